Source: an optimization exercise on an open RTL-to-GDS flow (aim: small area). Production flows keep margins and buffers that such runs may drop. Where RTL was checked, it was by simulation tests only, not by an equivalence proof against the original. The runs stand in the order in which they began. Some may have run side by side, so a run need not build on the results above it, and the first need not be the original design. The series may have gaps, and a smaller design here may also do less where the tests do not look. Only the layout flow was run in runs 1 and 2; the RTL was not checked for function there. In run 18 the design's own scripts or RTL, not TritonCTS, make the clock network. The clock port is modelled as an ideal driver, which makes a skipped or thinned clock tree look cheaper than it is; a real chip needs a root buffer or a tree. Power is estimated from default activity; no workload was simulated.

===== design/flow/design.v =====
`timescale 1ns / 1ps
module top_FSM_LightStand_PWM(
    input i_clk, i_reset,
    input [2:0] i_button,
    output o_light
    );
    reg [6:0] r_div;
    wire w_tick = (r_div == 7'd99);
    always @(posedge i_clk or posedge i_reset) begin
        if (i_reset) r_div <= 7'd50;
        else if (w_tick) r_div <= 7'd0;
        else r_div <= r_div + 7'd1;
    end
    reg [49:0] r_ring;
    reg [3:0] r_carry;       
    reg [2:1] r_pushed;      
    reg [2:0] r_level;       
    reg r_light;
    wire [12:0] w_cnt0 = r_ring[12:0];
    wire [12:0] w_cnt1 = r_ring[25:13];
    wire [12:0] w_cnt2 = r_ring[38:26];
    wire [9:0]  w_pwm  = r_ring[48:39];
    wire [2:0]  w_p    = {r_pushed, r_ring[49]};
    wire [2:0] w_full = {
        w_cnt2[12] & w_cnt2[9] & w_cnt2[8] & w_cnt2[7] & w_cnt2[3],
        w_cnt1[12] & w_cnt1[9] & w_cnt1[8] & w_cnt1[7] & w_cnt1[3],
        w_cnt0[12] & w_cnt0[9] & w_cnt0[8] & w_cnt0[7] & w_cnt0[3]};
    wire w_pwm_full = w_pwm[9] & w_pwm[8] & w_pwm[7] & w_pwm[6] & w_pwm[5]
                    & w_pwm[2] & w_pwm[1] & w_pwm[0];
    wire [2:0] w_diff = i_button ^ w_p;
    wire [2:0] w_flip = {3{w_tick}} & w_diff & w_full;    
    wire [2:0] w_inc  = {3{w_tick}} & w_diff & ~w_full;
    wire [2:0] w_rel  = w_flip & w_p;                     
    wire w_pwm_clr = w_tick & w_pwm_full;
    wire w_pwm_inc = w_tick & ~w_pwm_full;
    wire [3:0] w_cin = r_carry | {w_pwm_inc, w_inc};
    wire [3:0] w_ain = {r_ring[39], r_ring[26], r_ring[13], r_ring[0]};
    wire [49:0] w_next;
    genvar g;
    generate for (g = 0; g < 50; g = g + 1) begin : sh
        if (g == 49)      assign w_next[g] = w_ain[0] ^ w_cin[0];
        else if (g == 12) assign w_next[g] = w_ain[1] ^ w_cin[1];
        else if (g == 25) assign w_next[g] = w_ain[2] ^ w_cin[2];
        else if (g == 38) assign w_next[g] = (w_ain[3] & ~w_pwm_clr) ^ w_cin[3];
        else if (g == 48) assign w_next[g] = r_ring[49] ^ w_flip[0];
        else if (g == 2 || g == 6 || g == 7 || g == 8 || g == 11)
            assign w_next[g] = r_ring[g+1] & ~w_flip[0];
        else if (g == 15 || g == 19 || g == 20 || g == 21 || g == 24)
            assign w_next[g] = r_ring[g+1] & ~w_flip[1];
        else if (g == 28 || g == 32 || g == 33 || g == 34 || g == 37)
            assign w_next[g] = r_ring[g+1] & ~w_flip[2];
        else if (g == 39 || g == 40 || g == 43 || g == 44 || g == 45 || g == 46 || g == 47)
            assign w_next[g] = r_ring[g+1] & ~w_pwm_clr;
        else
            assign w_next[g] = r_ring[g+1];
    end endgenerate
    reg [2:0] w_lnext;
    always @(*) begin
        if (w_rel[0]) w_lnext = (r_level == 3'd4) ? 3'd4 : r_level + 3'd1;
        else if (w_rel[1]) w_lnext = (r_level == 3'd0) ? 3'd0 : r_level - 3'd1;
        else if (w_rel[2]) w_lnext = 3'd0;
        else w_lnext = r_level;
    end
    reg w_y;
    always @(*) begin
        case (r_level)
            3'd1: w_y = (w_pwm < 10'd300);
            3'd2: w_y = (w_pwm < 10'd600);
            3'd3: w_y = (w_pwm < 10'd800);
            3'd4: w_y = (w_pwm < 10'd999);
            default: w_y = 1'b0;
        endcase
    end
    always @(posedge i_clk or posedge i_reset) begin
        if (i_reset) begin
            r_ring <= 50'd1 << 38;    
            r_carry <= 4'd0;
            r_pushed <= 2'b00;
            r_level <= 3'd0;
            r_light <= 1'b0;
        end else begin
            r_ring <= w_next;
            r_carry <= w_cin & w_ain;
            if (w_tick) begin
                r_pushed <= r_pushed ^ w_flip[2:1];
                r_level <= w_lnext;
                r_light <= w_y;
            end
        end
    end
    assign o_light = r_light;
endmodule

===== design/flow/run.sh =====
#!/bin/bash
# synth_recipe.tcl (not shown) runs the flow's synth.tcl, then flattens the netlist and writes it again
# the make line also repeats each setting of config.mk as NAME=value (left out here)
make -C /OpenROAD-flow-scripts/flow DESIGN_CONFIG=/design/flow/config.mk WORK_HOME=/design/flow/orfs CLKGATE_MAP_FILE= SYNTH_SCRIPT=/design/flow/synth_recipe.tcl finish

===== design/flow/config.mk =====
export PLATFORM = sky130hd
export DESIGN_NAME = top_FSM_LightStand_PWM
export DESIGN_NICKNAME = top_FSM_LightStand_PWM
export VERILOG_FILES = /design/flow/design.v
export SDC_FILE = /design/flow/constraint.sdc
export NUM_CORES = 4
export LEC_CHECK = 0
export CAP_MARGIN = 20
export CORE_MARGIN = 2
export CORE_UTILIZATION = 40
export SLEW_MARGIN = 20

===== design/flow/constraint.sdc =====
create_clock -name core_clock -period 10.0 [get_ports {i_clk}]
set_input_delay 2.0000 -clock core_clock [delete_from_list [all_inputs] [get_ports {i_clk}]]
set_output_delay 2.0000 -clock core_clock [all_outputs]
set_load 0.01 [all_outputs]

==> qor.log, run 1 <==
qor: outcome.status no timing/DRC/antenna violations
qor: sta.holdWs 0.350 ns
qor: drt.first_iter_violations 80
qor: worst_setup_path.timing_worst_setup_path_type input port to flop
qor: sta.timing.final.crit_share 0.375
qor: worst_setup_path.cp_data_arrival_time 3.97 ns
qor: sta.grt_setup_unrepaired no
qor: job.timing.max_cap.violations 0
qor: sta.slew-limit-headroom 0.467
qor: drt.post_drt_via_cell_ratio 4.97
qor: drt.avgRoutedWirePerCell 13.2 µm
qor: sta.finalClockSkew 0.00871 ns
qor: worst_setup_path.cp.required 10.22 ns
qor: final_layout.final_layout_size_suffix_gt1_frac 0.133
qor: worst_setup_path.critical_path.max_fanout 7
qor: floorplan.io-pin-count 6
qor: power.power_density_of_the_placed_cells 176 nW/µm²
qor: global_routing.globalRouteTotalUtil 0.127
qor: cts.cts-resized-gates 0
qor: cts.clock_path_buffers 2
qor: drt.drt_pre_antenna_iters 4
qor: sta.finalSetupViolations 0
qor: global_routing.number_of_antenna_violations_at_the_first_check_in_global_routing 0
qor: power.p_comb_frac 0.016
qor: power.swShare 0.202
qor: power.share_clk_of_total_power 0.461
qor: worst_setup_path.path_buf_inv 1
qor: global_routing.first_global_vias 1481
qor: worst_setup_path.cp_top_family simple AND/OR/NAND/NOR gates
qor: cts.cts.clk_slew.worst_paths 0.07 ns
qor: global_routing.grt_remaining_overflow 0
qor: sta.max_clock_freq 267 MHz
qor: sta.tightest_slew 0.799 ns
qor: final_layout.multi_input_area 877 µm²
qor: sta.hold_viol_final 0
qor: cts.ctsRootBufferMaster sky130_fd_sc_hd__clkbuf_8
qor: worst_setup_path.cp_cell_sequence clkdlybuf4s50_1 > xnor2_1 > nor3_2 > ha_1 > nor2b_1 > a21boi_0 > o221ai_1 > mux2_2
qor: power.vdd_drop_max 0.0000869 V
qor: cts.worst_skew_pair.late_latency 0.34 ns
qor: logic_synthesis.netlist_top_cells_area sky130_fd_sc_hd__dfrtp_1 61%, sky130_fd_sc_hd__ha_1 6.3%, sky130_fd_sc_hd__nor2b_1 5.5%
qor: worst_setup_path.critPathSlowestCell sky130_fd_sc_hd__clkdlybuf4s50_1
qor: drt.ant_nets 0
qor: logic_synthesis.number_of_warning_messages_in_the_yosys_log 1
qor: logic_synthesis.syn_area_per_cell 13.1 µm²
qor: power.total_leakage_power 1.46 nW
qor: floorplan.core-area 6310 µm²
qor: logic_synthesis.synth_adder_area_share 0.0626
qor: worst_setup_path.timing.critical_path.depth 8
qor: global_routing.grt_start_max_net_pins 68
qor: logic_synthesis.ys_seq_area_frac 0.647
qor: floorplan.die_area 7160 µm²
qor: logic_synthesis.share_of_the_synthesized_area_in_compound_gates_ao_oa_aoi_oai 0.0804
qor: worst_setup_path.worst_setup_path_start_kind input port
qor: cts.postCtsSetupRepairBufs 0
qor: final_layout.syn_to_final_growth 13.5%
qor: logic_synthesis.synth_ff_type sky130_fd_sc_hd__dfrtp_1
qor: floorplan.placement_rows 29
qor: final_layout.insertedDiodeCount 0
qor: cts.htreeDepth 3
qor: final_layout.nets 231
qor: cts.clock-sinks 67
qor: worst_setup_path.worst_path_max_stage_delay 0.41 ns
qor: worst_hold_path.holdPathStages 0
qor: sta.finalWorstPathRequiredPeriod 3.75 ns
qor: final_layout.seq_area 1680 µm²
qor: drt.remaining_drc_errors 0
qor: global_routing.grt_pass1_wl 6910 µm
qor: logic_synthesis.synthesis.nets 217
qor: drt.vias 1465
qor: floorplan.overall_die_width 84.6 µm
qor: sta.setup_total_negative_slack 0 ns
qor: logic_synthesis.largest_family_of_logic_cells_by_synthesized_area simple AND/OR/NAND/NOR gates
qor: placement.place_hpwl 2520 µm
qor: power.power.net_switching 0.105 mW
qor: drt.routed_wire_length 3880 µm
qor: logic_synthesis.synth_mux_area_frac 0.00818
qor: logic_synthesis.synth_top_cell_area_share 0.607
qor: worst_setup_path.setup.worst_path.end_class flop
qor: logic_synthesis.synth-async-reset-ratio 1.00
qor: logic_synthesis.synth_xor_xnor_area_share 0.0270
qor: power.report.power.total 0.519 mW
qor: placement.port_buffers 5
qor: logic_synthesis.netlist-cell-type-count 39
qor: cts.cts_hold_buffers 0
qor: logic_synthesis.number_of_flops_mapped_to_enable_cells_by_yosys 0
qor: power.power.internal 0.414 mW
qor: logic_synthesis.yosys_reg_bits 67
qor: floorplan.initial_utilization 0.412
qor: logic_synthesis.synth.cell_area 2600 µm²
qor: logic_synthesis.synth_simple_gate_area_frac 0.159
qor: worst_setup_path.reg2regPathDepth 9
qor: cts.clock_tree_from_tritoncts built
qor: power.pwr-share-seq 0.523
qor: logic_synthesis.synthCells 199
qor: floorplan.dieHeight 84.6 µm
qor: logic_synthesis.post-synth-top-area-cell sky130_fd_sc_hd__dfrtp_1
qor: sta.final-max-slew-violation-count 0
qor: placement.routabilityCongestion 0.862
qor: cts.cts_buffers 9
qor: final_layout.nFillCells 580
qor: worst_hold_path.worstHoldPathType flop to flop
==> cell usage after synthesis, types with 2 or more instances <==
cell type and number:
sky130_fd_sc_hd__ha_1 13, sky130_fd_sc_hd__a31oi_1 3, sky130_fd_sc_hd__nor3_2 2, sky130_fd_sc_hd__a21o_1 4
sky130_fd_sc_hd__and3_1 4, sky130_fd_sc_hd__and2_1 2, sky130_fd_sc_hd__inv_1 5, sky130_fd_sc_hd__nor2_1 9
sky130_fd_sc_hd__nand3_1 10, sky130_fd_sc_hd__nand2_1 12, sky130_fd_sc_hd__dfstp_2 4, sky130_fd_sc_hd__o21ai_0 5
sky130_fd_sc_hd__o311ai_0 2, sky130_fd_sc_hd__nor3_1 2, sky130_fd_sc_hd__dfrtp_1 63, sky130_fd_sc_hd__nor3_4 2
sky130_fd_sc_hd__a21oi_1 3, sky130_fd_sc_hd__o2111ai_1 3, sky130_fd_sc_hd__nor2b_1 23, sky130_fd_sc_hd__buf_2 2
sky130_fd_sc_hd__xnor2_1 7, sky130_fd_sc_hd__a22o_1 2
==> area by class of cell <==
| class | instances | area share |
|---|---|---|
| flip-flops and latches | 67 | 0.570 |
| multi-input cells | 124 | 0.297 |
| inverters | 5 | 0.00636 |
| clock buffers | 10 | 0.0433 |
| well taps | 77 | 0.0327 |
| clock inverters | 6 | 0.0305 |
| repair buffers | 6 | 0.0195 |
==> layout by cell type (no fill, tap or decap), types with 5 or more instances in the layout <==
| cell type | count |
|---|---|
| sky130_fd_sc_hd__o21ai_0 | 5 |
| sky130_fd_sc_hd__nand3_1 | 10 |
| sky130_fd_sc_hd__clkdlybuf4s50_1 | 5 |
| sky130_fd_sc_hd__nand2_1 | 12 |
| sky130_fd_sc_hd__clkbuf_8 | 9 |
| sky130_fd_sc_hd__nor2b_1 | 23 |
| sky130_fd_sc_hd__xnor2_1 | 7 |
| sky130_fd_sc_hd__nor2_1 | 9 |
| sky130_fd_sc_hd__ha_1 | 13 |
| sky130_fd_sc_hd__dfrtp_1 | 63 |
==> path summary, 6_finish.rpt <==
| kind | startpoint | end | slack [ns] |
|---|---|---|---|
| worst min register to register | r_ring[17] | r_ring[16] | 0.35 |
| worst max register to register | r_div[1] | r_level[1] | 7.08 |
| min in group asynchronous | i_reset | r_ring[31] | 2.19 |
| worst max-delay path | i_button[0] | r_level[1] | 6.25 |
| worst min-delay path | r_ring[17] | r_ring[16] | 0.35 |
| max in group asynchronous | i_reset | r_div[3] | 7.26 |
==> through the flow <==
| stage | cells | util | instance area, µm² | setup WS (ns) |
|---|---|---|---|---|
| 5_1_grt | 295 | 0.467 | 2950 | 6.11 |
| 4_1_cts | 295 | 0.467 | 2950 | 6.28 |
| 2_1_floorplan | 199 | - | 2600 | 6.32 |
| 3_3_place_gp | 279 | 0.433 | 2730 | 6.01 |
| 6_report | 295 | 0.467 | 2950 | 6.25 |
| 3_5_place_dp | 279 | 0.433 | 2730 | 5.93 |
==> cells by family after synthesis <==
kind of cell | count (synthesis)
simple gates | 72
flops | 67
compound gates | 29
fa+ha+maj | 13
xor+xnor | 8
buf+inv | 8
mux | 2
==> layer usage <==
layer,share of wire,global-route usage,up-vias
met3,0.042,0.0619,4
met2,0.43,0.175,17
li1,-,-,714
met4,0.0098,0.0390,0
met5,0,0,-
met1,0.52,0.177,730
==> power groups by stage <==
stage               logic, mW  clock network, mW  registers (mW)
finish                0.00812              0.239           0.271
detailed placement    0.00872                  0           0.276
floorplan             0.00511                  0           0.276
global placement      0.00860                  0           0.276
global route          0.00983              0.262           0.271
CTS                   0.00867              0.249           0.271
==> sequential cells by signal, summed over array words and instances (netlist names) <==
register / cells
r_light: 1
r_pushed: 2
r_carry: 4
r_level: 3
r_ring: 50
r_div: 7
==> run 2, diff against run 1 <==
--- a/design/flow/config.mk
+++ b/design/flow/config.mk
@@ -8,4 +8,7 @@
 export CAP_MARGIN = 20
 export CORE_MARGIN = 2
 export CORE_UTILIZATION = 40
+export CTS_BUF_LIST = sky130_fd_sc_hd__clkbuf_4
+export CTS_CLUSTER_DIAMETER = 100
+export CTS_CLUSTER_SIZE = 32
 export SLEW_MARGIN = 20
==> run 2 against run 1 <==
Compared with the run above:
- critical path depth did not move
- register-to-register slack improved by 0.02 ns
- combinational power barely moved
==> qor.log, run 2 <==
qor: worst_setup_path.critical_path.max_fanout 7
qor: logic_synthesis.yosys_reg_bits 67
qor: global_routing.first_global_vias 1485
qor: global_routing.globalRouteTotalUtil 0.127
qor: drt.first_iter_violations 60
qor: logic_synthesis.number_of_warning_messages_in_the_yosys_log 1
qor: floorplan.dieHeight 84.6 µm
qor: drt.drt_pre_antenna_iters 4
qor: floorplan.initial_utilization 0.412
qor: floorplan.placement_rows 29
qor: worst_setup_path.cp_data_arrival_time 3.95 ns
qor: cts.cts-resized-gates 0
qor: drt.remaining_drc_errors 0
qor: logic_synthesis.number_of_flops_mapped_to_enable_cells_by_yosys 0
qor: logic_synthesis.synth-async-reset-ratio 1.00
qor: drt.ant_nets 0
qor: sta.timing.final.crit_share 0.364
qor: power.total_leakage_power 1.44 nW
qor: sta.finalSetupViolations 0
qor: logic_synthesis.post-synth-top-area-cell sky130_fd_sc_hd__dfrtp_1
qor: global_routing.grt_pass1_wl 6860 µm
qor: floorplan.die_area 7160 µm²
qor: worst_setup_path.reg2reg_from r_div[1]
qor: final_layout.largest_registers_in_the_final_layout r_ring x50, r_div x7, r_carry x4
qor: cts.ctsRootBufferMaster sky130_fd_sc_hd__clkbuf_4
qor: worst_setup_path.timing_worst_setup_path_type input port to flop
qor: final_layout.largest_register_ffs 50
qor: placement.place_hpwl 2520 µm
qor: drt.avgRoutedWirePerCell 13.1 µm
qor: logic_synthesis.netlist_top_cells_area sky130_fd_sc_hd__dfrtp_1 61%, sky130_fd_sc_hd__ha_1 6.3%, sky130_fd_sc_hd__nor2b_1 5.5%
qor: worst_setup_path.cp_top_family buffers and inverters
qor: cts.clock-sinks 67
qor: global_routing.number_of_antenna_violations_at_the_first_check_in_global_routing 0
qor: worst_hold_path.worstHoldPathType flop to flop
qor: power.vdd_drop_max 0.000112 V
qor: sta.hold_viol_final 0
qor: logic_synthesis.synth_ff_type sky130_fd_sc_hd__dfrtp_1
qor: final_layout.layout.cells.most_common sky130_fd_sc_hd__dfrtp_1
qor: power.report.power.total 0.477 mW
qor: cts.cts_buffers 9
qor: final_layout.final_layout_size_suffix_gt1_frac 0.138
qor: sta.setup_total_negative_slack 0 ns
qor: outcome.status no timing/DRC/antenna violations
qor: placement.routabilityCongestion 0.862
qor: worst_setup_path.cp_cell_sequence clkdlybuf4s50_1 > xnor2_1 > nor3_2 > ha_1 > nor2b_1 > a21boi_0 > o221ai_1 > mux2_2
qor: cts.cts_hold_buffers 0
qor: floorplan.core-area 6310 µm²
qor: worst_setup_path.critPathSlowestCell sky130_fd_sc_hd__clkdlybuf4s50_1
qor: final_layout.syn_to_final_growth 11.5%
qor: worst_setup_path.timing.critical_path.depth 8
qor: drt.vias 1460
qor: worst_setup_path.timing.reg2reg.setup_slack 7.10 ns
qor: worst_setup_path.regToRegEndpoint r_level[1]
qor: placement.dp_cells 279
qor: logic_synthesis.synth_common_cells 63 x sky130_fd_sc_hd__dfrtp_1, 23 x sky130_fd_sc_hd__nor2b_1, 13 x sky130_fd_sc_hd__ha_1
qor: final_layout.commonest_non_fill_non_tap_cells_in_the_layout 63 x sky130_fd_sc_hd__dfrtp_1, 23 x sky130_fd_sc_hd__nor2b_1, 13 x sky130_fd_sc_hd__ha_1, 12 x sky130_fd_sc_hd__nand2_1
qor: final_layout.final_core_utilization 0.459
qor: worst_setup_path.worst_path_max_stage_delay 0.41 ns
qor: global_routing.grt_remaining_overflow 0
qor: worst_setup_path.worst_setup_path_start_kind input port
qor: drt.post_drt_via_cell_ratio 4.95
qor: sta.finalWorstPathRequiredPeriod 3.64 ns
qor: logic_synthesis.synth_most_common_cell sky130_fd_sc_hd__dfrtp_1
qor: cts.htreeDepth 3
qor: sta.finalClockSkew 0.0122 ns
qor: cts.postCtsSetupRepairBufs 0
qor: logic_synthesis.ys_seq_area_frac 0.647
qor: worst_setup_path.setup.worst_path.end_class flop
qor: worst_setup_path.cp.required 10.30 ns
qor: cts.cts.clk_slew.worst_paths 0.11 ns
qor: job.timing.max_cap.violations 0
qor: logic_synthesis.synth.cell_area 2600 µm²
qor: logic_synthesis.synthesis.nets 217
qor: final_layout.regMostFlops r_ring
qor: cts.clock_tree_from_tritoncts built
qor: global_routing.grt_start_max_net_pins 68
qor: final_layout.nets 231
qor: sta.grt_setup_unrepaired no
qor: placement.port_buffers 5
qor: worst_setup_path.path_buf_inv 1
qor: worst_setup_path.reg2regPathDepth 9
qor: floorplan.overall_die_width 84.6 µm
qor: sta.tightest_slew 0.803 ns
qor: drt.routed_wire_length 3860 µm
qor: sta.max_clock_freq 275 MHz
qor: sta.final-max-slew-violation-count 0
qor: logic_synthesis.synth_top_cell_area_share 0.607
qor: power.power_density_of_the_placed_cells 165 nW/µm²
qor: logic_synthesis.syn_area_per_cell 13.1 µm²
qor: final_layout.finalNonFillerCells 295
qor: logic_synthesis.synthCells 199
qor: worst_setup_path.endpoint r_level[1]
qor: worst_setup_path.crit_path_start i_button[0]
qor: final_layout.insertedDiodeCount 0
qor: cts.worst_skew_pair.late_latency 0.40 ns
qor: sta.slew-limit-headroom 0.464
qor: floorplan.io-pin-count 6
qor: cts.clock_path_buffers 2
qor: logic_synthesis.netlist-cell-type-count 39
==> run 2: cell counts after synthesis <==
Identical to the previous run, type by type.
==> run 2: cell families (layout without fill, tap and decap cells) <==
family | count (synthesis) | in the layout | synth area share
and+or+nand+nor | 72 | 72 | 0.159
xor gates and xnor gates | 8 | 8 | 0.0270
buffers and inverters | 8 | 27 | 0.0154
muxes | 2 | 2 | 0.00818
DFF | 67 | 67 | 0.647
adders and majority gates | 13 | 13 | 0.0626
AOI/OAI and AO/OA | 29 | 29 | 0.0804
==> run 2: how the worst min path moves through the flow <==
| stage | endpoint | slack, ns | start | cells after the start |
|---|---|---|---|---|
| 2_1_floorplan | r_ring[0] | 0.33 | r_ring[1] | 0 |
| 3_3_place_gp | r_ring[22] | 0.33 | r_ring[23] | 0 |
| 3_5_place_dp | r_ring[16] | 0.33 | r_ring[17] | 0 |
| 4_1_cts | r_ring[16] | 0.36 | r_ring[17] | 0 |
| 5_1_grt | r_ring[16] | 0.37 | r_ring[17] | 0 |
| 6_report | r_ring[16] | 0.36 | r_ring[17] | 0 |
==> run 2: metrics by stage <==
step                worst slack (ns)  cell area (µm²)  hold WS, ns
finish                          6.36             2900        0.359
global route                    6.22             2900        0.373
CTS                             6.39             2900        0.362
detailed placement              5.93             2730        0.335
global placement                6.01             2730        0.332
floorplan                       6.32             2600        0.331
==> run 2: where the power goes <==
group,switching [mW],leakage (nW),internal (mW)
Combinational,0.00588,0.459,0.00225
Sequential,0.000180,0.895,0.271
Clock,0.0935,0.0866,0.105
Total,0.0995,1.44,0.378
==> run 2: area by class of cell <==
type | instances | area, µm²
Clock buffer | 10 | 75.1
Clock inverter | 6 | 90.1
Fill cell | 586 | 3420
Inverter | 5 | 18.8
Multi-Input combinational cell | 124 | 877
Sequential cell | 67 | 1680
Tap cell | 77 | 96.3
Timing Repair Buffer | 6 | 57.6
==> run 2: metal layers <==
layer  up-vias  share of wire  GRT usage
li1        715              -          -
met1       723           0.52      0.176
met2        13           0.42      0.171
met3         9          0.030     0.0501
met4         0          0.025     0.0693
met5         -              0          0
==> run 3, diff against run 2 <==
==> design/flow/design.v (replaced) <==
`timescale 1ns / 1ps
module top_FSM_LightStand_PWM(
    input i_clk, i_reset,
    input [2:0] i_button,
    output o_light
    );
    localparam [12:0] CNT_OFS  = 13'd128;
    localparam [12:0] CNT_END  = CNT_OFS + 13'd5000;
    localparam [12:0] CNT_SEEN = 13'b1010000001000;
    localparam [9:0]  PWM_OFS  = 10'd1;
    localparam [9:0]  PWM_END  = PWM_OFS + 10'd999;
    localparam [9:0]  PWM_SEEN = 10'b1111101000;
    reg [6:0] r_div;
    wire w_tick = (r_div[5:0] == 6'b100011);
    always @(posedge i_clk or posedge i_reset) begin
        if (i_reset) r_div <= 7'd12;
        else r_div <= {r_div[5:0], r_div[6] ^ r_div[0] ^ w_tick};
    end
    reg [49:0] r_ring;
    reg [3:0] r_carry;       
    reg [2:1] r_pushed;      
    reg [2:0] r_level;       
    reg r_light;
    wire [12:0] w_cnt0 = r_ring[12:0];
    wire [12:0] w_cnt1 = r_ring[25:13];
    wire [12:0] w_cnt2 = r_ring[38:26];
    wire [9:0]  w_pwm  = r_ring[48:39];
    wire [2:0]  w_p    = {r_pushed, r_ring[49]};
    wire [2:0] w_full = {
        (w_cnt2 & CNT_SEEN) == (CNT_END & CNT_SEEN),
        (w_cnt1 & CNT_SEEN) == (CNT_END & CNT_SEEN),
        (w_cnt0 & CNT_SEEN) == (CNT_END & CNT_SEEN)};
    wire w_pwm_full = (w_pwm & PWM_SEEN) == (PWM_END & PWM_SEEN);
    wire [2:0] w_diff = i_button ^ w_p;
    wire [2:0] w_flip = {3{w_tick}} & w_diff & w_full;    
    wire [2:0] w_inc  = {3{w_tick}} & w_diff & ~w_full;
    wire [2:0] w_rel  = w_flip & w_p;                     
    wire w_pwm_clr = w_tick & w_pwm_full;
    wire w_pwm_inc = w_tick & ~w_pwm_full;
    wire [3:0] w_cin = r_carry | {w_pwm_inc, w_inc};
    wire [3:0] w_ain = {r_ring[39], r_ring[26], r_ring[13], r_ring[0]};
    wire [3:0] w_sum = w_ain ^ w_cin;
    wire [49:0] w_clr;
    wire [49:0] w_val;
    assign w_clr = {1'b0, {10{w_pwm_clr}}, {13{w_flip[2]}}, {13{w_flip[1]}}, {13{w_flip[0]}}};
    assign w_val = {1'b0, PWM_OFS, CNT_OFS, CNT_OFS, CNT_OFS};
    localparam [49:0] CHG = {1'b0, PWM_END ^ PWM_OFS, CNT_END ^ CNT_OFS, CNT_END ^ CNT_OFS, CNT_END ^ CNT_OFS};
    wire [49:0] w_in = {w_sum[0], r_ring[49:40], w_sum[3], r_ring[38:27], w_sum[2],
                        r_ring[25:14], w_sum[1], r_ring[12:1]};
    wire [49:0] w_at = {r_ring[0], r_ring[49:1]};    
    wire [49:0] w_next;
    genvar g;
    generate for (g = 0; g < 50; g = g + 1) begin : sh
        localparam integer S = (g + 1) % 50;    
        if (S == 49)
            assign w_next[g] = r_ring[49] ^ w_flip[0];
        else if (CHG[S])
            assign w_next[g] = w_clr[S] ? w_val[S] : w_in[g];
        else
            assign w_next[g] = w_in[g];
    end endgenerate
    function lt_const(input [9:0] a, input [9:0] k);
        integer i;
        reg lt, eq;
        begin
            lt = 1'b0; eq = 1'b1;
            for (i = 9; i >= 0; i = i - 1) begin
                if (k[i]) begin
                    lt = lt | (eq & ~a[i]);
                    eq = eq & a[i];
                end else
                    eq = eq & ~a[i];
            end
            lt_const = lt;
        end
    endfunction
    reg [2:0] w_lnext;
    always @(*) begin
        w_lnext = r_level;
        if (w_rel[0])
            case (r_level)
                3'd0: w_lnext = 3'd1;
                3'd1: w_lnext = 3'd2;
                3'd2: w_lnext = 3'd3;
                default: w_lnext = 3'd4;
            endcase
        else if (w_rel[1])
            case (r_level)
                3'd4: w_lnext = 3'd3;
                3'd3: w_lnext = 3'd2;
                3'd2: w_lnext = 3'd1;
                default: w_lnext = 3'd0;
            endcase
        else if (w_rel[2])
            w_lnext = 3'd0;
    end
    reg w_y;
    always @(*) begin
        case (r_level)
            3'd1: w_y = lt_const(w_pwm, PWM_OFS + 10'd300);
            3'd2: w_y = lt_const(w_pwm, PWM_OFS + 10'd600);
            3'd3: w_y = lt_const(w_pwm, PWM_OFS + 10'd800);
            3'd4: w_y = lt_const(w_pwm, PWM_OFS + 10'd999);
            default: w_y = 1'b0;
        endcase
    end
    localparam [49:0] TICK0 = {1'b0, PWM_OFS + 10'd1, CNT_OFS, CNT_OFS, CNT_OFS};
    localparam [49:0] RESET = {TICK0[0], TICK0[49:1]};
    always @(posedge i_clk or posedge i_reset) begin
        if (i_reset) begin
            r_ring <= RESET;
            r_carry <= 4'd0;
            r_pushed <= 2'b00;
            r_level <= 3'd0;
            r_light <= 1'b0;
        end else begin
            r_ring <= w_next;
            r_carry <= w_cin & w_ain;
            r_pushed <= r_pushed ^ w_flip[2:1];
            r_level <= w_lnext;
            if (w_tick) r_light <= w_y;
        end
    end
    assign o_light = r_light;
endmodule
==> run 3 against run 2 <==
Compared with the run above:
- wire length is 8.4% lower
- non-clock buffer count grew 1
- total power rose by 1.0%
- count of clock-buffer cells in the layout unchanged
- utilization barely moved
- synthesized cell count down 18%
- sequential share of layout area is 5.0 points higher
- clock skew hardly changed
- combinational power increased by 18%
- register-to-register slack better by 0.74 ns
==> qor.log, run 3 <==
qor: power.share_clk_of_total_power 0.414
qor: drt.remaining_drc_errors 0
qor: drt.routed-wl-met3 168 µm
qor: floorplan.io-pin-count 6
qor: sta.setup_total_negative_slack 0 ns
qor: sta.final.setup.worst_slack 6.64 ns
qor: worst_setup_path.worst_path_max_stage_delay 0.55 ns
qor: drt.routed_wire_length 3530 µm
qor: drt.post_drt_via_cell_ratio 4.86
qor: logic_synthesis.post-synth-top-area-cell sky130_fd_sc_hd__dfrtp_1
qor: power.power.net_switching 0.103 mW
qor: power.pwr-share-seq 0.566
qor: sta.finalSetupViolations 0
qor: floorplan.core-area 5820 µm²
qor: final_layout.largest_register_ffs 50
qor: job.timing.max_cap.violations 0
qor: power.total_leakage_power 1.36 nW
qor: floorplan.overall_die_width 81.0 µm
qor: final_layout.insertedDiodeCount 0
qor: logic_synthesis.synth_most_common_cell sky130_fd_sc_hd__dfrtp_1
qor: power.vdd_drop_max 0.000108 V
qor: drt.wl_met2 1640 µm
qor: cts.clock_tree_from_tritoncts built
qor: global_routing.grt_start_max_net_pins 68
qor: global_routing.number_of_antenna_violations_at_the_first_check_in_global_routing 0
qor: sta.final-max-slew-violation-count 0
qor: cts.cts_buffers 9
qor: outcome.status no timing/DRC/antenna violations
qor: cts.clock_path_buffers 2
qor: sta.grt_setup_unrepaired no
qor: worst_setup_path.critPathSlowestCell sky130_fd_sc_hd__clkdlybuf4s50_1
qor: floorplan.dieHeight 81.0 µm
qor: drt.drt_pre_antenna_iters 4
qor: placement.routabilityCongestion 0.817
qor: power.swShare 0.213
qor: sta.finalClockSkew 0.0123 ns
qor: sta.timing.final.crit_share 0.336
qor: cts.cts-resized-gates 0
qor: cts.htreeDepth 3
qor: worst_setup_path.cp_cell_sequence clkdlybuf4s50_1
qor: logic_synthesis.synthesis.nets 176
qor: logic_synthesis.netlist-cell-type-count 39
qor: drt.highest-signal-layer met4
qor: logic_synthesis.synth_top_cell_area_share 0.644
qor: worst_setup_path.timing_worst_setup_path_type flop to output pin
qor: sta.slew-limit-headroom 0.481
qor: logic_synthesis.yosys_reg_bits 67
qor: power.power_density_of_the_placed_cells 181 nW/µm²
qor: logic_synthesis.syn_area_per_cell 14.4 µm²
qor: final_layout.nFillCells 544
qor: worst_setup_path.cp_data_arrival_time 1.36 ns
qor: logic_synthesis.netlist_top_cells_area sky130_fd_sc_hd__dfrtp_1 64%, sky130_fd_sc_hd__dfstp_2 6.7%, sky130_fd_sc_hd__nor2b_1 4.0%
qor: logic_synthesis.synth_ff_type sky130_fd_sc_hd__dfrtp_1
qor: sta.hold_viol_final 0
qor: final_layout.nets 190
qor: final_layout.commonest_non_fill_non_tap_cells_in_the_layout 61 x sky130_fd_sc_hd__dfrtp_1, 15 x sky130_fd_sc_hd__nor2b_1, 10 x sky130_fd_sc_hd__clkbuf_4, 7 x sky130_fd_sc_hd__ha_1
qor: worst_setup_path.worst_setup_path_start_kind flop
qor: logic_synthesis.synth_common_cells 61 x sky130_fd_sc_hd__dfrtp_1, 15 x sky130_fd_sc_hd__nor2b_1, 7 x sky130_fd_sc_hd__ha_1
qor: drt.avgRoutedWirePerCell 13.7 µm
qor: worst_setup_path.critical_path.max_fanout 3
qor: power.power.internal 0.380 mW
qor: global_routing.globalRouteTotalUtil 0.132
qor: cts.cts.clk_slew.worst_paths 0.11 ns
qor: worst_setup_path.cp_top_family buffers and inverters
qor: global_routing.grt_remaining_overflow 0
qor: worst_setup_path.path_buf_inv 1
qor: placement.port_buffers 5
qor: sta.finalWorstPathRequiredPeriod 3.36 ns
qor: cts.clock-sinks 67
qor: floorplan.die_area 6560 µm²
qor: power.p_comb_frac 0.020
qor: sta.tightest_slew 0.779 ns
qor: cts.cts_hold_buffers 0
qor: sta.max_clock_freq 298 MHz
qor: final_layout.layout.cells.most_common sky130_fd_sc_hd__dfrtp_1
qor: final_layout.final_layout_size_suffix_gt1_frac 0.169
qor: placement.placement.setup.worst_slack 6.23 ns
qor: logic_synthesis.synth.cell_area 2370 µm²
qor: logic_synthesis.number_of_warning_messages_in_the_yosys_log 1
qor: floorplan.placement_rows 28
qor: global_routing.first_global_vias 1327
qor: worst_hold_path.worstHoldPathType flop to flop
qor: drt.wl_met1 1640 µm
qor: worst_setup_path.cp.required 8.00 ns
qor: drt.ant_nets 0
qor: final_layout.regMostFlops r_ring
qor: final_layout.syn_to_final_growth 12.7%
qor: worst_setup_path.setup.worst_path.end_class output pin
qor: logic_synthesis.ys_seq_area_frac 0.711
qor: final_layout.seq_area 1680 µm²
qor: logic_synthesis.synth-async-reset-ratio 1.00
qor: floorplan.initial_utilization 0.407
qor: placement.place_hpwl 2220 µm
qor: cts.postCtsSetupRepairBufs 0
qor: drt.vias 1254
qor: logic_synthesis.synthCells 164
qor: cts.ctsRootBufferMaster sky130_fd_sc_hd__clkbuf_4
qor: global_routing.grt_pass1_wl 6130 µm
qor: final_layout.largest_registers_in_the_final_layout r_ring x50, r_div x7, r_carry x4
qor: final_layout.multi_input_area 654 µm²
qor: logic_synthesis.number_of_flops_mapped_to_enable_cells_by_yosys 0
qor: cts.worst_skew_pair.late_latency 0.42 ns
qor: drt.first_iter_violations 121
run 3: cell type report:
type	count	share of cell area
Multi-Input combinational cell	91	0.245
Tap cell	75	0.0351
Timing Repair Buffer	7	0.0244
Sequential cell	67	0.631
Clock buffer	10	0.0281
Clock inverter	6	0.0337
Inverter	2	0.00281
run 3: logic make-up (layout without fill, tap and decap cells):
group	Yosys count	after routing	synth area share
compound gates	21	21	0.0607
xor+xnor	6	6	0.0222
fa+ha+maj	7	7	0.0370
buf+inv	6	25	0.0132
flops	67	67	0.711
mux	1	1	0.00422
simple gates	56	56	0.152
run 3: worst paths after layout:
kind / slack [ns] / from / depth (start not counted) / to
setup reg to reg: 7.84 / r_div[3] / 8 / r_level[0]
min in group asynchronous: 2.13 / i_reset / 3 / r_div[0]
hold / removal: 0.36 / r_ring[2] / 0 / r_ring[1]
setup / recovery: 6.64 / r_light / 1 / o_light
hold reg to reg: 0.36 / r_ring[2] / 0 / r_ring[1]
max in group asynchronous: 7.36 / i_reset / 3 / r_ring[5]
run 3: power by group through the flow:
stage	Clock [mW]	Combinational (mW)	Sequential, mW
floorplan	0	0.00639	0.278
global placement	0	0.00984	0.278
detailed placement	0	0.0102	0.278
CTS	0.210	0.0102	0.273
global route	0.220	0.0113	0.273
finish	0.200	0.00963	0.273
run 3: metal layers:
layer | vias up | global-route usage
met4 | 0 | 0.0763
li1 | 594 | -
met3 | 8 | 0.0700
met1 | 632 | 0.161
met5 | - | 0
met2 | 20 | 0.187
run 3: metrics by stage:
stage | cells | hold WS, ns | total power, mW | utilization | area, µm²
2_1_floorplan | 164 | 0.331 | 0.284 | - | 2370
3_3_place_gp | 242 | 0.334 | 0.288 | 0.431 | 2500
3_5_place_dp | 242 | 0.337 | 0.288 | 0.431 | 2500
4_1_cts | 258 | 0.361 | 0.493 | 0.459 | 2670
5_1_grt | 258 | 0.371 | 0.504 | 0.459 | 2670
6_report | 258 | 0.359 | 0.482 | 0.459 | 2670
==> run 4, diff against run 3 <==
==> design/flow/flow/run.sh (new file) <==
#!/bin/bash
# The standard layout with three changes: CTS without dummy clock loads,
# port buffers of the smallest buffer cell, and downsizing of gates off the
# critical path after global routing.
set -euo pipefail
bash standard.sh \
  "CTS_ARGS=-sink_clustering_enable -repair_clock_nets -dont_use_dummy_load -buf_list sky130_fd_sc_hd__clkbuf_4 -sink_clustering_size 32 -sink_clustering_max_diameter 100" \
  "BUFFER_PORTS_ARGS=-buffer_cell sky130_fd_sc_hd__buf_1" \
  RECOVER_POWER=100 \
  finish > standard.log 2>&1
==> design/flow/standard.sh (new file) <==
#!/bin/bash
# synth_recipe.tcl (not shown) runs the flow's synth.tcl, then flattens the netlist and writes it again
# the make line also repeats each setting of config.mk as NAME=value (left out here)
make -C /OpenROAD-flow-scripts/flow DESIGN_CONFIG=/design/flow/config.mk WORK_HOME=/design/flow/orfs CLKGATE_MAP_FILE= SYNTH_SCRIPT=/design/flow/synth_recipe.tcl "${@:-finish}"
removed: design/flow/run.sh
==> run 4 against run 3 <==
Compared with the run above:
- the layout now fails its checks (capacitance limit, slew limit)
- utilization fell by 3.1 points
- worst hold slack got worse by 0.023 ns
- synthesized area unchanged
- via count down 0.88%
- first-iteration DRC count is 4.1% lower
- count of clock-buffer cells in the layout fell by 1
- final area decreased by 6.8%
- sequential share of layout area increased by 4.6 points
==> qor.log, run 4 <==
qor: global_routing.first_global_vias 1313
qor: final_layout.largest_register_ffs 50
qor: final_layout.syn_to_final_growth 5.02%
qor: final_layout.commonest_non_fill_non_tap_cells_in_the_layout 61 x sky130_fd_sc_hd__dfrtp_1, 15 x sky130_fd_sc_hd__nor2b_1, 9 x sky130_fd_sc_hd__clkbuf_4, 8 x sky130_fd_sc_hd__nor3_1, 7 x sky130_fd_sc_hd__ha_1
qor: final_layout.nets 190
qor: job.timing.max_cap.violations 1
qor: cts.ctsRootBufferMaster sky130_fd_sc_hd__clkbuf_4
qor: cts.cts.clk_slew.worst_paths 0.10 ns
qor: logic_synthesis.post-synth-top-area-cell sky130_fd_sc_hd__dfrtp_1
qor: placement.routabilityCongestion 0.810
qor: global_routing.globalRouteTotalUtil 0.138
qor: worst_setup_path.cp_cell_sequence buf_1 > clkinv_1 > clkbuf_1
qor: drt.remaining_drc_errors 0
qor: logic_synthesis.synthCells 164
qor: final_layout.nFillCells 573
qor: worst_setup_path.critPathSlowestCell sky130_fd_sc_hd__clkbuf_1
qor: cts.cts_hold_buffers 0
qor: global_routing.grt_pass1_wl 6430 µm
qor: cts.clock-sinks 67
qor: drt.drt_pre_antenna_iters 5
qor: power.vdd_drop_max 0.000106 V
qor: placement.dp_cells 242
qor: sta.final-max-slew-violation-count 68
qor: worst_setup_path.timing_worst_setup_path_type input port to asynchronous set/reset pin
qor: cts.htreeDepth 3
qor: cts.cts_buffers 9
qor: floorplan.placement_rows 28
qor: final_layout.insertedDiodeCount 0
qor: floorplan.dieHeight 81.0 µm
qor: final_layout.largest_registers_in_the_final_layout r_ring x50, r_div x7, r_carry x4
qor: final_layout.layout.cells.most_common sky130_fd_sc_hd__dfrtp_1
qor: drt.vias 1243
qor: power.power_density_of_the_placed_cells 160 nW/µm²
qor: drt.first_iter_violations 116
qor: drt.ant_nets 0
qor: floorplan.io-pin-count 6
qor: logic_synthesis.ys_seq_area_frac 0.711
qor: worst_setup_path.setup.worst_path.end_class asynchronous set/reset pin
qor: cts.clock_path_buffers 2
qor: logic_synthesis.netlist-cell-type-count 39
qor: logic_synthesis.synth_most_common_cell sky130_fd_sc_hd__dfrtp_1
qor: worst_setup_path.cp_top_family buffers and inverters
qor: logic_synthesis.synth_top_cell_area_share 0.644
qor: logic_synthesis.syn_area_per_cell 14.4 µm²
qor: logic_synthesis.number_of_warning_messages_in_the_yosys_log 1
qor: logic_synthesis.yosys_reg_bits 67
qor: final_layout.finalNonFillerCells 251
qor: floorplan.die_area 6560 µm²
qor: logic_synthesis.netlist_top_cells_area sky130_fd_sc_hd__dfrtp_1 64%, sky130_fd_sc_hd__dfstp_2 6.7%, sky130_fd_sc_hd__nor2b_1 4.0%
qor: worst_hold_path.worstHoldPathType flop to flop
qor: placement.port_buffers 5
qor: worst_setup_path.critical_path.max_fanout 67
qor: placement.placement.setup.worst_slack 6.62 ns
qor: floorplan.core-area 5820 µm²
qor: sta.slew-limit-headroom -1.23
qor: sta.final.setup.worst_slack 5.24 ns
qor: logic_synthesis.synth_common_cells 61 x sky130_fd_sc_hd__dfrtp_1, 15 x sky130_fd_sc_hd__nor2b_1, 7 x sky130_fd_sc_hd__ha_1
qor: global_routing.grt_start_max_net_pins 68
qor: global_routing.number_of_antenna_violations_at_the_first_check_in_global_routing 0
qor: sta.finalClockSkew 0.0340 ns
qor: cts.cts-resized-gates 0
qor: outcome.failed_layout_checks capacitance limit, slew limit
qor: floorplan.overall_die_width 81.0 µm
qor: worst_setup_path.cp.required 9.72 ns
qor: final_layout.regMostFlops r_ring
qor: cts.postCtsSetupRepairBufs 0
qor: drt.post_drt_via_cell_ratio 4.95
qor: logic_synthesis.number_of_flops_mapped_to_enable_cells_by_yosys 0
qor: logic_synthesis.synthesis.nets 176
qor: outcome.status finished with violations
qor: worst_setup_path.worst_setup_path_start_kind input port
qor: floorplan.initial_utilization 0.407
qor: global_routing.grt_remaining_overflow 0
qor: final_layout.final_layout_size_suffix_gt1_frac 0.0795
qor: sta.finalWorstPathRequiredPeriod 4.76 ns
qor: worst_setup_path.cp_data_arrival_time 4.49 ns
qor: worst_setup_path.worst_path_max_stage_delay 2.34 ns
qor: logic_synthesis.synth.cell_area 2370 µm²
qor: sta.timing.final.crit_share 0.476
qor: sta.tightest_slew 3.35 ns
qor: drt.avgRoutedWirePerCell 14.2 µm
qor: sta.hold_viol_final 0
qor: drt.routed_wire_length 3570 µm
qor: sta.grt_setup_unrepaired no
qor: worst_setup_path.path_buf_inv 3
qor: sta.finalSetupViolations 0
qor: sta.max_clock_freq 210 MHz
qor: placement.place_hpwl 2340 µm
qor: logic_synthesis.synth_ff_type sky130_fd_sc_hd__dfrtp_1
qor: cts.clock_tree_from_tritoncts built
qor: logic_synthesis.synth-async-reset-ratio 1.00
qor: sta.setup_total_negative_slack 0 ns
qor: power.total_leakage_power 1.25 nW
qor: cts.worst_skew_pair.late_latency 0.40 ns
[run 4: cell counts after synthesis]
No cell type changed its count.
[run 4: routing by layer]
metal  up-vias  track usage  wire length, µm
li1        588            -                -
met1       627        0.181             1720
met2        23        0.192             1620
met3         5       0.0733              169
met4         0       0.0559               54
met5         -            0                0
[run 4: kinds of logic after synthesis]
| kind of cell | share of synthesized area |
|---|---|
| AOI/OAI and AO/OA | 0.0607 |
| xor gates and xnor gates | 0.0222 |
| adders and majority gates | 0.0370 |
| buffers and inverters | 0.0132 |
| DFF | 0.711 |
| muxes | 0.00422 |
| and+or+nand+nor | 0.152 |
[run 4: metrics by stage]
| step | instance area, µm² | power (mW) | hold WS, ns | util |
|---|---|---|---|---|
| global route | 2490 | 0.421 | 0.351 | 0.428 |
| detailed placement | 2470 | 0.287 | 0.336 | 0.425 |
| global placement | 2470 | 0.287 | 0.334 | 0.425 |
| finish | 2490 | 0.398 | 0.335 | 0.428 |
| CTS | 2540 | 0.407 | 0.338 | 0.437 |
| floorplan | 2370 | 0.284 | 0.331 | - |
[run 4: area by class of cell]
| class | count | area, µm² | share of cell area |
|---|---|---|---|
| sequential | 67 | 1680 | 0.677 |
| clock buffer | 9 | 67.6 | 0.0271 |
| timing repair buffer | 7 | 26.3 | 0.0106 |
| multi-input combinational | 91 | 609 | 0.245 |
| inverter | 2 | 7.51 | 0.00302 |
| tap | 75 | 93.8 | 0.0377 |
[run 4: final timing paths]
kind | cells past startpoint | endpoint | from | slack (ns)
max | 3 | r_ring[44] | i_reset | 5.24
min | 0 | r_ring[4] | r_ring[5] | 0.34
max reg2reg | 8 | r_level[0] | r_div[2] | 7.34
min reg2reg | 0 | r_ring[4] | r_ring[5] | 0.34
max in group core_clock | 7 | r_level[0] | i_button[0] | 6.81
min in group asynchronous | 3 | r_ring[18] | i_reset | 2.85
[run 4: where the power goes]
part           internal (mW)  switching [mW]  leakage (nW)
clock network         0.0417          0.0752        0.0414
registers              0.272        0.000611         0.903
logic                0.00172         0.00624         0.310
total                  0.316          0.0820          1.25
==> run 5, diff against run 4 <==
--- a/design/flow/design.v
+++ b/design/flow/design.v
@@ -4,6 +4,7 @@
     input [2:0] i_button,
     output o_light
     );
+    localparam integer B0 = 0, B1 = 13, BP = 26, BC = 27, B2 = 37;
     localparam [12:0] CNT_OFS  = 13'd128;
     localparam [12:0] CNT_END  = CNT_OFS + 13'd5000;
     localparam [12:0] CNT_SEEN = 13'b1010000001000;
@@ -12,20 +13,21 @@
     localparam [9:0]  PWM_SEEN = 10'b1111101000;
     reg [6:0] r_div;
     wire w_tick = (r_div[5:0] == 6'b100011);
+    wire w_pwm_step = (r_div[4:0] == 5'b01101);
     always @(posedge i_clk or posedge i_reset) begin
         if (i_reset) r_div <= 7'd12;
         else r_div <= {r_div[5:0], r_div[6] ^ r_div[0] ^ w_tick};
     end
     reg [49:0] r_ring;
-    reg [3:0] r_carry;       
+    reg [2:0] r_carry;       
     reg [2:1] r_pushed;      
     reg [2:0] r_level;       
     reg r_light;
-    wire [12:0] w_cnt0 = r_ring[12:0];
-    wire [12:0] w_cnt1 = r_ring[25:13];
-    wire [12:0] w_cnt2 = r_ring[38:26];
-    wire [9:0]  w_pwm  = r_ring[48:39];
-    wire [2:0]  w_p    = {r_pushed, r_ring[49]};
+    wire [12:0] w_cnt0 = r_ring[B0+12:B0];
+    wire [12:0] w_cnt1 = r_ring[B1+12:B1];
+    wire [12:0] w_cnt2 = r_ring[B2+12:B2];
+    wire [9:0]  w_pwm  = r_ring[BC+9:BC];
+    wire [2:0]  w_p    = {r_pushed, r_ring[BP]};
     wire [2:0] w_full = {
         (w_cnt2 & CNT_SEEN) == (CNT_END & CNT_SEEN),
         (w_cnt1 & CNT_SEEN) == (CNT_END & CNT_SEEN),
@@ -36,26 +38,24 @@
     wire [2:0] w_inc  = {3{w_tick}} & w_diff & ~w_full;
     wire [2:0] w_rel  = w_flip & w_p;                     
     wire w_pwm_clr = w_tick & w_pwm_full;
-    wire w_pwm_inc = w_tick & ~w_pwm_full;
-    wire [3:0] w_cin = r_carry | {w_pwm_inc, w_inc};
-    wire [3:0] w_ain = {r_ring[39], r_ring[26], r_ring[13], r_ring[0]};
-    wire [3:0] w_sum = w_ain ^ w_cin;
-    wire [49:0] w_clr;
-    wire [49:0] w_val;
-    assign w_clr = {1'b0, {10{w_pwm_clr}}, {13{w_flip[2]}}, {13{w_flip[1]}}, {13{w_flip[0]}}};
-    assign w_val = {1'b0, PWM_OFS, CNT_OFS, CNT_OFS, CNT_OFS};
-    localparam [49:0] CHG = {1'b0, PWM_END ^ PWM_OFS, CNT_END ^ CNT_OFS, CNT_END ^ CNT_OFS, CNT_END ^ CNT_OFS};
-    wire [49:0] w_in = {w_sum[0], r_ring[49:40], w_sum[3], r_ring[38:27], w_sum[2],
-                        r_ring[25:14], w_sum[1], r_ring[12:1]};
-    wire [49:0] w_at = {r_ring[0], r_ring[49:1]};    
+    wire [2:0] w_cin = r_carry | w_inc | {2'b00, w_pwm_step};
+    wire [2:0] w_ain = {r_ring[B2], r_ring[B1], r_ring[B0]};
+    wire [2:0] w_sum = w_ain ^ w_cin;
+    localparam [12:0] CNT_CHG = CNT_END ^ CNT_OFS;
+    localparam [9:0]  PWM_CHG = PWM_END ^ (PWM_OFS - 10'd1);
+    localparam [49:0] CHG = {CNT_CHG, PWM_CHG, 1'b0, CNT_CHG, CNT_CHG};
+    localparam [49:0] VAL = {CNT_OFS, PWM_OFS - 10'd1, 1'b0, CNT_OFS, CNT_OFS};
+    wire [49:0] w_clr = {{13{w_flip[2]}}, {10{w_pwm_clr}}, 1'b0, {13{w_flip[1]}}, {13{w_flip[0]}}};
+    wire [49:0] w_in = {w_sum[0], r_ring[49:B2+1], w_sum[2], r_ring[B2-1:B1+1],
+                        w_sum[1], r_ring[B1-1:1]};
     wire [49:0] w_next;
     genvar g;
     generate for (g = 0; g < 50; g = g + 1) begin : sh
         localparam integer S = (g + 1) % 50;    
-        if (S == 49)
-            assign w_next[g] = r_ring[49] ^ w_flip[0];
+        if (S == BP)
+            assign w_next[g] = r_ring[BP] ^ w_flip[0];
         else if (CHG[S])
-            assign w_next[g] = w_clr[S] ? w_val[S] : w_in[g];
+            assign w_next[g] = w_clr[S] ? VAL[S] : w_in[g];
         else
             assign w_next[g] = w_in[g];
     end endgenerate
@@ -100,16 +100,16 @@
             3'd1: w_y = lt_const(w_pwm, PWM_OFS + 10'd300);
             3'd2: w_y = lt_const(w_pwm, PWM_OFS + 10'd600);
             3'd3: w_y = lt_const(w_pwm, PWM_OFS + 10'd800);
-            3'd4: w_y = lt_const(w_pwm, PWM_OFS + 10'd999);
+            3'd4: w_y = ~w_pwm_full;
             default: w_y = 1'b0;
         endcase
     end
-    localparam [49:0] TICK0 = {1'b0, PWM_OFS + 10'd1, CNT_OFS, CNT_OFS, CNT_OFS};
+    localparam [49:0] TICK0 = {CNT_OFS, PWM_OFS + 10'd1, 1'b0, CNT_OFS, CNT_OFS};
     localparam [49:0] RESET = {TICK0[0], TICK0[49:1]};
     always @(posedge i_clk or posedge i_reset) begin
         if (i_reset) begin
             r_ring <= RESET;
-            r_carry <= 4'd0;
+            r_carry <= 3'd0;
             r_pushed <= 2'b00;
             r_level <= 3'd0;
             r_light <= 1'b0;
==> design/flow/flow/run.sh (replaced) <==
#!/bin/bash
# The standard layout with these changes:
# - after the standard synthesis, every combinational cell gets its smallest
#   drive strength (flow/downsize.py); the placement resizer sizes up what
#   needs it;
# - CTS without dummy clock loads, with clkbuf_4;
# - port buffers of the smallest buffer cell.
set -euo pipefail
bash standard.sh synth > synth.log 2>&1
R=orfs/results/$FLOW_PLATFORM/top_FSM_LightStand_PWM/base
python3 flow/downsize.py $R/1_2_yosys.v \
  $FLOW_HOME/platforms/sky130hd/lib/sky130_fd_sc_hd__tt_025C_1v80.lib > downsize.log 2>&1
bash standard.sh \
  "CTS_ARGS=-sink_clustering_enable -repair_clock_nets -dont_use_dummy_load -buf_list sky130_fd_sc_hd__clkbuf_4 -sink_clustering_size 32 -sink_clustering_max_diameter 100" \
  "BUFFER_PORTS_ARGS=-buffer_cell sky130_fd_sc_hd__buf_1" \
  finish > standard.log 2>&1
==> design/flow/flow/downsize.py (new file) <==
"""Give every combinational cell of the synthesized netlist its smallest
drive strength; the placement resizer sizes up what needs it."""
import re, sys
lib = open(sys.argv[2]).read()
area = {m.group(1): float(m.group(2)) for m in re.finditer(
    r'cell\s*\(\s*"?(sky130_fd_sc_hd__\w+?)"?\s*\)\s*\{.*?area\s*:\s*([\d.]+)', lib, re.S)}
dont = set(sys.argv[3].split()) if len(sys.argv) > 3 else set()
fam = {}
for c in area:
    m = re.match(r'(sky130_fd_sc_hd__\w+)_(\d+)$', c)
    if m and c not in dont:
        fam.setdefault(m.group(1), []).append(c)
def smallest(c):
    m = re.match(r'(sky130_fd_sc_hd__\w+)_(\d+)$', c)
    if not m or m.group(1).split('__')[1].startswith(('df', 'sdf', 'edf', 'dl', 'conb')):
        return c
    opts = fam.get(m.group(1), [c])
    return min(opts, key=lambda x: (area[x], x != c))
src = open(sys.argv[1]).read()
n = 0
def sub(m):
    global n
    new = smallest(m.group(2))
    n += new != m.group(2)
    return m.group(1) + new
out = re.sub(r'^(\s*)(sky130_fd_sc_hd__\w+)(?=\s)', sub, src, flags=re.M)
open(sys.argv[1], 'w').write(out)
print(f"downsized {n} cells")
--- a/design/flow/config.mk
+++ b/design/flow/config.mk
@@ -8,7 +8,4 @@
 export CAP_MARGIN = 20
 export CORE_MARGIN = 2
 export CORE_UTILIZATION = 40
-export CTS_BUF_LIST = sky130_fd_sc_hd__clkbuf_4
-export CTS_CLUSTER_DIAMETER = 100
-export CTS_CLUSTER_SIZE = 32
 export SLEW_MARGIN = 20
==> run 5 against run 4 <==
Compared with the run above:
- first-iteration DRC count shrank 53%
- register-to-register slack got worse by 0.12 ns
- synthesized cell count is 5.5% lower
- critical path depth increased by 5
- now clean on timing, DRC and antenna
- maximum frequency is 41% higher
- final cell count decreased by 4.8%
- sequential share of layout area grew 1.5 points
- largest cell class unchanged
- clock power about the same
- die area is 5.8% lower
- largest power group unchanged
- clock skew shrank 0.0071 ns
- setup slack improved by 1.4 ns
- critical path type is now input port to flop
==> qor.log, run 5 <==
qor: logic_synthesis.synthCells 155
qor: drt.vias 1161
qor: placement.area_after_detailed_placement 2330 µm²
qor: final_layout.commonest_non_fill_non_tap_cells_in_the_layout 60 x sky130_fd_sc_hd__dfrtp_1, 13 x sky130_fd_sc_hd__nor2b_1, 11 x sky130_fd_sc_hd__nor2_1, 9 x sky130_fd_sc_hd__clkbuf_4, 8 x sky130_fd_sc_hd__nor3_1
qor: worst_setup_path.critical_path.max_fanout 7
qor: cts.cts-resized-gates 0
qor: sta.finalWorstPathRequiredPeriod 3.38 ns
qor: placement.routabilityCongestion 0.862
qor: drt.ant_nets 0
qor: drt.drt_pre_antenna_iters 4
qor: sta.grt_setup_unrepaired no
qor: final_layout.stdcell_area 2400 µm²
qor: cts.clock_path_buffers 2
qor: cts.cts_hold_buffers 0
qor: final_layout.final_layout_size_suffix_gt1_frac 0.114
qor: logic_synthesis.synthesis.nets 166
qor: drt.post_drt_via_cell_ratio 4.86
qor: floorplan.die_area 6170 µm²
qor: drt.first_iter_violations 54
qor: sta.slew-limit-headroom 0.491
qor: logic_synthesis.synth.cell_area 2220 µm²
qor: sta.setup_total_negative_slack 0 ns
qor: placement.dp_cells 230
qor: global_routing.grt_start_max_net_pins 67
qor: worst_setup_path.worst_setup_path_start_kind input port
qor: floorplan.placement_rows 27
qor: worst_setup_path.timing_worst_setup_path_type input port to flop
qor: cts.htreeDepth 3
qor: sta.max_clock_freq 296 MHz
qor: worst_setup_path.regToRegEndpoint r_level[0]
qor: worst_setup_path.reg2reg_from r_div[3]
qor: final_layout.syn_to_final_growth 7.76%
qor: final_layout.nets 180
qor: worst_hold_path.worstHoldPathType flop to flop
qor: worst_setup_path.endpoint r_level[0]
qor: global_routing.grt_pass1_wl 6010 µm
qor: worst_setup_path.reg2regPathDepth 8
qor: drt.avgRoutedWirePerCell 14.0 µm
qor: final_layout.nFillCells 487
qor: sta.hold_viol_final 0
qor: global_routing.grt_remaining_overflow 0
qor: cts.worst_skew_pair.late_latency 0.41 ns
qor: placement.place_hpwl 2100 µm
qor: worst_setup_path.cp_data_arrival_time 3.64 ns
qor: final_layout.largest_registers_in_the_final_layout r_ring x50, r_div x7
qor: final_layout.insertedDiodeCount 0
qor: floorplan.overall_die_width 78.6 µm
qor: sta.final.setup.worst_slack 6.62 ns
qor: global_routing.globalRouteTotalUtil 0.135
qor: sta.finalClockSkew 0.0269 ns
qor: final_layout.regMostFlops r_ring
qor: final_layout.layout.cells.most_common sky130_fd_sc_hd__dfrtp_1
qor: cts.cts_buffers 9
qor: cts.clock_tree_from_tritoncts built
qor: floorplan.dieHeight 78.6 µm
qor: sta.final-max-slew-violation-count 0
qor: placement.placement.setup.worst_slack 6.22 ns
qor: sta.holdWs 0.340 ns
qor: logic_synthesis.number_of_warning_messages_in_the_yosys_log 1
qor: drt.routed_wire_length 3350 µm
qor: drt.remaining_drc_errors 0
qor: worst_setup_path.setup.worst_path.end_class flop
qor: sta.timing.final.crit_share 0.338
qor: floorplan.io-pin-count 6
qor: worst_setup_path.timing.reg2reg.setup_slack 7.22 ns
qor: power.total_leakage_power 1.18 nW
qor: logic_synthesis.syn_area_per_cell 14.4 µm²
qor: job.timing.max_cap.violations 0
qor: global_routing.number_of_antenna_violations_at_the_first_check_in_global_routing 0
qor: cts.postCtsSetupRepairBufs 0
qor: power.vdd_drop_max 0.0000903 V
qor: cts.clock-sinks 66
qor: final_layout.largest_register_ffs 50
qor: placement.port_buffers 5
qor: worst_setup_path.cp.required 10.27 ns
qor: floorplan.initial_utilization 0.409
qor: sta.finalSetupViolations 0
qor: floorplan.core-area 5440 µm²
qor: sta.tightest_slew 0.764 ns
qor: outcome.status no timing/DRC/antenna violations
qor: power.power_density_of_the_placed_cells 164 nW/µm²
qor: cts.cts.clk_slew.worst_paths 0.09 ns
qor: worst_setup_path.crit_path_start i_button[0]
qor: final_layout.finalNonFillerCells 239
qor: global_routing.first_global_vias 1220
qor: cts.ctsRootBufferMaster sky130_fd_sc_hd__clkbuf_4
==> run 5: critical path, cell delays in order <==
cell and delay [ns]:
sky130_fd_sc_hd__buf_1 0.08, sky130_fd_sc_hd__xnor2_1 0.13, sky130_fd_sc_hd__nor3_1 0.39, sky130_fd_sc_hd__ha_1 0.38, sky130_fd_sc_hd__nor2_1 0.06, sky130_fd_sc_hd__mux2_2 0.27, sky130_fd_sc_hd__a221oi_1 0.25, sky130_fd_sc_hd__a21oi_1 0.08
==> run 5: how the worst min path moves through the flow <==
| stage | from | endpoint | slack, ns | cells after the start |
|---|---|---|---|---|
| 4_1_cts | r_ring[38] | r_ring[37] | 0.34 | 0 |
| 3_5_place_dp | r_ring[15] | r_ring[14] | 0.33 | 0 |
| 2_1_floorplan | r_ring[1] | r_ring[0] | 0.33 | 0 |
| 6_report | r_ring[2] | r_ring[1] | 0.34 | 0 |
| 3_3_place_gp | r_ring[4] | r_ring[3] | 0.33 | 0 |
| 5_1_grt | r_ring[41] | r_ring[40] | 0.35 | 0 |
==> run 5: cell type report <==
cell class | count | area, µm² | area share
flip-flops and latches | 66 | 1660 | 0.692
multi-input cells | 81 | 536 | 0.223
well taps | 72 | 90.1 | 0.0376
clock buffers | 9 | 67.6 | 0.0282
repair buffers | 6 | 26.3 | 0.0110
inverters | 5 | 18.8 | 0.00783
==> run 5: per-layer routing <==
layer	share of wire	vias up	routed length (µm)	global-route usage
met5	0	-	0	0
met4	0.015	0	50	0.0579
met3	0.048	8	161	0.0724
met2	0.46	27	1540	0.191
met1	0.48	578	1590	0.171
li1	-	548	-	-
==> run 5: report_power, final <==
group	total (mW)	switching [mW]	internal, mW
registers	0.269	0.000645	0.268
logic	0.00792	0.00603	0.00189
clock network	0.116	0.0747	0.0417
total	0.393	0.0814	0.312
==> run 5: per-stage QoR <==
| step | power, mW | utilization |
|---|---|---|
| after detailed placement | 0.282 | 0.428 |
| after global routing | 0.418 | 0.441 |
| after CTS | 0.400 | 0.441 |
| after floorplan | 0.279 | - |
| final | 0.393 | 0.441 |
| after global placement | 0.282 | 0.428 |
==> run 6, diff against run 5 <==
==> design/flow/flow/run.sh (replaced) <==
#!/bin/bash
# The standard layout with these changes:
# - after the standard synthesis, every combinational cell gets its smallest
#   drive strength (flow/downsize.py); the placement resizer sizes up what
#   needs it;
# - the clock tree is four clkbuf_8 driven by the clock port, one per
#   quarter of the registers (flow/pre_cts.tcl, run before CTS, which then
#   has nothing left to do);
# - port buffers of the smallest buffer cell.
set -euo pipefail
bash standard.sh synth > synth.log 2>&1
R=orfs/results/$FLOW_PLATFORM/top_FSM_LightStand_PWM/base
python3 flow/downsize.py $R/1_2_yosys.v \
  $FLOW_HOME/platforms/sky130hd/lib/sky130_fd_sc_hd__tt_025C_1v80.lib > downsize.log 2>&1
bash standard.sh \
  "PRE_CTS_TCL=$PWD/flow/pre_cts.tcl" \
  "CTS_ARGS=-clk_nets i_clk -dont_use_dummy_load -buf_list sky130_fd_sc_hd__clkbuf_1" \
  "BUFFER_PORTS_ARGS=-buffer_cell sky130_fd_sc_hd__buf_1" \
  finish > standard.log 2>&1
==> design/flow/flow/pre_cts.tcl (new file) <==
# The clock tree: the clock port drives four clkbuf_8, each of which drives
# the registers of one quarter of the placed design (split at the median x,
# then each half at its median y). Run before CTS, which then finds only the
# port's net, with its four buffers, and leaves it alone.
set block [ord::get_db_block]
set clk_net [$block findNet i_clk]
set master [[ord::get_db] findMaster sky130_fd_sc_hd__clkbuf_8]
set sinks {}
foreach iterm [$clk_net getITerms] {
  set loc [[$iterm getInst] getLocation]
  lappend sinks [list $iterm [lindex $loc 0] [lindex $loc 1]]
}
set sinks [lsort -real -index 1 $sinks]
set half [expr {[llength $sinks] / 2}]
set groups {}
foreach part [list [lrange $sinks 0 [expr {$half - 1}]] [lrange $sinks $half end]] {
  set part [lsort -real -index 2 $part]
  set q [expr {[llength $part] / 2}]
  lappend groups [lrange $part 0 [expr {$q - 1}]] [lrange $part $q end]
}
set i 0
foreach group $groups {
  set buf [odb::dbInst_create $block $master clkbuf_leaf_$i]
  set net [odb::dbNet_create $block clknet_leaf_$i]
  $net setSigType CLOCK
  set sx 0; set sy 0
  foreach s $group {
    set iterm [lindex $s 0]
    $iterm disconnect
    $iterm connect $net
    set sx [expr {$sx + [lindex $s 1]}]
    set sy [expr {$sy + [lindex $s 2]}]
  }
  [$buf findITerm A] connect $clk_net
  [$buf findITerm X] connect $net
  set n [llength $group]
  $buf setLocation [expr {int($sx / $n)}] [expr {int($sy / $n)}]
  $buf setPlacementStatus PLACED
  puts "clock buffer $i drives $n registers"
  incr i
}
detailed_placement
==> run 6 against run 5 <==
Compared with the run above:
- still clean on timing, DRC and antenna
- combinational power barely moved
- maximum frequency rose by 4.1%
- clock power fell by 3%
==> qor.log, run 6 <==
qor: cts.worst_skew_pair.late_latency 0.51 ns
qor: worst_setup_path.cp.required 10.39 ns
qor: final_layout.final_layout_size_suffix_gt1_frac 0.0848
qor: floorplan.initial_utilization 0.409
qor: worst_setup_path.cp_cell_sequence buf_1 > xnor2_1 > nor3_1 > ha_1 > nor2_1 > mux2_2 > a221oi_1 > a21oi_1
qor: outcome.status no timing/DRC/antenna violations
qor: drt.post_drt_via_cell_ratio 4.79
qor: cts.cts_hold_buffers 0
qor: worst_setup_path.reg2reg_from r_div[3]
qor: global_routing.number_of_antenna_violations_at_the_first_check_in_global_routing 0
qor: worst_setup_path.worst_setup_path_start_kind input port
qor: final_layout.regMostFlops r_ring
qor: sta.hold_viol_final 0
qor: floorplan.die_area 6170 µm²
qor: placement.port_buffers 5
qor: final_layout.nets 178
qor: sta.holdWs 0.347 ns
qor: floorplan.io-pin-count 6
qor: sta.slew-limit-headroom 0.492
qor: worst_setup_path.critical_path.max_fanout 7
qor: worst_setup_path.worst_path_max_stage_delay 0.39 ns
qor: final_layout.layout.cells.most_common sky130_fd_sc_hd__dfrtp_1
qor: power.report.power.total 0.389 mW
qor: worst_hold_path.worstHoldPathType flop to flop
qor: sta.final-max-slew-violation-count 0
qor: drt.first_iter_violations 64
qor: drt.avgRoutedWirePerCell 13.6 µm
qor: worst_setup_path.critPathSlowestCell sky130_fd_sc_hd__nor3_1
qor: final_layout.syn_to_final_growth 7.71%
qor: logic_synthesis.syn_area_per_cell 14.4 µm²
qor: cts.cts-resized-gates 0
qor: placement.routabilityCongestion 0.862
qor: floorplan.placement_rows 27
qor: final_layout.largest_register_ffs 50
qor: floorplan.dieHeight 78.6 µm
qor: final_layout.insertedDiodeCount 0
qor: placement.area_after_detailed_placement 2330 µm²
qor: global_routing.grt_start_max_net_pins 67
qor: cts.cts_buffers 3
qor: drt.drt_pre_antenna_iters 4
qor: sta.finalClockSkew 0.00632 ns
qor: drt.vias 1135
qor: worst_hold_path.hold_path.startpoint r_ring[2]
qor: worst_setup_path.crit_path_start i_button[0]
qor: cts.clock_tree_from_tritoncts built
qor: sta.grt_setup_unrepaired no
qor: final_layout.largest_registers_in_the_final_layout r_ring x50, r_div x7
qor: sta.final.setup.worst_slack 6.76 ns
qor: final_layout.commonest_non_fill_non_tap_cells_in_the_layout 60 x sky130_fd_sc_hd__dfrtp_1, 13 x sky130_fd_sc_hd__nor2b_1, 11 x sky130_fd_sc_hd__nor2_1, 8 x sky130_fd_sc_hd__nor3_1
qor: global_routing.first_global_vias 1217
qor: sta.finalWorstPathRequiredPeriod 3.24 ns
qor: drt.routed_wire_length 3230 µm
qor: drt.ant_nets 0
qor: sta.setup_total_negative_slack 0 ns
qor: power.vdd_drop_max 0.0000984 V
qor: sta.timing.final.crit_share 0.324
qor: placement.placement.setup.worst_slack 6.22 ns
qor: worst_setup_path.timing.reg2reg.setup_slack 7.25 ns
qor: logic_synthesis.synthCells 155
qor: floorplan.overall_die_width 78.6 µm
qor: power.total_leakage_power 1.18 nW
qor: drt.remaining_drc_errors 0
qor: worst_setup_path.setup.worst_path.end_class flop
qor: cts.postCtsSetupRepairBufs 0
qor: global_routing.grt_pass1_wl 5920 µm
qor: sta.tightest_slew 0.763 ns
qor: global_routing.grt_remaining_overflow 0
qor: placement.place_hpwl 2100 µm
qor: logic_synthesis.synthesis.nets 166
qor: final_layout.nFillCells 480
qor: worst_setup_path.cp_data_arrival_time 3.63 ns
qor: worst_setup_path.timing_worst_setup_path_type input port to flop
qor: cts.cts.clk_slew.worst_paths 0.10 ns
qor: power.power_density_of_the_placed_cells 162 nW/µm²
qor: logic_synthesis.synth.cell_area 2220 µm²
qor: sta.max_clock_freq 309 MHz
qor: global_routing.globalRouteTotalUtil 0.123
qor: logic_synthesis.number_of_warning_messages_in_the_yosys_log 1
qor: sta.finalSetupViolations 0
qor: final_layout.stdcell_area 2400 µm²
qor: floorplan.core-area 5440 µm²
qor: job.timing.max_cap.violations 0
==> run 6: final timing paths <==
kind                                    end  cells past startpoint
worst max-delay path             r_level[0]                      8
worst min-delay path              r_ring[1]                      0
worst max register to register   r_level[0]                      8
worst min register to register    r_ring[1]                      0
max in group asynchronous        r_ring[37]                      3
min in group asynchronous       r_pushed[1]                      3
==> run 6: power by group <==
group	leakage [nW]	internal, mW	switching, mW
Clock	0.0323	0.0408	0.0716
Combinational	0.255	0.00189	0.00602
Sequential	0.888	0.268	0.000663
==> run 6: per-layer routing <==
metal  up-vias  global-route usage  share of wire
met5         -                   0              0
li1        547                   -              -
met4         0              0.0474         0.0071
met3         2              0.0287          0.041
met2        20               0.185           0.47
met1       566               0.173           0.48
==> run 6: cell type report, without the clock buffers <==
class / count / area, µm² / share of cell area
buffer: 4 / 55.1 / 0.0230
inverter: 5 / 18.8 / 0.00783
multi-input combinational: 81 / 536 / 0.223
sequential: 66 / 1660 / 0.692
tap: 72 / 90.1 / 0.0376
timing repair buffer: 6 / 26.3 / 0.0110
==> run 6: worst max-delay path: cells and delay by family <==
kind            cells  cell delay, ns
buf+inv             1            0.08
compound gates      2            0.33
fa+ha+maj           1            0.37
simple gates        2            0.45
xor+xnor            1            0.13
mux                 1            0.27
==> run 6: through the flow <==
| stage | cells | utilization |
|---|---|---|
| after detailed placement | 230 | 0.428 |
| final | 237 | 0.441 |
| after CTS | 237 | 0.441 |
| after global placement | 230 | 0.428 |
| after global routing | 237 | 0.441 |
| after floorplan | 155 | - |
==> run 7, diff against run 6 <==
==> design/flow/flow/run.sh (replaced) <==
#!/bin/bash
# The standard layout with these changes:
# - the standard synthesis maps the logic with an area-oriented ABC script
#   (flow/abc_map.script in place of ORFS's abc_speed.script; everything
#   else in synthesis is unchanged);
# - after the standard synthesis, every combinational cell gets its smallest
#   drive strength (flow/downsize.py); the placement resizer sizes up what
#   needs it;
# - the clock tree is a clkbuf_2 that drives four clkbuf_8, one per quarter
#   of the registers (flow/pre_cts.tcl, run before CTS, which then has
#   nothing left to do);
# - port buffers of the smallest buffer cell.
set -euo pipefail
rm -rf scripts_abc
cp -r "$FLOW_HOME/scripts" scripts_abc
cp flow/abc_map.script scripts_abc/abc_speed.script
bash standard.sh "SCRIPTS_DIR=$PWD/scripts_abc" synth > synth.log 2>&1
R=orfs/results/$FLOW_PLATFORM/top_FSM_LightStand_PWM/base
python3 flow/downsize.py $R/1_2_yosys.v \
  $FLOW_HOME/platforms/sky130hd/lib/sky130_fd_sc_hd__tt_025C_1v80.lib > downsize.log 2>&1
bash standard.sh \
  "PRE_CTS_TCL=$PWD/flow/pre_cts.tcl" \
  "CTS_ARGS=-clk_nets i_clk -dont_use_dummy_load -buf_list sky130_fd_sc_hd__clkbuf_1" \
  "BUFFER_PORTS_ARGS=-buffer_cell sky130_fd_sc_hd__buf_1" \
  finish > standard.log 2>&1
==> design/flow/flow/abc_map.script (new file) <==
&get -n
&st
&dch -f
&nf -R 1000
&put
--- a/design/flow/flow/pre_cts.tcl
+++ b/design/flow/flow/pre_cts.tcl
@@ -1,7 +1,8 @@
-# The clock tree: the clock port drives four clkbuf_8, each of which drives
-# the registers of one quarter of the placed design (split at the median x,
-# then each half at its median y). Run before CTS, which then finds only the
-# port's net, with its four buffers, and leaves it alone.
+# The clock tree: the clock port drives one clkbuf_2, which drives four
+# clkbuf_8, each of which drives the registers of one quarter of the placed
+# design (split at the median x, then each half at its median y). Run before
+# CTS, which then finds the port's net with a single sink and leaves it
+# alone.
 set block [ord::get_db_block]
 set clk_net [$block findNet i_clk]
 set master [[ord::get_db] findMaster sky130_fd_sc_hd__clkbuf_8]
@@ -18,6 +19,18 @@
   set q [expr {[llength $part] / 2}]
   lappend groups [lrange $part 0 [expr {$q - 1}]] [lrange $part $q end]
 }
+set root [odb::dbInst_create $block [[ord::get_db] findMaster sky130_fd_sc_hd__clkbuf_2] clkbuf_root]
+set root_net [odb::dbNet_create $block clknet_root]
+$root_net setSigType CLOCK
+[$root findITerm A] connect $clk_net
+[$root findITerm X] connect $root_net
+set rx 0; set ry 0
+foreach s $sinks {
+  set rx [expr {$rx + [lindex $s 1]}]
+  set ry [expr {$ry + [lindex $s 2]}]
+}
+$root setLocation [expr {int($rx / [llength $sinks])}] [expr {int($ry / [llength $sinks])}]
+$root setPlacementStatus PLACED
 set i 0
 foreach group $groups {
   set buf [odb::dbInst_create $block $master clkbuf_leaf_$i]
@@ -31,7 +44,7 @@
     set sx [expr {$sx + [lindex $s 1]}]
     set sy [expr {$sy + [lindex $s 2]}]
   }
-  [$buf findITerm A] connect $clk_net
+  [$buf findITerm A] connect $root_net
   [$buf findITerm X] connect $net
   set n [llength $group]
   $buf setLocation [expr {int($sx / $n)}] [expr {int($sy / $n)}]
==> run 7 against run 6 <==
Compared with the run above:
- final area down 1.4%
- critical path depth shrank 1
- first-iteration DRC count is 47% higher
- register-to-register slack better by 0.36 ns
- maximum frequency grew 6.9%
- critical path type unchanged
- critical endpoint is now r_level[1]
- highest routed layer unchanged
==> qor.log, run 7 <==
qor: outcome.status no timing/DRC/antenna violations
qor: worst_setup_path.cp.required 10.30 ns
qor: global_routing.grt_start_max_net_pins 67
qor: logic_synthesis.number_of_warning_messages_in_the_yosys_log 1
qor: cts.worst_skew_pair.late_latency 0.41 ns
qor: global_routing.number_of_antenna_violations_at_the_first_check_in_global_routing 0
qor: floorplan.placement_rows 26
qor: final_layout.layout.cells.most_common sky130_fd_sc_hd__dfrtp_1
qor: global_routing.grt_remaining_overflow 0
qor: logic_synthesis.synth-async-reset-ratio 1.00
qor: power.power_density_of_the_placed_cells 164 nW/µm²
qor: worst_setup_path.timing_worst_setup_path_type input port to flop
qor: logic_synthesis.synth_most_common_cell sky130_fd_sc_hd__dfrtp_1
qor: logic_synthesis.synth_ff_type sky130_fd_sc_hd__dfrtp_1
qor: logic_synthesis.synth_common_cells 60 x sky130_fd_sc_hd__dfrtp_1, 13 x sky130_fd_sc_hd__nand2_1, 9 x sky130_fd_sc_hd__nor2_1, 9 x sky130_fd_sc_hd__nor2b_1, 7 x sky130_fd_sc_hd__o21ai_0
qor: sta.final-max-slew-violation-count 0
qor: final_layout.syn_to_final_growth 7.94%
qor: drt.post_drt_via_cell_ratio 4.92
qor: sta.timing.final.crit_share 0.303
qor: floorplan.core-area 5200 µm²
qor: final_layout.commonest_non_fill_non_tap_cells_in_the_layout 60 x sky130_fd_sc_hd__dfrtp_1, 13 x sky130_fd_sc_hd__nand2_1, 9 x sky130_fd_sc_hd__nor2_1, 9 x sky130_fd_sc_hd__nor2b_1, 7 x sky130_fd_sc_hd__o21ai_0
qor: final_layout.finalNonFillerCells 233
qor: sta.hold_viol_final 0
qor: logic_synthesis.synth_top_cell_area_share 0.686
qor: placement.area_after_detailed_placement 2300 µm²
qor: logic_synthesis.netlist-cell-type-count 27
qor: sta.setup_total_negative_slack 0 ns
qor: cts.postCtsSetupRepairBufs 0
qor: floorplan.die_area 6080 µm²
qor: sta.finalWorstPathRequiredPeriod 3.03 ns
qor: drt.routed_wire_length 3170 µm
qor: logic_synthesis.number_of_flops_mapped_to_enable_cells_by_yosys 0
qor: drt.first_iter_violations 94
qor: logic_synthesis.post-synth-top-area-cell sky130_fd_sc_hd__dfrtp_1
qor: drt.avgRoutedWirePerCell 13.6 µm
qor: cts.cts-resized-gates 0
qor: placement.dp_cells 228
qor: sta.finalSetupViolations 0
qor: logic_synthesis.netlist_top_cells_area sky130_fd_sc_hd__dfrtp_1 69%, sky130_fd_sc_hd__dfstp_2 7.2%, sky130_fd_sc_hd__ha_1 3.4%
qor: worst_hold_path.worstHoldPathType flop to flop
qor: cts.cts.clk_slew.worst_paths 0.10 ns
qor: floorplan.overall_die_width 78.0 µm
qor: final_layout.final_layout_size_suffix_gt1_frac 0.0798
qor: logic_synthesis.synthCells 152
qor: final_layout.nFillCells 472
qor: final_layout.regMostFlops r_ring
qor: drt.drt_pre_antenna_iters 4
qor: worst_setup_path.critical_path.max_fanout 6
qor: global_routing.grt_pass1_wl 5550 µm
qor: sta.slew-limit-headroom 0.485
qor: worst_setup_path.cp_cell_sequence buf_1 > xnor2_1 > nor3_1 > ha_1 > nor3_1 > a22oi_1 > o21ai_0
qor: floorplan.initial_utilization 0.421
qor: final_layout.largest_registers_in_the_final_layout r_ring x50, r_div x7
qor: floorplan.dieHeight 78.0 µm
qor: sta.finalClockSkew 0.00909 ns
qor: power.total_leakage_power 1.20 nW
qor: logic_synthesis.syn_area_per_cell 14.4 µm²
qor: floorplan.io-pin-count 6
qor: drt.vias 1146
qor: drt.remaining_drc_errors 0
qor: worst_setup_path.critPathSlowestCell sky130_fd_sc_hd__nor3_1
qor: power.vdd_drop_max 0.000109 V
qor: worst_setup_path.cp_data_arrival_time 3.33 ns
qor: logic_synthesis.synth.cell_area 2190 µm²
qor: final_layout.stdcell_area 2360 µm²
qor: worst_setup_path.worst_setup_path_start_kind input port
qor: job.timing.max_cap.violations 0
qor: placement.port_buffers 5
qor: sta.max_clock_freq 330 MHz
qor: logic_synthesis.synthesis.nets 163
qor: global_routing.globalRouteTotalUtil 0.110
qor: placement.routabilityCongestion 0.783
qor: worst_setup_path.setup.worst_path.end_class flop
qor: global_routing.first_global_vias 1151
qor: final_layout.insertedDiodeCount 0
qor: drt.ant_nets 0
qor: final_layout.nets 176
qor: worst_setup_path.timing.critical_path.mode_cell sky130_fd_sc_hd__nor3_1
qor: logic_synthesis.yosys_reg_bits 66
qor: cts.cts_hold_buffers 0
qor: sta.grt_setup_unrepaired no
qor: final_layout.largest_register_ffs 50
qor: logic_synthesis.ys_seq_area_frac 0.758
qor: sta.tightest_slew 0.773 ns
qor: placement.place_hpwl 2050 µm
qor: worst_setup_path.worst_path_max_stage_delay 0.42 ns
==> run 7: power breakdown <==
group	leakage [nW]	switching (mW)	total, mW	internal (mW)
Combinational	0.284	0.00598	0.00781	0.00183
Sequential	0.888	0.000707	0.269	0.268
Clock	0.0329	0.0716	0.110	0.0384
Total	1.20	0.0783	0.387	0.308
==> run 7: path summary, 6_finish.rpt <==
check | start | slack, ns | end | cells past startpoint
max | i_button[0] | 6.97 | r_level[1] | 7
max reg2reg | r_div[2] | 7.61 | r_level[1] | 7
min | r_ring[18] | 0.35 | r_ring[17] | 0
min reg2reg | r_ring[18] | 0.35 | r_ring[17] | 0
max in group asynchronous | i_reset | 7.72 | r_ring[13] | 3
min in group asynchronous | i_reset | 1.78 | r_ring[47] | 3
==> run 7: logic make-up (layout without fill, tap and decap cells) <==
| kind of cell | count (synthesis) | in the layout | share of synthesized area |
|---|---|---|---|
| flops | 66 | 66 | 0.758 |
| simple gates | 55 | 55 | 0.129 |
| compound gates | 19 | 19 | 0.0571 |
| fa+ha+maj | 6 | 6 | 0.0343 |
| xor+xnor | 5 | 5 | 0.0200 |
| buf+inv | 1 | 12 | 0.00171 |
==> run 7: layout make-up <==
cell class / instances / area, µm² / area share
multi-input combinational: 85 / 527 / 0.223
timing repair buffer: 6 / 26.3 / 0.0111
buffer: 5 / 60.1 / 0.0254
inverter: 1 / 3.75 / 0.00159
tap: 70 / 87.6 / 0.0371
sequential: 66 / 1660 / 0.702
==> run 7: metrics by stage <==
stage               power (mW)  worst slack, ns  utilization  hold WS [ns]
floorplan                0.280             6.82            -         0.331
global placement         0.282             6.64        0.443         0.335
detailed placement       0.282             6.52        0.443         0.335
CTS                      0.367             6.51        0.454         0.335
global route             0.405             6.83        0.454         0.358
finish                   0.387             6.97        0.454         0.348
==> run 7: worst max-delay path, delay by kind of cell <==
kind	cells	cell delay [ns]
xor+xnor	1	0.13
buf+inv	1	0.08
fa+ha+maj	1	0.34
compound gates	2	0.26
simple gates	2	0.53
==> run 7: routing by layer <==
| metal | global-route usage | vias to the layer above | wire (µm) |
|---|---|---|---|
| li1 | - | 537 | - |
| met3 | 0.0151 | 7 | 128 |
| met5 | 0 | - | 0 |
| met4 | 0.0281 | 0 | 67 |
| met2 | 0.166 | 27 | 1490 |
| met1 | 0.170 | 575 | 1480 |
==> run 8, diff against run 7 <==
--- a/design/flow/flow/pre_cts.tcl
+++ b/design/flow/flow/pre_cts.tcl
@@ -12,12 +12,13 @@
   lappend sinks [list $iterm [lindex $loc 0] [lindex $loc 1]]
 }
 set sinks [lsort -real -index 1 $sinks]
-set half [expr {[llength $sinks] / 2}]
+set nleaf 3
 set groups {}
-foreach part [list [lrange $sinks 0 [expr {$half - 1}]] [lrange $sinks $half end]] {
-  set part [lsort -real -index 2 $part]
-  set q [expr {[llength $part] / 2}]
-  lappend groups [lrange $part 0 [expr {$q - 1}]] [lrange $part $q end]
+set total [llength $sinks]
+for {set k 0} {$k < $nleaf} {incr k} {
+  set lo [expr {($k * $total) / $nleaf}]
+  set hi [expr {(($k + 1) * $total) / $nleaf - 1}]
+  lappend groups [lrange $sinks $lo $hi]
 }
 set root [odb::dbInst_create $block [[ord::get_db] findMaster sky130_fd_sc_hd__clkbuf_2] clkbuf_root]
 set root_net [odb::dbNet_create $block clknet_root]
==> run 8 against run 7 <==
Compared with the run above:
- still clean
- critical path depth did not move
- utilization fell by 0.26 points
- wire length fell by 1.2%
- total power fell by 3.5%
- die area did not move
- sequential power barely moved
==> qor.log, run 8 <==
qor: outcome.status no timing/DRC/antenna violations
qor: logic_synthesis.yosys_reg_bits 66
qor: sta.setup_total_negative_slack 0 ns
qor: global_routing.globalRouteTotalUtil 0.108
qor: worst_setup_path.cp.required 10.24 ns
qor: logic_synthesis.synthCells 152
qor: placement.routabilityCongestion 0.783
qor: sta.tightest_slew 0.780 ns
qor: cts.cts_hold_buffers 0
qor: floorplan.overall_die_width 78.0 µm
qor: floorplan.die_area 6080 µm²
qor: sta.grt_setup_unrepaired no
qor: final_layout.regMostFlops r_ring
qor: cts.cts.clk_slew.worst_paths 0.12 ns
qor: logic_synthesis.syn_area_per_cell 14.4 µm²
qor: final_layout.final_layout_size_suffix_gt1_frac 0.0741
qor: worst_hold_path.worstHoldPathType flop to flop
qor: global_routing.grt_start_max_net_pins 67
qor: logic_synthesis.netlist_top_cells_area sky130_fd_sc_hd__dfrtp_1 69%, sky130_fd_sc_hd__dfstp_2 7.2%, sky130_fd_sc_hd__ha_1 3.4%
qor: drt.post_drt_via_cell_ratio 4.91
qor: power.power_density_of_the_placed_cells 159 nW/µm²
qor: logic_synthesis.synth_adder_area_share 0.0343
qor: sta.timing.final.crit_share 0.308
qor: global_routing.number_of_antenna_violations_at_the_first_check_in_global_routing 0
qor: sta.finalSetupViolations 0
qor: logic_synthesis.post-synth-top-area-cell sky130_fd_sc_hd__dfrtp_1
qor: logic_synthesis.number_of_warning_messages_in_the_yosys_log 1
qor: global_routing.grt_remaining_overflow 0
qor: logic_synthesis.synth_simple_gate_area_frac 0.129
qor: floorplan.io-pin-count 6
qor: logic_synthesis.synth_common_cells 60 x sky130_fd_sc_hd__dfrtp_1, 13 x sky130_fd_sc_hd__nand2_1, 9 x sky130_fd_sc_hd__nor2_1, 9 x sky130_fd_sc_hd__nor2b_1, 7 x sky130_fd_sc_hd__o21ai_0
qor: placement.place_hpwl 2050 µm
qor: worst_setup_path.cp_data_arrival_time 3.32 ns
qor: logic_synthesis.number_of_flops_mapped_to_enable_cells_by_yosys 0
qor: drt.drt_pre_antenna_iters 4
qor: logic_synthesis.synth_most_common_cell sky130_fd_sc_hd__dfrtp_1
qor: sta.slew-limit-headroom 0.480
qor: drt.remaining_drc_errors 0
qor: final_layout.insertedDiodeCount 0
qor: sta.max_clock_freq 325 MHz
qor: floorplan.dieHeight 78.0 µm
qor: sta.final-max-slew-violation-count 0
qor: logic_synthesis.netlist-cell-type-count 27
qor: final_layout.nets 175
qor: power.vdd_drop_max 0.000125 V
qor: drt.vias 1138
qor: logic_synthesis.synth_xor_xnor_area_share 0.0200
qor: sta.finalClockSkew 0.0109 ns
qor: floorplan.initial_utilization 0.421
qor: logic_synthesis.synth_ff_type sky130_fd_sc_hd__dfrtp_1
qor: job.timing.max_cap.violations 0
qor: logic_synthesis.synth_mux_area_frac 0
qor: final_layout.commonest_non_fill_non_tap_cells_in_the_layout 60 x sky130_fd_sc_hd__dfrtp_1, 13 x sky130_fd_sc_hd__nand2_1, 9 x sky130_fd_sc_hd__nor2_1, 9 x sky130_fd_sc_hd__nor2b_1, 7 x sky130_fd_sc_hd__o21ai_0
qor: final_layout.largest_registers_in_the_final_layout r_ring x50, r_div x7
qor: drt.first_iter_violations 108
qor: drt.routed_wire_length 3130 µm
qor: sta.hold_viol_final 0
qor: final_layout.finalNonFillerCells 232
qor: worst_setup_path.setup.worst_path.end_class flop
qor: drt.avgRoutedWirePerCell 13.5 µm
qor: global_routing.grt_pass1_wl 5530 µm
qor: logic_synthesis.share_of_the_synthesized_area_in_compound_gates_ao_oa_aoi_oai 0.0571
qor: worst_setup_path.timing_worst_setup_path_type input port to flop
qor: cts.postCtsSetupRepairBufs 0
qor: logic_synthesis.synth-async-reset-ratio 1.00
qor: final_layout.syn_to_final_growth 7.31%
qor: worst_setup_path.critical_path.max_fanout 6
qor: sta.finalWorstPathRequiredPeriod 3.08 ns
qor: floorplan.core-area 5200 µm²
qor: placement.dp_cells 228
qor: floorplan.placement_rows 26
qor: final_layout.layout.cells.most_common sky130_fd_sc_hd__dfrtp_1
qor: drt.ant_nets 0
qor: worst_setup_path.worst_setup_path_start_kind input port
qor: logic_synthesis.ys_seq_area_frac 0.758
qor: cts.worst_skew_pair.late_latency 0.36 ns
qor: cts.cts-resized-gates 0
qor: logic_synthesis.largest_family_of_logic_cells_by_synthesized_area simple AND/OR/NAND/NOR gates
qor: global_routing.first_global_vias 1143
qor: placement.port_buffers 5
qor: logic_synthesis.synthesis.nets 163
qor: logic_synthesis.synth.cell_area 2190 µm²
qor: final_layout.largest_register_ffs 50
qor: logic_synthesis.synth_top_cell_area_share 0.686
qor: power.total_leakage_power 1.20 nW
[run 8: cell counts after synthesis]
No cell type changed its count.
[run 8: layout make-up]
cell class,instances,area (µm²)
multi-input combinational,85,527
timing repair buffer,6,26.3
buffer,4,46.3
inverter,1,3.75
fill,476,2860
tap,70,87.6
sequential,66,1660
[run 8: cell families (layout without fill, tap and decap cells)]
logic type | after synthesis | after routing
compound gates | 19 | 19
xor+xnor | 5 | 5
fa+ha+maj | 6 | 6
buf+inv | 1 | 11
flops | 66 | 66
simple gates | 55 | 55
[run 8: report_power, final]
group	switching (mW)	total [mW]	internal (mW)
Combinational	0.00602	0.00784	0.00182
Clock	0.0662	0.0965	0.0302
Sequential	0.000702	0.269	0.268
Total	0.0730	0.373	0.300
[run 8: path summary, 6_finish.rpt]
check,depth (start not counted),slack (ns),to,startpoint
min in group asynchronous,3,1.83,r_div[5],i_reset
hold / removal,0,0.35,r_ring[20],r_ring[21]
hold reg to reg,0,0.35,r_ring[20],r_ring[21]
max in group asynchronous,3,7.66,r_ring[14],i_reset
setup reg to reg,7,7.61,r_level[1],r_div[2]
setup / recovery,7,6.92,r_level[1],i_button[0]
[run 8: worst max-delay path: stages]
cell	delay (ns)
sky130_fd_sc_hd__buf_1	0.08
sky130_fd_sc_hd__xnor2_1	0.13
sky130_fd_sc_hd__nor3_1	0.42
sky130_fd_sc_hd__ha_1	0.34
sky130_fd_sc_hd__nor3_1	0.10
sky130_fd_sc_hd__a22oi_1	0.14
sky130_fd_sc_hd__o21ai_0	0.12
[run 8: routing by layer]
layer / wire [µm] / up-vias / track usage
met4: 39 / 0 / 0.0158
met2: 1460 / 25 / 0.168
met3: 129 / 4 / 0.0163
met5: 0 / - / 0
li1: - / 531 / -
met1: 1500 / 578 / 0.167
[run 8: per-stage QoR]
stage / hold slack, ns / cell area (µm²) / setup slack [ns] / util / power (mW)
finish: 0.349 / 2350 / 6.92 / 0.451 / 0.373
global route: 0.370 / 2350 / 6.79 / 0.451 / 0.392
CTS: 0.335 / 2350 / 6.51 / 0.451 / 0.357
detailed placement: 0.335 / 2300 / 6.52 / 0.443 / 0.282
global placement: 0.335 / 2300 / 6.64 / 0.443 / 0.282
floorplan: 0.331 / 2190 / 6.82 / - / 0.280
==> run 9, diff against run 8 <==
--- a/design/flow/flow/pre_cts.tcl
+++ b/design/flow/flow/pre_cts.tcl
@@ -5,20 +5,25 @@
 # alone.
 set block [ord::get_db_block]
 set clk_net [$block findNet i_clk]
-set master [[ord::get_db] findMaster sky130_fd_sc_hd__clkbuf_8]
+set master [[ord::get_db] findMaster sky130_fd_sc_hd__clkbuf_4]
 set sinks {}
 foreach iterm [$clk_net getITerms] {
   set loc [[$iterm getInst] getLocation]
   lappend sinks [list $iterm [lindex $loc 0] [lindex $loc 1]]
 }
+# split the registers into NCOL columns by x, each column into NROW groups by y
+set ncol 2
+set nrow 3
 set sinks [lsort -real -index 1 $sinks]
-set nleaf 3
 set groups {}
 set total [llength $sinks]
-for {set k 0} {$k < $nleaf} {incr k} {
-  set lo [expr {($k * $total) / $nleaf}]
-  set hi [expr {(($k + 1) * $total) / $nleaf - 1}]
-  lappend groups [lrange $sinks $lo $hi]
+for {set c 0} {$c < $ncol} {incr c} {
+  set col [lrange $sinks [expr {($c * $total) / $ncol}] [expr {(($c + 1) * $total) / $ncol - 1}]]
+  set col [lsort -real -index 2 $col]
+  set n [llength $col]
+  for {set r 0} {$r < $nrow} {incr r} {
+    lappend groups [lrange $col [expr {($r * $n) / $nrow}] [expr {(($r + 1) * $n) / $nrow - 1}]]
+  }
 }
 set root [odb::dbInst_create $block [[ord::get_db] findMaster sky130_fd_sc_hd__clkbuf_2] clkbuf_root]
 set root_net [odb::dbNet_create $block clknet_root]
==> run 9 against run 8 <==
Compared with the run above:
- worst hold slack worse by 0.0019 ns
- first-iteration DRC count down 12%
- sequential power about the same
- synthesized cell count unchanged
- via count up 2.0%
- combinational power up 0.8%
- maximum frequency up 1.9%
- register-to-register slack about the same
- critical endpoint unchanged
- largest power group unchanged
==> qor.log, run 9 <==
qor: power.power_density_of_the_placed_cells 161 nW/µm²
qor: sta.slew-limit-headroom 0.475
qor: worst_setup_path.cp_data_arrival_time 3.33 ns
qor: cts.cts_hold_buffers 0
qor: drt.vias 1161
qor: power.swShare 0.208
qor: sta.finalClockSkew 0.0171 ns
qor: global_routing.grt_start_max_net_pins 67
qor: power.power.internal 0.300 mW
qor: logic_synthesis.number_of_flops_mapped_to_enable_cells_by_yosys 0
qor: sta.timing.final.crit_share 0.302
qor: power.vdd_drop_max 0.0000946 V
qor: sta.hold_viol_final 0
qor: sta.holdWs 0.347 ns
qor: placement.place_hpwl 2050 µm
qor: worst_setup_path.timing_worst_setup_path_type input port to flop
qor: worst_setup_path.cp.required 10.30 ns
qor: logic_synthesis.ys_seq_area_frac 0.758
qor: logic_synthesis.synth-async-reset-ratio 1.00
qor: final_layout.syn_to_final_growth 7.49%
qor: global_routing.grt_remaining_overflow 0
qor: outcome.status no timing/DRC/antenna violations
qor: logic_synthesis.netlist-cell-type-count 27
qor: final_layout.commonest_non_fill_non_tap_cells_in_the_layout 60 x sky130_fd_sc_hd__dfrtp_1, 13 x sky130_fd_sc_hd__nand2_1, 9 x sky130_fd_sc_hd__nor2_1, 9 x sky130_fd_sc_hd__nor2b_1, 7 x sky130_fd_sc_hd__o21ai_0
qor: power.total_leakage_power 1.20 nW
qor: drt.ant_nets 0
qor: logic_synthesis.synth_common_cells 60 x sky130_fd_sc_hd__dfrtp_1, 13 x sky130_fd_sc_hd__nand2_1, 9 x sky130_fd_sc_hd__nor2_1, 9 x sky130_fd_sc_hd__nor2b_1, 7 x sky130_fd_sc_hd__o21ai_0
qor: drt.post_drt_via_cell_ratio 4.94
qor: cts.postCtsSetupRepairBufs 0
qor: floorplan.die_area 6080 µm²
qor: placement.placement.setup.worst_slack 6.52 ns
qor: logic_synthesis.yosys_reg_bits 66
qor: logic_synthesis.post-synth-top-area-cell sky130_fd_sc_hd__dfrtp_1
qor: logic_synthesis.synth.cell_area 2190 µm²
qor: cts.worst_skew_pair.late_latency 0.43 ns
qor: sta.final-max-slew-violation-count 0
qor: floorplan.dieHeight 78.0 µm
qor: logic_synthesis.synth_ff_type sky130_fd_sc_hd__dfrtp_1
qor: worst_setup_path.critical_path.max_fanout 6
qor: final_layout.largest_register_ffs 50
qor: logic_synthesis.synthesis.nets 163
qor: sta.setup_total_negative_slack 0 ns
qor: global_routing.grt_pass1_wl 5570 µm
qor: logic_synthesis.number_of_warning_messages_in_the_yosys_log 1
qor: logic_synthesis.netlist_top_cells_area sky130_fd_sc_hd__dfrtp_1 69%, sky130_fd_sc_hd__dfstp_2 7.2%, sky130_fd_sc_hd__ha_1 3.4%
qor: final_layout.final_layout_size_suffix_gt1_frac 0.0909
qor: logic_synthesis.synth_top_cell_area_share 0.686
qor: power.share_clk_of_total_power 0.270
qor: drt.avgRoutedWirePerCell 13.6 µm
qor: worst_hold_path.worstHoldPathType flop to flop
qor: sta.final.setup.worst_slack 6.98 ns
qor: sta.max_clock_freq 331 MHz
qor: worst_setup_path.setup.worst_path.end_class flop
qor: sta.grt_setup_unrepaired no
qor: power.pwr-share-seq 0.709
qor: power.power.net_switching 0.0787 mW
qor: cts.cts-resized-gates 0
qor: placement.routabilityCongestion 0.783
qor: floorplan.io-pin-count 6
qor: final_layout.largest_registers_in_the_final_layout r_ring x50, r_div x7
qor: global_routing.number_of_antenna_violations_at_the_first_check_in_global_routing 0
qor: floorplan.core-area 5200 µm²
qor: sta.finalSetupViolations 0
qor: drt.remaining_drc_errors 0
qor: sta.tightest_slew 0.787 ns
qor: sta.finalWorstPathRequiredPeriod 3.02 ns
qor: final_layout.regMostFlops r_ring
qor: global_routing.first_global_vias 1157
qor: job.timing.max_cap.violations 0
qor: global_routing.globalRouteTotalUtil 0.110
qor: final_layout.insertedDiodeCount 0
qor: worst_setup_path.worst_setup_path_start_kind input port
qor: floorplan.overall_die_width 78.0 µm
qor: placement.port_buffers 5
qor: drt.routed_wire_length 3210 µm
qor: final_layout.layout.cells.most_common sky130_fd_sc_hd__dfrtp_1
qor: drt.first_iter_violations 95
qor: final_layout.nets 178
qor: logic_synthesis.synthCells 152
qor: floorplan.initial_utilization 0.421
qor: floorplan.placement_rows 26
qor: logic_synthesis.syn_area_per_cell 14.4 µm²
qor: logic_synthesis.synth_most_common_cell sky130_fd_sc_hd__dfrtp_1
qor: power.p_comb_frac 0.021
qor: cts.cts.clk_slew.worst_paths 0.12 ns
qor: drt.drt_pre_antenna_iters 4
-- run 9: stage by stage --
| stage | instance area (µm²) | cells | util | power [mW] |
|---|---|---|---|---|
| final | 2350 | 235 | 0.452 | 0.379 |
| after global routing | 2350 | 235 | 0.452 | 0.397 |
| after global placement | 2300 | 228 | 0.443 | 0.282 |
| after detailed placement | 2300 | 228 | 0.443 | 0.282 |
| after CTS | 2350 | 235 | 0.452 | 0.358 |
| after floorplan | 2190 | 152 | - | 0.280 |
-- run 9: kinds of logic (layout without fill, tap and decap cells) --
family | Yosys count | count (layout) | synth area share
flip-flops | 66 | 66 | 0.758
adder cells (fa/ha/maj) | 6 | 6 | 0.0343
AND/OR/NAND/NOR | 55 | 55 | 0.129
buffers and inverters | 1 | 14 | 0.00171
XOR/XNOR | 5 | 5 | 0.0200
AO/OA/AOI/OAI | 19 | 19 | 0.0571
-- run 9: layer usage --
layer / global-route usage / part of all wire
met1: 0.170 / 0.48
met2: 0.166 / 0.46
met3: 0.0151 / 0.035
met4: 0.0246 / 0.023
met5: 0 / 0
-- run 9: worst paths after layout --
path	from	slack [ns]	endpoint	depth (start not counted)
setup / recovery	i_button[0]	6.98	r_level[1]	7
hold / removal	r_ring[18]	0.35	r_ring[17]	0
setup reg to reg	r_div[2]	7.61	r_level[1]	7
hold reg to reg	r_ring[18]	0.35	r_ring[17]	0
max in group asynchronous	i_reset	7.71	r_ring[7]	3
min in group asynchronous	i_reset	1.77	r_ring[48]	3
-- run 9: cell type report --
cell class	instances	area, µm²
Timing Repair Buffer	6	26.3
Inverter	1	3.75
Buffer	7	50.0
Sequential cell	66	1660
Multi-Input combinational cell	85	527
Fill cell	474	2850
Tap cell	70	87.6
-- run 9: power groups by stage --
| stage | clock network (mW) | registers [mW] | logic (mW) |
|---|---|---|---|
| 3_5_place_dp | 0 | 0.274 | 0.00828 |
| 3_3_place_gp | 0 | 0.274 | 0.00794 |
| 6_report | 0.102 | 0.269 | 0.00790 |
| 2_1_floorplan | 0 | 0.274 | 0.00578 |
| 5_1_grt | 0.118 | 0.269 | 0.00939 |
| 4_1_cts | 0.0758 | 0.274 | 0.00832 |
-- run 9: critical path: stages --
cell and delay (ns):
sky130_fd_sc_hd__buf_1 0.08, sky130_fd_sc_hd__xnor2_1 0.13, sky130_fd_sc_hd__nor3_1 0.42, sky130_fd_sc_hd__ha_1 0.34, sky130_fd_sc_hd__nor3_1 0.11, sky130_fd_sc_hd__a22oi_1 0.14, sky130_fd_sc_hd__o21ai_0 0.12
==> run 10, diff against run 9 <==
--- a/design/flow/design.v
+++ b/design/flow/design.v
@@ -8,9 +8,9 @@
     localparam [12:0] CNT_OFS  = 13'd128;
     localparam [12:0] CNT_END  = CNT_OFS + 13'd5000;
     localparam [12:0] CNT_SEEN = 13'b1010000001000;
-    localparam [9:0]  PWM_OFS  = 10'd1;
+    localparam [9:0]  PWM_OFS  = 10'd4;
     localparam [9:0]  PWM_END  = PWM_OFS + 10'd999;
-    localparam [9:0]  PWM_SEEN = 10'b1111101000;
+    localparam [9:0]  PWM_SEEN = 10'b1111101011;
     reg [6:0] r_div;
     wire w_tick = (r_div[5:0] == 6'b100011);
     wire w_pwm_step = (r_div[4:0] == 5'b01101);
--- a/design/flow/flow/pre_cts.tcl
+++ b/design/flow/flow/pre_cts.tcl
@@ -5,25 +5,19 @@
 # alone.
 set block [ord::get_db_block]
 set clk_net [$block findNet i_clk]
-set master [[ord::get_db] findMaster sky130_fd_sc_hd__clkbuf_4]
+set master [[ord::get_db] findMaster sky130_fd_sc_hd__clkbuf_8]
 set sinks {}
 foreach iterm [$clk_net getITerms] {
   set loc [[$iterm getInst] getLocation]
   lappend sinks [list $iterm [lindex $loc 0] [lindex $loc 1]]
 }
-# split the registers into NCOL columns by x, each column into NROW groups by y
-set ncol 2
-set nrow 3
 set sinks [lsort -real -index 1 $sinks]
+set half [expr {[llength $sinks] / 2}]
 set groups {}
-set total [llength $sinks]
-for {set c 0} {$c < $ncol} {incr c} {
-  set col [lrange $sinks [expr {($c * $total) / $ncol}] [expr {(($c + 1) * $total) / $ncol - 1}]]
-  set col [lsort -real -index 2 $col]
-  set n [llength $col]
-  for {set r 0} {$r < $nrow} {incr r} {
-    lappend groups [lrange $col [expr {($r * $n) / $nrow}] [expr {(($r + 1) * $n) / $nrow - 1}]]
-  }
+foreach part [list [lrange $sinks 0 [expr {$half - 1}]] [lrange $sinks $half end]] {
+  set part [lsort -real -index 2 $part]
+  set q [expr {[llength $part] / 2}]
+  lappend groups [lrange $part 0 [expr {$q - 1}]] [lrange $part $q end]
 }
 set root [odb::dbInst_create $block [[ord::get_db] findMaster sky130_fd_sc_hd__clkbuf_2] clkbuf_root]
 set root_net [odb::dbNet_create $block clknet_root]
==> run 10 against run 9 <==
Compared with the run above:
- sequential share of layout area hardly changed
- critical path type unchanged
- die area decreased by 0.37%
- largest cell class unchanged
- register-to-register slack better by 0.12 ns
- synthesized cell count up 1.3%
- clock power rose by 7%
- critical path depth unchanged
- still clean on timing, DRC and antenna
==> qor.log, run 10 <==
qor: final_layout.final_layout_size_suffix_gt1_frac 0.0848
qor: drt.avgRoutedWirePerCell 13.4 µm
qor: global_routing.grt_pass1_wl 5620 µm
qor: cts.cts.clk_slew.worst_paths 0.10 ns
qor: cts.cts_hold_buffers 0
qor: worst_setup_path.reg2reg_from r_div[2]
qor: drt.vias 1137
qor: power.report.power.total 0.383 mW
qor: floorplan.overall_die_width 77.8 µm
qor: final_layout.regMostFlops r_ring
qor: sta.slew-limit-headroom 0.485
qor: worst_hold_path.worstHoldPathType flop to flop
qor: power.total_leakage_power 1.18 nW
qor: power.pwr-share-seq 0.698
qor: worst_setup_path.critical_path.max_fanout 5
qor: sta.holdWs 0.352 ns
qor: sta.hold_viol_final 0
qor: sta.final-max-slew-violation-count 0
qor: logic_synthesis.synth_ff_type sky130_fd_sc_hd__dfrtp_1
qor: floorplan.placement_rows 26
qor: final_layout.nets 178
qor: global_routing.grt_remaining_overflow 0
qor: final_layout.nFillCells 469
qor: floorplan.die_area 6060 µm²
qor: power.power_density_of_the_placed_cells 163 nW/µm²
qor: worst_setup_path.worst_setup_path_start_kind input port
qor: global_routing.globalRouteTotalUtil 0.113
qor: worst_setup_path.regToRegEndpoint r_level[1]
qor: global_routing.met2_usage 0.176
qor: worst_setup_path.timing.reg2reg.setup_slack 7.73 ns
qor: placement.port_buffers 5
qor: global_routing.groute.layer.met1.usage 0.173
qor: sta.finalClockSkew 0.00793 ns
qor: sta.tightest_slew 0.772 ns
qor: logic_synthesis.netlist_top_cells_area sky130_fd_sc_hd__dfrtp_1 68%, sky130_fd_sc_hd__dfstp_2 8.4%, sky130_fd_sc_hd__ha_1 3.4%
qor: power.p_comb_frac 0.018
qor: job.timing.max_cap.violations 0
qor: logic_synthesis.number_of_flops_mapped_to_enable_cells_by_yosys 0
qor: logic_synthesis.ys_seq_area_frac 0.761
qor: global_routing.grt_most_used_layer met2
qor: outcome.status no timing/DRC/antenna violations
qor: power.vdd_drop_max 0.000103 V
qor: logic_synthesis.share_of_the_synthesized_area_in_compound_gates_ao_oa_aoi_oai 0.0453
qor: global_routing.globalRouteMet3Util 0.0116
qor: logic_synthesis.number_of_warning_messages_in_the_yosys_log 1
qor: sta.finalWorstPathRequiredPeriod 2.96 ns
qor: placement.routabilityCongestion 0.789
qor: drt.remaining_drc_errors 0
qor: worst_setup_path.setup.worst_path.end_class flop
qor: logic_synthesis.yosys_reg_bits 66
qor: global_routing.number_of_antenna_violations_at_the_first_check_in_global_routing 0
qor: logic_synthesis.synthCells 154
qor: worst_setup_path.timing_worst_setup_path_type input port to flop
qor: logic_synthesis.post-synth-top-area-cell sky130_fd_sc_hd__dfrtp_1
qor: logic_synthesis.largest_family_of_logic_cells_by_synthesized_area simple AND/OR/NAND/NOR gates
qor: placement.area_after_detailed_placement 2290 µm²
qor: floorplan.dieHeight 77.8 µm
qor: sta.grt_setup_unrepaired no
qor: cts.worst_skew_pair.late_latency 0.40 ns
qor: logic_synthesis.synth_xor_xnor_area_share 0.0201
qor: final_layout.layout.cells.most_common sky130_fd_sc_hd__dfrtp_1
qor: logic_synthesis.synth_common_cells 59 x sky130_fd_sc_hd__dfrtp_1, 19 x sky130_fd_sc_hd__nand2_1, 9 x sky130_fd_sc_hd__nor2_1, 9 x sky130_fd_sc_hd__nor2b_1, 7 x sky130_fd_sc_hd__dfstp_2
qor: worst_hold_path.hold_path.startpoint r_ring[41]
qor: logic_synthesis.synth.cell_area 2180 µm²
qor: logic_synthesis.synth_mux_area_frac 0
qor: final_layout.final_core_utilization 0.455
qor: final_layout.largest_register_ffs 50
qor: cts.postCtsSetupRepairBufs 0
qor: drt.ant_nets 0
qor: power.swShare 0.199
qor: logic_synthesis.synth_most_common_cell sky130_fd_sc_hd__dfrtp_1
qor: final_layout.stdcell_area 2350 µm²
qor: sta.finalSetupViolations 0
qor: power.share_clk_of_total_power 0.284
qor: worst_setup_path.cp.required 10.29 ns
qor: final_layout.insertedDiodeCount 0
qor: final_layout.commonest_non_fill_non_tap_cells_in_the_layout 59 x sky130_fd_sc_hd__dfrtp_1, 19 x sky130_fd_sc_hd__nand2_1, 9 x sky130_fd_sc_hd__nor2_1, 9 x sky130_fd_sc_hd__nor2b_1, 7 x sky130_fd_sc_hd__dfstp_2
qor: global_routing.first_global_vias 1192
qor: placement.place_hpwl 2150 µm
qor: logic_synthesis.synthesis.nets 165
qor: worst_hold_path.hold-path-endpoint r_ring[40]
qor: logic_synthesis.synth_adder_area_share 0.0344
qor: floorplan.io-pin-count 6
qor: power.power.net_switching 0.0760 mW
qor: drt.post_drt_via_cell_ratio 4.84
qor: drt.drt_pre_antenna_iters 4
qor: drt.routed_wire_length 3150 µm
qor: sta.max_clock_freq 337 MHz
qor: logic_synthesis.netlist-cell-type-count 26
qor: logic_synthesis.synth-async-reset-ratio 1.00
qor: final_layout.largest_registers_in_the_final_layout r_ring x50, r_div x7
qor: floorplan.initial_utilization 0.422
qor: logic_synthesis.synth_simple_gate_area_frac 0.137
qor: power.power.internal 0.307 mW
qor: floorplan.core-area 5170 µm²
qor: final_layout.syn_to_final_growth 7.97%
qor: sta.timing.final.crit_share 0.296
qor: logic_synthesis.syn_area_per_cell 14.2 µm²
qor: worst_setup_path.cp_data_arrival_time 3.25 ns
qor: worst_setup_path.reg2regPathDepth 7
qor: global_routing.grt_start_max_net_pins 67
qor: sta.setup_total_negative_slack 0 ns
qor: drt.first_iter_violations 73
qor: cts.cts-resized-gates 0
qor: logic_synthesis.synth_top_cell_area_share 0.677
qor: worst_hold_path.holdPathStages 0
[run 10: cell types whose count changed after synthesis, moves of 2 or more]
cell,change
sky130_fd_sc_hd__xnor2_1,-2
sky130_fd_sc_hd__a21oi_1,+2
sky130_fd_sc_hd__nand2_1,+6
sky130_fd_sc_hd__o21ai_0,-2
sky130_fd_sc_hd__xor2_1,+2
[run 10: final cells by class]
| class | instances | area (µm²) | area share |
|---|---|---|---|
| flip-flops and latches | 66 | 1660 | 0.705 |
| inverters | 1 | 3.75 | 0.00159 |
| well taps | 70 | 87.6 | 0.0372 |
| plain buffers | 5 | 60.1 | 0.0255 |
| multi-input cells | 87 | 517 | 0.219 |
| repair buffers | 6 | 26.3 | 0.0112 |
[run 10: power by group through the flow]
| stage | Combinational (mW) | Sequential (mW) | Clock, mW |
|---|---|---|---|
| 5_1_grt | 0.00831 | 0.268 | 0.124 |
| 3_3_place_gp | 0.00703 | 0.273 | 0 |
| 4_1_cts | 0.00734 | 0.273 | 0.0846 |
| 2_1_floorplan | 0.00486 | 0.273 | 0 |
| 6_report | 0.00676 | 0.267 | 0.109 |
| 3_5_place_dp | 0.00732 | 0.273 | 0 |
[run 10: metrics by stage]
step	instances	setup slack, ns
5_1_grt	235	6.91
6_report	235	7.04
4_1_cts	235	6.61
3_3_place_gp	230	6.72
3_5_place_dp	230	6.60
2_1_floorplan	154	6.90
[run 10: metal layers]
metal,vias to the layer above,share of wire
met5,-,0
met1,571,0.48
li1,535,-
met4,0,0.024
met2,22,0.46
met3,9,0.040
[run 10: worst max-delay path, cell delays in order]
cell and delay (ns):
sky130_fd_sc_hd__buf_1 0.08, sky130_fd_sc_hd__xnor2_1 0.13, sky130_fd_sc_hd__nor3_1 0.38, sky130_fd_sc_hd__ha_1 0.29
sky130_fd_sc_hd__nor3_1 0.10, sky130_fd_sc_hd__a22oi_1 0.16, sky130_fd_sc_hd__o21ai_0 0.10
[run 10: cells by family after synthesis]
logic type	Yosys count
fa+ha+maj	6
compound gates	16
buf+inv	1
xor+xnor	5
flops	66
simple gates	60
[run 10: worst max-delay path by stage]
stage | from | end | slack (ns)
2_1_floorplan | i_button[0] | r_level[1] | 6.90
3_3_place_gp | i_button[0] | r_level[1] | 6.72
3_5_place_dp | i_button[1] | r_level[1] | 6.60
4_1_cts | i_button[1] | r_level[1] | 6.61
5_1_grt | i_button[0] | r_level[1] | 6.91
6_report | i_button[1] | r_level[1] | 7.04
==> run 11, diff against run 10 <==
--- a/design/flow/flow/pre_cts.tcl
+++ b/design/flow/flow/pre_cts.tcl
@@ -12,12 +12,13 @@
   lappend sinks [list $iterm [lindex $loc 0] [lindex $loc 1]]
 }
 set sinks [lsort -real -index 1 $sinks]
-set half [expr {[llength $sinks] / 2}]
+set nleaf 3
 set groups {}
-foreach part [list [lrange $sinks 0 [expr {$half - 1}]] [lrange $sinks $half end]] {
-  set part [lsort -real -index 2 $part]
-  set q [expr {[llength $part] / 2}]
-  lappend groups [lrange $part 0 [expr {$q - 1}]] [lrange $part $q end]
+set total [llength $sinks]
+for {set k 0} {$k < $nleaf} {incr k} {
+  set lo [expr {($k * $total) / $nleaf}]
+  set hi [expr {(($k + 1) * $total) / $nleaf - 1}]
+  lappend groups [lrange $sinks $lo $hi]
 }
 set root [odb::dbInst_create $block [[ord::get_db] findMaster sky130_fd_sc_hd__clkbuf_2] clkbuf_root]
 set root_net [odb::dbNet_create $block clknet_root]
--- a/design/flow/config.mk
+++ b/design/flow/config.mk
@@ -7,5 +7,5 @@
 export LEC_CHECK = 0
 export CAP_MARGIN = 20
 export CORE_MARGIN = 2
-export CORE_UTILIZATION = 40
+export CORE_UTILIZATION = 60
 export SLEW_MARGIN = 20
==> run 11 against run 10 <==
Compared with the run above:
- first-iteration DRC count increased by 29%
- final cell count decreased by 11%
- utilization increased by 22 points
- clock skew decreased by 0.0027 ns
- register-to-register slack about the same
- critical path depth increased by 1
- setup slack got worse by 0.054 ns
- largest power group unchanged
- highest routed layer unchanged
==> qor.log, run 11 <==
qor: job.timing.max_cap.violations 0
qor: drt.vias 1135
qor: logic_synthesis.synthCells 154
qor: placement.area_after_detailed_placement 2260 µm²
qor: logic_synthesis.synth_common_cells 59 x sky130_fd_sc_hd__dfrtp_1, 19 x sky130_fd_sc_hd__nand2_1, 9 x sky130_fd_sc_hd__nor2_1, 9 x sky130_fd_sc_hd__nor2b_1, 7 x sky130_fd_sc_hd__dfstp_2
qor: logic_synthesis.ys_seq_area_frac 0.761
qor: logic_synthesis.number_of_warning_messages_in_the_yosys_log 1
qor: drt.remaining_drc_errors 0
qor: sta.max_clock_freq 331 MHz
qor: worst_hold_path.holdPathStages 0
qor: sta.slew-limit-headroom 0.498
qor: worst_setup_path.reg2reg_from r_div[2]
qor: final_layout.insertedDiodeCount 0
qor: logic_synthesis.syn_area_per_cell 14.2 µm²
qor: final_layout.nets 177
qor: drt.routed_wire_length 3190 µm
qor: worst_setup_path.regToRegEndpoint r_level[1]
qor: cts.cts.clk_slew.worst_paths 0.12 ns
qor: logic_synthesis.netlist_top_cells_area sky130_fd_sc_hd__dfrtp_1 68%, sky130_fd_sc_hd__dfstp_2 8.4%, sky130_fd_sc_hd__ha_1 3.4%
qor: outcome.status no timing/DRC/antenna violations
qor: final_layout.final_layout_size_suffix_gt1_frac 0.0793
qor: logic_synthesis.synthesis.nets 165
qor: power.vdd_drop_max 0.000130 V
qor: floorplan.initial_utilization 0.638
qor: floorplan.core-area 3420 µm²
qor: worst_setup_path.critPathSlowestCell sky130_fd_sc_hd__ha_1
qor: placement.placement.setup.worst_slack 6.60 ns
qor: power.total_leakage_power 1.17 nW
qor: cts.cts_hold_buffers 0
qor: global_routing.grt_start_max_net_pins 67
qor: final_layout.syn_to_final_growth 5.97%
qor: drt.avgRoutedWirePerCell 15.2 µm
qor: sta.setup_total_negative_slack 0 ns
qor: cts.postCtsSetupRepairBufs 0
qor: logic_synthesis.post-synth-top-area-cell sky130_fd_sc_hd__dfrtp_1
qor: worst_setup_path.timing.reg2reg.setup_slack 7.72 ns
qor: worst_setup_path.timing_worst_setup_path_type input port to flop
qor: final_layout.commonest_non_fill_non_tap_cells_in_the_layout 59 x sky130_fd_sc_hd__dfrtp_1, 19 x sky130_fd_sc_hd__nand2_1, 9 x sky130_fd_sc_hd__nor2_1, 9 x sky130_fd_sc_hd__nor2b_1, 7 x sky130_fd_sc_hd__dfstp_2
qor: drt.ant_nets 0
qor: cts.cts-resized-gates 0
qor: logic_synthesis.synth_top_cell_area_share 0.677
qor: global_routing.first_global_vias 1216
qor: final_layout.largest_register_ffs 50
qor: final_layout.nFillCells 254
qor: final_layout.layout.cells.most_common sky130_fd_sc_hd__dfrtp_1
qor: worst_hold_path.worstHoldPathType flop to flop
qor: global_routing.number_of_antenna_violations_at_the_first_check_in_global_routing 0
qor: worst_setup_path.worst_setup_path_start_kind input port
qor: worst_setup_path.cp.required 10.25 ns
qor: sta.finalSetupViolations 0
qor: floorplan.io-pin-count 6
qor: sta.finalClockSkew 0.00521 ns
qor: logic_synthesis.synth_ff_type sky130_fd_sc_hd__dfrtp_1
qor: placement.port_buffers 5
qor: cts.worst_skew_pair.late_latency 0.36 ns
qor: sta.timing.final.crit_share 0.302
qor: logic_synthesis.netlist-cell-type-count 26
qor: worst_setup_path.setup.worst_path.end_class flop
qor: worst_hold_path.hold_path.startpoint r_ring[14]
qor: drt.first_iter_violations 94
qor: power.power_density_of_the_placed_cells 160 nW/µm²
qor: sta.grt_setup_unrepaired no
qor: placement.routabilityCongestion 0.848
qor: sta.holdWs 0.360 ns
qor: drt.drt_pre_antenna_iters 4
qor: logic_synthesis.synth.cell_area 2180 µm²
qor: worst_setup_path.cp_cell_sequence buf_1 > xor2_1 > nand2_1 > nor2_1 > ha_1 > nor3_1 > a22oi_1 > o21ai_0
qor: floorplan.overall_die_width 64.3 µm
qor: floorplan.dieHeight 64.3 µm
qor: worst_setup_path.cp_data_arrival_time 3.27 ns
qor: placement.place_hpwl 2180 µm
qor: sta.final-max-slew-violation-count 0
qor: drt.post_drt_via_cell_ratio 5.40
qor: worst_hold_path.hold-path-endpoint r_ring[13]
qor: worst_setup_path.reg2regPathDepth 7
qor: final_layout.stdcell_area 2310 µm²
qor: sta.final.setup.worst_slack 6.98 ns
qor: logic_synthesis.synth_most_common_cell sky130_fd_sc_hd__dfrtp_1
qor: sta.finalWorstPathRequiredPeriod 3.02 ns
qor: floorplan.placement_rows 21
qor: floorplan.die_area 4130 µm²
qor: sta.tightest_slew 0.753 ns
qor: logic_synthesis.yosys_reg_bits 66
qor: worst_setup_path.worst_path_max_stage_delay 0.30 ns
qor: final_layout.regMostFlops r_ring
qor: global_routing.grt_pass1_wl 5800 µm
qor: global_routing.grt_remaining_overflow 0
qor: final_layout.largest_registers_in_the_final_layout r_ring x50, r_div x7
qor: global_routing.globalRouteTotalUtil 0.176
qor: final_layout.final_core_utilization 0.677
qor: sta.hold_viol_final 0
qor: logic_synthesis.number_of_flops_mapped_to_enable_cells_by_yosys 0
qor: logic_synthesis.synth-async-reset-ratio 1.00
qor: worst_setup_path.critical_path.max_fanout 6
-- run 11: worst max path at each step --
stage,startpoint,to,slack (ns),depth (start not counted)
floorplan,i_button[0],r_level[1],6.90,7
global placement,i_button[0],r_level[1],6.71,8
detailed placement,i_button[0],r_level[1],6.60,8
CTS,i_button[0],r_level[1],6.60,8
global route,i_button[0],r_level[1],6.80,8
finish,i_button[0],r_level[1],6.98,8
-- run 11: cells by family (layout without fill, tap and decap cells) --
logic type,Yosys count,after routing,share of synthesized area
xor+xnor,5,5,0.0201
compound gates,16,16,0.0453
buf+inv,1,11,0.00172
flops,66,66,0.761
fa+ha+maj,6,6,0.0344
simple gates,60,60,0.137
-- run 11: through the flow --
| step | instances | power (mW) |
|---|---|---|
| 2_1_floorplan | 154 | 0.277 |
| 3_3_place_gp | 206 | 0.279 |
| 3_5_place_dp | 206 | 0.280 |
| 4_1_cts | 210 | 0.354 |
| 5_1_grt | 210 | 0.386 |
| 6_report | 210 | 0.370 |
-- run 11: critical path: cells and delay by family --
kind	cells	cell delay (ns)
AOI/OAI and AO/OA	2	0.24
buffers and inverters	1	0.10
xor gates and xnor gates	1	0.20
adders and majority gates	1	0.30
and+or+nand+nor	3	0.43
-- run 11: layout make-up --
cell class / count / area, µm² / area share
inverters: 1 / 3.75 / 0.00162
multi-input cells: 87 / 517 / 0.224
repair buffers: 6 / 26.3 / 0.0114
plain buffers: 4 / 46.3 / 0.0200
well taps: 46 / 57.6 / 0.0249
flip-flops and latches: 66 / 1660 / 0.718
-- run 11: metal layers --
layer	GRT usage	up-vias	wire length, µm
li1	-	535	-
met1	0.264	573	1500
met4	0.0186	0	36
met3	0.0229	4	160
met5	0	-	0
met2	0.292	23	1500
-- run 11: report_power, final --
part           total (mW)  switching (mW)  leakage [nW]  internal (mW)
Clock              0.0960          0.0658        0.0257         0.0302
Sequential          0.268        0.000243         0.889          0.267
Combinational     0.00671         0.00550         0.255        0.00120
==> run 12, diff against run 11 <==
--- a/design/flow/config.mk
+++ b/design/flow/config.mk
@@ -7,5 +7,5 @@
 export LEC_CHECK = 0
 export CAP_MARGIN = 20
 export CORE_MARGIN = 2
-export CORE_UTILIZATION = 60
+export CORE_UTILIZATION = 70
 export SLEW_MARGIN = 20
==> run 12 against run 11 <==
Compared with the run above:
- flip-flop and latch count unchanged
- critical path depth unchanged
- maximum frequency increased by 0.73%
- still clean
==> qor.log, run 12 <==
qor: final_layout.nets 177
qor: worst_setup_path.critPathSlowestCell sky130_fd_sc_hd__ha_1
qor: global_routing.first_global_vias 1145
qor: cts.cts.clk_slew.worst_paths 0.12 ns
qor: logic_synthesis.synth.cell_area 2180 µm²
qor: final_layout.seq_area 1660 µm²
qor: sta.finalWorstPathRequiredPeriod 3.00 ns
qor: final_layout.insertedDiodeCount 0
qor: power.vdd_drop_max 0.000118 V
qor: cts.cts-resized-gates 0
qor: drt.ant_nets 0
qor: final_layout.largest_register_ffs 50
qor: cts.cts_hold_buffers 0
qor: worst_setup_path.timing.reg2reg.setup_slack 7.76 ns
qor: job.timing.max_cap.violations 0
qor: floorplan.placement_rows 20
qor: floorplan.core-area 3000 µm²
qor: worst_setup_path.regToRegEndpoint r_level[1]
qor: worst_setup_path.setup.worst_path.end_class flop
qor: logic_synthesis.syn_area_per_cell 14.2 µm²
qor: final_layout.largest_registers_in_the_final_layout r_ring x50, r_div x7
qor: drt.post_drt_via_cell_ratio 5.73
qor: sta.finalClockSkew 0.0134 ns
qor: drt.drt_pre_antenna_iters 4
qor: drt.vias 1129
qor: placement.dp_cells 193
qor: worst_hold_path.worstHoldPathType flop to flop
qor: sta.setup_total_negative_slack 0 ns
qor: worst_setup_path.worst_setup_path_start_kind input port
qor: final_layout.regMostFlops r_ring
qor: worst_setup_path.reg2reg_from r_div[2]
qor: sta.grt_setup_unrepaired no
qor: cts.postCtsSetupRepairBufs 0
qor: final_layout.final_layout_size_suffix_gt1_frac 0.0793
qor: placement.routabilityCongestion 0.722
qor: cts.worst_skew_pair.late_latency 0.35 ns
qor: logic_synthesis.synth_ff_type sky130_fd_sc_hd__dfrtp_1
qor: sta.timing.final.crit_share 0.300
qor: worst_hold_path.hold_path.startpoint r_ring[17]
qor: logic_synthesis.netlist-cell-type-count 26
qor: sta.hold_viol_final 0
qor: worst_setup_path.reg2regPathDepth 7
qor: outcome.status no timing/DRC/antenna violations
qor: placement.place_hpwl 2130 µm
qor: global_routing.grt_pass1_wl 5230 µm
qor: power.power_density_of_the_placed_cells 161 nW/µm²
qor: sta.tightest_slew 0.752 ns
qor: logic_synthesis.yosys_reg_bits 66
qor: logic_synthesis.synth_top_cell_area_share 0.677
qor: floorplan.io-pin-count 6
qor: sta.finalSetupViolations 0
qor: drt.routed_wire_length 3100 µm
qor: global_routing.grt_start_max_net_pins 67
qor: logic_synthesis.number_of_warning_messages_in_the_yosys_log 1
qor: global_routing.grt_remaining_overflow 0
qor: worst_setup_path.cp.required 10.24 ns
qor: logic_synthesis.synthesis.nets 165
qor: global_routing.number_of_antenna_violations_at_the_first_check_in_global_routing 0
qor: logic_synthesis.synthCells 154
qor: logic_synthesis.synth_common_cells 59 x sky130_fd_sc_hd__dfrtp_1, 19 x sky130_fd_sc_hd__nand2_1, 9 x sky130_fd_sc_hd__nor2_1, 9 x sky130_fd_sc_hd__nor2b_1, 7 x sky130_fd_sc_hd__dfstp_2
qor: floorplan.die_area 3580 µm²
qor: sta.slew-limit-headroom 0.498
qor: final_layout.layout.cells.most_common sky130_fd_sc_hd__dfrtp_1
qor: final_layout.syn_to_final_growth 5.22%
qor: worst_setup_path.cp_data_arrival_time 3.24 ns
qor: worst_hold_path.holdPathStages 0
qor: logic_synthesis.synth_most_common_cell sky130_fd_sc_hd__dfrtp_1
qor: global_routing.globalRouteTotalUtil 0.192
qor: worst_setup_path.cp_cell_sequence buf_1 > xor2_1 > nand2_1 > nor2_1 > ha_1 > nor3_1 > a22oi_1 > o21ai_0
qor: final_layout.multi_input_area 517 µm²
qor: logic_synthesis.number_of_flops_mapped_to_enable_cells_by_yosys 0
qor: sta.final-max-slew-violation-count 0
qor: worst_setup_path.critical_path.max_fanout 6
qor: floorplan.overall_die_width 59.8 µm
qor: worst_setup_path.timing_worst_setup_path_type input port to flop
qor: power.total_leakage_power 1.17 nW
qor: final_layout.nFillCells 193
qor: sta.max_clock_freq 334 MHz
qor: floorplan.dieHeight 59.8 µm
qor: worst_setup_path.worst_path_max_stage_delay 0.30 ns
qor: floorplan.initial_utilization 0.726
qor: sta.holdWs 0.359 ns
qor: logic_synthesis.post-synth-top-area-cell sky130_fd_sc_hd__dfrtp_1
qor: final_layout.commonest_non_fill_non_tap_cells_in_the_layout 59 x sky130_fd_sc_hd__dfrtp_1, 19 x sky130_fd_sc_hd__nand2_1, 9 x sky130_fd_sc_hd__nor2_1, 9 x sky130_fd_sc_hd__nor2b_1, 7 x sky130_fd_sc_hd__dfstp_2
qor: placement.port_buffers 5
qor: logic_synthesis.netlist_top_cells_area sky130_fd_sc_hd__dfrtp_1 68%, sky130_fd_sc_hd__dfstp_2 8.4%, sky130_fd_sc_hd__ha_1 3.4%
qor: drt.first_iter_violations 30
qor: logic_synthesis.synth-async-reset-ratio 1.00
qor: final_layout.finalNonFillerCells 197
qor: worst_hold_path.hold-path-endpoint r_ring[16]
qor: drt.avgRoutedWirePerCell 15.7 µm
qor: logic_synthesis.ys_seq_area_frac 0.761
qor: drt.remaining_drc_errors 0
## run 12: layer usage
metal  vias up  share of wire  track usage
met5         -              0            0
met2        14           0.51        0.342
met4         0         0.0055       0.0159
met3         2          0.019       0.0130
li1        533              -            -
met1       580           0.47        0.274
## run 12: per-stage QoR
stage / worst slack, ns / utilization / total power [mW] / instance area (µm²)
floorplan: 6.90 / - / 0.277 / 2180
global placement: 6.72 / 0.749 / 0.279 / 2250
detailed placement: 6.64 / 0.749 / 0.280 / 2250
CTS: 6.65 / 0.764 / 0.354 / 2290
global route: 6.90 / 0.764 / 0.384 / 2290
finish: 7.00 / 0.764 / 0.370 / 2290
## run 12: worst max-delay path by stage
stage,slack [ns],from,depth (start not counted),end
after floorplan,6.90,i_button[0],7,r_level[1]
after global placement,6.72,i_button[0],8,r_level[1]
after detailed placement,6.64,i_button[0],8,r_level[1]
after CTS,6.65,i_button[0],8,r_level[1]
after global routing,6.90,i_button[0],8,r_level[1]
final,7.00,i_button[0],8,r_level[1]
## run 12: kinds of logic after synthesis
| kind of cell | Yosys count | share of synthesized area |
|---|---|---|
| xor gates and xnor gates | 5 | 0.0201 |
| DFF | 66 | 0.761 |
| adders and majority gates | 6 | 0.0344 |
| AOI/OAI and AO/OA | 16 | 0.0453 |
| buffers and inverters | 1 | 0.00172 |
| and+or+nand+nor | 60 | 0.137 |
## run 12: final cells by class
type	instances	area share
plain buffers	4	0.0202
inverters	1	0.00164
multi-input cells	87	0.225
flip-flops and latches	66	0.724
well taps	33	0.0180
repair buffers	6	0.0115
## run 12: worst max-delay path, delay by kind of cell
kind                     cells  cell delay, ns
buffers and inverters        1            0.08
AND/OR/NAND/NOR              3            0.42
adder cells (fa/ha/maj)      1            0.30
XOR/XNOR                     1            0.20
AO/OA/AOI/OAI                2            0.24
## run 12: power by group
| group | internal, mW | switching, mW | leakage, nW |
|---|---|---|---|
| Clock | 0.0303 | 0.0650 | 0.0257 |
| Sequential | 0.267 | 0.000247 | 0.889 |
| Combinational | 0.00121 | 0.00544 | 0.255 |
| Total | 0.299 | 0.0707 | 1.17 |
==> run 13, diff against run 12 <==
--- a/design/flow/flow/pre_cts.tcl
+++ b/design/flow/flow/pre_cts.tcl
@@ -5,20 +5,19 @@
 # alone.
 set block [ord::get_db_block]
 set clk_net [$block findNet i_clk]
-set master [[ord::get_db] findMaster sky130_fd_sc_hd__clkbuf_8]
+set master [[ord::get_db] findMaster sky130_fd_sc_hd__buf_6]
 set sinks {}
 foreach iterm [$clk_net getITerms] {
   set loc [[$iterm getInst] getLocation]
   lappend sinks [list $iterm [lindex $loc 0] [lindex $loc 1]]
 }
 set sinks [lsort -real -index 1 $sinks]
-set nleaf 3
+set half [expr {[llength $sinks] / 2}]
 set groups {}
-set total [llength $sinks]
-for {set k 0} {$k < $nleaf} {incr k} {
-  set lo [expr {($k * $total) / $nleaf}]
-  set hi [expr {(($k + 1) * $total) / $nleaf - 1}]
-  lappend groups [lrange $sinks $lo $hi]
+foreach part [list [lrange $sinks 0 [expr {$half - 1}]] [lrange $sinks $half end]] {
+  set part [lsort -real -index 2 $part]
+  set q [expr {[llength $part] / 2}]
+  lappend groups [lrange $part 0 [expr {$q - 1}]] [lrange $part $q end]
 }
 set root [odb::dbInst_create $block [[ord::get_db] findMaster sky130_fd_sc_hd__clkbuf_2] clkbuf_root]
 set root_net [odb::dbNet_create $block clknet_root]
--- a/design/flow/config.mk
+++ b/design/flow/config.mk
@@ -7,5 +7,5 @@
 export LEC_CHECK = 0
 export CAP_MARGIN = 20
 export CORE_MARGIN = 2
-export CORE_UTILIZATION = 70
+export CORE_UTILIZATION = 40
 export SLEW_MARGIN = 20
==> run 13 against run 12 <==
Compared with the run above:
- final area grew 2.2%
- via count grew 1.9%
- sequential power hardly changed
- maximum frequency grew 0.54%
- still clean
- largest cell class unchanged
==> qor.log, run 13 <==
qor: sta.finalSetupViolations 0
qor: drt.routed_wire_length 3180 µm
qor: worst_hold_path.hold_path.startpoint r_ring[41]
qor: worst_setup_path.cp.required 10.28 ns
qor: final_layout.nFillCells 474
qor: worst_setup_path.reg2reg_from r_div[2]
qor: final_layout.syn_to_final_growth 7.52%
qor: logic_synthesis.number_of_flops_mapped_to_enable_cells_by_yosys 0
qor: floorplan.initial_utilization 0.422
qor: logic_synthesis.synthCells 154
qor: drt.routed-wl-met3 113 µm
qor: drt.wl_met2 1440 µm
qor: logic_synthesis.synth_top_cell_area_share 0.677
qor: final_layout.final_layout_size_suffix_gt1_frac 0.0848
qor: drt.remaining_drc_errors 0
qor: final_layout.commonest_non_fill_non_tap_cells_in_the_layout 59 x sky130_fd_sc_hd__dfrtp_1, 19 x sky130_fd_sc_hd__nand2_1, 9 x sky130_fd_sc_hd__nor2_1, 9 x sky130_fd_sc_hd__nor2b_1, 7 x sky130_fd_sc_hd__dfstp_2
qor: global_routing.globalRouteTotalUtil 0.113
qor: cts.cts-resized-gates 0
qor: worst_setup_path.timing.reg2reg.setup_slack 7.72 ns
qor: logic_synthesis.synthesis.nets 165
qor: power.total_leakage_power 1.17 nW
qor: cts.cts.clk_slew.worst_paths 0.10 ns
qor: floorplan.core-area 5170 µm²
qor: drt.post_drt_via_cell_ratio 4.89
qor: power.power.net_switching 0.0776 mW
qor: logic_synthesis.netlist_top_cells_area sky130_fd_sc_hd__dfrtp_1 68%, sky130_fd_sc_hd__dfstp_2 8.4%, sky130_fd_sc_hd__ha_1 3.4%
qor: final_layout.layout.cells.most_common sky130_fd_sc_hd__dfrtp_1
qor: logic_synthesis.synth_common_cells 59 x sky130_fd_sc_hd__dfrtp_1, 19 x sky130_fd_sc_hd__nand2_1, 9 x sky130_fd_sc_hd__nor2_1, 9 x sky130_fd_sc_hd__nor2b_1, 7 x sky130_fd_sc_hd__dfstp_2
qor: drt.drt_pre_antenna_iters 4
qor: power.power_density_of_the_placed_cells 162 nW/µm²
qor: final_layout.largest_registers_in_the_final_layout r_ring x50, r_div x7
qor: outcome.status no timing/DRC/antenna violations
qor: placement.routabilityCongestion 0.789
qor: logic_synthesis.syn_area_per_cell 14.2 µm²
qor: worst_setup_path.reg2regPathDepth 7
qor: final_layout.largest_register_ffs 50
qor: drt.avgRoutedWirePerCell 13.5 µm
qor: worst_setup_path.worst_setup_path_start_kind input port
qor: sta.slew-limit-headroom 0.486
qor: sta.finalWorstPathRequiredPeriod 2.98 ns
qor: sta.final-max-slew-violation-count 0
qor: floorplan.dieHeight 77.8 µm
qor: floorplan.placement_rows 26
qor: worst_hold_path.holdPathStages 0
qor: power.p_comb_frac 0.018
qor: logic_synthesis.number_of_warning_messages_in_the_yosys_log 1
qor: final_layout.finalNonFillerCells 235
qor: worst_setup_path.timing_worst_setup_path_type input port to flop
qor: power.power.internal 0.302 mW
qor: cts.cts_hold_buffers 0
qor: drt.first_iter_violations 63
qor: worst_setup_path.cp_data_arrival_time 3.26 ns
qor: worst_setup_path.setup.worst_path.end_class flop
qor: floorplan.io-pin-count 6
qor: placement.place_hpwl 2150 µm
qor: worst_setup_path.critical_path.max_fanout 5
qor: power.vdd_drop_max 0.000111 V
qor: sta.max_clock_freq 336 MHz
qor: global_routing.number_of_antenna_violations_at_the_first_check_in_global_routing 0
qor: global_routing.grt_start_max_net_pins 67
qor: placement.dp_cells 230
qor: drt.wl_met1 1550 µm
qor: logic_synthesis.ys_seq_area_frac 0.761
qor: power.share_clk_of_total_power 0.277
qor: worst_hold_path.hold-path-endpoint r_ring[40]
qor: placement.port_buffers 5
qor: power.pwr-share-seq 0.705
qor: floorplan.overall_die_width 77.8 µm
qor: logic_synthesis.yosys_reg_bits 66
qor: global_routing.grt_remaining_overflow 0
qor: drt.vias 1150
qor: sta.finalClockSkew 0.00914 ns
qor: global_routing.first_global_vias 1195
qor: global_routing.grt_pass1_wl 5620 µm
qor: final_layout.insertedDiodeCount 0
qor: logic_synthesis.synth.cell_area 2180 µm²
qor: power.swShare 0.204
qor: logic_synthesis.synth_ff_type sky130_fd_sc_hd__dfrtp_1
qor: worst_setup_path.regToRegEndpoint r_level[1]
qor: sta.hold_viol_final 0
qor: drt.highest-signal-layer met4
qor: worst_hold_path.worstHoldPathType flop to flop
qor: logic_synthesis.netlist-cell-type-count 26
qor: final_layout.regMostFlops r_ring
qor: sta.timing.final.crit_share 0.298
qor: logic_synthesis.synth_most_common_cell sky130_fd_sc_hd__dfrtp_1
qor: logic_synthesis.synth-async-reset-ratio 1.00
qor: drt.ant_nets 0
qor: floorplan.die_area 6060 µm²
qor: sta.grt_setup_unrepaired no
qor: final_layout.nets 178
qor: cts.worst_skew_pair.late_latency 0.39 ns
qor: sta.tightest_slew 0.771 ns
qor: logic_synthesis.post-synth-top-area-cell sky130_fd_sc_hd__dfrtp_1
qor: sta.setup_total_negative_slack 0 ns
qor: cts.postCtsSetupRepairBufs 0
qor: job.timing.max_cap.violations 0
-- run 13: cell counts after synthesis --
Identical to the previous run, type by type.
-- run 13: per-stage QoR --
step	hold WS (ns)	total power, mW	utilization	worst slack (ns)	instance area, µm²
after floorplan	0.331	0.277	-	6.90	2180
after global placement	0.332	0.280	0.444	6.72	2290
after detailed placement	0.337	0.280	0.444	6.60	2290
after CTS	0.335	0.361	0.453	6.61	2340
after global routing	0.364	0.396	0.453	6.89	2340
final	0.354	0.380	0.453	7.02	2340
-- run 13: power groups by stage --
stage	registers, mW	clock network, mW	logic (mW)
floorplan	0.273	0	0.00486
CTS	0.273	0.0809	0.00734
global placement	0.273	0	0.00703
detailed placement	0.273	0	0.00732
finish	0.268	0.105	0.00677
global route	0.268	0.120	0.00832
-- run 13: per-layer routing --
layer / up-vias / global-route usage
met1: 585 / 0.171
met3: 9 / 0.0116
met2: 22 / 0.178
met4: 0 / 0.0250
met5: - / 0
li1: 534 / -
-- run 13: worst max-delay path by stage --
stage,startpoint,to,slack (ns),cells after the start
after floorplan,i_button[0],r_level[1],6.90,7
after global placement,i_button[0],r_level[1],6.72,8
after detailed placement,i_button[1],r_level[1],6.60,7
after CTS,i_button[1],r_level[1],6.61,7
after global routing,i_button[0],r_level[1],6.89,8
final,i_button[1],r_level[1],7.02,7
-- run 13: cells by family (layout without fill, tap and decap cells) --
| logic type | Yosys count | count (layout) | share of synthesized area |
|---|---|---|---|
| fa+ha+maj | 6 | 6 | 0.0344 |
| buf+inv | 1 | 12 | 0.00172 |
| flops | 66 | 66 | 0.761 |
| compound gates | 16 | 16 | 0.0453 |
| xor+xnor | 5 | 5 | 0.0201 |
| simple gates | 60 | 60 | 0.137 |
-- run 13: cell type report --
| type | count | area [µm²] | area share |
|---|---|---|---|
| tap | 70 | 87.6 | 0.0374 |
| inverter | 1 | 3.75 | 0.00160 |
| sequential | 66 | 1660 | 0.708 |
| multi-input combinational | 87 | 517 | 0.220 |
| timing repair buffer | 6 | 26.3 | 0.0112 |
| buffer | 5 | 50.0 | 0.0213 |
-- run 13: worst max-delay path, cell delays in order --
cell	delay (ns)
sky130_fd_sc_hd__buf_1	0.08
sky130_fd_sc_hd__xnor2_1	0.13
sky130_fd_sc_hd__nor3_1	0.38
sky130_fd_sc_hd__ha_1	0.30
sky130_fd_sc_hd__nor3_1	0.10
sky130_fd_sc_hd__a22oi_1	0.16
sky130_fd_sc_hd__o21ai_0	0.10
==> run 14, diff against run 13 <==
--- a/design/flow/flow/pre_cts.tcl
+++ b/design/flow/flow/pre_cts.tcl
@@ -19,18 +19,6 @@
   set q [expr {[llength $part] / 2}]
   lappend groups [lrange $part 0 [expr {$q - 1}]] [lrange $part $q end]
 }
-set root [odb::dbInst_create $block [[ord::get_db] findMaster sky130_fd_sc_hd__clkbuf_2] clkbuf_root]
-set root_net [odb::dbNet_create $block clknet_root]
-$root_net setSigType CLOCK
-[$root findITerm A] connect $clk_net
-[$root findITerm X] connect $root_net
-set rx 0; set ry 0
-foreach s $sinks {
-  set rx [expr {$rx + [lindex $s 1]}]
-  set ry [expr {$ry + [lindex $s 2]}]
-}
-$root setLocation [expr {int($rx / [llength $sinks])}] [expr {int($ry / [llength $sinks])}]
-$root setPlacementStatus PLACED
 set i 0
 foreach group $groups {
   set buf [odb::dbInst_create $block $master clkbuf_leaf_$i]
@@ -44,7 +32,7 @@
     set sx [expr {$sx + [lindex $s 1]}]
     set sy [expr {$sy + [lindex $s 2]}]
   }
-  [$buf findITerm A] connect $root_net
+  [$buf findITerm A] connect $clk_net
   [$buf findITerm X] connect $net
   set n [llength $group]
   $buf setLocation [expr {int($sx / $n)}] [expr {int($sy / $n)}]
@@ -53,3 +41,5 @@
   incr i
 }
 detailed_placement
+# keep CTS from buffering the port net
+set_dont_touch [get_nets i_clk]
==> run 14 against run 13 <==
Compared with the run above:
- the run now fails in clock tree synthesis (4_1_cts)
- synthesized cell count did not move
- synthesized area stayed put
==> qor.log, run 14 <==
qor: outcome.status aborted with a tool error
qor: outcome.halt_stage clock tree synthesis (4_1_cts)
qor: outcome.run.stop_error [ERROR ODB-0372] Attempt to disconnect iterm clkbuf_leaf_3/A of dont_touch net i_clk
qor: floorplan.placement_rows 26
qor: logic_synthesis.synth-async-reset-ratio 1.00
qor: floorplan.initial_utilization 0.422
qor: logic_synthesis.synth_common_cells 59 x sky130_fd_sc_hd__dfrtp_1, 19 x sky130_fd_sc_hd__nand2_1, 9 x sky130_fd_sc_hd__nor2_1, 9 x sky130_fd_sc_hd__nor2b_1, 7 x sky130_fd_sc_hd__dfstp_2
qor: logic_synthesis.number_of_warning_messages_in_the_yosys_log 1
qor: logic_synthesis.synth_most_common_cell sky130_fd_sc_hd__dfrtp_1
qor: logic_synthesis.syn_area_per_cell 14.2 µm²
qor: placement.area_after_detailed_placement 2290 µm²
qor: floorplan.io-pin-count 6
qor: logic_synthesis.netlist-cell-type-count 26
qor: logic_synthesis.ys_seq_area_frac 0.761
qor: logic_synthesis.number_of_flops_mapped_to_enable_cells_by_yosys 0
qor: floorplan.dieHeight 77.8 µm
qor: placement.routabilityCongestion 0.789
qor: logic_synthesis.synth_ff_type sky130_fd_sc_hd__dfrtp_1
qor: logic_synthesis.synth.cell_area 2180 µm²
qor: logic_synthesis.synth_top_cell_area_share 0.677
qor: logic_synthesis.yosys_reg_bits 66
qor: logic_synthesis.post-synth-top-area-cell sky130_fd_sc_hd__dfrtp_1
qor: floorplan.overall_die_width 77.8 µm
qor: logic_synthesis.synthCells 154
qor: placement.place_hpwl 2150 µm
qor: logic_synthesis.synthesis.nets 165
qor: placement.port_buffers 5
qor: logic_synthesis.netlist_top_cells_area sky130_fd_sc_hd__dfrtp_1 68%, sky130_fd_sc_hd__dfstp_2 8.4%, sky130_fd_sc_hd__ha_1 3.4%
## run 14: cell counts after synthesis
Identical to the previous run, type by type.
## run 14: worst min-delay path by stage
stage                     slack [ns]  startpoint    endpoint
after floorplan                 0.33   r_ring[1]   r_ring[0]
after global placement          0.33   r_ring[9]   r_ring[8]
after detailed placement        0.34  r_ring[45]  r_ring[44]
## run 14: kinds of logic after synthesis
family                   synth area share
AND/OR/NAND/NOR                     0.137
XOR/XNOR                           0.0201
flip-flops                          0.761
buffers and inverters             0.00172
AO/OA/AOI/OAI                      0.0453
adder cells (fa/ha/maj)            0.0344
## run 14: power by group through the flow
stage	sequential [mW]	clock [mW]	combinational, mW
after floorplan	0.273	0	0.00486
after detailed placement	0.273	0	0.00732
after global placement	0.273	0	0.00703
## run 14: metrics by stage
step / power, mW / setup WS [ns] / cells / hold slack, ns
2_1_floorplan: 0.277 / 6.90 / 154 / 0.331
3_3_place_gp: 0.280 / 6.72 / 230 / 0.332
3_5_place_dp: 0.280 / 6.60 / 230 / 0.337
==> run 15, diff against run 14 <==
==> design/flow/flow/pre_cts.tcl (replaced) <==
# The clock tree: the clock port drives one clkbuf_2, which drives four
# clkbuf_8, each of which drives the registers of one quarter of the placed
# design (split at the median x, then each half at its median y). Run before
# CTS, which then finds the port's net with a single sink and leaves it
# alone.
set block [ord::get_db_block]
set clk_net [$block findNet i_clk]
set master [[ord::get_db] findMaster sky130_fd_sc_hd__buf_4]
set sinks {}
foreach iterm [$clk_net getITerms] {
  set loc [[$iterm getInst] getLocation]
  lappend sinks [list $iterm [lindex $loc 0] [lindex $loc 1]]
}
# split the registers into NLEAF groups: bands by x, each band cut in two by y
set nleaf 5
set sinks [lsort -real -index 1 $sinks]
set groups {}
set total [llength $sinks]
for {set k 0} {$k < $nleaf} {incr k} {
  lappend groups [lrange $sinks [expr {($k * $total) / $nleaf}] [expr {(($k + 1) * $total) / $nleaf - 1}]]
}
set root [odb::dbInst_create $block [[ord::get_db] findMaster sky130_fd_sc_hd__clkbuf_2] clkbuf_root]
set root_net [odb::dbNet_create $block clknet_root]
$root_net setSigType CLOCK
[$root findITerm A] connect $clk_net
[$root findITerm X] connect $root_net
set rx 0; set ry 0
foreach s $sinks {
  set rx [expr {$rx + [lindex $s 1]}]
  set ry [expr {$ry + [lindex $s 2]}]
}
$root setLocation [expr {int($rx / [llength $sinks])}] [expr {int($ry / [llength $sinks])}]
$root setPlacementStatus PLACED
set i 0
foreach group $groups {
  set buf [odb::dbInst_create $block $master clkbuf_leaf_$i]
  set net [odb::dbNet_create $block clknet_leaf_$i]
  $net setSigType CLOCK
  set sx 0; set sy 0
  foreach s $group {
    set iterm [lindex $s 0]
    $iterm disconnect
    $iterm connect $net
    set sx [expr {$sx + [lindex $s 1]}]
    set sy [expr {$sy + [lindex $s 2]}]
  }
  [$buf findITerm A] connect $root_net
  [$buf findITerm X] connect $net
  set n [llength $group]
  $buf setLocation [expr {int($sx / $n)}] [expr {int($sy / $n)}]
  $buf setPlacementStatus PLACED
  puts "clock buffer $i drives $n registers"
  incr i
}
detailed_placement
==> run 15 against run 14 <==
Compared with the run above:
- the run now finishes clean
- synthesized area unchanged
- synthesized cell count unchanged
==> qor.log, run 15 <==
qor: power.power_density_of_the_placed_cells 158 nW/µm²
qor: global_routing.grt_pass1_wl 5720 µm
qor: worst_setup_path.cp_top_family simple AND/OR/NAND/NOR gates
qor: global_routing.grt_start_max_net_pins 67
qor: floorplan.core-area 5170 µm²
qor: worst_setup_path.cp.required 10.24 ns
qor: sta.final-max-slew-violation-count 0
qor: worst_setup_path.worst_path_max_stage_delay 0.41 ns
qor: sta.grt_setup_unrepaired no
qor: logic_synthesis.synth_ff_type sky130_fd_sc_hd__dfrtp_1
qor: final_layout.regMostFlops r_ring
qor: worst_setup_path.path_buf_inv 1
qor: worst_setup_path.timing_worst_setup_path_type input port to flop
qor: drt.vias 1130
qor: logic_synthesis.synth_top_cell_area_share 0.677
qor: global_routing.number_of_antenna_violations_at_the_first_check_in_global_routing 0
qor: drt.drt_pre_antenna_iters 4
qor: logic_synthesis.netlist-cell-type-count 26
qor: logic_synthesis.yosys_reg_bits 66
qor: sta.hold_viol_final 0
qor: placement.place_hpwl 2150 µm
qor: sta.holdWs 0.349 ns
qor: power.report.power.total 0.370 mW
qor: final_layout.seq_area 1660 µm²
qor: cts.cts.clk_slew.worst_paths 0.11 ns
qor: logic_synthesis.synth_common_cells 59 x sky130_fd_sc_hd__dfrtp_1, 19 x sky130_fd_sc_hd__nand2_1, 9 x sky130_fd_sc_hd__nor2_1, 9 x sky130_fd_sc_hd__nor2b_1, 7 x sky130_fd_sc_hd__dfstp_2
qor: cts.cts-resized-gates 0
qor: drt.first_iter_violations 47
qor: drt.post_drt_via_cell_ratio 4.79
qor: worst_setup_path.cp_cell_sequence buf_1 > xnor2_1 > nor3_1 > ha_1 > nor3_1 > a22oi_1 > o21ai_0
qor: power.vdd_drop_max 0.000156 V
qor: floorplan.dieHeight 77.8 µm
qor: final_layout.largest_registers_in_the_final_layout r_ring x50, r_div x7
qor: worst_setup_path.cp_data_arrival_time 3.29 ns
qor: floorplan.overall_die_width 77.8 µm
qor: logic_synthesis.synthCells 154
qor: worst_setup_path.critical_path.max_fanout 5
qor: final_layout.commonest_non_fill_non_tap_cells_in_the_layout 59 x sky130_fd_sc_hd__dfrtp_1, 19 x sky130_fd_sc_hd__nand2_1, 9 x sky130_fd_sc_hd__nor2_1, 9 x sky130_fd_sc_hd__nor2b_1, 7 x sky130_fd_sc_hd__dfstp_2
qor: logic_synthesis.synth.cell_area 2180 µm²
qor: worst_setup_path.timing.critical_path.mode_cell sky130_fd_sc_hd__nor3_1
qor: final_layout.layout.cells.most_common sky130_fd_sc_hd__dfrtp_1
qor: logic_synthesis.netlist_top_cells_area sky130_fd_sc_hd__dfrtp_1 68%, sky130_fd_sc_hd__dfstp_2 8.4%, sky130_fd_sc_hd__ha_1 3.4%
qor: floorplan.io-pin-count 6
qor: sta.finalSetupViolations 0
qor: cts.worst_skew_pair.late_latency 0.35 ns
qor: global_routing.globalRouteTotalUtil 0.115
qor: worst_hold_path.worstHoldPathType flop to flop
qor: job.timing.max_cap.violations 0
qor: drt.remaining_drc_errors 0
qor: logic_synthesis.number_of_warning_messages_in_the_yosys_log 1
qor: outcome.status no timing/DRC/antenna violations
qor: logic_synthesis.synth_most_common_cell sky130_fd_sc_hd__dfrtp_1
qor: final_layout.final_layout_size_suffix_gt1_frac 0.0904
qor: logic_synthesis.syn_area_per_cell 14.2 µm²
qor: drt.routed_wire_length 3180 µm
qor: final_layout.nFillCells 476
qor: sta.max_clock_freq 328 MHz
qor: logic_synthesis.ys_seq_area_frac 0.761
qor: placement.port_buffers 5
qor: sta.timing.final.crit_share 0.305
qor: global_routing.first_global_vias 1212
qor: power.total_leakage_power 1.17 nW
qor: final_layout.nets 179
qor: sta.slew-limit-headroom 0.474
qor: sta.finalWorstPathRequiredPeriod 3.05 ns
qor: final_layout.syn_to_final_growth 7.17%
qor: logic_synthesis.post-synth-top-area-cell sky130_fd_sc_hd__dfrtp_1
qor: final_layout.multi_input_area 517 µm²
qor: drt.ant_nets 0
qor: floorplan.die_area 6060 µm²
qor: placement.routabilityCongestion 0.789
qor: worst_setup_path.critPathSlowestCell sky130_fd_sc_hd__nor3_1
qor: final_layout.insertedDiodeCount 0
qor: worst_setup_path.worst_setup_path_start_kind input port
qor: cts.cts_hold_buffers 0
qor: sta.finalClockSkew 0.0113 ns
qor: logic_synthesis.synthesis.nets 165
qor: logic_synthesis.number_of_flops_mapped_to_enable_cells_by_yosys 0
qor: logic_synthesis.synth-async-reset-ratio 1.00
qor: floorplan.initial_utilization 0.422
qor: sta.tightest_slew 0.789 ns
qor: drt.avgRoutedWirePerCell 13.5 µm
qor: floorplan.placement_rows 26
qor: global_routing.grt_remaining_overflow 0
qor: final_layout.largest_register_ffs 50
qor: sta.setup_total_negative_slack 0 ns
qor: cts.postCtsSetupRepairBufs 0
qor: worst_setup_path.setup.worst_path.end_class flop
[run 15: cell counts after synthesis]
No cell type changed its count.
[run 15: area by class of cell]
type                       count  share of cell area
sequential                    66               0.710
tap                           70              0.0375
buffer                         6              0.0182
multi-input combinational     87               0.221
inverter                       1             0.00161
timing repair buffer           6              0.0112
[run 15: metrics by stage]
step | cells | instance area (µm²) | setup slack, ns | util
after floorplan | 154 | 2180 | 6.90 | -
after global placement | 230 | 2290 | 6.72 | 0.444
after detailed placement | 230 | 2290 | 6.60 | 0.444
after CTS | 236 | 2340 | 6.59 | 0.452
after global routing | 236 | 2340 | 6.88 | 0.452
final | 236 | 2340 | 6.95 | 0.452
[run 15: final timing paths]
check	startpoint	to	slack (ns)	depth (start not counted)
max	i_button[1]	r_level[1]	6.95	7
min	r_ring[17]	r_ring[16]	0.35	0
max reg2reg	r_div[2]	r_level[1]	7.70	7
min reg2reg	r_ring[17]	r_ring[16]	0.35	0
max in group asynchronous	i_reset	r_ring[11]	7.64	3
min in group asynchronous	i_reset	r_ring[7]	1.83	3
[run 15: cell families (layout without fill, tap and decap cells)]
logic type | count (synthesis) | in the layout | synth area share
AOI/OAI and AO/OA | 16 | 16 | 0.0453
xor gates and xnor gates | 5 | 5 | 0.0201
adders and majority gates | 6 | 6 | 0.0344
buffers and inverters | 1 | 13 | 0.00172
DFF | 66 | 66 | 0.761
and+or+nand+nor | 60 | 60 | 0.137
[run 15: metal layers]
layer,GRT usage,up-vias,part of all wire
met2,0.199,17,0.48
met5,0,-,0
li1,-,536,-
met4,0.0161,0,0.0085
met3,0.0140,4,0.032
met1,0.159,573,0.48
[run 15: power by group]
part | internal [mW] | switching, mW | leakage [nW] | total, mW
clock network | 0.0283 | 0.0672 | 0.0282 | 0.0955
logic | 0.00121 | 0.00567 | 0.255 | 0.00688
registers | 0.267 | 0.000218 | 0.889 | 0.267
[run 15: worst register-to-register path: stages (launching register included)]
cell	delay, ns
sky130_fd_sc_hd__dfstp_2	0.40
sky130_fd_sc_hd__nor4b_1	0.36
sky130_fd_sc_hd__nand3_1	0.26
sky130_fd_sc_hd__nor3_1	0.51
sky130_fd_sc_hd__ha_1	0.30
sky130_fd_sc_hd__nor3_1	0.10
sky130_fd_sc_hd__a22oi_1	0.16
sky130_fd_sc_hd__o21ai_0	0.10
==> run 16, diff against run 15 <==
--- a/design/flow/flow/run.sh
+++ b/design/flow/flow/run.sh
@@ -6,7 +6,7 @@
 # - after the standard synthesis, every combinational cell gets its smallest
 #   drive strength (flow/downsize.py); the placement resizer sizes up what
 #   needs it;
-# - the clock tree is a clkbuf_2 that drives four clkbuf_8, one per quarter
+# - the clock tree is a clkbuf_2 that drives four buf_6, one per quarter
 #   of the registers (flow/pre_cts.tcl, run before CTS, which then has
 #   nothing left to do);
 # - port buffers of the smallest buffer cell.
--- a/design/flow/flow/pre_cts.tcl
+++ b/design/flow/flow/pre_cts.tcl
@@ -1,23 +1,23 @@
 # The clock tree: the clock port drives one clkbuf_2, which drives four
-# clkbuf_8, each of which drives the registers of one quarter of the placed
+# buf_6, each of which drives the registers of one quarter of the placed
 # design (split at the median x, then each half at its median y). Run before
 # CTS, which then finds the port's net with a single sink and leaves it
 # alone.
 set block [ord::get_db_block]
 set clk_net [$block findNet i_clk]
-set master [[ord::get_db] findMaster sky130_fd_sc_hd__buf_4]
+set master [[ord::get_db] findMaster sky130_fd_sc_hd__buf_6]
 set sinks {}
 foreach iterm [$clk_net getITerms] {
   set loc [[$iterm getInst] getLocation]
   lappend sinks [list $iterm [lindex $loc 0] [lindex $loc 1]]
 }
-# split the registers into NLEAF groups: bands by x, each band cut in two by y
-set nleaf 5
 set sinks [lsort -real -index 1 $sinks]
+set half [expr {[llength $sinks] / 2}]
 set groups {}
-set total [llength $sinks]
-for {set k 0} {$k < $nleaf} {incr k} {
-  lappend groups [lrange $sinks [expr {($k * $total) / $nleaf}] [expr {(($k + 1) * $total) / $nleaf - 1}]]
+foreach part [list [lrange $sinks 0 [expr {$half - 1}]] [lrange $sinks $half end]] {
+  set part [lsort -real -index 2 $part]
+  set q [expr {[llength $part] / 2}]
+  lappend groups [lrange $part 0 [expr {$q - 1}]] [lrange $part $q end]
 }
 set root [odb::dbInst_create $block [[ord::get_db] findMaster sky130_fd_sc_hd__clkbuf_2] clkbuf_root]
 set root_net [odb::dbNet_create $block clknet_root]
==> run 16 against run 15 <==
Compared with the run above:
- maximum frequency grew 2.4%
- flip-flop and latch count is the same
- total power grew 2.6%
- final cell count shrank 0.42%
- global-route usage shrank 0.13 points
- clock power grew 9.9%
- critical endpoint unchanged
- largest cell class unchanged
==> qor.log, run 16 <==
qor: final_layout.multi_input_area 517 µm²
qor: placement.placement.setup.worst_slack 6.60 ns
qor: placement.place_hpwl 2150 µm
qor: worst_setup_path.setup.worst_path.end_class flop
qor: logic_synthesis.synth_most_common_cell sky130_fd_sc_hd__dfrtp_1
qor: drt.remaining_drc_errors 0
qor: sta.grt_setup_unrepaired no
qor: cts.cts-resized-gates 0
qor: drt.avgRoutedWirePerCell 13.5 µm
qor: final_layout.largest_registers_in_the_final_layout r_ring x50, r_div x7
qor: worst_hold_path.worstHoldPathType flop to flop
qor: sta.max_clock_freq 336 MHz
qor: worst_hold_path.hold-path-endpoint r_ring[40]
qor: final_layout.syn_to_final_growth 7.52%
qor: logic_synthesis.synth.cell_area 2180 µm²
qor: floorplan.die_area 6060 µm²
qor: worst_setup_path.timing.reg2reg.setup_slack 7.72 ns
qor: logic_synthesis.synth_common_cells 59 x sky130_fd_sc_hd__dfrtp_1, 19 x sky130_fd_sc_hd__nand2_1, 9 x sky130_fd_sc_hd__nor2_1, 9 x sky130_fd_sc_hd__nor2b_1, 7 x sky130_fd_sc_hd__dfstp_2
qor: outcome.status no timing/DRC/antenna violations
qor: final_layout.seq_area 1660 µm²
qor: global_routing.first_global_vias 1195
qor: global_routing.grt_remaining_overflow 0
qor: worst_setup_path.reg2reg_from r_div[2]
qor: power.total_leakage_power 1.17 nW
qor: floorplan.overall_die_width 77.8 µm
qor: final_layout.final_layout_size_suffix_gt1_frac 0.0848
qor: worst_setup_path.cp.required 10.28 ns
qor: job.timing.max_cap.violations 0
qor: floorplan.core-area 5170 µm²
qor: global_routing.number_of_antenna_violations_at_the_first_check_in_global_routing 0
qor: logic_synthesis.number_of_flops_mapped_to_enable_cells_by_yosys 0
qor: sta.setup_total_negative_slack 0 ns
qor: final_layout.insertedDiodeCount 0
qor: sta.hold_viol_final 0
qor: logic_synthesis.post-synth-top-area-cell sky130_fd_sc_hd__dfrtp_1
qor: drt.wl_met1 1550 µm
qor: global_routing.grt_pass1_wl 5620 µm
qor: floorplan.placement_rows 26
qor: floorplan.dieHeight 77.8 µm
qor: final_layout.nets 178
qor: global_routing.globalRouteTotalUtil 0.113
qor: final_layout.regMostFlops r_ring
qor: worst_setup_path.critical_path.max_fanout 5
qor: placement.routabilityCongestion 0.789
qor: drt.vias 1150
qor: worst_setup_path.regToRegEndpoint r_level[1]
qor: global_routing.grt_start_max_net_pins 67
qor: sta.finalSetupViolations 0
qor: sta.slew-limit-headroom 0.486
qor: logic_synthesis.synth-async-reset-ratio 1.00
qor: cts.postCtsSetupRepairBufs 0
qor: floorplan.initial_utilization 0.422
qor: placement.port_buffers 5
qor: drt.drt_pre_antenna_iters 4
qor: worst_hold_path.holdPathStages 0
qor: sta.final.setup.worst_slack 7.02 ns
qor: worst_hold_path.hold_path.startpoint r_ring[41]
qor: final_layout.commonest_non_fill_non_tap_cells_in_the_layout 59 x sky130_fd_sc_hd__dfrtp_1, 19 x sky130_fd_sc_hd__nand2_1, 9 x sky130_fd_sc_hd__nor2_1, 9 x sky130_fd_sc_hd__nor2b_1, 7 x sky130_fd_sc_hd__dfstp_2
qor: sta.final-max-slew-violation-count 0
qor: worst_setup_path.worst_setup_path_start_kind input port
qor: final_layout.stdcell_area 2340 µm²
qor: worst_setup_path.cp_data_arrival_time 3.26 ns
qor: cts.cts.clk_slew.worst_paths 0.10 ns
qor: logic_synthesis.synth_ff_type sky130_fd_sc_hd__dfrtp_1
qor: drt.wl_met2 1440 µm
qor: sta.tightest_slew 0.771 ns
qor: power.vdd_drop_max 0.000111 V
qor: sta.timing.final.crit_share 0.298
qor: placement.area_after_detailed_placement 2290 µm²
qor: sta.finalWorstPathRequiredPeriod 2.98 ns
qor: drt.highest-signal-layer met4
qor: final_layout.largest_register_ffs 50
qor: power.power_density_of_the_placed_cells 162 nW/µm²
qor: logic_synthesis.synthCells 154
qor: drt.routed-wl-met3 113 µm
qor: cts.worst_skew_pair.late_latency 0.39 ns
qor: floorplan.io-pin-count 6
qor: cts.cts_hold_buffers 0
qor: logic_synthesis.synthesis.nets 165
qor: logic_synthesis.syn_area_per_cell 14.2 µm²
qor: logic_synthesis.netlist-cell-type-count 26
qor: logic_synthesis.synth_top_cell_area_share 0.677
qor: final_layout.nFillCells 474
qor: logic_synthesis.number_of_warning_messages_in_the_yosys_log 1
qor: logic_synthesis.yosys_reg_bits 66
qor: final_layout.layout.cells.most_common sky130_fd_sc_hd__dfrtp_1
qor: drt.routed_wire_length 3180 µm
qor: drt.first_iter_violations 63
qor: worst_setup_path.timing_worst_setup_path_type input port to flop
qor: worst_setup_path.reg2regPathDepth 7
qor: drt.post_drt_via_cell_ratio 4.89
qor: logic_synthesis.ys_seq_area_frac 0.761
qor: sta.finalClockSkew 0.00914 ns
qor: drt.ant_nets 0
qor: logic_synthesis.netlist_top_cells_area sky130_fd_sc_hd__dfrtp_1 68%, sky130_fd_sc_hd__dfstp_2 8.4%, sky130_fd_sc_hd__ha_1 3.4%
-- run 16: changes by cell type in the layout (fill, tap and decap cells not counted), sizes merged --
cell,delta
buf,-1
-- run 16: how the worst max path moves through the flow --
stage | start | to | slack [ns] | cells after the start
2_1_floorplan | i_button[0] | r_level[1] | 6.90 | 7
3_3_place_gp | i_button[0] | r_level[1] | 6.72 | 8
3_5_place_dp | i_button[1] | r_level[1] | 6.60 | 7
4_1_cts | i_button[1] | r_level[1] | 6.61 | 7
5_1_grt | i_button[0] | r_level[1] | 6.89 | 8
6_report | i_button[1] | r_level[1] | 7.02 | 7
-- run 16: cell type report --
class,instances,share of cell area
well taps,70,0.0374
multi-input cells,87,0.220
inverters,1,0.00160
flip-flops and latches,66,0.708
repair buffers,6,0.0112
plain buffers,5,0.0213
-- run 16: stage by stage --
stage	cells	util	total power, mW	hold WS [ns]
finish	235	0.453	0.380	0.354
global route	235	0.453	0.396	0.364
detailed placement	230	0.444	0.280	0.337
floorplan	154	-	0.277	0.331
CTS	235	0.453	0.361	0.335
global placement	230	0.444	0.280	0.332
-- run 16: cells by family after synthesis --
family                     Yosys count  share of synthesized area
AOI/OAI and AO/OA                   16                     0.0453
xor gates and xnor gates             5                     0.0201
adders and majority gates            6                     0.0344
buffers and inverters                1                    0.00172
DFF                                 66                      0.761
and+or+nand+nor                     60                      0.137
-- run 16: critical path: stages --
cell and delay (ns):
sky130_fd_sc_hd__buf_1 0.08, sky130_fd_sc_hd__xnor2_1 0.13, sky130_fd_sc_hd__nor3_1 0.38, sky130_fd_sc_hd__ha_1 0.30
sky130_fd_sc_hd__nor3_1 0.10, sky130_fd_sc_hd__a22oi_1 0.16, sky130_fd_sc_hd__o21ai_0 0.10
-- run 16: power breakdown --
part           switching, mW  leakage (nW)  internal, mW  total (mW)
clock                 0.0718        0.0284        0.0335       0.105
sequential          0.000217         0.889         0.267       0.268
combinational        0.00555         0.255       0.00121     0.00677
total                 0.0776          1.17         0.302       0.380
-- run 16: layer usage --
layer,vias to the layer above,GRT usage
met5,-,0
met4,0,0.0250
met3,9,0.0116
met2,22,0.178
met1,585,0.171
li1,534,-
==> run 17, diff against run 16 <==
--- a/design/flow/flow/downsize.py
+++ b/design/flow/flow/downsize.py
@@ -1,5 +1,7 @@
 """Give every combinational cell of the synthesized netlist its smallest
-drive strength; the placement resizer sizes up what needs it."""
+drive strength; the placement resizer sizes up what needs it. The inverter
+on the reset port, which drives every register's reset pin, gets inv_4
+instead, strong enough for that load without a buffer tree."""
 import re, sys
 lib = open(sys.argv[2]).read()
 area = {m.group(1): float(m.group(2)) for m in re.finditer(
@@ -24,5 +26,7 @@
     n += new != m.group(2)
     return m.group(1) + new
 out = re.sub(r'^(\s*)(sky130_fd_sc_hd__\w+)(?=\s)', sub, src, flags=re.M)
+out = re.sub(r'sky130_fd_sc_hd__(?:clk)?inv_\d+(\s+\S+\s*\(\s*\.A\(i_reset\))',
+             r'sky130_fd_sc_hd__inv_4\1', out)
 open(sys.argv[1], 'w').write(out)
 print(f"downsized {n} cells")
==> run 17 against run 16 <==
Compared with the run above:
- clock power is essentially flat
- flip-flop and latch count is the same
- setup slack gained 0.024 ns
- critical path type unchanged
- highest routed layer unchanged
==> qor.log, run 17 <==
qor: placement.port_buffers 5
qor: logic_synthesis.ys_seq_area_frac 0.761
qor: cts.postCtsSetupRepairBufs 0
qor: sta.grt_setup_unrepaired no
qor: placement.area_after_detailed_placement 2290 µm²
qor: global_routing.globalRouteTotalUtil 0.114
qor: worst_setup_path.setup.worst_path.end_class flop
qor: logic_synthesis.synth_most_common_cell sky130_fd_sc_hd__dfrtp_1
qor: worst_setup_path.cp_top_family simple AND/OR/NAND/NOR gates
qor: floorplan.initial_utilization 0.422
qor: logic_synthesis.largest_family_of_logic_cells_by_synthesized_area simple AND/OR/NAND/NOR gates
qor: sta.setup_total_negative_slack 0 ns
qor: logic_synthesis.share_of_the_synthesized_area_in_compound_gates_ao_oa_aoi_oai 0.0453
qor: sta.final.setup.worst_slack 7.05 ns
qor: sta.holdWs 0.353 ns
qor: logic_synthesis.synth.cell_area 2180 µm²
qor: logic_synthesis.netlist_top_cells_area sky130_fd_sc_hd__dfrtp_1 68%, sky130_fd_sc_hd__dfstp_2 8.4%, sky130_fd_sc_hd__ha_1 3.4%
qor: worst_setup_path.cp_cell_sequence buf_1 > xor2_1 > nand2_1 > nor2_1 > ha_1 > nor3_1 > a22oi_1 > o21ai_0
qor: sta.max_clock_freq 338 MHz
qor: final_layout.commonest_non_fill_non_tap_cells_in_the_layout 59 x sky130_fd_sc_hd__dfrtp_1, 19 x sky130_fd_sc_hd__nand2_1, 9 x sky130_fd_sc_hd__nor2_1, 9 x sky130_fd_sc_hd__nor2b_1, 7 x sky130_fd_sc_hd__dfstp_2
qor: drt.routed_wire_length 3290 µm
qor: drt.ant_nets 0
qor: logic_synthesis.synth_common_cells 59 x sky130_fd_sc_hd__dfrtp_1, 19 x sky130_fd_sc_hd__nand2_1, 9 x sky130_fd_sc_hd__nor2_1, 9 x sky130_fd_sc_hd__nor2b_1, 7 x sky130_fd_sc_hd__dfstp_2
qor: power.pwr-share-seq 0.704
qor: cts.cts_hold_buffers 0
qor: placement.place_hpwl 2200 µm
qor: sta.final-max-slew-violation-count 0
qor: placement.placement.setup.worst_slack 6.61 ns
qor: logic_synthesis.netlist-cell-type-count 26
qor: power.vdd_drop_max 0.0000852 V
qor: floorplan.io-pin-count 6
qor: logic_synthesis.synth-async-reset-ratio 1.00
qor: final_layout.final_layout_size_suffix_gt1_frac 0.0793
qor: logic_synthesis.synth_simple_gate_area_frac 0.137
qor: worst_setup_path.timing_worst_setup_path_type input port to flop
qor: final_layout.layout.cells.most_common sky130_fd_sc_hd__dfrtp_1
qor: global_routing.grt_pass1_wl 5650 µm
qor: job.timing.max_cap.violations 0
qor: power.swShare 0.206
qor: power.total_leakage_power 1.17 nW
qor: sta.timing.final.crit_share 0.295
qor: floorplan.dieHeight 77.9 µm
qor: power.report.power.total 0.380 mW
qor: global_routing.first_global_vias 1184
qor: sta.slew-limit-headroom 0.497
qor: logic_synthesis.synth_adder_area_share 0.0344
qor: drt.drt_pre_antenna_iters 4
qor: power.power_density_of_the_placed_cells 162 nW/µm²
qor: floorplan.core-area 5170 µm²
qor: final_layout.largest_registers_in_the_final_layout r_ring x50, r_div x7
qor: logic_synthesis.synthCells 154
qor: sta.finalWorstPathRequiredPeriod 2.95 ns
qor: power.power.internal 0.302 mW
qor: worst_setup_path.critical_path.max_fanout 6
qor: global_routing.grt_remaining_overflow 0
qor: final_layout.regMostFlops r_ring
qor: logic_synthesis.synth_ff_type sky130_fd_sc_hd__dfrtp_1
qor: final_layout.stdcell_area 2340 µm²
qor: worst_setup_path.path_buf_inv 1
qor: floorplan.overall_die_width 77.9 µm
qor: placement.routabilityCongestion 0.738
qor: sta.finalClockSkew 0.00979 ns
qor: global_routing.number_of_antenna_violations_at_the_first_check_in_global_routing 0
qor: sta.tightest_slew 0.755 ns
qor: logic_synthesis.synth_top_cell_area_share 0.677
qor: power.share_clk_of_total_power 0.279
qor: final_layout.nets 177
qor: logic_synthesis.syn_area_per_cell 14.2 µm²
qor: drt.post_drt_via_cell_ratio 4.93
qor: drt.remaining_drc_errors 0
qor: logic_synthesis.synthesis.nets 165
qor: final_layout.largest_register_ffs 50
qor: drt.first_iter_violations 103
qor: worst_setup_path.worst_path_max_stage_delay 0.30 ns
qor: final_layout.insertedDiodeCount 0
qor: logic_synthesis.post-synth-top-area-cell sky130_fd_sc_hd__dfrtp_1
qor: sta.hold_viol_final 0
qor: logic_synthesis.synth_xor_xnor_area_share 0.0201
qor: worst_setup_path.critPathSlowestCell sky130_fd_sc_hd__ha_1
qor: cts.cts-resized-gates 0
qor: logic_synthesis.synth_mux_area_frac 0
qor: drt.avgRoutedWirePerCell 14.0 µm
qor: outcome.status no timing/DRC/antenna violations
qor: floorplan.die_area 6070 µm²
qor: global_routing.grt_start_max_net_pins 67
qor: worst_setup_path.cp_data_arrival_time 3.23 ns
qor: final_layout.syn_to_final_growth 7.16%
qor: logic_synthesis.number_of_flops_mapped_to_enable_cells_by_yosys 0
qor: drt.vias 1154
qor: logic_synthesis.yosys_reg_bits 66
qor: sta.finalSetupViolations 0
qor: cts.cts.clk_slew.worst_paths 0.10 ns
qor: worst_hold_path.worstHoldPathType flop to flop
qor: power.power.net_switching 0.0782 mW
qor: floorplan.placement_rows 26
qor: cts.worst_skew_pair.late_latency 0.39 ns
qor: logic_synthesis.number_of_warning_messages_in_the_yosys_log 1
qor: power.p_comb_frac 0.017
qor: logic_synthesis.yosys_area 2180 µm²
qor: worst_setup_path.worst_setup_path_start_kind input port
qor: worst_setup_path.cp.required 10.28 ns
==> run 17: cell counts after synthesis <==
Identical to the previous run, type by type.
==> run 17: path summary, 6_finish.rpt <==
kind	slack [ns]	endpoint	cells after the start	from
worst min-delay path	0.35	r_ring[40]	0	r_ring[41]
max in group asynchronous	7.77	r_ring[47]	2	i_reset
worst max register to register	7.76	r_level[1]	7	r_div[2]
worst max-delay path	7.05	r_level[1]	8	i_button[0]
worst min register to register	0.35	r_ring[40]	0	r_ring[41]
min in group asynchronous	1.74	r_ring[30]	2	i_reset
==> run 17: layout make-up <==
class | count | area, µm²
buffer | 5 | 50.0
multi-input combinational | 87 | 517
tap | 70 | 87.6
fill | 466 | 2830
sequential | 66 | 1660
timing repair buffer | 5 | 18.8
inverter | 1 | 6.26
==> run 17: kinds of logic after synthesis <==
logic type               count (synthesis)
XOR/XNOR                                 5
AO/OA/AOI/OAI                           16
adder cells (fa/ha/maj)                  6
buffers and inverters                    1
AND/OR/NAND/NOR                         60
flip-flops                              66
==> run 17: per-layer routing <==
layer / global-route usage / up-vias / wire [µm]
li1: - / 535 / -
met1: 0.175 / 585 / 1620
met2: 0.170 / 24 / 1430
met3: 0.0186 / 10 / 162
met4: 0.0268 / 0 / 76
met5: 0 / - / 0
==> run 17: worst register-to-register path, delay by kind of cell, from the launching register on <==
| family | cells | cell delay [ns] |
|---|---|---|
| AOI/OAI and AO/OA | 2 | 0.25 |
| and+or+nand+nor | 4 | 1.21 |
| adders and majority gates | 1 | 0.29 |
| DFF | 1 | 0.39 |
==> run 17: stage by stage <==
stage / std cells / util
after global routing: 234 / 0.452
final: 234 / 0.452
after detailed placement: 229 / 0.443
after CTS: 234 / 0.452
after floorplan: 154 / -
after global placement: 229 / 0.443
==> run 17: power groups by stage <==
stage          clock [mW]  combinational, mW  sequential, mW
4_1_cts            0.0809            0.00714           0.273
3_3_place_gp            0            0.00688           0.273
2_1_floorplan           0            0.00492           0.273
3_5_place_dp            0            0.00713           0.273
6_report            0.106            0.00663           0.268
5_1_grt             0.122            0.00815           0.268
==> run 18, diff against run 17 <==
--- a/design/flow/flow/run.sh
+++ b/design/flow/flow/run.sh
@@ -6,9 +6,9 @@
 # - after the standard synthesis, every combinational cell gets its smallest
 #   drive strength (flow/downsize.py); the placement resizer sizes up what
 #   needs it;
-# - the clock tree is a clkbuf_2 that drives four buf_6, one per quarter
-#   of the registers (flow/pre_cts.tcl, run before CTS, which then has
-#   nothing left to do);
+# - the clock tree is four buf_6 driven by the clock port, one per quarter
+#   of the registers (flow/pre_cts.tcl, which replaces the CTS step's
+#   clock_tree_synthesis command);
 # - port buffers of the smallest buffer cell.
 set -euo pipefail
 rm -rf scripts_abc
@@ -20,6 +20,5 @@
   $FLOW_HOME/platforms/sky130hd/lib/sky130_fd_sc_hd__tt_025C_1v80.lib > downsize.log 2>&1
 bash standard.sh \
   "PRE_CTS_TCL=$PWD/flow/pre_cts.tcl" \
-  "CTS_ARGS=-clk_nets i_clk -dont_use_dummy_load -buf_list sky130_fd_sc_hd__clkbuf_1" \
   "BUFFER_PORTS_ARGS=-buffer_cell sky130_fd_sc_hd__buf_1" \
   finish > standard.log 2>&1
==> design/flow/flow/pre_cts.tcl (replaced) <==
# The clock tree: the clock port drives four buf_6, each of which drives
# the registers of one quarter of the placed design (split at the median x,
# then each half at its median y). Run in place of ORFS's
# clock_tree_synthesis command, which this script turns into a no-op; the
# rest of the CTS step (placement legalization, timing repair) runs as usual.
set block [ord::get_db_block]
set clk_net [$block findNet i_clk]
set master [[ord::get_db] findMaster sky130_fd_sc_hd__buf_6]
set sinks {}
foreach iterm [$clk_net getITerms] {
  set loc [[$iterm getInst] getLocation]
  lappend sinks [list $iterm [lindex $loc 0] [lindex $loc 1]]
}
set sinks [lsort -real -index 1 $sinks]
set half [expr {[llength $sinks] / 2}]
set groups {}
foreach part [list [lrange $sinks 0 [expr {$half - 1}]] [lrange $sinks $half end]] {
  set part [lsort -real -index 2 $part]
  set q [expr {[llength $part] / 2}]
  lappend groups [lrange $part 0 [expr {$q - 1}]] [lrange $part $q end]
}
set i 0
foreach group $groups {
  set buf [odb::dbInst_create $block $master clkbuf_leaf_$i]
  set net [odb::dbNet_create $block clknet_leaf_$i]
  $net setSigType CLOCK
  set sx 0; set sy 0
  foreach s $group {
    set iterm [lindex $s 0]
    $iterm disconnect
    $iterm connect $net
    set sx [expr {$sx + [lindex $s 1]}]
    set sy [expr {$sy + [lindex $s 2]}]
  }
  [$buf findITerm A] connect $clk_net
  [$buf findITerm X] connect $net
  set n [llength $group]
  $buf setLocation [expr {int($sx / $n)}] [expr {int($sy / $n)}]
  $buf setPlacementStatus PLACED
  puts "clock buffer $i drives $n registers"
  incr i
}
detailed_placement

# the tree is built: the CTS step's clock_tree_synthesis call has nothing to do
rename clock_tree_synthesis ""
proc clock_tree_synthesis {args} {
  puts "clock tree built by flow/pre_cts.tcl"
}
==> run 18 against run 17 <==
Compared with the run above:
- synthesized cell count did not move
- final area fell by 0.21%
- first-iteration DRC count fell by 14%
- utilization fell by 0.097 points
- global-route usage fell by 0.076 points
- highest routed layer unchanged
- still clean on timing, DRC and antenna
- clock power fell by 12%
- die area did not move
- final cell count fell by 0.43%
==> qor.log, run 18 <==
qor: outcome.status no timing/DRC/antenna violations
qor: logic_synthesis.netlist_top_cells_area sky130_fd_sc_hd__dfrtp_1 68%, sky130_fd_sc_hd__dfstp_2 8.4%, sky130_fd_sc_hd__ha_1 3.4%
qor: global_routing.grt_remaining_overflow 0
qor: final_layout.nets 176
qor: global_routing.grt_pass1_wl 5610 µm
qor: worst_hold_path.hold_path.startpoint r_ring[41]
qor: worst_setup_path.cp_data_arrival_time 3.23 ns
qor: global_routing.first_global_vias 1178
qor: worst_setup_path.timing_worst_setup_path_type input port to flop
qor: worst_setup_path.critical_path.max_fanout 6
qor: final_layout.largest_register_ffs 50
qor: global_routing.groute.layer.met1.usage 0.175
qor: logic_synthesis.synth_ff_type sky130_fd_sc_hd__dfrtp_1
qor: floorplan.dieHeight 77.9 µm
qor: worst_setup_path.cp.required 10.02 ns
qor: power.power.internal 0.301 mW
qor: sta.tightest_slew 0.756 ns
qor: final_layout.final_layout_size_suffix_gt1_frac 0.0736
qor: logic_synthesis.number_of_flops_mapped_to_enable_cells_by_yosys 0
qor: worst_setup_path.critPathSlowestCell sky130_fd_sc_hd__ha_1
qor: cts.postCtsSetupRepairBufs 0
qor: power.total_leakage_power 1.16 nW
qor: logic_synthesis.synth.cell_area 2180 µm²
qor: power.pwr-share-seq 0.727
qor: sta.max_clock_freq 311 MHz
qor: worst_setup_path.timing.reg2reg.setup_slack 7.76 ns
qor: power.share_clk_of_total_power 0.255
qor: worst_setup_path.cp_cell_sequence buf_1 > xor2_1 > nand2_1 > nor2_1 > ha_1 > nor3_1 > a22oi_1 > o21ai_0
qor: cts.cts.clk_slew.worst_paths 0.10 ns
qor: sta.timing.final.crit_share 0.321
qor: sta.hold_viol_final 0
qor: floorplan.core-area 5170 µm²
qor: floorplan.overall_die_width 77.9 µm
qor: placement.place_hpwl 2200 µm
qor: cts.cts_hold_buffers 0
qor: power.power.net_switching 0.0673 mW
qor: floorplan.placement_rows 26
qor: cts.cts-resized-gates 0
qor: sta.setup_total_negative_slack 0 ns
qor: power.p_comb_frac 0.018
qor: drt.avgRoutedWirePerCell 14.0 µm
qor: worst_hold_path.hold-path-endpoint r_ring[40]
qor: power.report.power.total 0.368 mW
qor: drt.first_iter_violations 89
qor: logic_synthesis.syn_area_per_cell 14.2 µm²
qor: logic_synthesis.synthCells 154
qor: logic_synthesis.synth-async-reset-ratio 1.00
qor: logic_synthesis.ys_seq_area_frac 0.761
qor: worst_setup_path.regToRegEndpoint r_level[1]
qor: logic_synthesis.number_of_warning_messages_in_the_yosys_log 1
qor: sta.finalSetupViolations 0
qor: worst_hold_path.worstHoldPathType flop to flop
qor: worst_setup_path.reg2regPathDepth 7
qor: global_routing.number_of_antenna_violations_at_the_first_check_in_global_routing 0
qor: floorplan.io-pin-count 6
qor: global_routing.globalRouteMet3Util 0.0163
qor: global_routing.met2_usage 0.171
qor: worst_setup_path.reg2reg_from r_div[2]
qor: final_layout.syn_to_final_growth 6.93%
qor: floorplan.die_area 6070 µm²
qor: job.timing.max_cap.violations 0
qor: floorplan.initial_utilization 0.422
qor: worst_setup_path.worst_path_max_stage_delay 0.30 ns
qor: sta.finalClockSkew 0.0109 ns
qor: final_layout.insertedDiodeCount 0
qor: final_layout.regMostFlops r_ring
qor: placement.routabilityCongestion 0.738
qor: worst_setup_path.worst_setup_path_start_kind input port
qor: logic_synthesis.yosys_reg_bits 66
qor: cts.worst_skew_pair.late_latency 0.13 ns
qor: drt.routed_wire_length 3270 µm
qor: final_layout.layout.cells.most_common sky130_fd_sc_hd__dfrtp_1
qor: worst_setup_path.setup.worst_path.end_class flop
qor: logic_synthesis.synth_top_cell_area_share 0.677
qor: logic_synthesis.yosys_area 2180 µm²
qor: sta.final-max-slew-violation-count 0
qor: drt.remaining_drc_errors 0
qor: logic_synthesis.synth_most_common_cell sky130_fd_sc_hd__dfrtp_1
qor: final_layout.commonest_non_fill_non_tap_cells_in_the_layout 59 x sky130_fd_sc_hd__dfrtp_1, 19 x sky130_fd_sc_hd__nand2_1, 9 x sky130_fd_sc_hd__nor2_1, 9 x sky130_fd_sc_hd__nor2b_1, 7 x sky130_fd_sc_hd__dfstp_2
qor: sta.grt_setup_unrepaired no
qor: power.vdd_drop_max 0.0000863 V
qor: logic_synthesis.synth_common_cells 59 x sky130_fd_sc_hd__dfrtp_1, 19 x sky130_fd_sc_hd__nand2_1, 9 x sky130_fd_sc_hd__nor2_1, 9 x sky130_fd_sc_hd__nor2b_1, 7 x sky130_fd_sc_hd__dfstp_2
qor: logic_synthesis.post-synth-top-area-cell sky130_fd_sc_hd__dfrtp_1
qor: final_layout.largest_registers_in_the_final_layout r_ring x50, r_div x7
qor: sta.slew-limit-headroom 0.496
qor: power.swShare 0.183
qor: logic_synthesis.synthesis.nets 165
qor: logic_synthesis.netlist-cell-type-count 26
qor: placement.port_buffers 5
qor: sta.finalWorstPathRequiredPeriod 3.21 ns
qor: power.power_density_of_the_placed_cells 158 nW/µm²
qor: global_routing.globalRouteTotalUtil 0.113
qor: drt.drt_pre_antenna_iters 4
qor: global_routing.grt_most_used_layer met1
qor: drt.post_drt_via_cell_ratio 4.88
qor: drt.ant_nets 0
qor: drt.vias 1138
qor: worst_hold_path.holdPathStages 0
qor: global_routing.grt_start_max_net_pins 67
-- run 18: routing by layer --
metal | up-vias | routed length [µm]
met5 | - | 0
met1 | 579 | 1660
met4 | 0 | 64
met3 | 6 | 115
met2 | 20 | 1430
li1 | 533 | -
-- run 18: layout make-up --
| cell class | instances | area, µm² |
|---|---|---|
| buffer | 4 | 45.0 |
| fill | 465 | 2840 |
| inverter | 1 | 6.26 |
| multi-input combinational | 87 | 517 |
| sequential | 66 | 1660 |
| tap | 70 | 87.6 |
| timing repair buffer | 5 | 18.8 |
-- run 18: critical path: cells and delay by family --
kind                       cells  cell delay, ns
buffers and inverters          1            0.09
adders and majority gates      1            0.30
and+or+nand+nor                3            0.41
AOI/OAI and AO/OA              2            0.25
xor gates and xnor gates       1            0.17
-- run 18: power by group through the flow --
stage / sequential (mW) / clock, mW / combinational (mW)
2_1_floorplan: 0.273 / 0 / 0.00492
3_3_place_gp: 0.273 / 0 / 0.00688
3_5_place_dp: 0.273 / 0 / 0.00713
4_1_cts: 0.273 / 0.0718 / 0.00714
5_1_grt: 0.268 / 0.108 / 0.00815
6_report: 0.267 / 0.0937 / 0.00664
-- run 18: worst max-delay path by stage --
stage                     slack (ns)        start    endpoint  cells past startpoint
after floorplan                 6.90  i_button[0]  r_level[1]                      7
after global placement          6.71  i_button[0]  r_level[1]                      8
after detailed placement        6.61  i_button[0]  r_level[1]                      8
after CTS                       6.61  i_button[0]  r_level[1]                      8
after global routing            6.63  i_button[0]  r_level[1]                      8
final                           6.79  i_button[0]  r_level[1]                      8
-- run 18: kinds of logic after synthesis --
logic type      Yosys count  synth area share
compound gates           16            0.0453
xor+xnor                  5            0.0201
fa+ha+maj                 6            0.0344
buf+inv                   1           0.00172
flops                    66             0.761
simple gates             60             0.137
-- run 18: stage by stage --
stage / util / setup WS (ns) / hold WS, ns / area, µm² / std cells
floorplan: - / 6.90 / 0.331 / 2180 / 154
CTS: 0.451 / 6.61 / 0.336 / 2330 / 233
detailed placement: 0.443 / 6.61 / 0.336 / 2290 / 229
global placement: 0.443 / 6.71 / 0.332 / 2290 / 229
global route: 0.451 / 6.63 / 0.366 / 2330 / 233
finish: 0.451 / 6.79 / 0.351 / 2330 / 233

## separate check: timing with driven ports
How much do the figures lean on ideal ports? The routed layouts below were timed once more, with nothing changed but the port constraints.
Step 1 sets driving cells, clkbuf_16 on the clock port and buf_2 on the other inputs (assumed; they add their load-dependent delay and slew).
Step 2 times the ports against the registers' clock, not the clock port: input delays grow and output delays shrink by t, the midpoint of the rising clock arrivals with the driver on.
a / b / c = ideal / step 1 / step 2; a / b = the first two.
run	shift t [ns]	slack for setup (ns)	worst setup path after step 2
run 1	0.362	6.254 / 6.259 / 5.896	input to register
run 2	0.425	6.357 / 6.362 / 5.937	input to register
run 3	0.435	6.641 / 6.616 / 6.230	input to register
run 4	0.407	5.235 / 5.240 / 4.833	input, reset recovery
run 5	0.418	6.625 / 6.630 / 6.211	input to register
run 6	0.526	6.759 / 6.762 / 6.235	input to register
run 7	0.433	6.969 / 6.965 / 6.532	input to register
run 8	0.376	6.919 / 6.914 / 6.539	input to register
run 9	0.443	6.977 / 6.974 / 6.531	input to register
run 10	0.419	7.037 / 7.039 / 6.620	input to register
run 11	0.380	6.983 / 6.978 / 6.599	input to register
run 12	0.362	7.005 / 7.004 / 6.641	input to register
run 13	0.408	7.021 / 7.023 / 6.615	input to register
run 15	0.371	6.950 / 6.952 / 6.581	input to register
run 16	0.408	7.021 / 7.023 / 6.615	input to register
run 17	0.409	7.045 / 7.046 / 6.637	input to register
run 18	0.183	6.787 / 6.820 / 6.637	input to register
The setup slack of run 6, which loses most, moves by +0.003 ns with the drivers and by -0.524 ns with both steps. The worst setup slack also covers recovery checks on asynchronous resets.
